This is an optimization exercise on Yosys and OpenROAD, whose aim is small area, a short achievable clock period and few clock cycles, not a production implementation.
Where RTL was checked, it was by simulation tests only, not by an equivalence proof against the original.
The runs stand in the order in which they began. Some may have run side by side, so a run need not build on the results above it, and the first need not be the original design.
The series may have gaps, and a smaller design here may also do less where the tests do not look.
Only the layout flow was run in runs 2, 3, 7, 12 and 13; the RTL was not checked for function there.

## design.v

```verilog
module Rotational_Cordic #( 
	parameter 	INT_LENGTH				=	7, 
	parameter		FRAC_LENGTH				=	11,
	parameter 	NUM_OF_ITERATIONS	=	11
)  (
input  wire                                        CLK,
input  wire                                        RST,
input  wire                                        ENABLE,
input  wire signed  [INT_LENGTH+FRAC_LENGTH-1:0]	 Xo,
input  wire signed  [INT_LENGTH+FRAC_LENGTH-1:0]	 Yo,
input  wire signed  [INT_LENGTH+FRAC_LENGTH-1:0]	 Zo,
output reg 	signed  [INT_LENGTH+FRAC_LENGTH-1:0]	 XN,
output reg 	signed  [INT_LENGTH+FRAC_LENGTH-1:0]	 YN,
output reg                                         Done
);
localparam WORD_LENGTH = INT_LENGTH + FRAC_LENGTH ;
wire signed [WORD_LENGTH-1:0] two_pi                = 'h03243 ;
wire signed [WORD_LENGTH-1:0] minus_two_pi          = 'h3cdbc ;
wire signed [WORD_LENGTH-1:0] pi                    = 'h01921 ;
wire signed [WORD_LENGTH-1:0] half_pi               = 'h00c90 ;
wire signed [WORD_LENGTH-1:0] minus_half_pi         = 'h3f36f ;
wire signed [WORD_LENGTH-1:0] three_pi_over_2       = 'h025b2 ;
wire signed [WORD_LENGTH-1:0] minus_three_pi_over_2 = 'h3da4d ;
wire signed [WORD_LENGTH-1:0] Kn               			= 'h004db ;
reg 	signed [WORD_LENGTH-1:0] 	x_n_reg ;
reg 	signed [WORD_LENGTH-1:0] 	y_n_reg ;
reg 	signed [WORD_LENGTH-1:0] 	z_n_reg ;
wire 	signed [2*WORD_LENGTH-1:0] XN_double  ;
wire 	signed [2*WORD_LENGTH-1:0] YN_double  ;
wire 	signed	[WORD_LENGTH-1:0] x_shifted ;
wire 	signed	[WORD_LENGTH-1:0] y_shifted ;
reg 	[$clog2(NUM_OF_ITERATIONS):0] Count_iterations_reg;
reg flag_reg;
reg neg_reg;
wire before_end;
reg signed  [WORD_LENGTH-1:0]    arctan_LUT    [NUM_OF_ITERATIONS - 1:0];
integer i;
always @(posedge CLK or negedge RST) begin
	if (!RST) begin
		for ( i = 0 ; i <= (NUM_OF_ITERATIONS - 1) ; i = i + 1 ) begin
        	arctan_LUT [i] <= 'b0;
    	end 
	end
	else begin
		arctan_LUT[0]  <= 'b000000011001001000 ;
		arctan_LUT[1]  <= 'b000000001110110101 ;
		arctan_LUT[2]  <= 'b000000000111110101 ;
		arctan_LUT[3]  <= 'b000000000011111110 ;
		arctan_LUT[4]  <= 'b000000000001111111 ;
		arctan_LUT[5]  <= 'b000000000000111111 ;
		arctan_LUT[6]  <= 'b000000000000011111 ;
		arctan_LUT[7]  <= 'b000000000000001111 ;
		arctan_LUT[8]  <= 'b000000000000000111 ;
		arctan_LUT[9]  <= 'b000000000000000011 ;
		arctan_LUT[10] <= 'b000000000000000001 ;
	end
end
always @(posedge CLK or negedge RST)
 begin
	if (!RST) begin
		x_n_reg 	<= 'b0;
		y_n_reg		<= 'b0;
		z_n_reg 	<= 'b0;
		flag_reg	<=	'b0;
		Done        <=  'b0;
		neg_reg     <=  'b0;
		Count_iterations_reg <= 0;
	end
	else begin 
		if(ENABLE) begin
			x_n_reg 	<= 	Xo;
			y_n_reg 	<= 	Yo;
			flag_reg	<=	'b1;
			Done        <=  'b0;
			Count_iterations_reg <= 'b0;
			neg_reg     <=  ((Zo >= (half_pi) && Zo <= (three_pi_over_2)) ||
			                 (Zo <= (minus_half_pi) && Zo >= (minus_three_pi_over_2)));
      if(Zo	>=	two_pi)    begin
      	z_n_reg <= Zo - two_pi ;
      end        
      else if(Zo <= minus_two_pi) begin
      	z_n_reg <= Zo + two_pi ;
      end
      else if(Zo >= (half_pi) && Zo <= (three_pi_over_2)) begin
      	z_n_reg <= Zo - pi;       
      end
      else if(Zo > (three_pi_over_2) && Zo <= (two_pi)) begin
      	z_n_reg <= Zo - two_pi;            
      end
      else if(Zo >= (minus_three_pi_over_2) && Zo <= (minus_half_pi)) begin
      	z_n_reg <= Zo + pi;
      end
      else if(Zo >= (minus_two_pi) && Zo < (minus_three_pi_over_2))	begin
      	z_n_reg <= Zo + two_pi;
      end
      else begin 
      	z_n_reg <= Zo;
      end
		end
	  else if( flag_reg == 'b1 ) begin   
			if (z_n_reg[WORD_LENGTH-1])  begin
			      x_n_reg <= x_n_reg + y_shifted ;
			      y_n_reg <= y_n_reg - x_shifted ;
			      z_n_reg <= z_n_reg + arctan_LUT[Count_iterations_reg] ;
			end
			else begin
			      x_n_reg <= x_n_reg - y_shifted ;
			      y_n_reg <= y_n_reg + x_shifted ;
			      z_n_reg <= z_n_reg - arctan_LUT[Count_iterations_reg] ;		   	
			end
			if(Count_iterations_reg	==	(NUM_OF_ITERATIONS)) begin
			    flag_reg	 <=	'b0;
			    Done         <= 'b1;     
			    z_n_reg      <= 'b0;
			end
			else begin
			    Count_iterations_reg <=  Count_iterations_reg + 1'b1 ;
			    Done                 <=  'b0;
			    flag_reg	         <=	 'b1;
			end
	  end
	  else begin
			flag_reg	<=	'b0;
			x_n_reg 	<= 	'b0;
			y_n_reg		<= 	'b0;
			z_n_reg 	<= 	'b0;
			Done        <=  'b0;
			Count_iterations_reg	<=	'b0;
	  end
	end
end
assign before_end=(Count_iterations_reg==(NUM_OF_ITERATIONS))? 1'b1:1'b0;
assign x_shifted = x_n_reg >>> Count_iterations_reg;
assign y_shifted = y_n_reg >>> Count_iterations_reg;
assign XN_double = x_n_reg * Kn ;
assign YN_double = y_n_reg * Kn ;
always@(posedge CLK,negedge RST)begin
    if(!RST) begin
        XN <= 'b0;
        YN <= 'b0;
    end
	else if(before_end && !Done)  begin
	    if(neg_reg)
	    begin
	    	XN <= - XN_double[WORD_LENGTH+FRAC_LENGTH-1:FRAC_LENGTH];
	    	YN <= - YN_double[WORD_LENGTH+FRAC_LENGTH-1:FRAC_LENGTH];
	    end
	    else begin
	    	XN <= XN_double[WORD_LENGTH+FRAC_LENGTH-1:FRAC_LENGTH];
	    	YN <= YN_double[WORD_LENGTH+FRAC_LENGTH-1:FRAC_LENGTH];	         	
	    end
	 end
end
endmodule
```

## run.sh

```bash
#!/bin/bash
# synth_recipe.tcl (not shown) runs the flow's synth.tcl, then flattens the netlist and writes it again
# the make line also repeats each setting of config.mk as NAME=value (left out here)
make -C /OpenROAD-flow-scripts/flow DESIGN_CONFIG=/design/flow/config.mk WORK_HOME=/design/flow/orfs CLKGATE_MAP_FILE= SYNTH_SCRIPT=/design/flow/synth_recipe.tcl finish
```

## config.mk

```make
export PLATFORM = sky130hd
export DESIGN_NAME = Rotational_Cordic
export DESIGN_NICKNAME = Rotational_Cordic
export VERILOG_FILES = /design/flow/design.v
export SDC_FILE = /design/flow/constraint.sdc
export NUM_CORES = 4
export LEC_CHECK = 0
export CAP_MARGIN = 20
export CORE_MARGIN = 2
export CORE_UTILIZATION = 40
export PLACE_DENSITY = 0.6
export SLEW_MARGIN = 20
```

## constraint.sdc

```tcl
create_clock -name core_clock -period 8.0 [get_ports {CLK}]
set_input_delay 1.6000 -clock core_clock [delete_from_list [all_inputs] [get_ports {CLK}]]
set_output_delay 1.6000 -clock core_clock [all_outputs]
set_load 0.01 [all_outputs]
```

==> run summary, run 1 <==
* Run status: timing/DRC/antenna clean
* Final Max Tran Viols at 0
* Unrepaired setup endpoints after global routing: false
* Vias in the first global route at 16697
* Crit. End Element: flip-flop
* Maxcap violations at 0
* CP max-delay cell: fa_1
* Crit Path Max Fanout at 10
* Via density per instance at roughly 5.7
* Worst Setup SP: y_n_reg[9]
* Hold WC Path Type: flip-flop to flip-flop
* Rel. slew slack at 27.0%
* Fillers at 4720
* Critical R2R Launch: y_n_reg[9]
* Synthesized Nets at 2760
* Wire per inst at 18.1 um
* Post-Syn Area per Cell at 8.36 um2
* Number of buffers created by CTS at 9
* Synth area leader: fa_1
* Clock skew at 11.7 ps
* Max incr delay on CP at 550 ps
* Syn. warnings at 2
* Vias at 16659
* Final WL at about 53 mm
* Area growth, synth to finish at 8.70%
* Ys async rst share at 100%
* Commonest cells post-synth: 307 x inv_1, 226 x ha_1, 203 x nand2_1
* Starting Density at 40.6%
* Clock buffer depth at 2
* I/O pins at 94
* DRC viols at 0
* Core Rows at 80
* Die W at 224 um
* Slew @ Worst Pin at 1090 ps
* Detailed Routing Iterations Pass 1 at 5
* Post-CTS setup buffers at 0
* Final Wtd Congestion at around 0.90
* Most common cell in the synthesized netlist: inv_1
* Nets at around 2800
* First-pass GRT wire length at 87.1 mm
* Port bufs at 93
* Register area share after synthesis at about 13%
* Post-synth EDFFs at 0
* Hold buffers post-CTS at 0
* ANT cells at 0
* H-tree Lvls at 3
* Final HPWL DP at 42.8 mm
* Worst Hold Launch: YN[2]
* CP arrival at 6710 ps
* Area of the mapped netlist at between 0.015 and 0.02 mm2
* Required time of the critical path at 8250 ps
* Startpoint types: flip-flop
* Fmax at 155 MHz
* Largest cells by area after synthesis: fa_1 16%, ha_1 15%, dfrtp_1 13%, inv_1 5.9%, xnor2_1 4.1%
* Die area at 0.0503 mm2
* Ys flop type: dfrtp_1
* Overall routing resource usage at 21.4%
* TNS Setup at 0 ps
* Flops & latches, synth at just under 100
* Root Driver: clkbuf_16
* Crit path cell chain: ha_1, xor2_1, ha_1, fa_1, fa_1, inv_1, fa_1, inv_1, ha_1, a21oi_1, o21bai_1, a21o_1, a221o_1, xor2_1, nor4_1, a41oi_1, o32a_1, nor3_1, xnor2_1, o21ai_1
* Clk latency of the worst-skew pair at 390 ps
* Crit Path Class: flip-flop to flip-flop
* Tcrit/Tclk final at between 80% and 90%
* Final Hold Viols at 0
* Tmin final at 6460 ps
* Die Y at 224 um
* Initial antenna violation count at 0
* Layout cell share with drive strength beyond 1 at 4.97%
* Final Setup Violations at 0
* TritonCTS clock tree: yes
* Synthesized instance count at 2320
* Grt total ovfl at 0
* Starting DRT DRC Count at 1227
* Post-cts sizing count at 0
* Clock sinks at 99
* Top-area cell type share of the netlist area at 16.2%
* Yosys cell types at 91
* Largest net degree at the start of global routing at between 70 and 80
* CORE AREA at 0.0477 mm2
* Antenna Nets Post-Route at 0
* Worst-path clk slew at 70 ps
-- per-layer routing --
layer  track usage, %  vias up  share of wire [%]
met5                0        -                  0
met4             7.46        0                2.9
met3             2.14       77                3.9
met2             38.0      406                 49
met1             27.1     8039                 44
li1                 -     8137                  -
-- cell type report --
class                      count  area, um2  share of cell area (%)
clock buffer                  11        253                    1.20
clock inverter                 5       67.6                   0.321
inverter                     310       1160                    5.52
multi-input combinational   1799      15300                    72.6
sequential                    99       2480                    11.8
tap                          615        769                    3.65
timing repair buffer         109       1040                    4.95
-- per-stage QoR --
step | setup WS [ps] | cells | instance area [um2] | util [%] | hold slack [ps]
2_1_floorplan | 2040 | 2320 | 19400 | - | 472
3_3_place_gp | 1660 | 2932 | 20800 | 43.5 | 461
3_5_place_dp | 1560 | 2932 | 20800 | 43.5 | 470
4_1_cts | 1530 | 2948 | 21100 | 44.1 | 486
5_1_grt | 995 | 2948 | 21100 | 44.1 | 512
6_report | 1540 | 2948 | 21100 | 44.1 | 478
-- logic make-up after synthesis --
group                      share of synthesized area [%]
adders and majority gates                           30.8
other                                             0.0193
AOI/OAI and AO/OA                                   21.3
muxes                                               5.97
and+or+nand+nor                                     13.7
buffers and inverters                               8.35
xor gates and xnor gates                            7.05
DFF                                                 12.8
-- path summary, 6_finish.rpt --
| check | cells after the start | endpoint | slack [ps] |
|---|---|---|---|
| setup / recovery | 20 | YN[17] | 1540 |
| hold / removal | 2 | YN[2] | 480 |
| setup reg to reg | 20 | YN[17] | 1540 |
| hold reg to reg | 2 | YN[2] | 480 |
| max in group asynchronous | 2 | Count_iterations_reg[0] | 5540 |
| min in group asynchronous | 1 | XN[0] | 1320 |
-- worst max-delay path, delay by kind of cell (launching register included) --
family	cells	cell delay (ps)
AOI/OAI and AO/OA	7	1820
xor gates and xnor gates	3	560
adders and majority gates	6	2670
buffers and inverters	2	90
DFF	1	490
and+or+nand+nor	2	680
-- cells in the final DEF, fill, tap and decap left out, types with 31 or more instances in the layout --
cell type / synthesis / routed
inv_1: 307 / 307
ha_1: 226 / 226
nor3_1: 39 / 39
xor2_1: 66 / 66
nand2_1: 203 / 203
clkdlybuf4s50_1: 0 / 91
a21o_1: 31 / 31
xnor2_1: 90 / 90
o21ai_0: 151 / 151
fa_1: 157 / 157
nor2_1: 130 / 130
a211oi_1: 32 / 31
dfrtp_1: 99 / 98
nand3_1: 31 / 31
a21oi_1: 124 / 124
mux4_2: 34 / 34
Testbench counts, summed over its fixed seeds: cycles 20,800.
Power of run 1 is not shown: default switching activity piles up to over one toggle a cycle in this logic, so the estimate is an artifact.
==> inputs of run 2 (changes only) <==
==> design.v (replaced) <==
module Rotational_Cordic #(
	parameter INT_LENGTH = 7,
	parameter FRAC_LENGTH = 11,
	parameter NUM_OF_ITERATIONS = 11
) (
input  wire                      CLK,
input  wire                      RST,
input  wire                      ENABLE,
input  wire signed [17:0]        Xo,
input  wire signed [17:0]        Yo,
input  wire signed [17:0]        Zo,
output wire signed [17:0]        XN,
output wire signed [17:0]        YN,
output reg                       Done
);
localparam signed [17:0] TWO_PI=18'h03243, M2PI=18'h3cdbc, PI=18'h01921, HPI=18'h00c90,
  MHPI=18'h3f36f, T3PI2=18'h025b2, M3PI2=18'h3da4d;
reg signed [17:0] x, y, z;
reg neg, busy;
reg [3:0] cnt;
wire ge2pi = Zo >= TWO_PI;
wire le2pi = Zo <= M2PI;
wire inpos = Zo >= HPI && Zo <= T3PI2;
wire inneg = Zo >= M3PI2 && Zo <= MHPI;
wire hipos = Zo > T3PI2;
wire hineg = Zo < M3PI2;
wire signed [17:0] zred = (ge2pi | (hipos & ~ge2pi)) ? Zo - TWO_PI :
                          (le2pi | (hineg & ~le2pi)) ? Zo + TWO_PI :
                          inpos ? Zo - PI : inneg ? Zo + PI : Zo;
reg [17:0] a;
always @* case (cnt)
  4'd0: a = 18'h0648; 4'd1: a = 18'h03b5; 4'd2: a = 18'h01f5; 4'd3: a = 18'h00fe;
  4'd4: a = 18'h007f; 4'd5: a = 18'h003f; 4'd6: a = 18'h001f; 4'd7: a = 18'h000f;
  4'd8: a = 18'h0007; 4'd9: a = 18'h0003; default: a = 18'h0001;
endcase
wire s = z[17];
wire signed [17:0] xs = x >>> cnt;
wire signed [17:0] ys = y >>> cnt;
wire [17:0] xn = x + (ys ^ {18{~s}}) + {17'b0, ~s};
wire [17:0] yn = y + (xs ^ {18{s}}) + {17'b0, s};
wire [17:0] zn = z + (a ^ {18{~s}}) + {17'b0, ~s};
always @(posedge CLK or negedge RST)
  if (!RST) begin busy <= 1'b0; Done <= 1'b0; cnt <= 4'd0; end
  else begin
    Done <= busy && cnt == 4'd10;
    if (ENABLE) begin busy <= 1'b1; cnt <= 4'd0; end
    else if (busy) begin
      cnt <= cnt + 4'd1;
      if (cnt == 4'd10) busy <= 1'b0;
    end
  end
always @(posedge CLK)
  if (ENABLE) begin
    x <= Xo; y <= Yo; z <= zred;
    neg <= inpos | inneg;
  end else if (busy) begin
    x <= xn; y <= yn; z <= zn;
  end
wire signed [17:0] xq = x ^ {18{neg}};
wire signed [17:0] yq = y ^ {18{neg}};
wire [28:0] xe = {{11{xq[17]}}, xq};
wire [28:0] ye = {{11{yq[17]}}, yq};
wire [28:0] kc = neg ? 29'd3290 : 29'd0;
wire [28:0] P = (xe << 10) + (xe << 8) - (xe << 5) - (xe << 2) - xe + kc;
wire [28:0] Q = (ye << 10) + (ye << 8) - (ye << 5) - (ye << 2) - ye + kc;
assign XN = P[28:11];
assign YN = Q[28:11];
endmodule
==> run summary, run 2 <==
* Post-Synth Adder-Cell Area at 25.1% (was 30.8%)
* Syn. warnings at 1 (was 2)
* Core Rows at 68 (was 80)
* CORE AREA at 0.0345 mm2 (was 0.0477 mm2)
* Reg2reg end: y[16] (was YN[17])
* Synthesized instance count at 1733 (was 2320)
* Crit. End Element: primary output (was flip-flop)
* Starting DRT DRC Count at 793 (was 1227)
* Hold path endpoint: busy (was YN[2])
* Critical R2R Launch: cnt[0] (was y_n_reg[9])
* DRC viols at 0 (unchanged)
* Post-synth EDFFs at 55 (was 0)
* Final WL at 37.4 mm (was 53.3 mm)
* Die area at 0.0363 mm2 (was 0.0503 mm2)
* Area of the multi-input gates at 0.0111 mm2 (was 0.0153 mm2)
* Via density per instance at 5.49 (was 5.65)
* Slew @ Worst Pin at 796 ps (was 1090 ps)
* Largest cells by area after synthesis: ha_1 15%, edfxtp_1 12%, fa_1 10%, xnor2_1 9.2%, xor2_1 5.5% (was fa_1 16%, ha_1 15%, dfrtp_1 13%, inv_1 5.9%, xnor2_1 4.1%)
* TritonCTS clock tree: yes (unchanged)
* Overall routing resource usage at 20.9% (was 21.4%)
* Vias in the first global route at 12016 (was 16697)
* CP arrival at 5980 ps (was 6710 ps)
* Die W at 191 um (was 224 um)
* Depth of the worst hold-timing path at 2 (unchanged)
* Startpoint types: flip-flop (unchanged)
* Worst Hold Launch: busy (was YN[2])
* Number of buffers created by CTS at 9 (unchanged)
* Port bufs at 93 (unchanged)
* Clock buffer depth at 2 (unchanged)
* Initial antenna violation count at 1 (was 0)
* Ys async rst share at 9.84% (was 100%)
* Fillers at 3475 (was 4720)
* Post-synthesis simple-gate area fraction at 14.9% (was 13.7%)
* Clock skew at 7.71 ps (was 11.7 ps)
* Fmax at 132 MHz (was 155 MHz)
* Worst R2R Path Depth at 15 (was 20)
* Register area share after synthesis at 12.9% (was 12.8%)
* Grt total ovfl at 0 (unchanged)
* Maxcap violations at 0 (unchanged)
* Area growth, synth to finish at 11.3% (was 8.70%)
* Utilization after layout at 45.0% (was 44.1%)
* I/O pins at 94 (unchanged)
* Flops & latches, synth at 61 (was 99)
* Final Max Tran Viols at 0 (unchanged)
* Clock sinks at 61 (was 99)
* Unrepaired setup endpoints after global routing: false (unchanged)
* TNS Setup at 0 ps (unchanged)
* Final Wtd Congestion at 0.911 (was 0.902)
* Tcrit/Tclk final at 94.7% (was 80.7%)
* Antenna Nets Post-Route at 0 (unchanged)
* Final HPWL DP at 29.1 mm (was 42.8 mm)
* Final Hold Viols at 0 (unchanged)
* Most frequent cells in the layout: 170 x inv_1, 164 x ha_1, 150 x nand2_1, 146 x xnor2_1, 125 x a21oi_1 (was 307 x inv_1, 226 x ha_1, 203 x nand2_1, 157 x fa_1, 151 x o21ai_0)
* Minimum setup slack among reg-to-reg paths at 2530 ps (was 1540 ps)
* Final Setup Violations at 0 (unchanged)
* Required time of the critical path at 6400 ps (was 8250 ps)
* Area of the mapped netlist at 0.0139 mm2 (was 0.0194 mm2)
* Layout cell share with drive strength beyond 1 at 4.75% (was 4.97%)
* Tmin final at 7580 ps (was 6460 ps)
* Largest family of logic cells by synthesized area: adder cells (unchanged)
* Mux share of post-synthesis cell area at 6.78% (was 5.97%)
* Most common cell in the synthesized netlist: inv_1 (unchanged)
* Vias at 12214 (was 16659)
* Starting Density at 40.4% (was 40.6%)
* XOR/XNOR Fraction of Synth Area at 14.7% (was 7.05%)
* Nets at 2053 (was 2768)
* Hold buffers post-CTS at 0 (unchanged)
* Commonest non-fill, non-tap cell in the layout: inv_1 (unchanged)
* Worst-path clk slew at 50 ps (was 70 ps)
* Detailed Routing Iterations Pass 1 at 5 (unchanged)
* First-pass GRT wire length at 61.1 mm (was 87.1 mm)
* Synth Area in Compound Gates at 18.1% (was 21.3%)
* Top Registers: x (18), y (18), z (18)
* Die Y at 191 um (was 224 um)
* Synthesized Nets at 2024 (was 2760)
* Wire per inst at 16.8 um (was 18.1 um)
* H-tree Lvls at 3 (unchanged)
* Ys flop type: edfxtp_1 (was dfrtp_1)
* Rel. slew slack at 46.6% (was 27.0%)
* Run status: timing/DRC/antenna clean (unchanged)
* Top-area cell type share of the netlist area at 14.7% (was 16.2%)
* Clk latency of the worst-skew pair at 350 ps (was 390 ps)
* Root Driver: clkbuf_16 (unchanged)
* Yosys cell types at 79 (was 91)
* Synth area leader: ha_1 (was fa_1)
* Post-Syn Area per Cell at 8.04 um2 (was 8.36 um2)
* Commonest cells post-synth: 170 x inv_1, 164 x ha_1, 150 x nand2_1 (was 307 x inv_1, 226 x ha_1, 203 x nand2_1)
* Largest net degree at the start of global routing at 58 (was 73)
* FF+latch area at 0.00180 mm2 (was 0.00248 mm2)
* Crit Path Class: flip-flop to primary output (was flip-flop to flip-flop)
* Hold WC Path Type: flip-flop to flip-flop (unchanged)
* Crit Path Max Fanout at 6 (was 10)
==> run 2: cell types whose count changed after synthesis, moves of 53 or more <==
cell,previous run,this run
inv_1,307,170
dfrtp_1,99,6
fa_1,157,70
ha_1,226,164
xnor2_1,90,146
edfxtp_1,0,55
nand2_1,203,150
o21ai_0,151,98
==> run 2: final cells by class <==
cell class | instances | share of cell area [%]
diodes | 1 | 0.0161
flip-flops and latches | 61 | 11.6
clock inverters | 1 | 0.0323
inverters | 175 | 4.23
clock buffers | 15 | 1.73
well taps | 455 | 3.67
multi-input cells | 1397 | 71.5
repair buffers | 118 | 7.19
==> run 2: worst max path at each step <==
stage	start	end	slack (ps)	depth (start not counted)
finish	x[1]	XN[16]	420	19
detailed placement	neg	XN[16]	640	19
floorplan	neg	XN[16]	820	20
global placement	neg	XN[16]	760	19
global route	x[1]	XN[16]	40	19
CTS	neg	XN[16]	230	19
==> run 2: per-stage QoR <==
step | setup slack (ps) | instance area, um2 | std cells | hold slack [ps]
final | 423 | 15500 | 2223 | 661
after CTS | 231 | 15500 | 2221 | 657
after floorplan | 817 | 13900 | 1733 | 664
after global placement | 758 | 15200 | 2205 | 632
after detailed placement | 635 | 15200 | 2205 | 649
after global routing | 40.9 | 15500 | 2222 | 726
==> run 2: layer usage <==
layer | global-route usage, % | wire length (um) | vias up
met5 | 0 | 0 | -
met4 | 6.53 | 922 | 0
li1 | - | - | 6062
met3 | 2.48 | 1550 | 64
met2 | 38.5 | 18800 | 313
met1 | 25.1 | 16100 | 5775
==> run 2: kinds of logic (layout without fill, tap and decap cells) <==
| kind of cell | Yosys count | count (layout) |
|---|---|---|
| AOI/OAI and AO/OA | 406 | 406 |
| and+or+nand+nor | 447 | 447 |
| muxes | 72 | 72 |
| adders and majority gates | 238 | 238 |
| other | 0 | 1 |
| DFF | 61 | 61 |
| buffers and inverters | 275 | 309 |
| xor gates and xnor gates | 234 | 234 |
==> run 2: timing repair <==
| action | CTS | global route |
|---|---|---|
| setup endpoints to repair | 0 | 6 |
| setup buffers | 0 | 1 |
| resized for setup | 0 | 1 |
==> run 2: critical path: stages, from the launching register on <==
cell,delay [ps]
edfxtp_1,500
ha_1,450
inv_1,130
xnor2_1,140
ha_1,180
o21bai_1,160
fa_1,450
ha_1,320
ha_1,320
a21o_1,160
a21o_1,170
a211o_1,300
o2111ai_1,310
o211ai_1,170
a221oi_1,540
a21oi_1,210
a21o_1,240
a21oi_1,180
xnor2_1,140
clkdlybuf4s50_1,560
Power of run 2 is left out for the same reason.
==> inputs of run 3 (changes only) <==
==> design.v (replaced) <==
module Rotational_Cordic #(
	parameter INT_LENGTH        = 7,
	parameter FRAC_LENGTH       = 11,
	parameter NUM_OF_ITERATIONS = 11
) (
input  wire               CLK,
input  wire               RST,
input  wire               ENABLE,
input  wire signed [17:0] Xo,
input  wire signed [17:0] Yo,
input  wire signed [17:0] Zo,
output wire signed [17:0] XN,
output wire signed [17:0] YN,
output reg                Done
);
localparam signed [17:0] TWO_PI  = 18'h03243, M2PI  = 18'h3cdbc,
                         PI      = 18'h01921, MPI   = 18'h3e6df,
                         HPI     = 18'h00c90, MHPI  = 18'h3f36f,
                         T3PI2   = 18'h025b2, M3PI2 = 18'h3da4d;
reg signed [17:0] x, y;
reg signed [11:0] z;       
reg               neg, busy;
reg  [2:0]        pass;
wire hi  = Zo >  T3PI2;                
wire lo  = Zo <  M3PI2;                
wire qp  = Zo >= HPI  && Zo <= T3PI2;  
wire qn  = Zo >= M3PI2 && Zo <= MHPI;  
wire s0  = hi ? (Zo < TWO_PI) : lo ? (Zo <= M2PI) : qp ? (Zo < PI) : qn ? (Zo < MPI) : Zo[17];
reg signed [17:0] k1;
always @* begin
  case ({hi, lo, qp, qn})
    4'b1000: k1 = -TWO_PI;
    4'b0100: k1 =  TWO_PI;
    4'b0010: k1 = -PI;
    4'b0001: k1 =  PI;
    default: k1 = 18'sd0;
  endcase
  k1 = s0 ? k1 + 18'sd1608 : k1 - 18'sd1608;
end
wire signed [17:0] z1  = Zo + k1;
wire signed [11:0] z1s = (z1[17:11] == 7'h00 || z1[17:11] == 7'h7f) ? z1[11:0]
                                                                   : {z1[17], {11{~z1[17]}}};
wire [18:0] x1t = {Xo, 1'b1} + {Yo ^ {18{~s0}}, ~s0};
wire [18:0] y1t = {Yo, 1'b1} + {Xo ^ {18{s0}},  s0};
reg signed [17:0] xa, ya, xb, yb;    
reg        [11:0] aa, ab;            
always @* begin
  case (pass)
    3'd0:    begin aa = 12'h3b5; ab = 12'h1f5; end
    3'd1:    begin aa = 12'h0fe; ab = 12'h07f; end
    3'd2:    begin aa = 12'h03f; ab = 12'h01f; end
    3'd3:    begin aa = 12'h00f; ab = 12'h007; end
    default: begin aa = 12'h003; ab = 12'h001; end
  endcase
end
always @* begin
  case (pass)
    3'd0:    begin xa = x >>> 1; ya = y >>> 1; end
    3'd1:    begin xa = x >>> 3; ya = y >>> 3; end
    3'd2:    begin xa = x >>> 5; ya = y >>> 5; end
    3'd3:    begin xa = x >>> 7; ya = y >>> 7; end
    default: begin xa = x >>> 9; ya = y >>> 9; end
  endcase
end
wire sa = z[11];
wire [18:0] xat = {x, 1'b1} + {ya ^ {18{~sa}}, ~sa};
wire [18:0] yat = {y, 1'b1} + {xa ^ {18{sa}},  sa};
wire [12:0] zat = {z, 1'b1} + {aa ^ {12{~sa}}, ~sa};
wire signed [17:0] x2 = xat[18:1], y2 = yat[18:1];
wire signed [11:0] z2 = zat[12:1];
always @* begin
  case (pass)
    3'd0:    begin xb = x2 >>> 2; yb = y2 >>> 2; end
    3'd1:    begin xb = x2 >>> 4; yb = y2 >>> 4; end
    3'd2:    begin xb = x2 >>> 6; yb = y2 >>> 6; end
    3'd3:    begin xb = x2 >>> 8; yb = y2 >>> 8; end
    default: begin xb = x2 >>> 10; yb = y2 >>> 10; end
  endcase
end
wire sb = z2[11];
wire [18:0] xbt = {x2, 1'b1} + {yb ^ {18{~sb}}, ~sb};
wire [18:0] ybt = {y2, 1'b1} + {xb ^ {18{sb}},  sb};
wire [12:0] zbt = {z2, 1'b1} + {ab ^ {12{~sb}}, ~sb};
always @(posedge CLK or negedge RST)
  if (!RST) begin
    busy <= 1'b0; Done <= 1'b0; pass <= 3'd0;
  end else begin
    Done <= busy && pass == 3'd4;
    if (ENABLE) begin
      busy <= 1'b1; pass <= 3'd0;
    end else begin
      if (pass == 3'd4) busy <= 1'b0;
      pass <= pass + 3'd1;
    end
  end
always @(posedge CLK)
  if (ENABLE) begin
    x <= x1t[18:1]; y <= y1t[18:1]; z <= z1s;
    neg <= qp | qn;
  end else begin
    x <= xbt[18:1]; y <= ybt[18:1]; z <= zbt[12:1];
  end
wire [28:0] xq = {{11{x[17]^neg}}, x ^ {18{neg}}};
wire [28:0] yq = {{11{y[17]^neg}}, y ^ {18{neg}}};
wire [28:0] kc = neg ? 29'd3290 : 29'd0;
wire [28:0] x5 = (xq << 2) + xq;
wire [28:0] y5 = (yq << 2) + yq;
wire [28:0] P  = (x5 << 8) - (xq << 5) - x5 + kc;
wire [28:0] Q  = (y5 << 8) - (yq << 5) - y5 + kc;
assign XN = P[28:11];
assign YN = Q[28:11];
endmodule
==> run summary, run 3 <==
* Run status: failed layout checks (was timing/DRC/antenna clean)
* Layout check fault list: setup timing
* Post-Syn Area per Cell at 7.42 um2 (was 8.04 um2)
* Top-area cell type share of the netlist area at 19.3% (was 14.7%)
* Overall routing resource usage at 25.6% (was 20.9%)
* Clock skew at 7.61 ps (was 7.71 ps)
* CORE AREA at 0.0433 mm2 (was 0.0345 mm2)
* XOR/XNOR Fraction of Synth Area at 18.0% (was 14.7%)
* Hold WC Path Type: flip-flop to flip-flop (unchanged)
* Most frequent cells in the layout: 299 x buf_4, 252 x ha_1, 226 x xnor2_1, 165 x nand2_1, 161 x nor2_1 (was 170 x inv_1, 164 x ha_1, 150 x nand2_1, 146 x xnor2_1, 125 x a21oi_1)
* Initial antenna violation count at 1 (unchanged)
* Largest net degree at the start of global routing at 82 (was 58)
* Clock buffer depth at 2 (unchanged)
* Synthesized instance count at 2374 (was 1733)
* Worst-path clk slew at 70 ps (was 50 ps)
* Grt total ovfl at 0 (unchanged)
* Startpoint types: flip-flop (unchanged)
* Final Wtd Congestion at 0.959 (was 0.911)
* Layout cell share with drive strength beyond 1 at 19.2% (was 4.75%)
* Depth of the worst hold-timing path at 1 (was 2)
* Commonest cells post-synth: 272 x ha_1, 231 x xnor2_1, 179 x a21oi_1 (was 170 x inv_1, 164 x ha_1, 150 x nand2_1)
* Most common cell in the synthesized netlist: ha_1 (was inv_1)
* DRC viols at 0 (unchanged)
* Reg2reg end: y[11] (was y[16])
* Die area at 0.0457 mm2 (was 0.0363 mm2)
* Mux share of post-synthesis cell area at 0.831% (was 6.78%)
* Worst Hold Launch: busy (unchanged)
* Top Registers: x (18), y (18), z (12) (was x (18), y (18), z (18))
* Number of buffers created by CTS at 5 (was 9)
* FF+latch area at 0.00112 mm2 (was 0.00180 mm2)
* Die W at 214 um (was 191 um)
* TritonCTS clock tree: yes (unchanged)
* Final cell count without fillers at 3244 (was 2223)
* Max incr delay on CP at 580 ps (was 560 ps)
* Starting DRT DRC Count at 1492 (was 793)
* Vias at 18647 (was 12214)
* Setup WS post-layout at -741 ps (was 423 ps)
* Vias in the first global route at 18521 (was 12016)
* Crit. End Element: primary output (unchanged)
* Post-Synth Adder-Cell Area at 23.0% (was 25.1%)
* Required time of the critical path at 6400 ps (about the same)
* Ys flop type: dfxtp_1 (was edfxtp_1)
* Tmin final at 8740 ps (was 7580 ps)
* First-pass GRT wire length at 94.6 mm (was 61.1 mm)
* Hold buffers post-CTS at 0 (unchanged)
* Final Hold Viols at 0 (unchanged)
* I/O pins at 94 (unchanged)
* Critical R2R Launch: pass[0] (was cnt[0])
* Hold path endpoint: busy (unchanged)
* Tcrit/Tclk final at 109% (was 94.7%)
* Clock sinks at 54 (was 61)
* Yosys cell types at 98 (was 79)
* CP arrival at 7140 ps (was 5980 ps)
* Largest family of logic cells by synthesized area: compound AO/OA/AOI/OAI gates (was adder cells)
* Unrepaired setup endpoints after global routing: true (was false)
* Synthesized Nets at 2733 (was 2024)
* Area growth, synth to finish at 26.5% (was 11.3%)
* Nets at 3017 (was 2053)
* Minimum setup slack among reg-to-reg paths at 790 ps (was 2530 ps)
* Port bufs at 93 (unchanged)
* Crit Path Class: flip-flop to primary output (unchanged)
* Final Max Tran Viols at 0 (unchanged)
* Final HPWL DP at 47.2 mm (was 29.1 mm)
* Core Rows at 76 (was 68)
* Ys async rst share at 9.26% (was 9.84%)
* Area of the mapped netlist at 0.0176 mm2 (was 0.0139 mm2)
* Worst R2R Path Depth at 31 (was 15)
* Register area share after synthesis at 6.34% (was 12.9%)
* Post-synthesis simple-gate area fraction at 16.3% (was 14.9%)
* Maxcap violations at 0 (unchanged)
* Fmax at 114 MHz (was 132 MHz)
* Root Driver: clkbuf_16 (unchanged)
* Slew @ Worst Pin at 1070 ps (was 796 ps)
* Synth area leader: ha_1 (unchanged)
* ANT cells at 0 (was 1)
* Die Y at 214 um (was 191 um)
* Rel. slew slack at 28.4% (was 46.6%)
* Via density per instance at 5.75 (was 5.49)
* H-tree Lvls at 2 (was 3)
* CP max-delay cell: fa_1 (was clkdlybuf4s50_1)
* Syn. warnings at 1 (unchanged)
* Largest cells by area after synthesis: ha_1 19%, xnor2_1 11%, xor2_1 6.5%, dfxtp_1 5.5%, a21oi_1 5.1% (was ha_1 15%, edfxtp_1 12%, fa_1 10%, xnor2_1 9.2%, xor2_1 5.5%)
* Wire per inst at 18.2 um (was 16.8 um)
* Fillers at 4261 (was 3475)
* Starting Density at 40.7% (was 40.4%)
* Post-synth EDFFs at 1 (was 55)
* Synth Area in Compound Gates at 30.2% (was 18.1%)
* Post-Place Cells at 3186 (was 2205)
* Final WL at 59.2 mm (was 37.4 mm)
* Commonest non-fill, non-tap cell in the layout: buf_4 (was inv_1)
* Crit Path Max Fanout at 7 (was 6)
* Clk latency of the worst-skew pair at 320 ps (was 350 ps)
* Detailed Routing Iterations Pass 1 at 6 (was 5)
* Flops & latches, synth at 54 (was 61)
* Final Setup Violations at 17 (was 0)
* Antenna Nets Post-Route at 0 (unchanged)
* Area of the multi-input gates at 0.0165 mm2 (was 0.0111 mm2)
-- run 3: cell count changes after synthesis, moves of 54 or more --
cell / delta
inv_1: -60
edfxtp_1: -54
o21ai_0: +66
ha_1: +108
a21oi_1: +54
xnor2_1: +85
-- run 3: worst max-delay path by stage --
stage                     from  endpoint  slack (ps)  cells past startpoint
after floorplan            neg    YN[17]        -870                     36
after global placement     neg    YN[17]        -910                     32
after detailed placement   neg    YN[17]       -1120                     32
after CTS                  neg    YN[17]        -710                     33
after global routing       neg    YN[17]       -1110                     33
final                      neg    XN[17]        -740                     36
-- run 3: kinds of logic after synthesis --
kind of cell / Yosys count
buffers and inverters: 244
AOI/OAI and AO/OA: 789
xor gates and xnor gates: 362
adders and majority gates: 307
and+or+nand+nor: 604
muxes: 14
DFF: 54
-- run 3: through the flow --
stage / hold slack (ps) / setup WS, ps / TNS (ps) / cell area [um2] / util, %
final: 492 / -741 / -7770 / 22300 / 51.5
after global routing: 533 / -1110 / -14380 / 22300 / 51.5
after CTS: 502 / -710 / -4120 / 21900 / 50.6
after detailed placement: 484 / -1120 / -13320 / 21100 / 48.8
after global placement: 454 / -914 / -9500 / 21100 / 48.8
after floorplan: 443 / -872 / -3670 / 18000 / -
-- run 3: worst max-delay path: cells and delay by family, from the launching register on --
family          cells  cell delay [ps]
fa+ha+maj           4             1380
simple gates        3              560
buf+inv             7              940
flops               1              420
compound gates     20             3210
xor+xnor            2              280
-- run 3: area by class of cell --
| type | instances | area share (%) |
|---|---|---|
| multi-input cells | 2076 | 74.1 |
| repair buffers | 409 | 14.9 |
| flip-flops and latches | 54 | 5.01 |
| well taps | 585 | 3.28 |
| inverters | 112 | 1.90 |
| clock buffers | 6 | 0.623 |
| clock inverters | 2 | 0.174 |
-- run 3: per-layer routing --
metal	part of all wire [%]	vias to the layer above	global-route usage, %
met5	0	-	0
met4	2.9	0	8.29
met3	4.8	88	2.21
met2	48	522	44.8
met1	45	8803	33.2
li1	-	9234	-
-- run 3: what timing repair did --
action | in CTS | in global routing
pin swaps | 54 | 73
endpoints found under the setup margin | 31 | 34
cloned | 2 | 0
buffers inserted | 36 | 21
resized for setup | 157 | 83
Power of run 3 is left out for the same reason.
==> inputs of run 4 (changes only) <==
--- a/design.v
+++ b/design.v
@@ -102,11 +102,9 @@
   end
 wire [28:0] xq = {{11{x[17]^neg}}, x ^ {18{neg}}};
 wire [28:0] yq = {{11{y[17]^neg}}, y ^ {18{neg}}};
-wire [28:0] kc = neg ? 29'd3290 : 29'd0;
-wire [28:0] x5 = (xq << 2) + xq;
-wire [28:0] y5 = (yq << 2) + yq;
-wire [28:0] P  = (x5 << 8) - (xq << 5) - x5 + kc;
-wire [28:0] Q  = (y5 << 8) - (yq << 5) - y5 + kc;
+wire [28:0] kc = neg ? 29'd3293 : 29'd3;
+wire [28:0] P  = (xq << 10) + (xq << 8) + ~(xq << 5) + ~(xq << 2) + ~xq + kc;
+wire [28:0] Q  = (yq << 10) + (yq << 8) + ~(yq << 5) + ~(yq << 2) + ~yq + kc;
 assign XN = P[28:11];
 assign YN = Q[28:11];
 endmodule
==> run summary, run 4 <==
* CORE AREA at 0.0420 mm2 (was 0.0433 mm2)
* Crit Path Max Fanout at 40 (was 7)
* Core Rows at 75 (was 76)
* Die Y at 211 um (was 214 um)
* Maxcap violations at 0 (unchanged)
* Vias in the first global route at 15486 (was 18521)
* Minimum setup slack among reg-to-reg paths at 660 ps (was 790 ps)
* Placed inst area at 0.0189 mm2 (was 0.0211 mm2)
* Wire per inst at 18.4 um (was 18.2 um)
* Worst Setup SP: neg (unchanged)
* Post-Syn Area per Cell at 8.03 um2 (was 7.42 um2)
* DP Worst Slack at 393 ps (was -1120 ps)
* Port bufs at 93 (unchanged)
* Tmin final at 7580 ps (was 8740 ps)
* Slew @ Worst Pin at 946 ps (was 1070 ps)
* TritonCTS clock tree: yes (unchanged)
* Detailed Routing Iterations Pass 1 at 7 (was 6)
* Via density per instance at 5.82 (was 5.75)
* H-tree Lvls at 2 (unchanged)
* Tcrit/Tclk final at 94.8% (was 109%)
* Synth area leader: ha_1 (unchanged)
* Nets at 2622 (was 3017)
* Area growth, synth to finish at 11.8% (was 26.5%)
* Clock buffer depth at 2 (unchanged)
* TNS Setup at 0 ps (was -7770 ps)
* Syn. warnings at 1 (unchanged)
* FF+latch area at 0.00112 mm2 (about the same)
* Clock sinks at 54 (unchanged)
* Root Driver: clkbuf_16 (unchanged)
* Final WL at 50.6 mm (was 59.2 mm)
* Hold WC Path Type: flip-flop to flip-flop (unchanged)
* Required time of the critical path at 6400 ps (about the same)
* Largest cells by area after synthesis: ha_1 20%, xnor2_1 11%, fa_1 11%, dfxtp_1 5.6%, xor2_1 5.2% (was ha_1 19%, xnor2_1 11%, xor2_1 6.5%, dfxtp_1 5.5%, a21oi_1 5.1%)
* Run status: timing/DRC/antenna clean (was failed layout checks)
* Layout cell share with drive strength beyond 1 at 6.30% (was 19.2%)
* Rel. slew slack at 36.9% (was 28.4%)
* Vias at 16000 (was 18647)
* CP arrival at 5980 ps (was 7140 ps)
* Design Area, Final at 0.0191 mm2 (was 0.0223 mm2)
* Final Hold Viols at 0 (unchanged)
* Unrepaired setup endpoints after global routing: false (was true)
* Crit. End Element: primary output (unchanged)
* ANT cells at 0 (unchanged)
* Top-area cell type share of the netlist area at 19.6% (was 19.3%)
* Clk latency of the worst-skew pair at 320 ps (about the same)
* Startpoint types: flip-flop (unchanged)
* Post-synth EDFFs at 1 (unchanged)
* Yosys cell types at 99 (was 98)
* Flops & latches, synth at 54 (unchanged)
* Setup WS post-layout at 420 ps (was -741 ps)
* First-pass GRT wire length at 81.5 mm (was 94.6 mm)
* Synthesized Nets at 2542 (was 2733)
* Most frequent cells in the layout: 268 x ha_1, 220 x xnor2_1, 149 x nand2_1, 148 x nor2_1, 136 x a21oi_1 (was 299 x buf_4, 252 x ha_1, 226 x xnor2_1, 165 x nand2_1, 161 x nor2_1)
* Starting Density at 40.6% (was 40.7%)
* Antenna Nets Post-Route at 0 (unchanged)
* Ys flop type: dfxtp_1 (unchanged)
* DRC viols at 0 (unchanged)
* Area of the mapped netlist at 0.0171 mm2 (was 0.0176 mm2)
* Post-CTS setup buffers at 0 (was 36)
* Depth of the worst hold-timing path at 1 (unchanged)
* Crit path to: XN[17] (unchanged)
* Final HPWL DP at 42.0 mm (was 47.2 mm)
* Starting DRT DRC Count at 1107 (was 1492)
* Critical R2R Launch: pass[0] (unchanged)
* Worst-path clk slew at 70 ps (about the same)
* Top Registers: x (18), y (18), z (12) (unchanged)
* Final Setup Violations at 0 (was 17)
* Largest net degree at the start of global routing at 92 (was 82)
* Commonest cells post-synth: 268 x ha_1, 220 x xnor2_1, 149 x nand2_1 (was 272 x ha_1, 231 x xnor2_1, 179 x a21oi_1)
* Fillers at 4199 (was 4261)
* Synthesized instance count at 2127 (was 2374)
* Ys async rst share at 9.26% (unchanged)
* Die area at 0.0443 mm2 (was 0.0457 mm2)
* Register area share after synthesis at 6.54% (was 6.34%)
* Grt total ovfl at 0 (unchanged)
* Die W at 211 um (was 214 um)
* Final Wtd Congestion at 0.983 (was 0.959)
* Initial antenna violation count at 0 (was 1)
* Number of buffers created by CTS at 5 (unchanged)
* Final Max Tran Viols at 0 (unchanged)
* I/O pins at 94 (unchanged)
* Crit Path Class: flip-flop to primary output (unchanged)
* Reg2reg end: y[14] (was y[11])
* Fmax at 132 MHz (was 114 MHz)
* Overall routing resource usage at 22.6% (was 25.6%)
* Clock skew at 7.48 ps (was 7.61 ps)
* Commonest non-fill, non-tap cell in the layout: ha_1 (was buf_4)
* Worst R2R Path Depth at 33 (was 31)
* Most common cell in the synthesized netlist: ha_1 (unchanged)
* Area of the multi-input gates at 0.0153 mm2 (was 0.0165 mm2)
-- run 4: worst min-delay path by stage --
| stage | startpoint | endpoint | slack, ps |
|---|---|---|---|
| after floorplan | busy | busy | 440 |
| after global placement | busy | busy | 450 |
| after CTS | busy | busy | 480 |
| after detailed placement | busy | busy | 460 |
| after global routing | pass[0] | pass[0] | 520 |
| final | busy | busy | 480 |
-- run 4: per-stage QoR --
stage / instances / util (%) / hold slack, ps
6_report: 2747 / 45.4 / 478
5_1_grt: 2747 / 45.4 / 522
4_1_cts: 2747 / 45.3 / 481
3_5_place_dp: 2739 / 44.9 / 464
3_3_place_gp: 2739 / 44.9 / 453
2_1_floorplan: 2127 / - / 443
-- run 4: critical path, stage by stage, from the launching register on --
cell	delay (ps)
edfxtp_1	380
buf_12	270
buf_6	240
xor2_1	260
inv_1	130
fa_1	540
fa_1	420
ha_1	310
ha_1	210
or3_1	370
o31ai_1	370
a21boi_1	190
a21oi_2	240
o21ai_1	160
a41o_1	330
o41ai_4	320
nor2_1	90
a311oi_1	220
clkdlybuf4s50_1	580
-- run 4: per-layer routing --
layer  global-route usage [%]  share of wire (%)  up-vias  wire (um)
li1                         -                  -     7843          -
met1                     31.3                 46     7560      23300
met2                     36.8                 45      505      22800
met3                     1.95                5.8       92       2960
met4                     7.77                3.1        0       1590
met5                        0                  0        -          0
-- run 4: logic make-up after synthesis --
group	Yosys count	share of synthesized area, %
AOI/OAI and AO/OA	635	25.7
and+or+nand+nor	547	15.5
adders and majority gates	358	30.2
xor gates and xnor gates	322	16.6
buffers and inverters	194	4.41
DFF	54	6.54
muxes	17	1.03
-- run 4: final cells by class --
class / instances / area share (%)
inverters: 102 / 2.02
clock inverters: 1 / 0.0459
multi-input cells: 1879 / 80.0
flip-flops and latches: 54 / 5.85
clock buffers: 7 / 0.800
well taps: 539 / 3.53
repair buffers: 165 / 7.77
-- run 4: timing repair --
action	4_1_cts	5_1_grt
hold buffers	0	0
endpoints found under the setup margin	0	5
gates resized for setup	0	9
Testbench counts for the RTL of run 4, summed over its fixed seeds: cycles 9,600.
Power of run 4 is left out for the same reason.
==> inputs of run 5 (changes only) <==
--- a/design.v
+++ b/design.v
@@ -40,8 +40,6 @@
 wire signed [17:0] z1  = Zo + k1;
 wire signed [11:0] z1s = (z1[17:11] == 7'h00 || z1[17:11] == 7'h7f) ? z1[11:0]
                                                                    : {z1[17], {11{~z1[17]}}};
-wire [18:0] x1t = {Xo, 1'b1} + {Yo ^ {18{~s0}}, ~s0};
-wire [18:0] y1t = {Yo, 1'b1} + {Xo ^ {18{s0}},  s0};
 reg signed [17:0] xa, ya, xb, yb;    
 reg        [11:0] aa, ab;            
 always @* begin
@@ -68,18 +66,21 @@
 wire [12:0] zat = {z, 1'b1} + {aa ^ {12{~sa}}, ~sa};
 wire signed [17:0] x2 = xat[18:1], y2 = yat[18:1];
 wire signed [11:0] z2 = zat[12:1];
+wire signed [17:0] xi = busy ? x2 : Xo;
+wire signed [17:0] yi = busy ? y2 : Yo;
 always @* begin
-  case (pass)
-    3'd0:    begin xb = x2 >>> 2; yb = y2 >>> 2; end
-    3'd1:    begin xb = x2 >>> 4; yb = y2 >>> 4; end
-    3'd2:    begin xb = x2 >>> 6; yb = y2 >>> 6; end
-    3'd3:    begin xb = x2 >>> 8; yb = y2 >>> 8; end
-    default: begin xb = x2 >>> 10; yb = y2 >>> 10; end
+  if (!busy) begin xb = xi; yb = yi; end
+  else case (pass)
+    3'd0:    begin xb = xi >>> 2; yb = yi >>> 2; end
+    3'd1:    begin xb = xi >>> 4; yb = yi >>> 4; end
+    3'd2:    begin xb = xi >>> 6; yb = yi >>> 6; end
+    3'd3:    begin xb = xi >>> 8; yb = yi >>> 8; end
+    default: begin xb = xi >>> 10; yb = yi >>> 10; end
   endcase
 end
-wire sb = z2[11];
-wire [18:0] xbt = {x2, 1'b1} + {yb ^ {18{~sb}}, ~sb};
-wire [18:0] ybt = {y2, 1'b1} + {xb ^ {18{sb}},  sb};
+wire sb = busy ? z2[11] : s0;
+wire [18:0] xbt = {xi, 1'b1} + {yb ^ {18{~sb}}, ~sb};
+wire [18:0] ybt = {yi, 1'b1} + {xb ^ {18{sb}},  sb};
 wire [12:0] zbt = {z2, 1'b1} + {ab ^ {12{~sb}}, ~sb};
 always @(posedge CLK or negedge RST)
   if (!RST) begin
@@ -95,7 +96,7 @@
   end
 always @(posedge CLK)
   if (ENABLE) begin
-    x <= x1t[18:1]; y <= y1t[18:1]; z <= z1s;
+    x <= xbt[18:1]; y <= ybt[18:1]; z <= z1s;
     neg <= qp | qn;
   end else begin
     x <= xbt[18:1]; y <= ybt[18:1]; z <= zbt[12:1];
==> run summary, run 5 <==
* Run status: timing/DRC/antenna clean (unchanged)
* Largest net degree at the start of global routing at 48 (was 92)
* Clock buffer depth at 2 (unchanged)
* Via density per instance at 5.83 (was 5.82)
* Setup WS post-layout at 434 ps (was 420 ps)
* Tmin final at 7570 ps (was 7580 ps)
* I/O pins at 94 (unchanged)
* Area of the mapped netlist at 0.0154 mm2 (was 0.0171 mm2)
* Hold path endpoint: pass[0] (was busy)
* Core Rows at 71 (was 75)
* Fmax at 132 MHz (about the same)
* Final Setup Violations at 0 (unchanged)
* H-tree Lvls at 2 (unchanged)
* Die Y at 200 um (was 211 um)
* Antenna Nets Post-Route at 0 (unchanged)
* Worst R2R Path Depth at 32 (was 33)
* Tcrit/Tclk final at 94.6% (was 94.8%)
* Vias at 14586 (was 16000)
* Crit Path Class: flip-flop to primary output (unchanged)
* Grt total ovfl at 0 (unchanged)
* CP max-delay cell: clkdlybuf4s50_1 (unchanged)
* Post-Syn Area per Cell at 7.97 um2 (was 8.03 um2)
* Starting Density at 40.7% (was 40.6%)
* CP arrival at 5970 ps (was 5980 ps)
* Commonest cells post-synth: 233 x ha_1, 201 x xnor2_1, 143 x a21oi_1 (was 268 x ha_1, 220 x xnor2_1, 149 x nand2_1)
* Worst Hold Launch: pass[0] (was busy)
* Startpoint types: flip-flop (unchanged)
* Overall routing resource usage at 25.2% (was 22.6%)
* Clock sinks at 54 (unchanged)
* Layout cell share with drive strength beyond 1 at 6.32% (was 6.30%)
* Yosys cell types at 91 (was 99)
* CORE AREA at 0.0378 mm2 (was 0.0420 mm2)
* Top Registers: x (18), y (18), z (12) (unchanged)
* Root Driver: clkbuf_16 (unchanged)
* DRC viols at 0 (unchanged)
* Top-area cell type share of the netlist area at 19.0% (was 19.6%)
* Most common cell in the synthesized netlist: ha_1 (unchanged)
* Final HPWL DP at 40.7 mm (was 42.0 mm)
* Number of buffers created by CTS at 5 (unchanged)
* Syn. warnings at 1 (unchanged)
* Unrepaired setup endpoints after global routing: true (was false)
* Depth of the worst hold-timing path at 1 (unchanged)
* Die area at 0.0400 mm2 (was 0.0443 mm2)
* DP Worst Slack at 265 ps (was 393 ps)
* Crit Path Max Fanout at 47 (was 40)
* Worst-path clk slew at 80 ps (was 70 ps)
* Detailed Routing Iterations Pass 1 at 8 (was 7)
* Nets at 2372 (was 2622)
* TNS Setup at 0 ps (unchanged)
* Maxcap violations at 0 (unchanged)
* Die W at 200 um (was 211 um)
* Initial antenna violation count at 0 (unchanged)
* Register area share after synthesis at 7.27% (was 6.54%)
* Slew @ Worst Pin at 983 ps (was 946 ps)
* Crit path cell chain: buf_12, buf_4, xor2_1, inv_1, fa_1, fa_1, ha_1, ha_1, and4_1, o21ai_0, a21boi_0, o21ai_0, a21boi_0, buf_4, a31o_2, nor4_2, nor3_1, o31a_1, nor2_1, xnor2_1, clkdlybuf4s50_1 (was buf_12, buf_6, xor2_1, inv_1, fa_1, fa_1, ha_1, ha_1, or3_1, o31ai_1, a21boi_1, a21oi_2, o21ai_1, a41o_1, o41ai_4, nor2_1, a311oi_1, clkdlybuf4s50_1)
* Vias in the first global route at 14175 (was 15486)
* Worst Setup SP: neg (unchanged)
* Final Hold Viols at 0 (unchanged)
* Required time of the critical path at 6400 ps (about the same)
* Hold buffers post-CTS at 0 (unchanged)
* Rel. slew slack at 34.4% (was 36.9%)
* Synth area leader: ha_1 (unchanged)
* Post-synth EDFFs at 1 (unchanged)
* Critical R2R Launch: pass[0] (unchanged)
* Hold WC Path Type: flip-flop to flip-flop (unchanged)
* CP top delay family: adder cells (was compound AO/OA/AOI/OAI gates)
* Largest cells by area after synthesis: ha_1 19%, fa_1 12%, xnor2_1 11%, dfxtp_1 6.3%, a21oi_1 4.7% (was ha_1 20%, xnor2_1 11%, fa_1 11%, dfxtp_1 5.6%, xor2_1 5.2%)
* Reg2reg end: x[17] (was y[14])
* Worst Path Buf+Inv at 5 (was 4)
* Minimum setup slack among reg-to-reg paths at 560 ps (was 660 ps)
* Clk latency of the worst-skew pair at 330 ps (was 320 ps)
* Final Max Tran Viols at 0 (unchanged)
* Final cell count without fillers at 2504 (was 2747)
* Area growth, synth to finish at 12.5% (was 11.8%)
* Port bufs at 93 (unchanged)
* ANT cells at 0 (unchanged)
* Crit. End Element: primary output (unchanged)
* Commonest non-fill, non-tap cell in the layout: ha_1 (unchanged)
* Flops & latches, synth at 54 (unchanged)
* TritonCTS clock tree: yes (unchanged)
* First-pass GRT wire length at 78.2 mm (was 81.5 mm)
* Post-Place Cells at 2496 (was 2739)
* Synthesized instance count at 1927 (was 2127)
* Starting DRT DRC Count at 1412 (was 1107)
* Most frequent cells in the layout: 232 x ha_1, 201 x xnor2_1, 143 x a21oi_1, 135 x nor2_1, 132 x nand2_1 (was 268 x ha_1, 220 x xnor2_1, 149 x nand2_1, 148 x nor2_1, 136 x a21oi_1)
* Final Wtd Congestion at 0.983 (about the same)
* Final WL at 49.7 mm (was 50.6 mm)
* Fillers at 3793 (was 4199)
* Synthesized Nets at 2307 (was 2542)
* Ys async rst share at 9.26% (unchanged)
* Max incr delay on CP at 550 ps (was 580 ps)
* Wire per inst at 19.8 um (was 18.4 um)
* Clock skew at 12.1 ps (was 7.48 ps)
* Ys flop type: dfxtp_1 (unchanged)
-- run 5: cell count changes after synthesis, moves of 12 or more --
cell,change
ha_1,-35
xor2_1,-35
a31oi_1,-20
inv_1,+19
xnor2_1,-19
nand2_1,-17
nand2b_1,-16
o21a_1,-15
o21ai_1,-15
nor2_1,-13
a221oi_1,+12
-- run 5: worst max-delay path by stage --
stage	endpoint	slack [ps]	depth (start not counted)
final	XN[16]	430	21
after global routing	YN[14]	-20	21
after CTS	YN[14]	160	18
after detailed placement	z[4]	270	24
after global placement	z[8]	440	24
after floorplan	XN[16]	820	20
-- run 5: per-layer routing --
metal | GRT usage, % | routed length [um] | up-vias
met5 | 0 | 0 | -
met4 | 8.45 | 1530 | 0
met3 | 4.49 | 3980 | 71
met2 | 38.6 | 21300 | 571
met1 | 35.7 | 22900 | 6905
li1 | - | - | 7039
-- run 5: cell families (layout without fill, tap and decap cells) --
| group | count (synthesis) | after routing | synth area share [%] |
|---|---|---|---|
| AO/OA/AOI/OAI | 565 | 565 | 24.9 |
| XOR/XNOR | 268 | 268 | 15.3 |
| buffers and inverters | 210 | 276 | 5.20 |
| AND/OR/NAND/NOR | 486 | 486 | 15.1 |
| multiplexers | 21 | 21 | 1.49 |
| flip-flops | 54 | 54 | 7.27 |
| adder cells (fa/ha/maj) | 323 | 323 | 30.7 |
-- run 5: stage by stage --
stage	hold slack (ps)	utilization, %	cell area (um2)
after floorplan	460	-	15400
after global placement	486	45.1	17000
after detailed placement	505	45.1	17000
after CTS	519	45.6	17200
after global routing	536	45.8	17300
final	513	45.8	17300
-- run 5: repair_timing --
item,in CTS,in global routing
endpoints found under the setup margin,0,13
setup buffers,0,0
resized for setup,0,11
-- run 5: worst reg2reg max path: cells and delay by family (launching register included) --
| family | cells | cell delay [ps] |
|---|---|---|
| xor+xnor | 4 | 620 |
| simple gates | 8 | 1770 |
| flops | 1 | 430 |
| fa+ha+maj | 4 | 1270 |
| buf+inv | 1 | 260 |
| compound gates | 15 | 3010 |
-- run 5: cell type report --
type / instances / area, um2 / area share [%]
multi-input cells: 1663 / 13500 / 78.4
clock buffers: 5 / 125 / 0.724
flip-flops and latches: 54 / 1120 / 6.47
inverters: 122 / 458 / 2.65
well taps: 511 / 639 / 3.70
repair buffers: 146 / 1340 / 7.76
clock inverters: 3 / 47.5 / 0.275
Testbench counts for the RTL of run 5, summed over its fixed seeds: cycles 9,600.
Power of run 5 is left out for the same reason.
==> inputs of run 6 (changes only) <==
--- a/config.mk
+++ b/config.mk
@@ -7,6 +7,6 @@
 export LEC_CHECK = 0
 export CAP_MARGIN = 20
 export CORE_MARGIN = 2
-export CORE_UTILIZATION = 40
-export PLACE_DENSITY = 0.6
+export CORE_UTILIZATION = 70
+export PLACE_DENSITY = 0.8
 export SLEW_MARGIN = 20
==> run summary, run 6 <==
* Most common cell in the synthesized netlist: ha_1 (unchanged)
* CORE AREA at 0.0217 mm2 (was 0.0378 mm2)
* Slew @ Worst Pin at 805 ps (was 983 ps)
* Largest net degree at the start of global routing at 81 (was 48)
* Area of the mapped netlist at 0.0154 mm2 (unchanged)
* Die area at 0.0231 mm2 (was 0.0400 mm2)
* I/O pins at 94 (unchanged)
* Minimum setup slack among reg-to-reg paths at 640 ps (was 560 ps)
* CP max-delay cell: clkdlybuf4s50_1 (unchanged)
* Initial antenna violation count at 0 (unchanged)
* Clock sinks at 54 (unchanged)
* Tcrit/Tclk final at 96.6% (was 94.6%)
* Ys flop type: dfxtp_1 (unchanged)
* Number of buffers created by CTS at 5 (unchanged)
* TritonCTS clock tree: yes (unchanged)
* Final Wtd Congestion at 1.05 (was 0.983)
* Required time of the critical path at 6400 ps (about the same)
* Maxcap violations at 0 (unchanged)
* Post-Syn Area per Cell at 7.97 um2 (unchanged)
* Area growth, synth to finish at 10.4% (was 12.5%)
* Die W at 152 um (was 200 um)
* Crit path cell chain: clkbuf_16, xor2_1, inv_1, fa_1, fa_1, ha_1, ha_1, nand2_1, a211oi_1, o21ai_0, a2111oi_2, a31oi_1, o21ai_1, nor4_1, nor3_1, xnor2_1, clkdlybuf4s50_1 (was buf_12, buf_4, xor2_1, inv_1, fa_1, fa_1, ha_1, ha_1, and4_1, o21ai_0, a21boi_0, o21ai_0, a21boi_0, buf_4, a31o_2, nor4_2, nor3_1, o31a_1, nor2_1, xnor2_1, clkdlybuf4s50_1)
* Syn. warnings at 1 (unchanged)
* Clk latency of the worst-skew pair at 330 ps (about the same)
* Starting DRT DRC Count at 1695 (was 1412)
* Tmin final at 7730 ps (was 7570 ps)
* Worst-path clk slew at 80 ps (about the same)
* Most frequent cells in the layout: 232 x ha_1, 200 x xnor2_1, 143 x a21oi_1, 135 x nor2_1, 132 x nand2_1 (was 232 x ha_1, 201 x xnor2_1, 143 x a21oi_1, 135 x nor2_1, 132 x nand2_1)
* Crit Path Class: flip-flop to primary output (unchanged)
* Worst Path Buf+Inv at 3 (was 5)
* Synthesized instance count at 1927 (unchanged)
* Crit Path Max Fanout at 32 (was 47)
* Ys async rst share at 9.26% (unchanged)
* H-tree Lvls at 2 (unchanged)
* Starting Density at 70.8% (was 40.7%)
* ANT cells at 0 (unchanged)
* Rel. slew slack at 44.9% (was 34.4%)
* Port bufs at 93 (unchanged)
* First-pass GRT wire length at 74.2 mm (was 78.2 mm)
* Final Hold Viols at 0 (unchanged)
* Hold WC Path Type: flip-flop to flip-flop (unchanged)
* Final Setup Violations at 0 (unchanged)
* Post-synth EDFFs at 1 (unchanged)
* CP top delay family: compound AO/OA/AOI/OAI gates (was adder cells)
* Detailed Routing Iterations Pass 1 at 9 (was 8)
* Synth area leader: ha_1 (unchanged)
* Root Driver: clkbuf_16 (unchanged)
* Vias in the first global route at 14682 (was 14175)
* Final HPWL DP at 37.0 mm (was 40.7 mm)
* Die Y at 152 um (was 200 um)
* Fmax at 129 MHz (was 132 MHz)
* Final Max Tran Viols at 0 (unchanged)
* Register area share after synthesis at 7.27% (unchanged)
* Run status: timing/DRC/antenna clean (unchanged)
* CP arrival at 6130 ps (was 5970 ps)
* Unrepaired setup endpoints after global routing: true (unchanged)
* Overall routing resource usage at 39.0% (was 25.2%)
* Nets at 2363 (was 2372)
* Commonest cells post-synth: 233 x ha_1, 201 x xnor2_1, 143 x a21oi_1 (unchanged)
* Synthesized Nets at 2307 (unchanged)
* Worst Hold Launch: pass[0] (unchanged)
* Clock buffer depth at 2 (unchanged)
* DRC viols at 0 (unchanged)
* Layout cell share with drive strength beyond 1 at 6.25% (was 6.32%)
* Core Rows at 54 (was 71)
* Hold buffers post-CTS at 0 (unchanged)
* Grt total ovfl at 0 (unchanged)
* Vias at 15176 (was 14586)
* Antenna Nets Post-Route at 0 (unchanged)
* Flops & latches, synth at 54 (unchanged)
* Commonest non-fill, non-tap cell in the layout: ha_1 (unchanged)
* Crit. End Element: primary output (unchanged)
* Final WL at 46.6 mm (was 49.7 mm)
* Startpoint types: flip-flop (unchanged)
* Clock skew at 18.8 ps (was 12.1 ps)
* Yosys cell types at 91 (unchanged)
* Top Registers: x (18), y (18), z (12) (unchanged)
* Utilization after layout at 78.2% (was 45.8%)
* Worst Setup SP: neg (unchanged)
* Wire per inst at 20.6 um (was 19.8 um)
* Critical R2R Launch: pass[0] (unchanged)
* Max incr delay on CP at 570 ps (was 550 ps)
* Top-area cell type share of the netlist area at 19.0% (unchanged)
* Largest cells by area after synthesis: ha_1 19%, fa_1 12%, xnor2_1 11%, dfxtp_1 6.3%, a21oi_1 4.7% (unchanged)
* Via density per instance at 6.70 (was 5.83)
-- run 6: changes by cell type in the layout (fill, tap and decap cells not counted), moves of 2 or more --
cell,delta
xor2_2,+5
xor2_1,-6
buf_4,-11
o21ai_1,+2
-- run 6: per-stage QoR --
stage	cells	setup TNS (ps)	worst slack, ps	hold WS (ps)	cell area, um2
5_1_grt	2264	-75.3	-40.6	528	17000
6_report	2264	0	269	507	17000
3_5_place_dp	2253	0	209	491	16700
3_3_place_gp	2253	0	361	483	16700
4_1_cts	2261	0	150	503	16800
2_1_floorplan	1927	0	820	460	15400
-- run 6: routing by layer --
| metal | track usage (%) | share of wire (%) | up-vias |
|---|---|---|---|
| met5 | 0 | 0 | - |
| met4 | 16.5 | 5.3 | 0 |
| met3 | 7.51 | 11 | 205 |
| met2 | 62.3 | 44 | 898 |
| met1 | 51.9 | 40 | 7064 |
| li1 | - | - | 7009 |
-- run 6: path summary, 6_finish.rpt --
path,cells past startpoint,to
worst max register to register,32,x[17]
max in group asynchronous,1,busy
worst min-delay path,1,pass[0]
worst max-delay path,17,YN[17]
min in group asynchronous,1,Done
worst min register to register,1,pass[0]
-- run 6: final cells by class --
cell class / count / area [um2]
inverters: 122 / 458
flip-flops and latches: 54 / 1120
clock buffers: 5 / 125
fillers: 1564 / 4720
multi-input cells: 1663 / 13600
well taps: 280 / 350
repair buffers: 137 / 1290
clock inverters: 3 / 26.3
-- run 6: what timing repair did --
action | in CTS | in global routing
gates resized for setup | 1 | 19
cloned | 0 | 1
pin swaps | 0 | 1
endpoints found under the setup margin | 2 | 9
buffers inserted | 0 | 1
-- run 6: worst register-to-register path, delay by kind of cell, from the launching register on --
family                     cells  cell delay, ps
and+or+nand+nor                6            1170
AOI/OAI and AO/OA             18            4020
xor gates and xnor gates       4             700
buffers and inverters          1              90
DFF                            1             400
adders and majority gates      3             910
-- run 6: kinds of logic after synthesis --
| family | Yosys count | synth area share [%] |
|---|---|---|
| flops | 54 | 7.27 |
| compound gates | 565 | 24.9 |
| buf+inv | 210 | 5.20 |
| mux | 21 | 1.49 |
| fa+ha+maj | 323 | 30.7 |
| xor+xnor | 268 | 15.3 |
| simple gates | 486 | 15.1 |
Power of run 6 is left out for the same reason.
==> inputs of run 7 (changes only) <==
==> design.v (replaced) <==
module Rotational_Cordic #(
	parameter INT_LENGTH        = 7,
	parameter FRAC_LENGTH       = 11,
	parameter NUM_OF_ITERATIONS = 11
) (
input  wire               CLK,
input  wire               RST,
input  wire               ENABLE,
input  wire signed [17:0] Xo,
input  wire signed [17:0] Yo,
input  wire signed [17:0] Zo,
output wire signed [17:0] XN,
output wire signed [17:0] YN,
output reg                Done
);
localparam signed [17:0] TWO_PI  = 18'h03243, M2PI  = 18'h3cdbc,
                         PI      = 18'h01921, MPI   = 18'h3e6df,
                         HPI     = 18'h00c90, MHPI  = 18'h3f36f,
                         T3PI2   = 18'h025b2, M3PI2 = 18'h3da4d;
reg signed [17:0] x, y;
reg signed [11:0] z;       
reg               negx, negy_n;   
reg               busy;
reg  [4:0]        ph;      
wire hi  = Zo >  T3PI2;                
wire lo  = Zo <  M3PI2;                
wire qp  = Zo >= HPI  && Zo <= T3PI2;  
wire qn  = Zo >= M3PI2 && Zo <= MHPI;  
wire s0  = hi ? (Zo < TWO_PI) : lo ? (Zo <= M2PI) : qp ? (Zo < PI) : qn ? (Zo < MPI) : Zo[17];
reg signed [17:0] k1;
always @* begin
  case ({hi, lo, qp, qn})
    4'b1000: k1 = -TWO_PI;
    4'b0100: k1 =  TWO_PI;
    4'b0010: k1 = -PI;
    4'b0001: k1 =  PI;
    default: k1 = 18'sd0;
  endcase
  k1 = s0 ? k1 + 18'sd1608 : k1 - 18'sd1608;
end
wire signed [17:0] z1  = Zo + k1;
wire signed [11:0] z1s = (z1[17:11] == 7'h00 || z1[17:11] == 7'h7f) ? z1[11:0]
                                                                   : {z1[17], {11{~z1[17]}}};
wire signed [17:0] x_s1 = x >>> 1, x_s3 = x >>> 3, x_s5 = x >>> 5, x_s7 = x >>> 7, x_s9 = x >>> 9;
wire signed [17:0] xa = ({18{ph[0]}} & x_s1) | ({18{ph[1]}} & x_s3) |
                        ({18{ph[2]}} & x_s5) | ({18{ph[3]}} & x_s7) |
                        ({18{ph[4]}} & x_s9);
wire signed [17:0] y_s1 = y >>> 1, y_s3 = y >>> 3, y_s5 = y >>> 5, y_s7 = y >>> 7, y_s9 = y >>> 9;
wire signed [17:0] ya = ({18{ph[0]}} & y_s1) | ({18{ph[1]}} & y_s3) |
                        ({18{ph[2]}} & y_s5) | ({18{ph[3]}} & y_s7) |
                        ({18{ph[4]}} & y_s9);
wire [11:0] aa = ({12{ph[0]}} & 12'h3b5) | ({12{ph[1]}} & 12'h0fe) | ({12{ph[2]}} & 12'h03f) |
                 ({12{ph[3]}} & 12'h00f) | ({12{ph[4]}} & 12'h003);
wire sa = z[11];
wire [18:0] xat = {x, 1'b1} + {ya ^ {18{~sa}}, ~sa};
wire [18:0] yat = {y, 1'b1} + {xa ^ {18{sa}},  sa};
wire [12:0] zat = {z, 1'b1} + {aa ^ {12{~sa}}, ~sa};
wire signed [17:0] x2 = xat[18:1], y2 = yat[18:1];
wire signed [11:0] z2 = zat[12:1];
wire signed [17:0] xi = busy ? x2 : Xo;
wire signed [17:0] yi = busy ? y2 : Yo;
wire signed [17:0] xi_s2 = xi >>> 2, xi_s4 = xi >>> 4, xi_s6 = xi >>> 6, xi_s8 = xi >>> 8, xi_s10 = xi >>> 10;
wire signed [17:0] xb = ({18{~busy}} & xi) |
                        ({18{ph[0]}} & xi_s2) | ({18{ph[1]}} & xi_s4) |
                        ({18{ph[2]}} & xi_s6) | ({18{ph[3]}} & xi_s8) |
                        ({18{ph[4]}} & xi_s10);
wire signed [17:0] yi_s2 = yi >>> 2, yi_s4 = yi >>> 4, yi_s6 = yi >>> 6, yi_s8 = yi >>> 8, yi_s10 = yi >>> 10;
wire signed [17:0] yb = ({18{~busy}} & yi) |
                        ({18{ph[0]}} & yi_s2) | ({18{ph[1]}} & yi_s4) |
                        ({18{ph[2]}} & yi_s6) | ({18{ph[3]}} & yi_s8) |
                        ({18{ph[4]}} & yi_s10);
wire [11:0] ab = ({12{ph[0]}} & 12'h1f5) | ({12{ph[1]}} & 12'h07f) | ({12{ph[2]}} & 12'h01f) |
                 ({12{ph[3]}} & 12'h007) | ({12{ph[4]}} & 12'h001);
wire sb = busy ? z2[11] : s0;
wire [18:0] xbt = {xi, 1'b1} + {yb ^ {18{~sb}}, ~sb};
wire [18:0] ybt = {yi, 1'b1} + {xb ^ {18{sb}},  sb};
wire [12:0] zbt = {z2, 1'b1} + {ab ^ {12{~sb}}, ~sb};
always @(posedge CLK or negedge RST)
  if (!RST) begin
    busy <= 1'b0; Done <= 1'b0; ph <= 5'd0;
  end else begin
    Done <= ph[4];
    if (ENABLE) begin
      busy <= 1'b1; ph <= 5'b00001;
    end else begin
      busy <= |ph[3:0];
      ph <= {ph[3:0], 1'b0};
    end
  end
always @(posedge CLK) begin
  x <= xbt[18:1];
  y <= ybt[18:1];
  if (ENABLE) begin
    z <= z1s;
    negx <= qp | qn;
    negy_n <= ~(qp | qn);
  end else begin
    z <= zbt[12:1];
  end
end
wire negy = ~negy_n;
wire [28:0] xq = {{11{x[17]^negx}}, x ^ {18{negx}}};
wire [28:0] yq = {{11{y[17]^negy}}, y ^ {18{negy}}};
wire [28:0] kx = negx ? 29'd3293 : 29'd3;
wire [28:0] ky = negy ? 29'd3293 : 29'd3;
wire [28:0] P  = (xq << 10) + (xq << 8) + ~(xq << 5) + ~(xq << 2) + ~xq + kx;
wire [28:0] Q  = (yq << 10) + (yq << 8) + ~(yq << 5) + ~(yq << 2) + ~yq + ky;
assign XN = P[28:11];
assign YN = Q[28:11];
endmodule
--- a/config.mk
+++ b/config.mk
@@ -7,6 +7,6 @@
 export LEC_CHECK = 0
 export CAP_MARGIN = 20
 export CORE_MARGIN = 2
-export CORE_UTILIZATION = 70
-export PLACE_DENSITY = 0.8
+export CORE_UTILIZATION = 40
+export PLACE_DENSITY = 0.6
 export SLEW_MARGIN = 20
==> run summary, run 7 <==
* Run status: timing/DRC/antenna clean (unchanged)
* Ys flop type: dfxtp_1 (unchanged)
* Port bufs at 93 (unchanged)
* Starting DRT DRC Count at 1344 (was 1695)
* Register area share after synthesis at 7.68% (was 7.27%)
* Synth area leader: ha_1 (unchanged)
* Die Y at 201 um (was 152 um)
* Final Hold Viols at 0 (unchanged)
* Unrepaired setup endpoints after global routing: true (unchanged)
* Top-area cell type share of the netlist area at 18.6% (was 19.0%)
* CP arrival at 6220 ps (was 6130 ps)
* Clk latency of the worst-skew pair at 350 ps (was 330 ps)
* Wire per inst at 20.3 um (was 20.6 um)
* Largest net degree at the start of global routing at 51 (was 81)
* Met3 WL post-DR at 3.05 mm (was 5.04 mm)
* Max layer used: met5 (was met4)
* Fin Hold WS at 1010 ps (was 507 ps)
* Top Registers: x (18), y (18), z (12) (unchanged)
* Tcrit/Tclk final at 97.8% (was 96.6%)
* Clock skew at 13.0 ps (was 18.8 ps)
* Largest family of logic cells by synthesized area: adder cells (unchanged)
* Final HPWL DP at 41.6 mm (was 37.0 mm)
* Commonest non-fill, non-tap cell in the layout: ha_1 (unchanged)
* H-tree Lvls at 3 (was 2)
* I/O pins at 94 (unchanged)
* Crit. End Element: primary output (unchanged)
* Most frequent cells in the layout: 230 x ha_1, 202 x xnor2_1, 158 x nand2_1, 146 x a21oi_1, 120 x nor2_1 (was 232 x ha_1, 200 x xnor2_1, 143 x a21oi_1, 135 x nor2_1, 132 x nand2_1)
* Final Wtd Congestion at 0.971 (was 1.05)
* Starting Density at 40.4% (was 70.8%)
* Rel. slew slack at 37.2% (was 44.9%)
* Vias in the first global route at 14699 (was 14682)
* Vias at 15071 (was 15176)
* Met2 WL at 24.1 mm (was 20.6 mm)
* Slew @ Worst Pin at 941 ps (was 805 ps)
* Area of the mapped netlist at 0.0156 mm2 (was 0.0154 mm2)
* Initial antenna violation count at 3 (was 0)
* Worst-path clk slew at 60 ps (was 80 ps)
* Required time of the critical path at 6400 ps (about the same)
* Antenna Nets Post-Route at 0 (unchanged)
* Number of buffers created by CTS at 9 (was 5)
* Setup WS post-layout at 179 ps (was 269 ps)
* DP Worst Slack at 148 ps (was 209 ps)
* Detailed Routing Iterations Pass 1 at 10 (was 9)
* Grt total ovfl at 0 (unchanged)
* Final Setup Violations at 0 (unchanged)
* Tmin final at 7820 ps (was 7730 ps)
* Synth Area in Compound Gates at 25.9% (was 24.9%)
* Nets at 2383 (was 2363)
* Overall routing resource usage at 24.7% (was 39.0%)
* Final WL at 51.4 mm (was 46.6 mm)
* Via density per instance at 5.95 (was 6.70)
* Maxcap violations at 0 (unchanged)
* Hold WC Path Type: flip-flop to flip-flop (unchanged)
* CORE AREA at 0.0386 mm2 (was 0.0217 mm2)
* Largest cells by area after synthesis: ha_1 19%, xnor2_1 12%, fa_1 11%, dfxtp_1 6.2%, a21oi_1 4.7% (was ha_1 19%, fa_1 12%, xnor2_1 11%, dfxtp_1 6.3%, a21oi_1 4.7%)
* Crit Path Max Fanout at 6 (was 32)
* Startpoint types: flip-flop (unchanged)
* Clock buffer depth at 2 (unchanged)
* Post-Place Cells at 2515 (was 2253)
* Die area at 0.0405 mm2 (was 0.0231 mm2)
* Most common cell in the synthesized netlist: ha_1 (unchanged)
* Post-synth EDFFs at 2 (was 1)
* Syn. warnings at 1 (unchanged)
* Layout cell share with drive strength beyond 1 at 7.09% (was 6.25%)
* Flops & latches, synth at 57 (was 54)
* TritonCTS clock tree: yes (unchanged)
* Post-Synth Adder-Cell Area at 29.4% (was 30.7%)
* Final cell count without fillers at 2535 (was 2264)
* Die W at 201 um (was 152 um)
* Fmax at 128 MHz (was 129 MHz)
* DRC viols at 0 (unchanged)
* Clock sinks at 57 (was 54)
* Post-Syn Area per Cell at 8.03 um2 (was 7.97 um2)
* M1 wire length at 21.8 mm (was 18.4 mm)
* Crit Path Class: flip-flop to primary output (unchanged)
* Synthesized instance count at 1939 (was 1927)
* Commonest cells post-synth: 231 x ha_1, 206 x xnor2_1, 158 x nand2_1 (was 233 x ha_1, 201 x xnor2_1, 143 x a21oi_1)
* Core Rows at 72 (was 54)
* Final Max Tran Viols at 0 (unchanged)
* Root Driver: clkbuf_16 (unchanged)
* Utilization after layout at 45.9% (was 78.2%)
* Yosys cell types at 90 (was 91)
* Area growth, synth to finish at 13.6% (was 10.4%)
* Ys async rst share at 12.3% (was 9.26%)
* First-pass GRT wire length at 80.1 mm (was 74.2 mm)
* Mux share of post-synthesis cell area at 1.42% (was 1.49%)
* XOR/XNOR Fraction of Synth Area at 15.7% (was 15.3%)
* Post-synthesis simple-gate area fraction at 14.9% (was 15.1%)
* Synthesized Nets at 2311 (was 2307)
## run 7: cell types whose count changed in the layout (fill, tap and decap cells not counted), moves of 7 or more
cell / previous run / this run
buf_4: 41 / 65
nand2b_1: 17 / 24
nand2_1: 132 / 158
and3_1: 10 / 17
a211oi_1: 12 / 21
xor2_1: 55 / 66
inv_1: 119 / 103
nor2_1: 135 / 120
a21o_1: 61 / 72
a22oi_1: 45 / 32
nand3_1: 52 / 39
a222oi_1: 9 / 37
o21ai_0: 101 / 72
## run 7: worst paths after layout
kind / from / endpoint / slack [ps] / depth (start not counted)
min in group asynchronous: RST / Done / 1550 / 1
setup reg to reg: ph[4] / y[15] / 610 / 27
max in group asynchronous: RST / ph[0] / 6130 / 1
hold reg to reg: ph[0] / ph[1] / 1010 / 2
setup / recovery: negy_n / YN[15] / 180 / 22
hold / removal: ph[0] / ph[1] / 1010 / 2
## run 7: critical path: stages (launching register included)
cell             delay [ps]
edfxtp_1                530
buf_4                   200
xor2_1                  180
fa_1                    500
inv_1                    50
fa_1                    510
fa_1                    540
inv_1                    40
ha_1                    350
a21o_1                  180
a21o_1                  180
a21oi_1                 180
o21bai_1                 90
a21o_1                  200
a2111oi_2               340
nor3_1                  140
a41o_1                  310
o41ai_4                 250
buf_4                   160
o21bai_1                 80
a21oi_1                 190
xnor2_1                 130
clkdlybuf4s50_1         550
## run 7: cell families after synthesis
family | Yosys count
mux | 20
flops | 57
fa+ha+maj | 315
xor+xnor | 278
buf+inv | 204
simple gates | 491
compound gates | 574
## run 7: per-stage QoR
stage          cell area [um2]  TNS [ps]
2_1_floorplan            15600         0
3_3_place_gp             17300         0
3_5_place_dp             17300         0
4_1_cts                  17600         0
5_1_grt                  17700     -50.9
6_report                 17700         0
## run 7: layer usage
metal / track usage [%] / up-vias
li1: - / 7186
met3: 2.93 / 133
met5: 0 / -
met1: 31.2 / 7228
met4: 10.2 / 4
met2: 42.7 / 520
## run 7: timing repair
item | 4_1_cts | 5_1_grt
endpoints found under the setup margin | 2 | 5
setup buffers | 2 | 1
hold buffers | 0 | 0
resized for setup | 12 | 7
pin swaps | 3 | 1
## run 7: area by class of cell
cell class / instances / area (um2)
Fill cell: 3918 / 20900
Multi-Input combinational cell: 1678 / 13700
Timing Repair Buffer: 159 / 1430
Sequential cell: 57 / 1200
Tap cell: 518 / 648
Inverter: 106 / 398
Clock buffer: 13 / 292
Clock inverter: 3 / 20.0
Antenna cell: 1 / 2.50
Power of run 7 is left out for the same reason.
==> inputs of run 8 (changes only) <==
==> design.v: back to that of run 5 <==
--- a/config.mk
+++ b/config.mk
@@ -5,6 +5,7 @@
 export SDC_FILE = /design/flow/constraint.sdc
 export NUM_CORES = 4
 export LEC_CHECK = 0
+export ABC_AREA = 1
 export CAP_MARGIN = 20
 export CORE_MARGIN = 2
 export CORE_UTILIZATION = 40
==> run summary, run 8 <==
* Crit. End Element: primary output (unchanged)
* Initial antenna violation count at 0 (was 3)
* TritonCTS clock tree: yes (unchanged)
* Clock skew at 14.3 ps (was 13.0 ps)
* Worst-path clk slew at 80 ps (was 60 ps)
* CP arrival at 5990 ps (was 6220 ps)
* Startpoint types: flip-flop (unchanged)
* Commonest cells post-synth: 662 x nand2_1, 371 x inv_1, 233 x ha_1 (was 231 x ha_1, 206 x xnor2_1, 158 x nand2_1)
* TNS Setup at 0 ps (unchanged)
* Flops & latches, synth at 54 (was 57)
* H-tree Lvls at 2 (was 3)
* Final Hold Viols at 0 (unchanged)
* Ys flop type: dfxtp_1 (unchanged)
* Area growth, synth to finish at 10.3% (was 13.6%)
* Post-synth EDFFs at 1 (was 2)
* Tmin final at 7590 ps (was 7820 ps)
* Required time of the critical path at 6400 ps (about the same)
* Clock sinks at 54 (was 57)
* Core Rows at 75 (was 72)
* Clock buffer depth at 2 (unchanged)
* Die area at 0.0444 mm2 (was 0.0405 mm2)
* Hold WC Path Type: flip-flop to flip-flop (unchanged)
* I/O pins at 94 (unchanged)
* Post-Syn Area per Cell at 6.38 um2 (was 8.03 um2)
* Final HPWL DP at 49.4 mm (was 41.6 mm)
* Fmax at 132 MHz (was 128 MHz)
* Layout cell share with drive strength beyond 1 at 3.45% (was 7.09%)
* Post-CTS setup buffers at 0 (was 2)
* Slew @ Worst Pin at 902 ps (was 941 ps)
* CORE AREA at 0.0420 mm2 (was 0.0386 mm2)
* Rel. slew slack at 39.4% (was 37.2%)
* Die W at 211 um (was 201 um)
* Final Setup Violations at 0 (unchanged)
* Area of the mapped netlist at 0.0171 mm2 (was 0.0156 mm2)
* Hold buffers post-CTS at 0 (unchanged)
* Clk latency of the worst-skew pair at 320 ps (was 350 ps)
* Synthesized Nets at 3061 (was 2311)
* DRC viols at 0 (unchanged)
* Final Wtd Congestion at 0.974 (was 0.971)
* Detailed Routing Iterations Pass 1 at 8 (was 10)
* Tcrit/Tclk final at 94.8% (was 97.8%)
* Starting DRT DRC Count at 1592 (was 1344)
* ANT cells at 0 (was 1)
* Ys async rst share at 9.26% (was 12.3%)
* Run status: timing/DRC/antenna clean (unchanged)
* Grt total ovfl at 0 (unchanged)
* Vias at 18195 (was 15071)
* Final Max Tran Viols at 0 (unchanged)
* Antenna Nets Post-Route at 0 (unchanged)
* First-pass GRT wire length at 92.7 mm (was 80.1 mm)
* Most frequent cells in the layout: 662 x nand2_1, 371 x inv_1, 233 x ha_1, 202 x a21oi_1, 200 x nand3_1 (was 230 x ha_1, 202 x xnor2_1, 158 x nand2_1, 146 x a21oi_1, 120 x nor2_1)
* Commonest non-fill, non-tap cell in the layout: nand2_1 (was ha_1)
* Syn. warnings at 1 (unchanged)
* Starting Density at 40.7% (was 40.4%)
* Number of buffers created by CTS at 5 (was 9)
* Top Registers: x (18), y (18), z (12) (unchanged)
* Crit Path Class: flip-flop to primary output (unchanged)
* Via density per instance at 5.53 (was 5.95)
* Max layer used: met4 (was met5)
* M1 wire length at 26.8 mm (was 21.8 mm)
* Unrepaired setup endpoints after global routing: false (was true)
* Nets at 3131 (was 2383)
* Met3 WL post-DR at 3.76 mm (was 3.05 mm)
* Met2 WL at 26.5 mm (was 24.1 mm)
* Most common cell in the synthesized netlist: nand2_1 (was ha_1)
* Yosys cell types at 52 (was 90)
* Wire per inst at 17.9 um (was 20.3 um)
* Port bufs at 93 (unchanged)
* Maxcap violations at 0 (unchanged)
* Overall routing resource usage at 26.1% (was 24.7%)
* Largest cells by area after synthesis: ha_1 17%, nand2_1 15%, fa_1 11%, inv_1 8.1%, xor2_1 7.0% (was ha_1 19%, xnor2_1 12%, fa_1 11%, dfxtp_1 6.2%, a21oi_1 4.7%)
* Synthesized instance count at 2681 (was 1939)
* Post-cts sizing count at 0 (was 12)
* Top-area cell type share of the netlist area at 17.1% (was 18.6%)
* Die Y at 211 um (was 201 um)
* Crit Path Max Fanout at 12 (was 6)
* Vias in the first global route at 17542 (was 14699)
* Final WL at 58.8 mm (was 51.4 mm)
* Synth area leader: ha_1 (unchanged)
* Largest net degree at the start of global routing at 82 (was 51)
* Root Driver: clkbuf_16 (unchanged)
* Register area share after synthesis at 6.53% (was 7.68%)
## run 8: logic make-up (layout without fill, tap and decap cells)
family,Yosys count,in the layout,synth area share [%]
AND/OR/NAND/NOR,1170,1170,29.0
AO/OA/AOI/OAI,498,498,16.9
buffers and inverters,436,507,9.72
adder cells (fa/ha/maj),323,323,27.6
XOR/XNOR,200,200,10.2
flip-flops,54,54,6.53
## run 8: per-layer routing
| layer | track usage (%) | vias up |
|---|---|---|
| met1 | 35.8 | 8339 |
| li1 | - | 9034 |
| met4 | 7.94 | 0 |
| met2 | 43.6 | 732 |
| met3 | 2.14 | 90 |
| met5 | 0 | - |
## run 8: worst paths after layout
kind	slack, ps	cells after the start	to	from
worst max-delay path	410	18	YN[17]	neg
worst min-delay path	510	1	pass[0]	pass[0]
worst max register to register	1220	33	y[17]	pass[0]
worst min register to register	510	1	pass[0]	pass[0]
max in group asynchronous	6150	1	busy	RST
min in group asynchronous	1560	1	Done	RST
## run 8: layout make-up
| type | instances | area [um2] |
|---|---|---|
| inverter | 377 | 1420 |
| clock inverter | 3 | 48.8 |
| tap | 539 | 674 |
| multi-input combinational | 2191 | 14300 |
| clock buffer | 5 | 125 |
| fill | 4517 | 23200 |
| sequential | 54 | 1120 |
| timing repair buffer | 122 | 1150 |
## run 8: metrics by stage
| stage | cells | hold slack, ps | utilization, % | setup WS [ps] | cell area [um2] |
|---|---|---|---|---|---|
| 3_5_place_dp | 3282 | 491 | 44.4 | 569 | 18700 |
| 2_1_floorplan | 2681 | 460 | - | 1200 | 17100 |
| 5_1_grt | 3291 | 530 | 44.8 | 50.4 | 18900 |
| 6_report | 3291 | 506 | 44.8 | 413 | 18900 |
| 3_3_place_gp | 3282 | 485 | 44.4 | 644 | 18700 |
| 4_1_cts | 3290 | 502 | 44.8 | 232 | 18800 |
## run 8: critical path, cell delays in order, from the launching register on
cell	delay, ps
edfxtp_1	680
buf_4	290
xnor2_1	560
fa_1	500
inv_1	90
fa_1	420
fa_1	580
inv_1	60
ha_1	370
a21oi_1	250
o21a_1	160
o21ai_0	100
nand2_1	80
o211ai_1	150
nand2_1	100
o211ai_1	140
a221oi_1	420
xor2_1	180
clkdlybuf4s50_1	550
Testbench counts for the RTL of run 8, summed over its fixed seeds: cycles 9,600.
Power of run 8 is left out for the same reason.
==> inputs of run 9 (changes only) <==
--- a/config.mk
+++ b/config.mk
@@ -10,4 +10,5 @@
 export CORE_MARGIN = 2
 export CORE_UTILIZATION = 40
 export PLACE_DENSITY = 0.6
+export SETUP_SLACK_MARGIN = 1.0
 export SLEW_MARGIN = 20
==> run summary, run 9 <==
* Run status: timing/DRC/antenna clean (unchanged)
* Synth Area in Compound Gates at 16.9% (unchanged)
* Synthesized Nets at 3061 (unchanged)
* Startpoint types: flip-flop (unchanged)
* Crit path to: YN[9] (was YN[17])
* Clock sinks at 54 (unchanged)
* Port bufs at 93 (unchanged)
* Largest cells by area after synthesis: ha_1 17%, nand2_1 15%, fa_1 11%, inv_1 8.1%, xor2_1 7.0% (unchanged)
* Synthesized instance count at 2681 (unchanged)
* Maxcap violations at 0 (unchanged)
* Initial antenna violation count at 0 (unchanged)
* Wire per inst at 17.9 um (about the same)
* Area growth, synth to finish at 15.2% (was 10.3%)
* Tcrit/Tclk final at 84.1% (was 94.8%)
* Rel. slew slack at 39.6% (was 39.4%)
* Fmax at 149 MHz (was 132 MHz)
* Flops & latches, synth at 54 (unchanged)
* Antenna Nets Post-Route at 0 (unchanged)
* Worst Setup SP: neg (unchanged)
* Clk latency of the worst-skew pair at 320 ps (about the same)
* Vias in the first global route at 17575 (was 17542)
* ANT cells at 0 (unchanged)
* Commonest cells post-synth: 662 x nand2_1, 371 x inv_1, 233 x ha_1 (unchanged)
* Register area share after synthesis at 6.53% (unchanged)
* Final HPWL DP at 49.4 mm (unchanged)
* Crit Path Max Fanout at 12 (unchanged)
* Mux share of post-synthesis cell area at 0% (unchanged)
* Minimum setup slack among reg-to-reg paths at 1510 ps (was 1220 ps)
* Final Hold Viols at 0 (unchanged)
* Syn. warnings at 1 (unchanged)
* Tmin final at 6730 ps (was 7590 ps)
* Largest net degree at the start of global routing at 82 (unchanged)
* Post-Place Cells at 3282 (unchanged)
* Core Rows at 75 (unchanged)
* Area of the mapped netlist at 0.0171 mm2 (unchanged)
* Crit Path Class: flip-flop to primary output (unchanged)
* Worst-path clk slew at 80 ps (about the same)
* Worst R2R Path Depth at 33 (unchanged)
* Utilization after layout at 46.8% (was 44.8%)
* Via density per instance at 5.54 (was 5.53)
* Final Max Tran Viols at 0 (unchanged)
* Crit. End Element: primary output (unchanged)
* Unrepaired setup endpoints after global routing: true (was false)
* Grt total ovfl at 0 (unchanged)
* Nets at 3143 (was 3131)
* TNS Setup at 0 ps (unchanged)
* Fillers at 4421 (was 4517)
* Starting DRT DRC Count at 1606 (was 1592)
* Synth area leader: ha_1 (unchanged)
* Die area at 0.0444 mm2 (unchanged)
* Final WL at 59.2 mm (was 58.8 mm)
* Yosys cell types at 52 (unchanged)
* Slew @ Worst Pin at 905 ps (was 902 ps)
* Clock buffer depth at 2 (unchanged)
* Top-area cell type share of the netlist area at 17.1% (unchanged)
* Top Registers: x (18), y (18), z (12) (unchanged)
* Root Driver: clkbuf_16 (unchanged)
* Most frequent cells in the layout: 658 x nand2_1, 367 x inv_1, 227 x ha_1, 200 x nand3_1, 193 x a21oi_1 (was 662 x nand2_1, 371 x inv_1, 233 x ha_1, 202 x a21oi_1, 200 x nand3_1)
* Final Wtd Congestion at 0.974 (unchanged)
* Post-Synth Adder-Cell Area at 27.6% (unchanged)
* Ys async rst share at 9.26% (unchanged)
* Die W at 211 um (unchanged)
* H-tree Lvls at 2 (unchanged)
* Post-synthesis simple-gate area fraction at 29.0% (unchanged)
* TritonCTS clock tree: yes (unchanged)
* Starting Density at 40.7% (unchanged)
* Commonest non-fill, non-tap cell in the layout: nand2_1 (unchanged)
* DRC viols at 0 (unchanged)
* Die Y at 211 um (unchanged)
* Hold WC Path Type: flip-flop to flip-flop (unchanged)
* Ys flop type: dfxtp_1 (unchanged)
* XOR/XNOR Fraction of Synth Area at 10.2% (unchanged)
* Overall routing resource usage at 26.2% (was 26.1%)
* Largest family of logic cells by synthesized area: simple AND/OR/NAND/NOR gates (unchanged)
* First-pass GRT wire length at 93.0 mm (was 92.7 mm)
* CP arrival at 5130 ps (was 5990 ps)
* Post-Syn Area per Cell at 6.38 um2 (unchanged)
* Layout cell share with drive strength beyond 1 at 6.44% (was 3.45%)
* Reg2reg end: y[17] (unchanged)
* Final cell count without fillers at 3303 (was 3291)
* Number of buffers created by CTS at 5 (unchanged)
* Critical R2R Launch: pass[0] (unchanged)
* I/O pins at 94 (unchanged)
* Most common cell in the synthesized netlist: nand2_1 (unchanged)
* Required time of the critical path at 6400 ps (about the same)
* Final Setup Violations at 0 (unchanged)
* CORE AREA at 0.0420 mm2 (unchanged)
* Post-synth EDFFs at 1 (unchanged)
* Vias at 18289 (was 18195)
* Detailed Routing Iterations Pass 1 at 6 (was 8)
* Hold buffers post-CTS at 0 (unchanged)
* Clock skew at 15.6 ps (was 14.3 ps)
==> run 9: final cells by class <==
| type | instances | area (um2) | area share [%] |
|---|---|---|---|
| multi-input combinational | 2191 | 15000 | 76.0 |
| inverter | 377 | 1420 | 7.20 |
| timing repair buffer | 134 | 1340 | 6.81 |
| sequential | 54 | 1120 | 5.68 |
| tap | 539 | 674 | 3.43 |
| clock buffer | 5 | 125 | 0.636 |
| clock inverter | 3 | 48.8 | 0.248 |
==> run 9: critical path, stage by stage (launching register included) <==
cell	delay [ps]
edfxtp_1	410
buf_12	190
buf_4	210
xnor2_4	280
fa_1	500
fa_1	520
fa_1	490
ha_1	370
nand2_1	150
nor4_2	330
nand2_1	80
o211ai_1	290
buf_4	160
buf_4	90
xor2_1	160
clkdlybuf4s50_1	560
==> run 9: logic make-up after synthesis <==
family                     count (synthesis)
and+or+nand+nor                         1170
AOI/OAI and AO/OA                        498
buffers and inverters                    436
adders and majority gates                323
xor gates and xnor gates                 200
DFF                                       54
==> run 9: per-layer routing <==
metal / track usage [%] / share of wire, % / up-vias
met1: 35.9 / 45 / 8434
met5: 0 / 0 / -
met3: 2.08 / 6.2 / 92
li1: - / - / 9068
met4: 8.18 / 3.1 / 0
met2: 43.9 / 45 / 695
==> run 9: how the worst min path moves through the flow <==
stage / startpoint / endpoint / slack (ps) / cells after the start
after global placement: pass[0] / pass[0] / 480 / 1
after global routing: pass[0] / pass[0] / 530 / 1
final: pass[0] / pass[0] / 510 / 1
after CTS: pass[0] / pass[0] / 500 / 1
after floorplan: pass[0] / pass[0] / 460 / 1
after detailed placement: pass[0] / pass[0] / 490 / 1
==> run 9: repair_timing <==
action                                  4_1_cts  5_1_grt
gates cloned                                  0        1
resized for setup                            40       85
endpoints found under the hold margin         0        0
endpoints found under the setup margin       28       41
buffers inserted                              4        8
pin swaps                                     3       11
==> run 9: per-stage QoR <==
step	instance area (um2)	worst slack, ps	hold slack, ps
floorplan	17100	1200	460
global placement	18700	644	485
detailed placement	18700	569	491
CTS	19200	981	502
global route	19700	976	530
finish	19700	1270	509
Power of run 9 is left out for the same reason.
==> inputs of run 10 (changes only) <==
--- a/config.mk
+++ b/config.mk
@@ -5,7 +5,6 @@
 export SDC_FILE = /design/flow/constraint.sdc
 export NUM_CORES = 4
 export LEC_CHECK = 0
-export ABC_AREA = 1
 export CAP_MARGIN = 20
 export CORE_MARGIN = 2
 export CORE_UTILIZATION = 40
==> run summary, run 10 <==
* Die Y at 200 um (was 211 um)
* Top Registers: x (18), y (18), z (12) (unchanged)
* Commonest non-fill, non-tap cell in the layout: ha_1 (was nand2_1)
* Starting DRT DRC Count at 1402 (was 1606)
* Antenna Nets Post-Route at 0 (unchanged)
* Final Wtd Congestion at 0.959 (was 0.974)
* Die W at 200 um (was 211 um)
* CP max-delay cell: fa_1 (was clkdlybuf4s50_1)
* Final Max Tran Viols at 0 (unchanged)
* Post-synthesis simple-gate area fraction at 15.1% (was 29.0%)
* Synth area leader: ha_1 (unchanged)
* Rel. slew slack at 36.8% (was 39.6%)
* Final Hold Viols at 0 (unchanged)
* Final WL at 52.1 mm (was 59.2 mm)
* Hold buffers post-CTS at 0 (unchanged)
* H-tree Lvls at 2 (unchanged)
* Root Driver: clkbuf_16 (unchanged)
* Crit. End Element: primary output (unchanged)
* Top Usage Layer GRT: met2 (unchanged)
* Worst-path clk slew at 80 ps (about the same)
* Final Setup Violations at 0 (unchanged)
* Wire per inst at 20.4 um (was 17.9 um)
* Number of buffers created by CTS at 5 (unchanged)
* TritonCTS clock tree: yes (unchanged)
* Clk latency of the worst-skew pair at 340 ps (was 320 ps)
* Core Rows at 71 (was 75)
* Ys flop type: dfxtp_1 (unchanged)
* Port bufs at 93 (unchanged)
* Vias in the first global route at 14241 (was 17575)
* Hold path endpoint: pass[0] (unchanged)
* CP arrival at 5220 ps (was 5130 ps)
* Grt total ovfl at 0 (unchanged)
* Die area at 0.0400 mm2 (was 0.0444 mm2)
* Post-Synth Adder-Cell Area at 30.7% (was 27.6%)
* Depth of the worst hold-timing path at 1 (unchanged)
* Met1 Track Usage GR at 36.7% (was 35.9%)
* Vias at 15002 (was 18289)
* Yosys cell types at 91 (was 52)
* Via density per instance at 5.88 (was 5.54)
* Flops & latches, synth at 54 (unchanged)
* Overall routing resource usage at 25.8% (was 26.2%)
* Fmax at 147 MHz (was 149 MHz)
* Reg2reg end: x[17] (was y[17])
* Ys async rst share at 9.26% (unchanged)
* Commonest cells post-synth: 233 x ha_1, 201 x xnor2_1, 143 x a21oi_1 (was 662 x nand2_1, 371 x inv_1, 233 x ha_1)
* Layout cell share with drive strength beyond 1 at 14.7% (was 6.44%)
* Initial antenna violation count at 0 (unchanged)
* Minimum setup slack among reg-to-reg paths at 1210 ps (was 1510 ps)
* Startpoint types: flip-flop (unchanged)
* CORE AREA at 0.0378 mm2 (was 0.0420 mm2)
* Most frequent cells in the layout: 219 x ha_1, 190 x xnor2_1, 130 x nand2_1, 130 x a21oi_1, 129 x nor2_1 (was 658 x nand2_1, 367 x inv_1, 227 x ha_1, 200 x nand3_1, 193 x a21oi_1)
* Clock sinks at 54 (unchanged)
* XOR/XNOR Fraction of Synth Area at 15.3% (was 10.2%)
* Largest family of logic cells by synthesized area: adder cells (was simple AND/OR/NAND/NOR gates)
* Run status: timing/DRC/antenna clean (unchanged)
* DRC viols at 0 (unchanged)
* Final HPWL DP at 40.7 mm (was 49.4 mm)
* Slew @ Worst Pin at 947 ps (was 905 ps)
* Largest net degree at the start of global routing at 59 (was 82)
* First-pass GRT wire length at 79.7 mm (was 93.0 mm)
* TNS Setup at 0 ps (unchanged)
* Crit Path Class: flip-flop to primary output (unchanged)
* Tmin final at 6820 ps (was 6730 ps)
* Crit Path Max Fanout at 6 (was 12)
* I/O pins at 94 (unchanged)
* Nets at 2420 (was 3143)
* Tcrit/Tclk final at 85.3% (was 84.1%)
* Area of the mapped netlist at 0.0154 mm2 (was 0.0171 mm2)
* Most common cell in the synthesized netlist: ha_1 (was nand2_1)
* Detailed Routing Iterations Pass 1 at 9 (was 6)
* Mux share of post-synthesis cell area at 1.49% (was 0%)
* Hold WC Path Type: flip-flop to flip-flop (unchanged)
* Fillers at 3709 (was 4421)
* Met3 Usage GRT at 3.76% (was 2.08%)
* Most Frequent Cell on Critical Path: fa_1
* Met2 usage at 40.2% (was 43.9%)
* Synth Area in Compound Gates at 24.9% (was 16.9%)
* Max incr delay on CP at 600 ps (was 560 ps)
* Worst Hold Launch: pass[0] (unchanged)
* Synthesized instance count at 1927 (was 2681)
* Post-synth EDFFs at 1 (unchanged)
* Critical R2R Launch: pass[0] (unchanged)
* Synthesized Nets at 2307 (was 3061)
* Clock buffer depth at 2 (unchanged)
* Required time of the critical path at 6400 ps (about the same)
* Top-area cell type share of the netlist area at 19.0% (was 17.1%)
* Unrepaired setup endpoints after global routing: true (unchanged)
* Crit path cell chain: buf_6, buf_6, clkbuf_16, xor2_4, inv_4, fa_1, fa_1, fa_1, ha_4, a21o_1, a21oi_2, nor2b_1, o21ai_1, nand2b_1, a22o_1, a31o_4, nor4_4, nor3_2, o31a_1, nor2_1, xnor2_1, buf_2 (was buf_12, buf_4, xnor2_4, fa_1, fa_1, fa_1, ha_1, nand2_1, nor4_2, nand2_1, o211ai_1, buf_4, buf_4, xor2_1, clkdlybuf4s50_1)
* Syn. warnings at 1 (unchanged)
* ANT cells at 0 (unchanged)
* Register area share after synthesis at 7.27% (was 6.53%)
* Maxcap violations at 0 (unchanged)
* Largest cells by area after synthesis: ha_1 19%, fa_1 12%, xnor2_1 11%, dfxtp_1 6.3%, a21oi_1 4.7% (was ha_1 17%, nand2_1 15%, fa_1 11%, inv_1 8.1%, xor2_1 7.0%)
* Worst R2R Path Depth at 32 (was 33)
* Area growth, synth to finish at 21.4% (was 15.2%)
* Starting Density at 40.7% (about the same)
* Clock skew at 18.0 ps (was 15.6 ps)
* Post-Syn Area per Cell at 7.97 um2 (was 6.38 um2)
-- run 10: cell types whose count changed after synthesis, moves of 59 or more --
cell and change:
inv_1 -251, xnor2_1 +138, nand3_1 -148, xor2_1 -71
a21oi_1 -59, nand2_1 -530
-- run 10: how the worst max path moves through the flow --
stage / from / to / cells after the start
floorplan: neg / XN[16] / 20
global placement: Zo[8] / z[10] / 24
detailed placement: Zo[11] / z[10] / 24
CTS: neg / XN[16] / 23
global route: pass[0] / x[17] / 33
finish: neg / XN[16] / 22
-- run 10: per-layer routing --
layer | share of wire [%] | vias to the layer above
li1 | - | 7134
met1 | 45 | 7146
met2 | 44 | 628
met3 | 7.6 | 94
met4 | 3.0 | 0
met5 | 0 | -
-- run 10: worst max-delay path: cells and delay by family, from the launching register on --
| kind | cells | cell delay, ps |
|---|---|---|
| XOR/XNOR | 2 | 310 |
| adder cells (fa/ha/maj) | 4 | 1830 |
| AND/OR/NAND/NOR | 5 | 570 |
| AO/OA/AOI/OAI | 6 | 1120 |
| buffers and inverters | 5 | 690 |
| flip-flops | 1 | 380 |
-- run 10: cells by family after synthesis --
group,count (synthesis)
adder cells (fa/ha/maj),323
AND/OR/NAND/NOR,486
flip-flops,54
multiplexers,21
buffers and inverters,210
XOR/XNOR,268
AO/OA/AOI/OAI,565
-- run 10: area by class of cell --
type	instances	area (um2)	area share, %
multi-input cells	1663	14400	77.4
clock inverters	2	17.5	0.0939
clock buffers	6	150	0.805
flip-flops and latches	54	1120	6.00
inverters	122	472	2.53
repair buffers	194	1820	9.77
well taps	511	639	3.43
-- run 10: repair_timing --
| action | CTS | global route |
|---|---|---|
| gates resized for setup | 134 | 132 |
| cloned | 4 | 2 |
| hold endpoints to repair | 0 | 0 |
| pin swaps | 17 | 53 |
| setup endpoints to repair | 44 | 55 |
| buffers inserted | 10 | 37 |
-- run 10: per-stage QoR --
| stage | util (%) | worst slack [ps] | hold WS [ps] | area (um2) | std cells |
|---|---|---|---|---|---|
| floorplan | - | 1000 | 460 | 15400 | 1927 |
| global placement | 45.0 | 215 | 492 | 17000 | 2491 |
| detailed placement | 45.0 | 99.7 | 499 | 17000 | 2491 |
| CTS | 47.3 | 907 | 509 | 17900 | 2513 |
| global route | 49.4 | 824 | 514 | 18700 | 2552 |
| finish | 49.4 | 1180 | 503 | 18700 | 2552 |
Power of run 10 is left out for the same reason.
==> inputs of run 11 (changes only) <==
--- a/config.mk
+++ b/config.mk
@@ -9,5 +9,5 @@
 export CORE_MARGIN = 2
 export CORE_UTILIZATION = 40
 export PLACE_DENSITY = 0.6
-export SETUP_SLACK_MARGIN = 1.0
+export SETUP_SLACK_MARGIN = 1.5
 export SLEW_MARGIN = 20
==> run summary, run 11 <==
* Antenna Nets Post-Route at 0 (unchanged)
* Fmax at 150 MHz (was 147 MHz)
* Crit Path Class: flip-flop to primary output (unchanged)
* Unrepaired setup endpoints after global routing: true (unchanged)
* Tmin final at 6690 ps (was 6820 ps)
* Most common cell in the synthesized netlist: ha_1 (unchanged)
* Clock skew at 21.7 ps (was 18.0 ps)
* Synth area leader: ha_1 (unchanged)
* First-pass GRT wire length at 81.2 mm (was 79.7 mm)
* Ys async rst share at 9.26% (unchanged)
* Final WL at 53.8 mm (was 52.1 mm)
* Rel. slew slack at 47.1% (was 36.8%)
* Yosys cell types at 91 (unchanged)
* Root Driver: clkbuf_16 (unchanged)
* Starting DRT DRC Count at 1215 (was 1402)
* Port bufs at 93 (unchanged)
* I/O pins at 94 (unchanged)
* Run status: timing/DRC/antenna clean (unchanged)
* Final Hold Viols at 0 (unchanged)
* H-tree Lvls at 2 (unchanged)
* Synthesized instance count at 1927 (unchanged)
* Number of buffers created by CTS at 5 (unchanged)
* Maxcap violations at 0 (unchanged)
* Largest cells by area after synthesis: ha_1 19%, fa_1 12%, xnor2_1 11%, dfxtp_1 6.3%, a21oi_1 4.7% (unchanged)
* Crit. End Element: primary output (unchanged)
* Commonest cells post-synth: 233 x ha_1, 201 x xnor2_1, 143 x a21oi_1 (unchanged)
* Hold buffers post-CTS at 0 (unchanged)
* Crit Path Max Fanout at 8 (was 6)
* Startpoint types: flip-flop (unchanged)
* Final HPWL DP at 40.4 mm (was 40.7 mm)
* Hold WC Path Type: flip-flop to flip-flop (unchanged)
* Required time of the critical path at 6400 ps (about the same)
* Nets at 2516 (was 2420)
* Synthesized Nets at 2307 (unchanged)
* Flops & latches, synth at 54 (unchanged)
* CP arrival at 5090 ps (was 5220 ps)
* ANT cells at 0 (unchanged)
* Most Frequent Cell on Critical Path: fa_1 (unchanged)
* Die area at 0.0400 mm2 (unchanged)
* Vias at 15564 (was 15002)
* TNS Setup at 0 ps (unchanged)
* Post-Syn Area per Cell at 7.97 um2 (unchanged)
* Die Y at 200 um (unchanged)
* Ys flop type: dfxtp_1 (unchanged)
* Overall routing resource usage at 26.0% (was 25.8%)
* Slew @ Worst Pin at 790 ps (was 947 ps)
* Max incr delay on CP at 600 ps (about the same)
* Crit path cell chain: buf_12, buf_16, xor2_4, inv_4, fa_1, fa_1, fa_1, ha_4, a21o_1, a21oi_2, nor2b_1, o21ai_1, nand2b_1, a22o_1, a31o_4, nor4_4, nor3_2, buf_4, buf_4, nor4_4, nor2_1, buf_2 (was buf_6, buf_6, clkbuf_16, xor2_4, inv_4, fa_1, fa_1, fa_1, ha_4, a21o_1, a21oi_2, nor2b_1, o21ai_1, nand2b_1, a22o_1, a31o_4, nor4_4, nor3_2, o31a_1, nor2_1, xnor2_1, buf_2)
* CP max-delay cell: fa_1 (unchanged)
* Initial antenna violation count at 0 (unchanged)
* Area growth, synth to finish at 31.1% (was 21.4%)
* Final Wtd Congestion at 0.964 (was 0.959)
* Post-synth EDFFs at 1 (unchanged)
* Utilization after layout at 53.3% (was 49.4%)
* Most frequent cells in the layout: 198 x ha_1, 181 x xnor2_1, 165 x buf_4, 128 x nand2_1, 127 x nor2_1 (was 219 x ha_1, 190 x xnor2_1, 130 x nand2_1, 130 x a21oi_1, 129 x nor2_1)
* Vias in the first global route at 14788 (was 14241)
* Largest net degree at the start of global routing at 50 (was 59)
* Top Registers: x (18), y (18), z (12) (unchanged)
* Post-Place Cells at 2505 (was 2491)
* Die W at 200 um (unchanged)
* Top-area cell type share of the netlist area at 19.0% (unchanged)
* Syn. warnings at 1 (unchanged)
* Starting Density at 40.7% (unchanged)
* Commonest non-fill, non-tap cell in the layout: ha_1 (unchanged)
* Final cell count without fillers at 2648 (was 2552)
* Detailed Routing Iterations Pass 1 at 9 (unchanged)
* Clk latency of the worst-skew pair at 330 ps (was 340 ps)
* Clock buffer depth at 2 (unchanged)
* Via density per instance at 5.88 (about the same)
* Final Max Tran Viols at 0 (unchanged)
* Layout cell share with drive strength beyond 1 at 24.6% (was 14.7%)
* Final Setup Violations at 0 (unchanged)
* Area of the mapped netlist at 0.0154 mm2 (unchanged)
* TritonCTS clock tree: yes (unchanged)
* Register area share after synthesis at 7.27% (unchanged)
* Clock sinks at 54 (unchanged)
* Tcrit/Tclk final at 83.6% (was 85.3%)
* Grt total ovfl at 0 (unchanged)
* Core Rows at 71 (unchanged)
* CORE AREA at 0.0378 mm2 (unchanged)
* Worst-path clk slew at 80 ps (about the same)
* Wire per inst at 20.3 um (was 20.4 um)
* DRC viols at 0 (unchanged)
-- run 11: cell types whose count changed in the layout (fill, tap and decap cells not counted), sizes merged, moves of 2 or more --
cell and delta:
clkinvlp +2, dlymetal6s2s -6, o21ai +3, clkdlybuf4s50 -16
bufbuf -2, buf +113, inv -2, clkbuf +2
-- run 11: cells by family after synthesis --
logic type	after synthesis	synth area share [%]
compound gates	565	24.9
xor+xnor	268	15.3
fa+ha+maj	323	30.7
buf+inv	210	5.20
flops	54	7.27
mux	21	1.49
simple gates	486	15.1
-- run 11: worst max-delay path, delay by kind of cell (launching register included) --
| family | cells | cell delay, ps |
|---|---|---|
| adder cells (fa/ha/maj) | 4 | 1800 |
| flip-flops | 1 | 450 |
| AND/OR/NAND/NOR | 6 | 640 |
| buffers and inverters | 6 | 860 |
| AO/OA/AOI/OAI | 5 | 840 |
| XOR/XNOR | 1 | 180 |
-- run 11: timing repair --
item                                    CTS  global route
resized for setup                       279           258
setup buffers                            44            83
pin swaps                                70           160
endpoints found under the setup margin   66            67
cloned                                    4             4
-- run 11: final cells by class --
class	instances	area (um2)
clock buffer	6	139
clock inverter	2	16.3
fill	3499	17600
inverter	122	480
multi-input combinational	1668	15300
sequential	54	1120
tap	511	639
timing repair buffer	285	2420
-- run 11: through the flow --
step           hold WS [ps]  setup slack (ps)  area [um2]
6_report                521              1310       20100
5_1_grt                 553              1080       20100
4_1_cts                 497              1260       18600
3_5_place_dp            504               454       17200
3_3_place_gp            492               543       17200
2_1_floorplan           460              1480       15500
-- run 11: final timing paths --
| kind | from | endpoint | slack, ps | cells past startpoint |
|---|---|---|---|---|
| setup reg to reg | pass[1] | y[17] | 1640 | 27 |
| min in group asynchronous | RST | pass[2] | 1490 | 1 |
| hold reg to reg | pass[0] | pass[0] | 520 | 1 |
| max in group asynchronous | RST | busy | 6290 | 1 |
| hold / removal | pass[0] | pass[0] | 520 | 1 |
| setup / recovery | neg | XN[15] | 1310 | 22 |
-- run 11: metal layers --
layer / global-route usage [%] / vias to the layer above / part of all wire, %
li1: - / 7335 / -
met1: 35.8 / 7460 / 44
met2: 42.4 / 660 / 46
met3: 3.61 / 109 / 7.0
met4: 7.19 / 0 / 3.0
met5: 0 / - / 0
Power of run 11 is left out for the same reason.
==> inputs of run 12 (changes only) <==
--- a/design.v
+++ b/design.v
@@ -37,9 +37,6 @@
   endcase
   k1 = s0 ? k1 + 18'sd1608 : k1 - 18'sd1608;
 end
-wire signed [17:0] z1  = Zo + k1;
-wire signed [11:0] z1s = (z1[17:11] == 7'h00 || z1[17:11] == 7'h7f) ? z1[11:0]
-                                                                   : {z1[17], {11{~z1[17]}}};
 reg signed [17:0] xa, ya, xb, yb;    
 reg        [11:0] aa, ab;            
 always @* begin
@@ -81,7 +78,12 @@
 wire sb = busy ? z2[11] : s0;
 wire [18:0] xbt = {xi, 1'b1} + {yb ^ {18{~sb}}, ~sb};
 wire [18:0] ybt = {yi, 1'b1} + {xb ^ {18{sb}},  sb};
-wire [12:0] zbt = {z2, 1'b1} + {ab ^ {12{~sb}}, ~sb};
+wire signed [17:0] abs = {6'd0, ab};
+wire signed [17:0] za  = busy ? {{6{z2[11]}}, z2} : Zo;
+wire signed [17:0] zk  = busy ? (sb ? abs : -abs) : k1;
+wire signed [17:0] z3  = za + zk;
+wire signed [11:0] z3s = (z3[17:11] == 7'h00 || z3[17:11] == 7'h7f) ? z3[11:0]
+                                                                   : {z3[17], {11{~z3[17]}}};
 always @(posedge CLK or negedge RST)
   if (!RST) begin
     busy <= 1'b0; Done <= 1'b0; pass <= 3'd0;
@@ -94,13 +96,12 @@
       pass <= pass + 3'd1;
     end
   end
-always @(posedge CLK)
+always @(posedge CLK) begin
   if (ENABLE) begin
-    x <= xbt[18:1]; y <= ybt[18:1]; z <= z1s;
     neg <= qp | qn;
-  end else begin
-    x <= xbt[18:1]; y <= ybt[18:1]; z <= zbt[12:1];
   end
+  x <= xbt[18:1]; y <= ybt[18:1]; z <= z3s;
+end
 wire [28:0] xq = {{11{x[17]^neg}}, x ^ {18{neg}}};
 wire [28:0] yq = {{11{y[17]^neg}}, y ^ {18{neg}}};
 wire [28:0] kc = neg ? 29'd3293 : 29'd3;
--- a/config.mk
+++ b/config.mk
@@ -9,5 +9,4 @@
 export CORE_MARGIN = 2
 export CORE_UTILIZATION = 40
 export PLACE_DENSITY = 0.6
-export SETUP_SLACK_MARGIN = 1.5
 export SLEW_MARGIN = 20
==> run summary, run 12 <==
* Grt total ovfl at 0 (unchanged)
* Rel. slew slack at 40.6% (was 47.1%)
* Synthesized Nets at 2244 (was 2307)
* Final Wtd Congestion at 0.980 (was 0.964)
* Overall routing resource usage at 25.6% (was 26.0%)
* Final WL at 50.1 mm (was 53.8 mm)
* Clock buffer depth at 2 (unchanged)
* TritonCTS clock tree: yes (unchanged)
* Area of the multi-input gates at 0.0132 mm2 (was 0.0153 mm2)
* Final HPWL DP at 40.7 mm (was 40.4 mm)
* Layout cell share with drive strength beyond 1 at 7.34% (was 24.6%)
* Post-synth EDFFs at 1 (unchanged)
* Final Max Tran Viols at 0 (unchanged)
* TNS Setup at 0 ps (unchanged)
* Fin Hold WS at 502 ps (was 521 ps)
* Reg2reg end: x[17] (was y[17])
* Crit path to: XN[12] (was XN[15])
* Critical R2R Launch: pass[0] (was pass[1])
* Starting DRT DRC Count at 1383 (was 1215)
* Top Registers: x (18), y (18), z (12) (unchanged)
* Crit. End Element: primary output (unchanged)
* Tmin final at 7650 ps (was 6690 ps)
* Register area share after synthesis at 7.37% (was 7.27%)
* Wire per inst at 20.5 um (was 20.3 um)
* DP Worst Slack at 92.7 ps (was 454 ps)
* First-pass GRT wire length at 78.4 mm (was 81.2 mm)
* CP arrival at 6050 ps (was 5090 ps)
* Die Y at 199 um (was 200 um)
* Commonest cells post-synth: 221 x ha_1, 184 x xnor2_1, 134 x inv_1, 134 x nor2_1, 125 x a21oi_1 (was 233 x ha_1, 201 x xnor2_1, 143 x a21oi_1)
* Flops & latches, synth at 54 (unchanged)
* Detailed Routing Iterations Pass 1 at 8 (was 9)
* Synth area leader: ha_1 (unchanged)
* Syn. warnings at 1 (unchanged)
* Antenna Nets Post-Route at 0 (unchanged)
* Required time of the critical path at 6400 ps (about the same)
* Clock sinks at 54 (unchanged)
* Die area at 0.0394 mm2 (was 0.0400 mm2)
* Vias at 14330 (was 15564)
* Setup WS post-layout at 350 ps (was 1310 ps)
* Ys async rst share at 9.26% (unchanged)
* Vias in the first global route at 14238 (was 14788)
* Crit Path Max Fanout at 23 (was 8)
* Fmax at 131 MHz (was 150 MHz)
* Tcrit/Tclk final at 95.6% (was 83.6%)
* Most common cell in the synthesized netlist: ha_1 (unchanged)
* Synthesized instance count at 1876 (was 1927)
* Root Driver: clkbuf_16 (unchanged)
* Area of the mapped netlist at 0.0151 mm2 (was 0.0154 mm2)
* Clock skew at 10.6 ps (was 21.7 ps)
* Largest cells by area after synthesis: ha_1 18%, fa_1 12%, xnor2_1 11%, dfxtp_1 6.3%, xor2_1 4.3% (was ha_1 19%, fa_1 12%, xnor2_1 11%, dfxtp_1 6.3%, a21oi_1 4.7%)
* Yosys cell types at 90 (was 91)
* Unrepaired setup endpoints after global routing: false (was true)
* H-tree Lvls at 2 (unchanged)
* Final Hold Viols at 0 (unchanged)
* CORE AREA at 0.0375 mm2 (was 0.0378 mm2)
* Largest net degree at the start of global routing at 70 (was 50)
* Fillers at 3772 (was 3499)
* Starting Density at 40.4% (was 40.7%)
* Slew @ Worst Pin at 889 ps (was 790 ps)
* Most frequent cells in the layout: 221 x ha_1, 182 x xnor2_1, 134 x inv_1, 134 x nor2_1, 125 x a21oi_1 (was 198 x ha_1, 181 x xnor2_1, 165 x buf_4, 128 x nand2_1, 127 x nor2_1)
* Nets at 2301 (was 2516)
* Worst-path clk slew at 70 ps (was 80 ps)
* Area growth, synth to finish at 12.4% (was 31.1%)
* Post-Syn Area per Cell at 8.07 um2 (was 7.97 um2)
* Startpoint types: flip-flop (unchanged)
* FF+latch area at 0.00112 mm2 (unchanged)
* DRC viols at 0 (unchanged)
* Hold buffers post-CTS at 0 (unchanged)
* Number of buffers created by CTS at 5 (unchanged)
* I/O pins at 94 (unchanged)
* Clk latency of the worst-skew pair at 320 ps (was 330 ps)
* Initial antenna violation count at 2 (was 0)
* Top-area cell type share of the netlist area at 18.3% (was 19.0%)
* Worst Setup SP: neg (unchanged)
* Run status: timing/DRC/antenna clean (unchanged)
* Final Setup Violations at 0 (unchanged)
* Minimum setup slack among reg-to-reg paths at 510 ps (was 1640 ps)
* Maxcap violations at 0 (unchanged)
* Core Rows at 71 (unchanged)
* Commonest non-fill, non-tap cell in the layout: ha_1 (unchanged)
* Die W at 199 um (was 200 um)
* Via density per instance at 5.86 (was 5.88)
* Worst R2R Path Depth at 28 (was 27)
* Hold WC Path Type: flip-flop to flip-flop (unchanged)
* Ys flop type: dfxtp_1 (unchanged)
* Port bufs at 93 (unchanged)
* Crit Path Class: flip-flop to primary output (unchanged)
-- run 12: cell types whose count changed in the layout (fill, tap and decap cells not counted), moves of 16 or more --
cell	delta
nand2_1	-30
buf_4	-120
inv_1	+41
clkdlybuf4s50_1	+49
xor2_1	+26
ha_1	+23
inv_2	-19
o21ai_1	-16
a21oi_2	-22
buf_2	-23
xor2_4	-22
o21ai_0	+41
mux2_2	+18
ha_4	-24
-- run 12: worst min path at each step --
| stage | start | cells after the start | to | slack (ps) |
|---|---|---|---|---|
| after global placement | pass[0] | 1 | pass[0] | 480 |
| final | pass[0] | 1 | pass[0] | 500 |
| after floorplan | pass[0] | 1 | pass[0] | 450 |
| after detailed placement | pass[0] | 1 | pass[0] | 500 |
| after CTS | pass[0] | 1 | pass[0] | 510 |
| after global routing | pass[0] | 1 | pass[0] | 540 |
-- run 12: what timing repair did --
action,CTS,global route
resized for setup,0,18
buffers inserted,0,0
setup endpoints to repair,0,14
-- run 12: cell type report --
cell class                      instances  area share (%)
Multi-Input combinational cell       1594            77.8
Timing Repair Buffer                  143            7.98
Sequential cell                        54            6.59
Tap cell                              511            3.76
Inverter                              135            2.98
Clock buffer                            7           0.838
Clock inverter                          1          0.0294
Antenna cell                            1          0.0147
-- run 12: cell families (layout without fill, tap and decap cells) --
logic type,Yosys count,count (layout),share of synthesized area [%]
simple gates,429,429,13.5
flops,54,54,7.37
compound gates,558,558,25.4
mux,36,36,2.66
fa+ha+maj,311,311,30.2
buf+inv,228,286,5.78
other cells,0,1,0
xor+xnor,260,260,15.1
-- run 12: worst max-delay path, stage by stage (launching register included) --
cell and delay (ps):
edfxtp_1 390, buf_12 200, buf_8 240, xor2_1 300, inv_1 170, fa_1 450, fa_1 490, ha_1 320
ha_1 220, a2111oi_1 380, a21oi_1 120, o21ai_1 170, a21boi_1 150, o211a_1 270, or2_1 270, o41a_1 360
a41o_1 290, o21ai_0 150, nand2b_1 80, xor2_1 130, clkdlybuf4s50_1 550
-- run 12: per-stage QoR --
step | instances | utilization, % | instance area [um2]
6_report | 2446 | 45.4 | 17000
5_1_grt | 2445 | 45.4 | 17000
4_1_cts | 2445 | 45.2 | 16900
3_5_place_dp | 2437 | 44.8 | 16800
3_3_place_gp | 2437 | 44.8 | 16800
2_1_floorplan | 1876 | - | 15100
-- run 12: per-layer routing --
layer / GRT usage [%] / vias to the layer above / wire, um
li1: - / 6848 / -
met2: 42.6 / 509 / 23000
met4: 15.0 / 2 / 3200
met5: 0 / - / 11
met3: 2.97 / 117 / 2610
met1: 31.9 / 6854 / 21200
Power of run 12 is left out for the same reason.
==> inputs of run 13 (changes only) <==
--- a/config.mk
+++ b/config.mk
@@ -9,4 +9,5 @@
 export CORE_MARGIN = 2
 export CORE_UTILIZATION = 40
 export PLACE_DENSITY = 0.6
+export SETUP_SLACK_MARGIN = 1.0
 export SLEW_MARGIN = 20
==> run summary, run 13 <==
* Crit. End Element: primary output (unchanged)
* Area growth, synth to finish at 26.6% (was 12.4%)
* Largest family of logic cells by synthesized area: adder cells (unchanged)
* Top-area cell type share of the netlist area at 18.3% (unchanged)
* Final Wtd Congestion at 0.971 (was 0.980)
* DRC viols at 0 (unchanged)
* Most common cell in the synthesized netlist: ha_1 (unchanged)
* Post-synthesis simple-gate area fraction at 13.5% (unchanged)
* Die area at 0.0394 mm2 (unchanged)
* Synthesized instance count at 1876 (unchanged)
* Synth Area in Compound Gates at 25.4% (unchanged)
* Final Hold Viols at 0 (unchanged)
* Clock skew at 5.82 ps (was 10.6 ps)
* Most frequent cells in the layout: 188 x ha_1, 166 x xnor2_1, 128 x nor2_1, 123 x buf_4, 112 x inv_1 (was 221 x ha_1, 182 x xnor2_1, 134 x inv_1, 134 x nor2_1, 125 x a21oi_1)
* XOR/XNOR Fraction of Synth Area at 15.1% (unchanged)
* Vias at 14968 (was 14330)
* Starting DRT DRC Count at 1464 (was 1383)
* First-pass GRT wire length at 78.3 mm (was 78.4 mm)
* TNS Setup at 0 ps (unchanged)
* Hold buffers post-CTS at 0 (unchanged)
* Unrepaired setup endpoints after global routing: true (was false)
* Port bufs at 93 (unchanged)
* FF+latch area at 0.00112 mm2 (about the same)
* Run status: timing/DRC/antenna clean (unchanged)
* Synthesized Nets at 2244 (unchanged)
* Starting Density at 40.4% (unchanged)
* Crit Path Max Fanout at 6 (was 23)
* I/O pins at 94 (unchanged)
* Fmax at 143 MHz (was 131 MHz)
* Via density per instance at 5.88 (was 5.86)
* Detailed Routing Iterations Pass 1 at 8 (unchanged)
* Final Setup Violations at 0 (unchanged)
* Largest cells by area after synthesis: ha_1 18%, fa_1 12%, xnor2_1 11%, dfxtp_1 6.3%, xor2_1 4.3% (unchanged)
* Final Max Tran Viols at 0 (unchanged)
* Final HPWL DP at 40.7 mm (about the same)
* Commonest non-fill, non-tap cell in the layout: ha_1 (unchanged)
* Ys flop type: dfxtp_1 (unchanged)
* Post-Syn Area per Cell at 8.07 um2 (unchanged)
* Crit Path Class: flip-flop to primary output (unchanged)
* Synth area leader: ha_1 (unchanged)
* Vias in the first global route at 14238 (unchanged)
* Clock sinks at 54 (unchanged)
* Slew @ Worst Pin at 876 ps (was 889 ps)
* Post-synth EDFFs at 1 (unchanged)
* Layout cell share with drive strength beyond 1 at 20.7% (was 7.34%)
* TritonCTS clock tree: yes (unchanged)
* Worst-path clk slew at 70 ps (about the same)
* Antenna Nets Post-Route at 0 (unchanged)
* Largest net degree at the start of global routing at 78 (was 70)
* Yosys cell types at 90 (unchanged)
* Die Y at 199 um (unchanged)
* Tcrit/Tclk final at 87.7% (was 95.6%)
* Maxcap violations at 0 (unchanged)
* Hold WC Path Type: flip-flop to flip-flop (unchanged)
* Startpoint types: flip-flop (unchanged)
* Core Rows at 71 (unchanged)
* Flops & latches, synth at 54 (unchanged)
* Area of the multi-input gates at 0.0145 mm2 (was 0.0132 mm2)
* Root Driver: clkbuf_16 (unchanged)
* Nets at 2399 (was 2301)
* Tmin final at 7010 ps (was 7650 ps)
* Clock buffer depth at 2 (unchanged)
* CP arrival at 5410 ps (was 6050 ps)
* Syn. warnings at 1 (unchanged)
* Overall routing resource usage at 25.5% (was 25.6%)
* Die W at 199 um (unchanged)
* Top Registers: x (18), y (18), z (12) (unchanged)
* Number of buffers created by CTS at 5 (unchanged)
* Wire per inst at 20.6 um (was 20.5 um)
* Register area share after synthesis at 7.37% (unchanged)
* Ys async rst share at 9.26% (unchanged)
* Mux share of post-synthesis cell area at 2.66% (unchanged)
* Rel. slew slack at 41.6% (was 40.6%)
* Post-Synth Adder-Cell Area at 30.2% (unchanged)
* Fillers at 3556 (was 3772)
* Area of the mapped netlist at 0.0151 mm2 (unchanged)
* Grt total ovfl at 0 (unchanged)
* Clk latency of the worst-skew pair at 320 ps (about the same)
* Commonest cells post-synth: 221 x ha_1, 184 x xnor2_1, 134 x inv_1, 134 x nor2_1, 125 x a21oi_1 (unchanged)
* Final WL at 52.5 mm (was 50.1 mm)
* CORE AREA at 0.0375 mm2 (unchanged)
* Initial antenna violation count at 2 (unchanged)
* H-tree Lvls at 2 (unchanged)
* Required time of the critical path at 6400 ps (about the same)
## run 13: cell counts after synthesis
No cell type changed its count.
## run 13: area by class of cell
class	instances	share of cell area, %
Multi-Input combinational cell	1597	75.7
Clock inverter	2	0.0522
Timing Repair Buffer	238	11.6
Clock buffer	6	0.783
Tap cell	511	3.34
Sequential cell	54	5.85
Antenna cell	1	0.0131
Inverter	135	2.72
## run 13: path summary, 6_finish.rpt
path | startpoint | end | slack (ps) | depth (start not counted)
setup / recovery | neg | YN[15] | 990 | 21
hold / removal | pass[0] | pass[0] | 510 | 1
setup reg to reg | pass[0] | x[17] | 1110 | 29
hold reg to reg | pass[0] | pass[0] | 510 | 1
max in group asynchronous | RST | busy | 6250 | 1
min in group asynchronous | RST | busy | 1510 | 1
## run 13: per-layer routing
layer	track usage, %	part of all wire [%]	wire length, um
met4	14.6	6.1	3190
met1	32.2	42	22000
met3	2.76	5.5	2870
met5	0	0	0
met2	42.4	47	24500
## run 13: logic make-up (layout without fill, tap and decap cells)
logic type | count (synthesis) | count (layout)
muxes | 36 | 36
AOI/OAI and AO/OA | 558 | 559
adders and majority gates | 311 | 311
and+or+nand+nor | 429 | 431
xor gates and xnor gates | 260 | 260
DFF | 54 | 54
buffers and inverters | 228 | 381
other | 0 | 1
## run 13: timing repair
action                                 4_1_cts  5_1_grt
cloned                                       3        4
setup buffers                               14       70
gates resized for setup                    117      223
pin swaps                                   22      100
setup endpoints to repair                   49       50
endpoints found under the hold margin        0        0
## run 13: worst max-delay path, cell delays in order (launching register included)
cell	delay, ps
edfxtp_1	430
buf_12	180
buf_4	170
buf_16	160
xor2_4	200
inv_2	80
buf_4	140
fa_1	520
fa_1	450
fa_1	490
ha_1	250
or3_4	370
o21ai_2	120
o21bai_4	140
a311oi_4	120
buf_4	150
o311a_4	370
buf_4	140
o21a_1	180
nor2_2	120
xnor2_1	130
buf_2	170
## run 13: per-stage QoR
step	std cells	area [um2]	setup WS, ps	hold WS (ps)	util, %
finish	2544	19200	987	507	51.1
global placement	2444	16800	333	496	44.8
floorplan	1876	15100	1030	452	-
global route	2543	19200	764	549	51.1
detailed placement	2444	16800	221	497	44.8
CTS	2469	17700	761	508	47.1
Power of run 13 is left out for the same reason.
==> inputs of run 14 (changes only) <==
--- a/design.v
+++ b/design.v
@@ -37,6 +37,9 @@
   endcase
   k1 = s0 ? k1 + 18'sd1608 : k1 - 18'sd1608;
 end
+wire signed [17:0] z1  = Zo + k1;
+wire signed [11:0] z1s = (z1[17:11] == 7'h00 || z1[17:11] == 7'h7f) ? z1[11:0]
+                                                                   : {z1[17], {11{~z1[17]}}};
 reg signed [17:0] xa, ya, xb, yb;    
 reg        [11:0] aa, ab;            
 always @* begin
@@ -78,12 +81,7 @@
 wire sb = busy ? z2[11] : s0;
 wire [18:0] xbt = {xi, 1'b1} + {yb ^ {18{~sb}}, ~sb};
 wire [18:0] ybt = {yi, 1'b1} + {xb ^ {18{sb}},  sb};
-wire signed [17:0] abs = {6'd0, ab};
-wire signed [17:0] za  = busy ? {{6{z2[11]}}, z2} : Zo;
-wire signed [17:0] zk  = busy ? (sb ? abs : -abs) : k1;
-wire signed [17:0] z3  = za + zk;
-wire signed [11:0] z3s = (z3[17:11] == 7'h00 || z3[17:11] == 7'h7f) ? z3[11:0]
-                                                                   : {z3[17], {11{~z3[17]}}};
+wire [12:0] zbt = {z2, 1'b1} + {ab ^ {12{~sb}}, ~sb};
 always @(posedge CLK or negedge RST)
   if (!RST) begin
     busy <= 1'b0; Done <= 1'b0; pass <= 3'd0;
@@ -96,12 +94,13 @@
       pass <= pass + 3'd1;
     end
   end
-always @(posedge CLK) begin
+always @(posedge CLK)
   if (ENABLE) begin
+    x <= xbt[18:1]; y <= ybt[18:1]; z <= z1s;
     neg <= qp | qn;
+  end else begin
+    x <= xbt[18:1]; y <= ybt[18:1]; z <= zbt[12:1];
   end
-  x <= xbt[18:1]; y <= ybt[18:1]; z <= z3s;
-end
 wire [28:0] xq = {{11{x[17]^neg}}, x ^ {18{neg}}};
 wire [28:0] yq = {{11{y[17]^neg}}, y ^ {18{neg}}};
 wire [28:0] kc = neg ? 29'd3293 : 29'd3;
--- a/config.mk
+++ b/config.mk
@@ -9,5 +9,5 @@
 export CORE_MARGIN = 2
 export CORE_UTILIZATION = 40
 export PLACE_DENSITY = 0.6
-export SETUP_SLACK_MARGIN = 1.0
+export SETUP_SLACK_MARGIN = 0.5
 export SLEW_MARGIN = 20
==> run summary, run 14 <==
* Core Rows at 71 (unchanged)
* Detailed Routing Iterations Pass 1 at 9 (was 8)
* Largest cells by area after synthesis: ha_1 19%, fa_1 12%, xnor2_1 11%, dfxtp_1 6.3%, a21oi_1 4.7% (was ha_1 18%, fa_1 12%, xnor2_1 11%, dfxtp_1 6.3%, xor2_1 4.3%)
* Most common cell in the synthesized netlist: ha_1 (unchanged)
* Clock skew at 13.0 ps (was 5.82 ps)
* Maxcap violations at 0 (unchanged)
* Top Registers: x (18), y (18), z (12) (unchanged)
* TritonCTS clock tree: yes (unchanged)
* Largest family of logic cells by synthesized area: adder cells (unchanged)
* Required time of the critical path at 6400 ps (about the same)
* Rel. slew slack at 34.3% (was 41.6%)
* Reg2reg end: x[17] (unchanged)
* XOR/XNOR Fraction of Synth Area at 15.3% (was 15.1%)
* Fmax at 137 MHz (was 143 MHz)
* Antenna Nets Post-Route at 0 (unchanged)
* Synthesized Nets at 2307 (was 2244)
* Final HPWL DP at 40.7 mm (about the same)
* Crit. End Element: primary output (unchanged)
* Area of the mapped netlist at 0.0154 mm2 (was 0.0151 mm2)
* Clock sinks at 54 (unchanged)
* Post-synth EDFFs at 1 (unchanged)
* Initial antenna violation count at 0 (was 2)
* Area growth, synth to finish at 15.7% (was 26.6%)
* Nets at 2382 (was 2399)
* Ys async rst share at 9.26% (unchanged)
* Port bufs at 93 (unchanged)
* Root Driver: clkbuf_16 (unchanged)
* Vias at 14660 (was 14968)
* Crit path to: XN[17] (was YN[15])
* Synth Area in Compound Gates at 24.9% (was 25.4%)
* TNS Setup at 0 ps (unchanged)
* Register area share after synthesis at 7.27% (was 7.37%)
* Synth area leader: ha_1 (unchanged)
* Final Wtd Congestion at 0.983 (was 0.971)
* Worst-path clk slew at 80 ps (was 70 ps)
* Run status: timing/DRC/antenna clean (unchanged)
* Final Hold Viols at 0 (unchanged)
* Wire per inst at 20.1 um (was 20.6 um)
* Layout cell share with drive strength beyond 1 at 9.14% (was 20.7%)
* Final cell count without fillers at 2514 (was 2544)
* Syn. warnings at 1 (unchanged)
* Commonest cells post-synth: 233 x ha_1, 201 x xnor2_1, 143 x a21oi_1 (was 221 x ha_1, 184 x xnor2_1, 134 x inv_1, 134 x nor2_1, 125 x a21oi_1)
* Worst Setup SP: neg (unchanged)
* Ys flop type: dfxtp_1 (unchanged)
* Fin Hold WS at 517 ps (was 507 ps)
* Post-Syn Area per Cell at 7.97 um2 (was 8.07 um2)
* Worst R2R Path Depth at 30 (was 29)
* Most frequent cells in the layout: 229 x ha_1, 192 x xnor2_1, 140 x a21oi_1, 134 x nor2_1, 131 x nand2_1 (was 188 x ha_1, 166 x xnor2_1, 128 x nor2_1, 123 x buf_4, 112 x inv_1)
* Die Y at 200 um (was 199 um)
* CORE AREA at 0.0378 mm2 (was 0.0375 mm2)
* Overall routing resource usage at 25.5% (about the same)
* Hold WC Path Type: flip-flop to flip-flop (unchanged)
* Top-area cell type share of the netlist area at 19.0% (was 18.3%)
* Post-synthesis simple-gate area fraction at 15.1% (was 13.5%)
* ANT cells at 0 (was 1)
* Tmin final at 7300 ps (was 7010 ps)
* First-pass GRT wire length at 78.8 mm (was 78.3 mm)
* Vias in the first global route at 14245 (was 14238)
* Flops & latches, synth at 54 (unchanged)
* Starting Density at 40.7% (was 40.4%)
* Largest net degree at the start of global routing at 39 (was 78)
* Crit Path Max Fanout at 23 (was 6)
* Grt total ovfl at 0 (unchanged)
* Final Max Tran Viols at 0 (unchanged)
* Die W at 200 um (was 199 um)
* Final Setup Violations at 0 (unchanged)
* Final WL at 50.5 mm (was 52.5 mm)
* Synthesized instance count at 1927 (was 1876)
* I/O pins at 94 (unchanged)
* Yosys cell types at 91 (was 90)
* CP arrival at 5700 ps (was 5410 ps)
* Unrepaired setup endpoints after global routing: true (unchanged)
* Starting DRT DRC Count at 1386 (was 1464)
* Clk latency of the worst-skew pair at 330 ps (was 320 ps)
* Commonest non-fill, non-tap cell in the layout: ha_1 (unchanged)
* Slew @ Worst Pin at 984 ps (was 876 ps)
* Hold buffers post-CTS at 0 (unchanged)
* Critical R2R Launch: pass[1] (was pass[0])
* Die area at 0.0400 mm2 (was 0.0394 mm2)
* Mux share of post-synthesis cell area at 1.49% (was 2.66%)
* Crit Path Class: flip-flop to primary output (unchanged)
* Clock buffer depth at 2 (unchanged)
* Via density per instance at 5.83 (was 5.88)
* Minimum setup slack among reg-to-reg paths at 790 ps (was 1110 ps)
* Post-Place Cells at 2496 (was 2444)
* Post-Synth Adder-Cell Area at 30.7% (was 30.2%)
* Number of buffers created by CTS at 5 (unchanged)
* DRC viols at 0 (unchanged)
* Startpoint types: flip-flop (unchanged)
* H-tree Lvls at 2 (unchanged)
* Tcrit/Tclk final at 91.2% (was 87.7%)
==> run 14: final cells by class <==
cell class / count / area [um2]
Fill cell: 3738 / 20000
Multi-Input combinational cell: 1664 / 13900
Timing Repair Buffer: 155 / 1480
Sequential cell: 54 / 1120
Tap cell: 511 / 639
Inverter: 122 / 460
Clock buffer: 5 / 125
Clock inverter: 3 / 47.5
==> run 14: worst min path at each step <==
| stage | start | end | slack [ps] | cells after the start |
|---|---|---|---|---|
| final | pass[0] | pass[0] | 520 | 1 |
| after global routing | pass[0] | pass[0] | 540 | 1 |
| after floorplan | pass[0] | pass[0] | 460 | 1 |
| after detailed placement | pass[0] | pass[0] | 500 | 1 |
| after CTS | pass[0] | pass[0] | 520 | 1 |
| after global placement | pass[0] | pass[0] | 490 | 1 |
==> run 14: cells by family after synthesis <==
family	count (synthesis)
muxes	21
DFF	54
AOI/OAI and AO/OA	565
buffers and inverters	210
adders and majority gates	323
and+or+nand+nor	486
xor gates and xnor gates	268
==> run 14: routing by layer <==
metal,GRT usage (%),wire length (um),part of all wire (%),vias up
met3,4.49,3660,7.2,67
met5,0,0,0,-
met1,35.9,23400,46,6986
li1,-,-,-,7048
met2,39.2,22000,44,559
met4,8.45,1450,2.9,0
==> run 14: through the flow <==
step	worst slack, ps	utilization (%)	area [um2]
after floorplan	820	-	15400
after global placement	437	45.1	17000
after detailed placement	265	45.1	17000
after CTS	450	46.1	17400
after global routing	396	47.1	17800
final	701	47.1	17800
==> run 14: critical path: stages, from the launching register on <==
cell and delay (ps):
edfxtp_1 500, buf_4 200, buf_16 180, xnor2_1 150
buf_4 180, fa_1 480, inv_1 60, fa_1 520
inv_1 50, fa_1 580, ha_4 220, a21oi_1 140
nor2b_1 60, o21ai_0 150, nand2b_1 110, a22o_1 240
a31o_2 260, nor4_4 190, nor3_2 110, nor2_1 160
a21oi_1 90, xnor2_1 150, clkdlybuf4s50_1 560
==> run 14: repair_timing <==
item / 4_1_cts / 5_1_grt
buffers inserted: 1 / 6
resized for setup: 21 / 62
pin swaps: 1 / 4
endpoints found under the hold margin: 0 / 0
gates cloned: 2 / 1
setup endpoints to repair: 13 / 38
Testbench counts for the RTL of run 14, summed over its fixed seeds: cycles 9,600.
Power of run 14 is left out for the same reason.
==> inputs of run 15 (changes only) <==
--- a/config.mk
+++ b/config.mk
@@ -7,7 +7,7 @@
 export LEC_CHECK = 0
 export CAP_MARGIN = 20
 export CORE_MARGIN = 2
-export CORE_UTILIZATION = 40
-export PLACE_DENSITY = 0.6
-export SETUP_SLACK_MARGIN = 0.5
+export CORE_UTILIZATION = 55
+export PLACE_DENSITY = 0.7
+export SETUP_SLACK_MARGIN = 1.0
 export SLEW_MARGIN = 20
==> run summary, run 15 <==
* Top Registers: x (18), y (18), z (12) (unchanged)
* Most common cell in the synthesized netlist: ha_1 (unchanged)
* Required time of the critical path at 6400 ps (about the same)
* Area of the mapped netlist at 0.0154 mm2 (unchanged)
* Commonest cells post-synth: 233 x ha_1, 201 x xnor2_1, 143 x a21oi_1 (unchanged)
* Core Rows at 61 (was 71)
* Die area at 0.0293 mm2 (was 0.0400 mm2)
* Largest family of logic cells by synthesized area: adder cells (unchanged)
* Number of buffers created by CTS at 5 (unchanged)
* Overall routing resource usage at 33.2% (was 25.5%)
* Antenna Nets Post-Route at 0 (unchanged)
* Detailed Routing Iterations Pass 1 at 7 (was 9)
* Clock skew at 12.8 ps (was 13.0 ps)
* Largest cells by area after synthesis: ha_1 19%, fa_1 12%, xnor2_1 11%, dfxtp_1 6.3%, a21oi_1 4.7% (unchanged)
* Commonest non-fill, non-tap cell in the layout: ha_1 (unchanged)
* Yosys cell types at 91 (unchanged)
* CORE AREA at 0.0276 mm2 (was 0.0378 mm2)
* I/O pins at 94 (unchanged)
* Initial antenna violation count at 0 (unchanged)
* Ys async rst share at 9.26% (unchanged)
* Vias in the first global route at 14429 (was 14245)
* Fmax at 143 MHz (was 137 MHz)
* Final Setup Violations at 0 (unchanged)
* Maxcap violations at 0 (unchanged)
* Root Driver: clkbuf_16 (unchanged)
* Final cell count without fillers at 2428 (was 2514)
* Crit Path Max Fanout at 8 (was 23)
* H-tree Lvls at 2 (unchanged)
* Post-Syn Area per Cell at 7.97 um2 (unchanged)
* DRC viols at 0 (unchanged)
* Port bufs at 93 (unchanged)
* Nets at 2429 (was 2382)
* Hold buffers post-CTS at 0 (unchanged)
* Grt total ovfl at 0 (unchanged)
* Area growth, synth to finish at 21.2% (was 15.7%)
* Slew @ Worst Pin at 813 ps (was 984 ps)
* Layout cell share with drive strength beyond 1 at 15.3% (was 9.14%)
* Wire per inst at 20.7 um (was 20.1 um)
* Ys flop type: dfxtp_1 (unchanged)
* Synth Area in Compound Gates at 24.9% (unchanged)
* Crit. End Element: primary output (unchanged)
* Post-Synth Adder-Cell Area at 30.7% (unchanged)
* Die Y at 171 um (was 200 um)
* Synthesized Nets at 2307 (unchanged)
* Final WL at 50.3 mm (was 50.5 mm)
* Final Max Tran Viols at 0 (unchanged)
* Minimum setup slack among reg-to-reg paths at 1130 ps (was 790 ps)
* Final Hold Viols at 0 (unchanged)
* TNS Setup at 0 ps (unchanged)
* Fillers at 2328 (was 3738)
* Most frequent cells in the layout: 218 x ha_1, 190 x xnor2_1, 131 x nand2_1, 130 x nor2_1, 125 x a21oi_1 (was 229 x ha_1, 192 x xnor2_1, 140 x a21oi_1, 134 x nor2_1, 131 x nand2_1)
* Rel. slew slack at 45.7% (was 34.3%)
* XOR/XNOR Fraction of Synth Area at 15.3% (unchanged)
* Largest net degree at the start of global routing at 42 (was 39)
* Tmin final at 7010 ps (was 7300 ps)
* Clock buffer depth at 2 (unchanged)
* Final Wtd Congestion at 0.987 (was 0.983)
* Synthesized instance count at 1927 (unchanged)
* CP arrival at 5410 ps (was 5700 ps)
* Startpoint types: flip-flop (unchanged)
* Clk latency of the worst-skew pair at 320 ps (was 330 ps)
* ANT cells at 0 (unchanged)
* Post-synthesis simple-gate area fraction at 15.1% (unchanged)
* TritonCTS clock tree: yes (unchanged)
* First-pass GRT wire length at 76.8 mm (was 78.8 mm)
* Die W at 171 um (was 200 um)
* Starting DRT DRC Count at 1575 (was 1386)
* Post-synth EDFFs at 1 (unchanged)
* Top-area cell type share of the netlist area at 19.0% (unchanged)
* Flops & latches, synth at 54 (unchanged)
* Syn. warnings at 1 (unchanged)
* Tcrit/Tclk final at 87.6% (was 91.2%)
* Worst-path clk slew at 90 ps (was 80 ps)
* Synth area leader: ha_1 (unchanged)
* Starting Density at 55.6% (was 40.7%)
* Vias at 15340 (was 14660)
* Crit Path Class: flip-flop to primary output (unchanged)
* Register area share after synthesis at 7.27% (unchanged)
* Run status: timing/DRC/antenna clean (unchanged)
* Mux share of post-synthesis cell area at 1.49% (unchanged)
* Via density per instance at 6.32 (was 5.83)
* Final HPWL DP at 37.7 mm (was 40.7 mm)
* Unrepaired setup endpoints after global routing: true (unchanged)
* Clock sinks at 54 (unchanged)
* Hold WC Path Type: flip-flop to flip-flop (unchanged)
* Post-Place Cells at 2358 (was 2496)
run 15: cell types whose count changed in the layout (fill, tap and decap cells not counted), sizes merged, moves of 3 or more:
cell	previous run	this run
dlymetal6s2s	8	14
dlygate4sd2	0	4
buf	61	109
clkbuf	5	15
clkdlybuf4s50	85	59
clkdlybuf4s15	0	3
run 15: cell type report:
type / instances / area (um2) / area share [%]
Clock buffer: 5 / 125 / 0.672
Timing Repair Buffer: 200 / 1830 / 9.84
Inverter: 122 / 465 / 2.50
Multi-Input combinational cell: 1666 / 14600 / 78.3
Clock inverter: 3 / 28.8 / 0.155
Sequential cell: 54 / 1120 / 6.01
Tap cell: 378 / 473 / 2.54
run 15: critical path: stages (launching register included):
cell            delay [ps]
edfxtp_1               510
buf_4                  200
buf_16                 180
xor2_4                 220
inv_2                  100
fa_1                   580
inv_1                   80
fa_1                   470
fa_1                   510
inv_1                   40
ha_1                   310
or2_2                  330
a21oi_4                200
a2111oi_4               70
buf_4                  170
a31oi_4                190
buf_4                  140
o21ai_2                 60
buf_4                  140
o21a_1                 160
nor2_1                 110
xnor2_1                130
dlymetal6s2s_1         180
run 15: repair_timing:
action,in CTS,in global routing
setup endpoints to repair,39,51
gates resized for setup,122,152
cloned,4,4
setup buffers,10,44
pin swaps,12,55
run 15: worst paths after layout:
path                            to  startpoint  depth (start not counted)
max                         YN[16]         neg                         22
min                        pass[0]     pass[0]                          2
max reg2reg                  x[17]     pass[0]                         33
min reg2reg                pass[0]     pass[0]                          2
max in group asynchronous     busy         RST                          1
min in group asynchronous     Done         RST                          1
run 15: per-stage QoR:
step                      instance area [um2]  setup WS [ps]  hold WS [ps]  util (%)
after global routing                    18600            803           648      67.4
after CTS                               17700            830           525      64.0
final                                   18600            991           619      67.4
after global placement                  16800            176           494      60.9
after floorplan                         15400           1000           460         -
after detailed placement                16800            101           513      60.9
run 15: metal layers:
layer	vias up	routed length, um	part of all wire (%)	GRT usage, %
met5	-	0	0	0
met4	0	1950	3.9	11.3
met3	155	4480	8.9	4.63
met2	768	22900	45	53.2
met1	7272	21000	42	45.9
li1	7145	-	-	-
run 15: logic make-up (layout without fill, tap and decap cells):
logic type                 count (synthesis)  count (layout)
adders and majority gates                323             323
buffers and inverters                    210             330
muxes                                     21              21
xor gates and xnor gates                 268             268
and+or+nand+nor                          486             487
AOI/OAI and AO/OA                        565             567
DFF                                       54              54
Power of run 15 is left out for the same reason.

-- separate check: timing with driven ports --
In the flow no input, the clock included, has a driving cell. The finished layouts below were timed again as built, in two steps.
Step 1, drivers: a clkbuf_16 drives CLK and a buf_2 each remaining input, both assumed.
Step 2 also shifts input and output timing later by t, the mid clock arrival at the registers, as if the neighbouring blocks saw the same clock.
Slacks: no drivers / after step 1 / after step 2; pairs: no drivers / after step 1.
run	t (ns)	setup slack, ns	worst data-port slew with drivers (ns)
run 1	0.444	1.542 / 1.542 / 1.542	0.04
run 2	0.400	0.423 / 0.373 / 0.773	0.07
run 3	0.366	-0.741 / -0.789 / -0.423	0.04
run 4	0.359	0.420 / 0.372 / 0.382	0.04
run 5	0.371	0.434 / 0.388 / 0.510	0.05
run 6	0.361	0.269 / 0.224 / 0.362	0.05
run 7	0.393	0.179 / 0.134 / 0.326	0.08
run 8	0.365	0.413 / 0.361 / 0.726	0.06
run 9	0.368	1.274 / 1.221 / 1.008	0.07
run 10	0.382	1.178 / 1.125 / 0.901	0.04
run 11	0.371	1.313 / 1.262 / 1.356	0.05
run 12	0.354	0.350 / 0.306 / 0.018	0.07
run 13	0.369	0.987 / 0.935 / 0.893	0.07
run 14	0.374	0.701 / 0.654 / 0.612	0.05
run 15	0.364	0.991 / 0.941 / 0.892	0.04
For run 12, which loses most, drivers alone change the setup slack by -0.044 ns; drivers and shift together by -0.332 ns.
